This design comes from an exercise in tuning for small area on the open sky130 flow, not from production work. Where RTL was checked, it was by simulation tests only, not by an equivalence proof against the original. The runs stand in the order in which they began. Some may have run side by side, so a run need not build on the results above it, and the first need not be the original design. Some runs may be left out. An edit can pass the tests and still lose a function that they never use. The RTL of runs 3 to 5 was laid out without a check of its function. No activity file was given, so power comes from the tool's default toggle rates.

File: run.sh
#!/bin/bash
# synth_recipe.tcl (not shown) runs the flow's synth.tcl, then flattens the netlist and writes it again
# the make line also repeats each setting of config.mk as NAME=value (left out here)
make -C /OpenROAD-flow-scripts/flow DESIGN_CONFIG=/design/flow/config.mk WORK_HOME=/design/flow/orfs CLKGATE_MAP_FILE= SYNTH_SCRIPT=/design/flow/synth_recipe.tcl finish
File: config.mk
export PLATFORM = sky130hd
export DESIGN_NAME = ALU_DESIGN
export DESIGN_NICKNAME = ALU_DESIGN
export VERILOG_FILES = /design/flow/design.v
export SDC_FILE = /design/flow/constraint.sdc
export NUM_CORES = 4
export LEC_CHECK = 0
export CAP_MARGIN = 20
export CORE_MARGIN = 2
export CORE_UTILIZATION = 40
export SLEW_MARGIN = 20
File: constraint.sdc
create_clock -name core_clock -period 10.0 [get_ports {CLK}]
set_input_delay 2.0000 -clock core_clock [delete_from_list [all_inputs] [get_ports {CLK}]]
set_output_delay 2.0000 -clock core_clock [all_outputs]
set_load 0.01 [all_outputs]
File: design.v
module ALU_DESIGN #(parameter WIDTH_OP = 16, WIDTH_CMD = 4)(CLK,RST,INP_VALID,MODE,CMD,CE,OPA,OPB,CIN,ERR,RES,OFLOW,COUT,G,L,E);
localparam WIDTH = WIDTH_OP*2;
input [WIDTH_OP-1 : 0] OPA,OPB ;  
input CLK,RST,MODE,CIN,CE;
input [1:0] INP_VALID ;
input [WIDTH_CMD-1:0] CMD ;
output reg ERR,OFLOW,COUT,G,L,E;  
  output reg [WIDTH-1:0] RES;
reg [WIDTH_OP-1 : 0] TEMP_A , TEMP_B ;
reg [WIDTH_OP:0] TEMP_RES ;
reg signed [WIDTH_OP:0] SIGN_RES ;
reg [WIDTH-1:0] TEMP_MULT ;
reg [2:0] valid_pipe;
  localparam ROL_WIDTH = $clog2(WIDTH_OP);
reg [ROL_WIDTH-1 : 0] rotation ;
reg [ ( WIDTH_OP-(ROL_WIDTH+2)) : 0 ] err_flag;
always@(posedge CLK, posedge RST) begin
        if(RST) begin  
                ERR <= 1'b0;
                OFLOW <= 1'b0;
                COUT <= 1'b0;
                G <= 1'b0;
                L <= 1'b0;
                E <= 1'b0;
                RES <= {WIDTH{1'b0}};
                valid_pipe <= 3'd0;
                TEMP_A <= 0;
                TEMP_B <= 0;
                SIGN_RES <= 0;
                TEMP_RES <= 0;
                TEMP_MULT <= 0;
                rotation <= 0;
                err_flag <= 0;
        end
        else if(CE) begin
                ERR <= 1'b0;
                OFLOW <= 1'b0;
                COUT <= 1'b0;
                G <= 1'b0;
                L <= 1'b0;
                E <= 1'b0;
                RES <= {WIDTH{1'b0}};
                if(MODE)  
                begin
                        case(CMD)
                          4'd0 : begin  
                            valid_pipe <= {valid_pipe[1:0],(INP_VALID == 2'b11)};
                            if(valid_pipe[0]) begin  
                              TEMP_RES <= 0;
                            end
                            if(INP_VALID == 2'b11) begin
                                TEMP_RES <= OPA + OPB ;
                            end
                            if(valid_pipe[0]) begin
                              RES <= TEMP_RES ;
                              COUT <= (TEMP_RES[WIDTH_OP])? 1 : 0 ;
                            end
                            if(INP_VALID == 2'b10 || INP_VALID == 2'b01 || INP_VALID == 2'b00) begin
                              RES <= {WIDTH{1'b0}};
                              ERR <= 1'b1;
                              COUT <= 1'b0;
                            end
                          end
                          4'd1 : begin   
                            valid_pipe <= {valid_pipe[1:0],(INP_VALID == 2'b11)};
                            if(valid_pipe[0]) begin  
                              TEMP_RES <= 0;
                              TEMP_A <= 0;
                              TEMP_B <= 0;
                            end
                            if(INP_VALID == 2'b11) begin
                                TEMP_RES <= OPA - OPB ;
                                TEMP_A <= OPA;
                                TEMP_B <= OPB;
                            end
                            if(valid_pipe[0]) begin
                                RES <= TEMP_RES ;
                                OFLOW <= (TEMP_A < TEMP_B)? 1 : 0 ;
                            end
                            if(INP_VALID == 2'b10 || INP_VALID == 2'b01 || INP_VALID == 2'b00) begin
                                RES <= {WIDTH{1'b0}};
                                ERR <= 1'b1;
                                OFLOW <= 1'b0;
                            end
                          end
                          4'd2 : begin   
                            valid_pipe <= {valid_pipe[1:0],(INP_VALID == 2'b11)};
                            if(valid_pipe[0]) begin  
                              TEMP_RES <= 0;
                            end
                            if(INP_VALID == 2'b11) begin
                                TEMP_RES <= OPA + OPB + CIN ;
                            end
                            if(valid_pipe[0]) begin
                              RES <= TEMP_RES ;
                              COUT <= (TEMP_RES[WIDTH_OP])? 1 : 0 ;
                            end
                            if(INP_VALID == 2'b10 || INP_VALID == 2'b01 || INP_VALID == 2'b00) begin
                              RES <= {WIDTH{1'b0}};
                              ERR <= 1'b1;
                              COUT <= 1'b0;
                            end
                          end
                          4'd3 : begin  
                            valid_pipe <= {valid_pipe[1:0],(INP_VALID == 2'b11)};
                            if(valid_pipe[0]) begin  
                              TEMP_RES <= 0;
                            end
                            if(INP_VALID == 2'b11) begin
                                TEMP_RES <= OPA - OPB - CIN ;
                            end
                            if(valid_pipe[0]) begin
                              RES <= TEMP_RES ;
                              OFLOW <= (OPA < (OPB+CIN) )? 1 : 0 ;
                            end
                            if(INP_VALID == 2'b10 || INP_VALID == 2'b01 || INP_VALID == 2'b00) begin
                              RES <= {WIDTH{1'b0}};
                              ERR <= 1'b1;
                              OFLOW <= 1'b0;
                            end
                          end
                         4'd4 : begin  
                           valid_pipe <= {valid_pipe[1:0],(INP_VALID == 2'b01)};
                           if(valid_pipe[0]) begin  
                             TEMP_RES <= 0;
                           end
                           if(INP_VALID == 2'b01) begin
                             TEMP_RES <= OPA + 1 ;
                           end
                           if(valid_pipe[0]) begin
                             RES <= TEMP_RES ;
                             OFLOW <= (TEMP_RES[WIDTH_OP])? 1 : 0;
                           end
                           if(INP_VALID == 2'b10 || INP_VALID == 2'b11 || INP_VALID == 2'b00) begin
                             RES <= {WIDTH{1'b0}};
                             ERR <= 1'b1;
                             OFLOW <= 1'b0;
                           end
                         end
                         4'd5 : begin  
                           valid_pipe <= {valid_pipe[1:0],(INP_VALID == 2'b01)};
                           if(valid_pipe[0]) begin  
                             TEMP_RES <= 0;
                           end
                           if(INP_VALID == 2'b01) begin
                             TEMP_RES <= OPA - 1 ;
                           end
                           if(valid_pipe[0]) begin
                             RES <= TEMP_RES ;
                             OFLOW <= (TEMP_RES[WIDTH_OP])? 1 : 0;
                           end
                           if(INP_VALID == 2'b10 || INP_VALID == 2'b11 || INP_VALID == 2'b00) begin
                             RES <= {WIDTH{1'b0}};
                             ERR <= 1'b1;
                             OFLOW <= 1'b0;
                           end
                         end
                         4'd6 : begin  
                           valid_pipe <= {valid_pipe[1:0],(INP_VALID == 2'b10)};
                           if(valid_pipe[0]) begin  
                             TEMP_RES <= 0;
                           end
                           if(INP_VALID == 2'b10) begin
                             TEMP_RES <= OPB + 1 ;
                           end
                           if(valid_pipe[0]) begin
                             RES <= TEMP_RES;
                             OFLOW <= (TEMP_RES[WIDTH_OP])? 1 : 0;
                           end
                           if(INP_VALID == 2'b11 || INP_VALID == 2'b01 || INP_VALID == 2'b00) begin
                             RES <= {WIDTH{1'b0}};
                             ERR <= 1'b1;
                             OFLOW <= 1'b0;
                           end
                         end
                         4'd7 : begin  
                           valid_pipe <= {valid_pipe[1:0],(INP_VALID == 2'b10)};
                           if(valid_pipe[0]) begin  
                             TEMP_RES <= 0;
                           end
                           if(INP_VALID == 2'b10) begin
                             TEMP_RES <= OPB - 1'b1 ;
                           end
                           if(valid_pipe[0]) begin
                             RES <= TEMP_RES ;
                             OFLOW <= (TEMP_RES[WIDTH_OP])? 1 : 0;
                           end
                           if(INP_VALID == 2'b11 || INP_VALID == 2'b01 || INP_VALID == 2'b00) begin
                             RES <= {WIDTH{1'b0}};
                             ERR <= 1'b1;
                             OFLOW <= 1'b0;
                           end
                         end
                         4'd8 : begin  
                           valid_pipe <= {valid_pipe[1:0],(INP_VALID == 2'b11)};
                           if(valid_pipe[0]) begin  
                             TEMP_A <= 0;
                             TEMP_B <= 0;
                             TEMP_RES <= 0;
                           end
                           if(INP_VALID == 2'b11) begin
                                TEMP_A <= OPA ;
                                TEMP_B <= OPB ;
                                TEMP_RES <= {WIDTH{1'b0}};
                            end
                           if(valid_pipe[0]) begin
                             RES <= TEMP_RES ;
                             if(TEMP_A == TEMP_B) begin
                               E <= 1'b1;
                               G <= 1'b0;
                               L <= 1'b0;
                             end
                             else if(TEMP_A > TEMP_B) begin
                               E <= 1'b0;
                               G <= 1'b1;
                               L <= 1'b0;
                             end
                             else begin
                               E <= 1'b0;
                               G <= 1'b0;
                               L <= 1'b1;
                             end
                           end
                           if(INP_VALID == 2'b10 || INP_VALID == 2'b01 || INP_VALID == 2'b00) begin
                              RES <= {WIDTH{1'b0}};
                              ERR <= 1'b1;
                              OFLOW <= 1'b0;
                            end
                         end
                         4'd9 : begin  
                           valid_pipe <= {valid_pipe[1:0],(INP_VALID == 2'b11)};
                           if(INP_VALID == 2'b11) begin
                             TEMP_A <= OPA ;
                             TEMP_B <= OPB ;
                           end
                           if(valid_pipe[0]) begin
                             TEMP_MULT <= (TEMP_A + 1) * (TEMP_B + 1) ;
                           end
                           if(valid_pipe[1]) begin
                             RES <= TEMP_MULT ;
                           end
                           if(INP_VALID == 2'b10 || INP_VALID == 2'b01 || INP_VALID == 2'b00) begin
                              RES <= {WIDTH{1'b0}};
                              ERR <= 1'b1;
                            end
                         end
                         4'd10 : begin  
                           valid_pipe <= {valid_pipe[1:0],(INP_VALID == 2'b11)};
                           if(valid_pipe[1]) begin  
                             TEMP_MULT <= 0;
                             TEMP_A <= 0;
                             TEMP_B <= 0;
                           end
                           if(INP_VALID == 2'b11) begin
                             TEMP_A <= OPA ;
                             TEMP_B <= OPB ;
                           end
                           if(valid_pipe[0]) begin
                             TEMP_MULT <= (TEMP_A <<< 1) * (TEMP_B) ;  
                           end
                           if(valid_pipe[1]) begin
                             RES <= TEMP_MULT ;
                           end
                           if(INP_VALID == 2'b10 || INP_VALID == 2'b01 || INP_VALID == 2'b00) begin
                              RES <= {WIDTH{1'b0}};
                              ERR <= 1'b1;
                              COUT <= 1'b0;
                            end
                         end
                         4'd11 : begin  
                           valid_pipe <= {valid_pipe[1:0],(INP_VALID == 2'b11)};
                           if(valid_pipe[0]) begin  
                             SIGN_RES <= 0;
                             TEMP_A <= 0;
                             TEMP_B <= 0;
                           end
                           if(INP_VALID == 2'b11) begin
                             SIGN_RES <= $signed(OPA)+$signed(OPB) ;  
                             TEMP_A <= OPA;
                             TEMP_B <= OPB;
                           end
                           if(valid_pipe[0]) begin  
                             RES <= SIGN_RES ;
                             OFLOW <= (~TEMP_A[WIDTH_OP-1] && ~TEMP_B[WIDTH_OP-1] && SIGN_RES[WIDTH_OP-1] || TEMP_A[WIDTH_OP-1]  && TEMP_B[WIDTH_OP-1]  && ~SIGN_RES[WIDTH_OP-1] )? 1 : 0 ;
                             COUT <= (~TEMP_A[WIDTH_OP-1] && ~TEMP_B[WIDTH_OP-1] && SIGN_RES[WIDTH_OP-1] || TEMP_A[WIDTH_OP-1]  && TEMP_B[WIDTH_OP-1]  && ~SIGN_RES[WIDTH_OP-1] )? 1 : 0 ;
                             if($signed(TEMP_A) == $signed(TEMP_B)) begin
                               E <= 1'b1;
                               G <= 1'b0;
                               L <= 1'b0;
                             end
                             else if($signed(TEMP_A) > $signed(TEMP_B)) begin
                               E <= 1'b0;
                               G <= 1'b1;
                               L <= 1'b0;
                             end
                             else begin
                               E <= 1'b0;
                               G <= 1'b0;
                               L <= 1'b1;
                             end
                           end
                           if(INP_VALID == 2'b10 || INP_VALID == 2'b01 || INP_VALID == 2'b00) begin
                              RES <= {WIDTH{1'b0}};
                              ERR <= 1'b1;
                              COUT <= 1'b0;
                            end
                         end
                         4'd12 : begin  
                           valid_pipe <= {valid_pipe[1:0],(INP_VALID == 2'b11)};
                           if(valid_pipe[0]) begin  
                             SIGN_RES <= 0;
                             TEMP_A <= 0;
                             TEMP_B <= 0;
                           end
                           if(INP_VALID == 2'b11) begin
                             SIGN_RES <= $signed(OPA)-$signed(OPB);
                             TEMP_A <= OPA;
                             TEMP_B <= OPB;
                           end
                           if(valid_pipe[0]) begin
                             RES <= SIGN_RES;
                             OFLOW <= ( (TEMP_A[WIDTH_OP-1] != TEMP_B[WIDTH_OP-1]) && SIGN_RES[WIDTH_OP-1] != TEMP_A[WIDTH_OP-1] ) ? 1 : 0 ;
                             COUT <= ( (TEMP_A[WIDTH_OP-1] != TEMP_B[WIDTH_OP-1]) && SIGN_RES[WIDTH_OP-1] != TEMP_A[WIDTH_OP-1] ) ? 1 : 0 ;
                             if($signed(TEMP_A) == $signed(TEMP_B)) begin
                               E <= 1'b1;
                               G <= 1'b0;
                               L <= 1'b0;
                             end
                             else if($signed(TEMP_A) > $signed(TEMP_B)) begin
                               E <= 1'b0;
                               G <= 1'b1;
                               L <= 1'b0;
                             end
                             else begin
                               E <= 1'b0;
                               G <= 1'b0;
                               L <= 1'b1;
                             end
                           end
                           if(INP_VALID == 2'b10 || INP_VALID == 2'b01 || INP_VALID == 2'b00) begin
                              RES <= {WIDTH{1'b0}};
                              ERR <= 1'b1;
                              OFLOW <= 1'b0;
                            end
                         end
                         default : begin
                           RES <= {WIDTH{1'b0}};
                           ERR <= 1'b1;
                         end
                     endcase
               end
               else begin  
                case(CMD)
                 4'd0 : begin  
                         valid_pipe <= {valid_pipe[1:0],(INP_VALID==2'b11)};
                         if(valid_pipe[0]) begin  
                           TEMP_RES <= 0;
                         end
                         if(INP_VALID == 2'b11) begin
                                        TEMP_RES <= OPA & OPB ;
                                 end
                         if(valid_pipe[0])begin
                                        RES <= TEMP_RES;
                                 end
                                 if(INP_VALID == 2'b10 || INP_VALID == 2'b01 || INP_VALID == 2'b00) begin
                                 ERR <= 1;
                                 RES <= {WIDTH{1'b0}};
                                 end
                                end
                 4'd1 : begin  
                      valid_pipe <= {valid_pipe[1:0],(INP_VALID==2'b11)};
                      if(valid_pipe[0]) begin  
                        TEMP_RES <= 0;
                      end
                      if(INP_VALID == 2'b11) begin
                                TEMP_RES <= ~(OPA & OPB);
                      end
                      if(valid_pipe[0])begin
                          RES <= TEMP_RES ;
                      end
                      if(INP_VALID == 2'b10 || INP_VALID == 2'b01 || INP_VALID == 2'b00) begin
                                ERR <= 1;
                                RES <= {WIDTH{1'b0}};
                      end
                   end
                  4'd2 : begin  
                     valid_pipe <= {valid_pipe[1:0],(INP_VALID==2'b11)};
                     if(valid_pipe[0]) begin  
                       TEMP_RES <= 0;
                     end
                        if(INP_VALID == 2'b11) begin
                                TEMP_RES <= OPA | OPB ;
                        end
                        if(valid_pipe[0])begin
                          RES <= TEMP_RES ;
                        end
                        if(INP_VALID == 2'b10 || INP_VALID == 2'b01 || INP_VALID == 2'b00) begin
                                ERR <= 1;
                                RES <= {WIDTH{1'b0}};
                        end
                       end
                   4'd3 : begin  
                                 valid_pipe <= {valid_pipe[1:0],(INP_VALID==2'b11)};
                                 if(valid_pipe[0]) begin  
                                   TEMP_RES <= 0;
                                 end
                     if(INP_VALID == 2'b11) begin
                        TEMP_RES <= ~(OPA | OPB) ;
                     end
                     if(valid_pipe[0])begin
                        RES <= TEMP_RES;
                     end
                     if(INP_VALID == 2'b10 || INP_VALID == 2'b01 || INP_VALID == 2'b00) begin
                        ERR <= 1;
                        RES <= {WIDTH{1'b0}};
                     end
                    end
                   4'd4 : begin  
                                 valid_pipe <= {valid_pipe[1:0],(INP_VALID==2'b11)};
                                 if(valid_pipe[0]) begin  
                                   TEMP_A <= 0;
                                   TEMP_B <= 0;
                                 end
                     if(INP_VALID == 2'b11) begin
                                        TEMP_RES <= (OPA ^ OPB);
                                  end
                        if(valid_pipe[0])begin
                          RES <= TEMP_RES;
                        end
                        if(INP_VALID == 2'b10 || INP_VALID == 2'b01 || INP_VALID == 2'b00) begin
                                        ERR <= 1;
                                        RES <= {WIDTH{1'b0}};
                                 end
                                end
                   4'd5 : begin   
                    valid_pipe <= {valid_pipe[1:0],(INP_VALID==2'b11)};
                    if(valid_pipe[0]) begin  
                      TEMP_A <= 0;
                      TEMP_B <= 0;
                    end
                     if(INP_VALID == 2'b11) begin
                                        TEMP_RES <= ~(OPA ^ OPB) ;                                   end
                     if(valid_pipe[0])begin
                          RES <= TEMP_RES;
                         end
                         if(INP_VALID == 2'b10 || INP_VALID == 2'b01 || INP_VALID == 2'b00) begin
                                        ERR <= 1;
                                        RES <= {WIDTH{1'b0}};
                                 end
                                end
             4'd6 : begin   
                  valid_pipe <= {valid_pipe[1:0],(INP_VALID==2'b01)};
                  if(valid_pipe[0]) begin  
                    TEMP_A <= 0;
                  end
                  if(INP_VALID == 2'b01)begin
                                TEMP_A <= OPA;
                          end
                  if(valid_pipe[0])begin
                                RES <= ~(TEMP_A);
                          end
                  if(INP_VALID == 2'b10 || INP_VALID == 2'b11 || INP_VALID == 2'b00) begin
                                        ERR <= 1;
                                        RES <= {WIDTH{1'b0}};
                                 end
                                end
            4'd7 : begin   
                  valid_pipe <= {valid_pipe[1:0],(INP_VALID==2'b10)};
                  if(valid_pipe[0]) begin  
                    TEMP_B <= 0;
                  end
                  if(INP_VALID == 2'b10) begin
                                  TEMP_B <= OPB;
                          end
                  if(valid_pipe[0])begin
                                RES <= ~TEMP_B;
                          end
                  if(INP_VALID == 2'b11 || INP_VALID == 2'b01 || INP_VALID == 2'b00) begin
                                ERR <= 1;
                                RES <= {WIDTH{1'b0}};
                  end
                 end
              4'd8 : begin   
                  valid_pipe <= {valid_pipe[1:0],(INP_VALID==2'b01)};
                  if(valid_pipe[0]) begin  
                    TEMP_A <= 0;
                  end
                  if(INP_VALID == 2'b01) begin
                                TEMP_A <= OPA >> 1;
                  end
                  if(valid_pipe[0])begin
                      RES <= TEMP_A;
                  end
                  if(INP_VALID == 2'b10 || INP_VALID == 2'b11 || INP_VALID == 2'b00) begin
                                ERR <= 1;
                                RES <= {WIDTH{1'b0}};
                  end
                 end
                4'd9 : begin   
                    valid_pipe <= {valid_pipe[1:0],(INP_VALID==2'b01)};
                    if(valid_pipe[0]) begin  
                      TEMP_A <= 0;
                    end
                    if(INP_VALID == 2'b01) begin
                                TEMP_A <= OPA;
                      end
                      if(valid_pipe[0])begin
                                RES <= (TEMP_A << 1);
                      end
                      if(INP_VALID == 2'b10 || INP_VALID == 2'b11 || INP_VALID == 2'b00) begin
                                ERR <= 1;
                                RES <= {WIDTH{1'b0}};
                            end
                          end
                   4'd10 : begin   
                        valid_pipe <= {valid_pipe[1:0],(INP_VALID==2'b10)};
                        if(valid_pipe[0]) begin  
                          TEMP_B <= 0;
                        end
                        if(INP_VALID == 2'b10) begin
                                TEMP_B <= OPB;
                            end
                        if(valid_pipe[0])begin
                                RES <= (TEMP_B >> 1);
                        end
                        if(INP_VALID == 2'b11 || INP_VALID == 2'b01 || INP_VALID == 2'b00) begin
                                ERR <= 1;
                                RES <= {WIDTH{1'b0}};
                           end
                          end
                   4'd11 : begin   
                        valid_pipe <= {valid_pipe[1:0],(INP_VALID==2'b10)};
                        if(valid_pipe[0]) begin  
                          TEMP_B <= 0;
                        end
                        if(INP_VALID == 2'b10) begin
                                    TEMP_B <= OPB;
                            end
                        if(valid_pipe[0])begin
                                RES <= (TEMP_B << 1);
                        end
                        if(INP_VALID == 2'b11 || INP_VALID == 2'b01 || INP_VALID == 2'b00) begin
                                ERR <= 1;
                                RES <= {WIDTH{1'b0}};
                        end
                    end
                4'd12 : begin  
                  valid_pipe <= {valid_pipe[1:0], (INP_VALID==2'b11)};
                  if(valid_pipe[0]) begin  
                    TEMP_A <= 0;
                    TEMP_B <= 0;
                    rotation <= 0;
                    err_flag <= 0;
                  end
                  if(INP_VALID == 2'b11) begin
                      TEMP_A <= OPA;
                      rotation <= OPB[ROL_WIDTH-1:0] ;
                      err_flag <= OPB[WIDTH_OP-1 : ROL_WIDTH + 1] ;
                  end
                  if(valid_pipe[0]) begin  
                    RES <= { ( (TEMP_A << rotation) | (TEMP_A >> WIDTH_OP - rotation) ) };
                    if(err_flag != 0) ERR <= 1'b1 ;
                  end
                  if(INP_VALID == 2'b10 || INP_VALID == 2'b01 || INP_VALID == 2'b00) begin
                                        ERR <= 1;
                                        RES <= {WIDTH{1'b0}};
                          end
                end
                4'd13 : begin
                           valid_pipe <= {valid_pipe[1:0], (INP_VALID==2'b11)};
                           if(valid_pipe[0]) begin  
                             TEMP_A <= 0;
                             TEMP_B <= 0;
                             rotation <= 0;
                             err_flag <= 0;
                           end
                           if(INP_VALID==2'b11) begin
                                TEMP_A <= OPA;
                                rotation <= OPB[ROL_WIDTH-1:0];
                                err_flag <= OPB[WIDTH_OP-1 : ROL_WIDTH + 1] ;
                           end
                  if(valid_pipe[0])begin
                    RES <= { ( (TEMP_A >> rotation) | (TEMP_A << WIDTH_OP - rotation) )};
                    if(err_flag != 0) ERR <= 1'b1 ;
                  end
                  if(INP_VALID == 2'b10 || INP_VALID == 2'b01 || INP_VALID == 2'b00) begin
                                        ERR <= 1;
                                        RES <= {WIDTH{1'b0}};
                          end
                end
                default : begin
                        ERR <= 1'b1;
                        OFLOW <= 1'b0;
                        COUT <= 1'b0;
                        G <= 1'b0;
                        L <= 1'b0;
                        E <= 1'b0;
                        RES <= {WIDTH{1'b0}};
                end
              endcase
          end
        end
        else begin  
                ERR <= 1'b0;
                OFLOW <= 1'b0;
                COUT <= 1'b0;
                G <= 1'b0;
                L <= 1'b0;
                E <= 1'b0;
                RES <= {WIDTH{1'b0}};
        end
end
endmodule
==> results of run 1 <==
sequential cells by signal, summed over array words and instances (netlist names):
name        count
RES            32
TEMP_MULT      32
SIGN_RES       17
TEMP_RES       17
TEMP_A         16
TEMP_B         16
err_flag       11
rotation        4
valid_pipe      2
COUT            1
E               1
ERR             1
G               1
L               1
OFLOW           1
path summary, 6_finish.rpt:
path,depth (start not counted),slack [ns],endpoint,from
max in group asynchronous,3,6.84,rotation[0],RST
min in group asynchronous,2,1.85,TEMP_A[1],RST
min,2,0.48,SIGN_RES[14],SIGN_RES[14]
min reg2reg,2,0.48,SIGN_RES[14],SIGN_RES[14]
max,27,1.91,TEMP_MULT[31],TEMP_B[3]
max reg2reg,27,1.91,TEMP_MULT[31],TEMP_B[3]
layout make-up:
| type | instances | area, sq um | share of cell area, % |
|---|---|---|---|
| diodes | 3 | 7.51 | 0.0190 |
| clock buffers | 20 | 447 | 1.13 |
| clock inverters | 12 | 140 | 0.355 |
| inverters | 619 | 2330 | 5.90 |
| multi-input cells | 3723 | 29500 | 74.6 |
| flip-flops and latches | 153 | 3830 | 9.70 |
| well taps | 1186 | 1480 | 3.76 |
| repair buffers | 212 | 1780 | 4.51 |
routing by layer:
layer / part of all wire [%] / vias up
met4: 7.6 / 10
met2: 44 / 2165
met3: 9.7 / 549
met5: 0.038 / -
li1: - / 16100
met1: 39 / 17800
critical path, stage by stage (launching register included):
cell and delay, ns:
sky130_fd_sc_hd__dfrtp_1 0.32, sky130_fd_sc_hd__buf_4 0.29, sky130_fd_sc_hd__nand3_1 0.17, sky130_fd_sc_hd__nor3_1 0.59
sky130_fd_sc_hd__nand3_1 0.26, sky130_fd_sc_hd__xnor2_1 0.69, sky130_fd_sc_hd__nor2_1 0.16, sky130_fd_sc_hd__fa_1 0.56
sky130_fd_sc_hd__inv_1 0.05, sky130_fd_sc_hd__fa_1 0.47, sky130_fd_sc_hd__inv_1 0.05, sky130_fd_sc_hd__fa_1 0.50
sky130_fd_sc_hd__fa_1 0.44, sky130_fd_sc_hd__fa_1 0.49, sky130_fd_sc_hd__inv_1 0.05, sky130_fd_sc_hd__fa_1 0.47
sky130_fd_sc_hd__inv_1 0.05, sky130_fd_sc_hd__ha_1 0.38, sky130_fd_sc_hd__and3_1 0.21, sky130_fd_sc_hd__a221o_1 0.33
sky130_fd_sc_hd__o22ai_1 0.21, sky130_fd_sc_hd__o21ai_1 0.11, sky130_fd_sc_hd__a41oi_1 0.30, sky130_fd_sc_hd__nand2b_1 0.13
sky130_fd_sc_hd__a221oi_1 0.33, sky130_fd_sc_hd__xnor2_1 0.12, sky130_fd_sc_hd__a22oi_1 0.14, sky130_fd_sc_hd__a31oi_1 0.10
layout by cell type (no fill, tap or decap), drive strengths merged, types with 34 or more instances in the layout:
cell / netlist / final
a211oi: 35 / 35
a21o: 36 / 36
a21oi: 321 / 321
a221oi: 46 / 46
a31oi: 62 / 62
and2: 92 / 92
buf: 51 / 134
clkdlybuf4s50: 0 / 78
dfrtp: 153 / 153
fa: 418 / 418
ha: 307 / 307
inv: 615 / 619
mux2i: 34 / 34
nand2: 684 / 684
nand3: 92 / 92
nand4: 35 / 35
nor2: 424 / 424
nor2b: 46 / 46
nor3: 86 / 86
o211ai: 44 / 44
o21ai: 231 / 231
o22ai: 58 / 58
xnor2: 148 / 148
xor2: 42 / 42
cell families after synthesis:
kind of cell	count (synthesis)
simple gates	1609
xor+xnor	191
compound gates	1137
buf+inv	948
mux	61
flops	153
fa+ha+maj	725
report_power, final:
| part | switching, uW | total (uW) | leakage [uW] | internal (uW) |
|---|---|---|---|---|
| registers | 139 | 883 | 0.00197 | 744 |
| logic | 4900 | 7550 | 0.0151 | 2660 |
| clock network | 339 | 716 | 0.000278 | 377 |
| total | 5370 | 9150 | 0.0174 | 3780 |
through the flow:
step | power [uW] | hold WS (ns) | utilization (%)
after floorplan | 5810 | 0.438 | -
after global placement | 8260 | 0.470 | 42.5
after detailed placement | 8320 | 0.469 | 42.5
after CTS | 9070 | 0.485 | 43.2
after global routing | 9950 | 0.501 | 43.2
final | 9150 | 0.481 | 43.2
==> notes.md, run 1 <==
The flow ran to the end and the layout has no timing, DRC or antenna violations. The number of pins exceeding their max-slew limit in the final report was 0. The first global-routing pass estimated 233000 um of wire. The clock network latency to the later pin of the worst-skew pair is between 0.5 and 0.6 ns. The time the final worst path needs with I/O delays and setup is 8.09 ns. The length of the first detailed-routing pass in iterations came out at 9.

In this run the static leakage power is 0.0174 uW. The portion of the clock cycle consumed by the worst path in the final layout came out at 80.9%. The share of the synthesized netlist area taken by xor and xnor gates came out at between 4 and 5%. Summing the areas of all and, or, nand and nor instances in the mapped netlist gives 19.6% of the synthesized area.

In this run the power density over the cells is about 230 nW/um^2. The post-synthesis cell area came out at 36800 sq um. The via count of the first global-routing pass was ~36000.

The arrival time of the worst setup path came out at 8.45 ns. The slew at the pin with the worst max-slew slack came out at around 1.3 ns. The number of port buffers is 80. The final setup violation count is 0.

The detail-routed via count per cell came out at 6.18. The DRC violation count after routing came out at 0. Measured along the x axis, the die boundary spans a little over 300 um. The timing-limited maximum frequency is 124 MHz. The post-synthesis cell type with the largest combined area is sky130_fd_sc_hd__fa_1. The TritonCTS buffer count is 17. The commonest cells after synthesis are 684 x sky130_fd_sc_hd__nand2_1, 614 x sky130_fd_sc_hd__inv_1, 424 x sky130_fd_sc_hd__nor2_1. The required arrival time at the worst endpoint came out at 10.36 ns. The normalized max-slew margin came out at 13.7%. TritonCTS built the clock tree. Setup slack closes at around 1.9 ns. The clock tree buffer depth is 2. The initial utilization of the core area, before any placement, comes to approximately 40%. The share of the Yosys chip area taken by registers is a little over a tenth. The largest net degree at the start of global routing came out at 71. The share of synthesized registers carrying an async set or reset is 100%. The placement-stage worst setup slack is ~2 ns. For this run, global-route usage on met3 was measured as 6.28%. The average footprint of a synthesized cell is about 7.6 sq um. After synthesis, the largest family of logic cells by area is adder cells. The complex-gate fraction of the synthesized area is 20.3%. For this design the top-level I/O count stands at just over 80. Multiplexer cells account for approximately 2.0% of the synthesized area.

Clock tree synthesis found a total of 153 sinks. The peak supply drop came out at 0.000233 V. The die height is around 310 um. The number of antenna violations at the first check in global routing is 8. The core area is 91400 sq um. Setup repair after global routing left no endpoint under its margin.

The worst setup path is captured at a register. The final hold violation count came out at 0. The cell total after placement came out at just under 6000. The met2 demand-to-capacity share in global routing is 51.6%. The design area is ~39000 sq um. The count of different cell masters after synthesis is 96.

In the global route stage, met1 resource usage came out at 41.7%. The worst-path maximum fanout came out at 24. After global routing, the most crowded layer is met2. In the synthesized netlist, the number of instances is 4824. Ranked by total cell area, the synthesized netlist is headed by sky130_fd_sc_hd__fa_1 23%, sky130_fd_sc_hd__ha_1 10%, sky130_fd_sc_hd__dfrtp_1 10%, sky130_fd_sc_hd__nand2_1 7.0%, sky130_fd_sc_hd__inv_1 6.3%. At the end of the flow, the number of nets in the layout was 5494. The share of layout cells above drive strength 1 is 5.17%.

Counting the fill cells in the layout gives approximately 9500. The H-tree was split into 4 levels. The area fraction of the dominant cell type after synthesis came out at between 20% and 30%. The setup TNS is 0 ns. sky130_fd_sc_hd__nand2_1 is the most common cell in the netlist. The global placement routability congestion came out at 1.04.

The total length of routed wires came out at 157000 um. Global routing used between 30 and 40% of the available tracks. The die covers 94400 sq um. The number of enable flip-flop cells after synthesis came out at 0.

The count of routing violations after the opening detailed-route iteration is 4432. The cell row count is 111. The number of buffers added for setup after CTS came out at 0. The final global-route overflow total came out at 0. The area growth from synthesis to layout is 7.38%. For this run, the number of Yosys warnings is 1.

The clock transition at the register clock pins on the worst setup and hold paths after CTS came out at 0.07 ns. The placed instance area came out at 38900 sq um. The critical path is of the reg -> reg type. In the synthesized netlist the dominant register cell turns out to be sky130_fd_sc_hd__dfrtp_1. In this run, post-CTS repair resized a total of 0 instances. In the final routed layout, each cell accounts on average for 26.5 um. The total half-perimeter wirelength after legalization and detailed placement came out at 118000 um. The min-delay analysis places its worst path in the category reg -> reg. The via count of the routed design is 36600. The number of hold-repair buffers added at the cts stage came out at 0. The detail route stage leaves a number of antenna-violating nets equal to 0. The buffer type at the clock tree root is sky130_fd_sc_hd__clkbuf_16.

STA classifies the critical path startpoint as a register. The number of synthesized register bits is roughly 150. For this run, the number of standard cells in the final layout without fillers is between 5000 and 6000. The adder-cell share of the synthesized area is 33.2%. The clock skew is ~0.029 ns. The max-cap check violation count came out at 0.
==> run 2, diff against run 1 <==
==> design.v (replaced) <==
module ALU_DESIGN #(parameter WIDTH_OP = 16, WIDTH_CMD = 4)(CLK,RST,INP_VALID,MODE,CMD,CE,OPA,OPB,CIN,ERR,RES,OFLOW,COUT,G,L,E);
localparam WIDTH = WIDTH_OP*2;
input [WIDTH_OP-1 : 0] OPA,OPB ;
input CLK,RST,MODE,CIN,CE;
input [1:0] INP_VALID ;
input [WIDTH_CMD-1:0] CMD ;
output reg ERR,OFLOW,COUT,G,L,E;
output reg [WIDTH-1:0] RES;
reg [15:0] TEMP_A, TEMP_B;
reg [16:0] TEMP_RES, SIGN_RES;
reg [31:0] TEMP_MULT;
reg        zero_res, zero_sign, zero_mult;    
reg [1:0]  valid_pipe;
reg [3:0]  rotation;
reg        err_flag;
wire v0 = valid_pipe[0];
wire v1 = valid_pipe[1];
wire [15:0] c;                       
assign c = 16'd1 << CMD;
wire m1 = MODE, m0 = ~MODE;
wire legal = MODE ? (CMD <= 4'd12) : (CMD <= 4'd13);
wire need01 = m1 ? (c[4] | c[5]) : (c[6] | c[8] | c[9]);
wire need10 = m1 ? (c[6] | c[7]) : (c[7] | c[10] | c[11]);
wire need11 = ~need01 & ~need10;
wire ivok = need01 ? (INP_VALID == 2'b01) : need10 ? (INP_VALID == 2'b10) : (INP_VALID == 2'b11);
wire ok = legal & ivok;
wire mul9  = m1 & c[9];
wire mul10 = m1 & c[10];
wire mulc  = mul9 | mul10;
wire vsel  = mulc ? v1 : v0;
wire g     = ok & vsel;             
wire useA = ~(m1 & (c[6] | c[7]));
wire decB = m1 & c[7];
wire useB = ~(m1 & (c[4] | c[5]));
wire invY = m1 & (c[1] | c[3] | c[5] | c[12]);
wire sgn  = m1 & (c[11] | c[12]);
wire ci   = m1 & (c[1] | c[4] | c[6] | c[12] | (c[2] & CIN) | (c[3] & ~CIN));
wire [15:0] X = (OPA & {16{useA}}) | {16{decB}};
wire [15:0] Y = (OPB & {16{useB}}) ^ {16{invY}};
wire X16 = decB | (sgn & OPA[15]);
wire Y16 = invY ^ (sgn & OPB[15]);
wire aw1, aw2;
alu_fa u_aw1 (.a(X[0]), .b(Y[0]), .c(ci), .s(aw1), .co(aw2));
wire aw3, aw4;
alu_fa u_aw3 (.a(X[1]), .b(Y[1]), .c(aw2), .s(aw3), .co(aw4));
wire aw5, aw6;
alu_fa u_aw5 (.a(X[2]), .b(Y[2]), .c(aw4), .s(aw5), .co(aw6));
wire aw7, aw8;
alu_fa u_aw7 (.a(X[3]), .b(Y[3]), .c(aw6), .s(aw7), .co(aw8));
wire aw9, aw10;
alu_fa u_aw9 (.a(X[4]), .b(Y[4]), .c(aw8), .s(aw9), .co(aw10));
wire aw11, aw12;
alu_fa u_aw11 (.a(X[5]), .b(Y[5]), .c(aw10), .s(aw11), .co(aw12));
wire aw13, aw14;
alu_fa u_aw13 (.a(X[6]), .b(Y[6]), .c(aw12), .s(aw13), .co(aw14));
wire aw15, aw16;
alu_fa u_aw15 (.a(X[7]), .b(Y[7]), .c(aw14), .s(aw15), .co(aw16));
wire aw17, aw18;
alu_fa u_aw17 (.a(X[8]), .b(Y[8]), .c(aw16), .s(aw17), .co(aw18));
wire aw19, aw20;
alu_fa u_aw19 (.a(X[9]), .b(Y[9]), .c(aw18), .s(aw19), .co(aw20));
wire aw21, aw22;
alu_fa u_aw21 (.a(X[10]), .b(Y[10]), .c(aw20), .s(aw21), .co(aw22));
wire aw23, aw24;
alu_fa u_aw23 (.a(X[11]), .b(Y[11]), .c(aw22), .s(aw23), .co(aw24));
wire aw25, aw26;
alu_fa u_aw25 (.a(X[12]), .b(Y[12]), .c(aw24), .s(aw25), .co(aw26));
wire aw27, aw28;
alu_fa u_aw27 (.a(X[13]), .b(Y[13]), .c(aw26), .s(aw27), .co(aw28));
wire aw29, aw30;
alu_fa u_aw29 (.a(X[14]), .b(Y[14]), .c(aw28), .s(aw29), .co(aw30));
wire aw31, aw32;
alu_fa u_aw31 (.a(X[15]), .b(Y[15]), .c(aw30), .s(aw31), .co(aw32));
wire [16:0] s16;
assign s16 = {aw32, aw31, aw29, aw27, aw25, aw23, aw21, aw19, aw17, aw15, aw13, aw11, aw9, aw7, aw5, aw3, aw1};
wire [16:0] sum = {X16 ^ Y16 ^ s16[16], s16[15:0]};
reg [16:0] lres;
always @(*) begin
  case (CMD[2:0])
    3'd0: lres = {1'b0, OPA & OPB};
    3'd1: lres = {1'b1, ~(OPA & OPB)};
    3'd2: lres = {1'b0, OPA | OPB};
    3'd3: lres = {1'b1, ~(OPA | OPB)};
    3'd4: lres = {1'b0, OPA ^ OPB};
    default: lres = {1'b1, ~(OPA ^ OPB)};
  endcase
end
wire [15:0] cx = TEMP_A ^ TEMP_B;
wire [16:0] ltc;
assign ltc[0] = 1'b0;
genvar gi;
generate for (gi = 0; gi < 16; gi = gi + 1) begin : cmpchain
  assign ltc[gi+1] = (~TEMP_A[gi] & TEMP_B[gi]) | (~cx[gi] & ltc[gi]);
end endgenerate
wire ult = ltc[16];
wire eq  = ~|cx;
wire slt = (TEMP_A[15] ^ TEMP_B[15]) ? TEMP_A[15] : ult;
wire lt  = sgn ? slt : ult;
wire [16:0] a2 = mul9 ? {1'b0, TEMP_A} : {TEMP_A, 1'b0};
wire [15:0] ea = ~(TEMP_A & {16{mul9}});
wire [15:0] eb = ~(TEMP_B & {16{mul9}});
wire [16:0] pp0 = ~(a2 & {17{TEMP_B[0]}});
wire [16:0] pp1 = ~(a2 & {17{TEMP_B[1]}});
wire [16:0] pp2 = ~(a2 & {17{TEMP_B[2]}});
wire [16:0] pp3 = ~(a2 & {17{TEMP_B[3]}});
wire [16:0] pp4 = ~(a2 & {17{TEMP_B[4]}});
wire [16:0] pp5 = ~(a2 & {17{TEMP_B[5]}});
wire [16:0] pp6 = ~(a2 & {17{TEMP_B[6]}});
wire [16:0] pp7 = ~(a2 & {17{TEMP_B[7]}});
wire [16:0] pp8 = ~(a2 & {17{TEMP_B[8]}});
wire [16:0] pp9 = ~(a2 & {17{TEMP_B[9]}});
wire [16:0] pp10 = ~(a2 & {17{TEMP_B[10]}});
wire [16:0] pp11 = ~(a2 & {17{TEMP_B[11]}});
wire [16:0] pp12 = ~(a2 & {17{TEMP_B[12]}});
wire [16:0] pp13 = ~(a2 & {17{TEMP_B[13]}});
wire [16:0] pp14 = ~(a2 & {17{TEMP_B[14]}});
wire [16:0] pp15 = ~(a2 & {17{TEMP_B[15]}});
wire mul9n = ~mul9;
wire [31:0] prodn;
wire [31:0] prod = ~prodn;
wire mw1, mw2;
alu_fa u_mw1 (.a(pp0[11]), .b(pp1[10]), .c(1'b1), .s(mw1), .co(mw2));
wire mw3, mw4;
alu_fa u_mw3 (.a(pp0[12]), .b(pp1[11]), .c(pp2[10]), .s(mw3), .co(mw4));
wire mw5, mw6;
alu_fa u_mw5 (.a(pp3[9]), .b(pp4[8]), .c(1'b1), .s(mw5), .co(mw6));
wire mw7, mw8;
alu_fa u_mw7 (.a(pp0[13]), .b(pp1[12]), .c(pp2[11]), .s(mw7), .co(mw8));
wire mw9, mw10;
alu_fa u_mw9 (.a(pp3[10]), .b(pp4[9]), .c(pp5[8]), .s(mw9), .co(mw10));
wire mw11, mw12;
alu_fa u_mw11 (.a(pp6[7]), .b(pp7[6]), .c(1'b1), .s(mw11), .co(mw12));
wire mw13, mw14;
alu_fa u_mw13 (.a(pp0[14]), .b(pp1[13]), .c(pp2[12]), .s(mw13), .co(mw14));
wire mw15, mw16;
alu_fa u_mw15 (.a(pp3[11]), .b(pp4[10]), .c(pp5[9]), .s(mw15), .co(mw16));
wire mw17, mw18;
alu_fa u_mw17 (.a(pp6[8]), .b(pp7[7]), .c(pp8[6]), .s(mw17), .co(mw18));
wire mw19, mw20;
alu_fa u_mw19 (.a(pp9[5]), .b(pp10[4]), .c(1'b1), .s(mw19), .co(mw20));
wire mw21, mw22;
alu_fa u_mw21 (.a(pp0[15]), .b(pp1[14]), .c(pp2[13]), .s(mw21), .co(mw22));
wire mw23, mw24;
alu_fa u_mw23 (.a(pp3[12]), .b(pp4[11]), .c(pp5[10]), .s(mw23), .co(mw24));
wire mw25, mw26;
alu_fa u_mw25 (.a(pp6[9]), .b(pp7[8]), .c(pp8[7]), .s(mw25), .co(mw26));
wire mw27, mw28;
alu_fa u_mw27 (.a(pp9[6]), .b(pp10[5]), .c(pp11[4]), .s(mw27), .co(mw28));
wire mw29, mw30;
alu_fa u_mw29 (.a(pp12[3]), .b(pp13[2]), .c(1'b1), .s(mw29), .co(mw30));
wire mw31, mw32;
alu_fa u_mw31 (.a(pp0[16]), .b(pp1[15]), .c(pp2[14]), .s(mw31), .co(mw32));
wire mw33, mw34;
alu_fa u_mw33 (.a(pp3[13]), .b(pp4[12]), .c(pp5[11]), .s(mw33), .co(mw34));
wire mw35, mw36;
alu_fa u_mw35 (.a(pp6[10]), .b(pp7[9]), .c(pp8[8]), .s(mw35), .co(mw36));
wire mw37, mw38;
alu_fa u_mw37 (.a(pp9[7]), .b(pp10[6]), .c(pp11[5]), .s(mw37), .co(mw38));
wire mw39, mw40;
alu_fa u_mw39 (.a(pp1[16]), .b(pp2[15]), .c(pp3[14]), .s(mw39), .co(mw40));
wire mw41, mw42;
alu_fa u_mw41 (.a(pp4[13]), .b(pp5[12]), .c(pp6[11]), .s(mw41), .co(mw42));
wire mw43, mw44;
alu_fa u_mw43 (.a(pp7[10]), .b(pp8[9]), .c(pp9[8]), .s(mw43), .co(mw44));
wire mw45, mw46;
alu_fa u_mw45 (.a(pp2[16]), .b(pp3[15]), .c(pp4[14]), .s(mw45), .co(mw46));
wire mw47, mw48;
alu_fa u_mw47 (.a(pp5[13]), .b(pp6[12]), .c(pp7[11]), .s(mw47), .co(mw48));
wire mw49, mw50;
alu_fa u_mw49 (.a(pp3[16]), .b(pp4[15]), .c(pp5[14]), .s(mw49), .co(mw50));
wire mw51, mw52;
alu_fa u_mw51 (.a(pp0[7]), .b(pp1[6]), .c(1'b1), .s(mw51), .co(mw52));
wire mw53, mw54;
alu_fa u_mw53 (.a(pp0[8]), .b(pp1[7]), .c(pp2[6]), .s(mw53), .co(mw54));
wire mw55, mw56;
alu_fa u_mw55 (.a(pp3[5]), .b(pp4[4]), .c(1'b1), .s(mw55), .co(mw56));
wire mw57, mw58;
alu_fa u_mw57 (.a(pp0[9]), .b(pp1[8]), .c(pp2[7]), .s(mw57), .co(mw58));
wire mw59, mw60;
alu_fa u_mw59 (.a(pp3[6]), .b(pp4[5]), .c(pp5[4]), .s(mw59), .co(mw60));
wire mw61, mw62;
alu_fa u_mw61 (.a(pp6[3]), .b(pp7[2]), .c(1'b1), .s(mw61), .co(mw62));
wire mw63, mw64;
alu_fa u_mw63 (.a(pp0[10]), .b(pp1[9]), .c(pp2[8]), .s(mw63), .co(mw64));
wire mw65, mw66;
alu_fa u_mw65 (.a(pp3[7]), .b(pp4[6]), .c(pp5[5]), .s(mw65), .co(mw66));
wire mw67, mw68;
alu_fa u_mw67 (.a(pp6[4]), .b(pp7[3]), .c(pp8[2]), .s(mw67), .co(mw68));
wire mw69, mw70;
alu_fa u_mw69 (.a(pp9[1]), .b(pp10[0]), .c(1'b1), .s(mw69), .co(mw70));
wire mw71, mw72;
alu_fa u_mw71 (.a(pp2[9]), .b(pp3[8]), .c(pp4[7]), .s(mw71), .co(mw72));
wire mw73, mw74;
alu_fa u_mw73 (.a(pp5[6]), .b(pp6[5]), .c(pp7[4]), .s(mw73), .co(mw74));
wire mw75, mw76;
alu_fa u_mw75 (.a(pp8[3]), .b(pp9[2]), .c(pp10[1]), .s(mw75), .co(mw76));
wire mw77, mw78;
alu_fa u_mw77 (.a(pp11[0]), .b(ea[11]), .c(eb[11]), .s(mw77), .co(mw78));
wire mw79, mw80;
alu_fa u_mw79 (.a(pp5[7]), .b(pp6[6]), .c(pp7[5]), .s(mw79), .co(mw80));
wire mw81, mw82;
alu_fa u_mw81 (.a(pp8[4]), .b(pp9[3]), .c(pp10[2]), .s(mw81), .co(mw82));
wire mw83, mw84;
alu_fa u_mw83 (.a(pp11[1]), .b(pp12[0]), .c(ea[12]), .s(mw83), .co(mw84));
wire mw85, mw86;
alu_fa u_mw85 (.a(eb[12]), .b(mw2), .c(mw3), .s(mw85), .co(mw86));
wire mw87, mw88;
alu_fa u_mw87 (.a(pp8[5]), .b(pp9[4]), .c(pp10[3]), .s(mw87), .co(mw88));
wire mw89, mw90;
alu_fa u_mw89 (.a(pp11[2]), .b(pp12[1]), .c(pp13[0]), .s(mw89), .co(mw90));
wire mw91, mw92;
alu_fa u_mw91 (.a(ea[13]), .b(eb[13]), .c(mw4), .s(mw91), .co(mw92));
wire mw93, mw94;
alu_fa u_mw93 (.a(mw6), .b(mw7), .c(mw9), .s(mw93), .co(mw94));
wire mw95, mw96;
alu_fa u_mw95 (.a(pp11[3]), .b(pp12[2]), .c(pp13[1]), .s(mw95), .co(mw96));
wire mw97, mw98;
alu_fa u_mw97 (.a(pp14[0]), .b(ea[14]), .c(eb[14]), .s(mw97), .co(mw98));
wire mw99, mw100;
alu_fa u_mw99 (.a(mw8), .b(mw10), .c(mw12), .s(mw99), .co(mw100));
wire mw101, mw102;
alu_fa u_mw101 (.a(mw13), .b(mw15), .c(mw17), .s(mw101), .co(mw102));
wire mw103, mw104;
alu_fa u_mw103 (.a(pp14[1]), .b(pp15[0]), .c(ea[15]), .s(mw103), .co(mw104));
wire mw105, mw106;
alu_fa u_mw105 (.a(eb[15]), .b(mw14), .c(mw16), .s(mw105), .co(mw106));
wire mw107, mw108;
alu_fa u_mw107 (.a(mw18), .b(mw20), .c(mw21), .s(mw107), .co(mw108));
wire mw109, mw110;
alu_fa u_mw109 (.a(mw23), .b(mw25), .c(mw27), .s(mw109), .co(mw110));
wire mw111, mw112;
alu_fa u_mw111 (.a(pp12[4]), .b(pp13[3]), .c(pp14[2]), .s(mw111), .co(mw112));
wire mw113, mw114;
alu_fa u_mw113 (.a(pp15[1]), .b(mw22), .c(mw24), .s(mw113), .co(mw114));
wire mw115, mw116;
alu_fa u_mw115 (.a(mw26), .b(mw28), .c(mw30), .s(mw115), .co(mw116));
wire mw117, mw118;
alu_fa u_mw117 (.a(mw31), .b(mw33), .c(mw35), .s(mw117), .co(mw118));
wire mw119, mw120;
alu_fa u_mw119 (.a(pp10[7]), .b(pp11[6]), .c(pp12[5]), .s(mw119), .co(mw120));
wire mw121, mw122;
alu_fa u_mw121 (.a(pp13[4]), .b(pp14[3]), .c(pp15[2]), .s(mw121), .co(mw122));
wire mw123, mw124;
alu_fa u_mw123 (.a(mw32), .b(mw34), .c(mw36), .s(mw123), .co(mw124));
wire mw125, mw126;
alu_fa u_mw125 (.a(mw38), .b(mw39), .c(mw41), .s(mw125), .co(mw126));
wire mw127, mw128;
alu_fa u_mw127 (.a(pp8[10]), .b(pp9[9]), .c(pp10[8]), .s(mw127), .co(mw128));
wire mw129, mw130;
alu_fa u_mw129 (.a(pp11[7]), .b(pp12[6]), .c(pp13[5]), .s(mw129), .co(mw130));
wire mw131, mw132;
alu_fa u_mw131 (.a(pp14[4]), .b(pp15[3]), .c(mw40), .s(mw131), .co(mw132));
wire mw133, mw134;
alu_fa u_mw133 (.a(mw42), .b(mw44), .c(mw45), .s(mw133), .co(mw134));
wire mw135, mw136;
alu_fa u_mw135 (.a(pp6[13]), .b(pp7[12]), .c(pp8[11]), .s(mw135), .co(mw136));
wire mw137, mw138;
alu_fa u_mw137 (.a(pp9[10]), .b(pp10[9]), .c(pp11[8]), .s(mw137), .co(mw138));
wire mw139, mw140;
alu_fa u_mw139 (.a(pp12[7]), .b(pp13[6]), .c(pp14[5]), .s(mw139), .co(mw140));
wire mw141, mw142;
alu_fa u_mw141 (.a(pp15[4]), .b(mw46), .c(mw48), .s(mw141), .co(mw142));
wire mw143, mw144;
alu_fa u_mw143 (.a(pp4[16]), .b(pp5[15]), .c(pp6[14]), .s(mw143), .co(mw144));
wire mw145, mw146;
alu_fa u_mw145 (.a(pp7[13]), .b(pp8[12]), .c(pp9[11]), .s(mw145), .co(mw146));
wire mw147, mw148;
alu_fa u_mw147 (.a(pp10[10]), .b(pp11[9]), .c(pp12[8]), .s(mw147), .co(mw148));
wire mw149, mw150;
alu_fa u_mw149 (.a(pp13[7]), .b(pp14[6]), .c(pp15[5]), .s(mw149), .co(mw150));
wire mw151, mw152;
alu_fa u_mw151 (.a(pp5[16]), .b(pp6[15]), .c(pp7[14]), .s(mw151), .co(mw152));
wire mw153, mw154;
alu_fa u_mw153 (.a(pp8[13]), .b(pp9[12]), .c(pp10[11]), .s(mw153), .co(mw154));
wire mw155, mw156;
alu_fa u_mw155 (.a(pp11[10]), .b(pp12[9]), .c(pp13[8]), .s(mw155), .co(mw156));
wire mw157, mw158;
alu_fa u_mw157 (.a(pp6[16]), .b(pp7[15]), .c(pp8[14]), .s(mw157), .co(mw158));
wire mw159, mw160;
alu_fa u_mw159 (.a(pp9[13]), .b(pp10[12]), .c(pp11[11]), .s(mw159), .co(mw160));
wire mw161, mw162;
alu_fa u_mw161 (.a(pp7[16]), .b(pp8[15]), .c(pp9[14]), .s(mw161), .co(mw162));
wire mw163, mw164;
alu_fa u_mw163 (.a(pp0[4]), .b(pp1[3]), .c(1'b1), .s(mw163), .co(mw164));
wire mw165, mw166;
alu_fa u_mw165 (.a(pp0[5]), .b(pp1[4]), .c(pp2[3]), .s(mw165), .co(mw166));
wire mw167, mw168;
alu_fa u_mw167 (.a(pp3[2]), .b(pp4[1]), .c(1'b1), .s(mw167), .co(mw168));
wire mw169, mw170;
alu_fa u_mw169 (.a(pp0[6]), .b(pp1[5]), .c(pp2[4]), .s(mw169), .co(mw170));
wire mw171, mw172;
alu_fa u_mw171 (.a(pp3[3]), .b(pp4[2]), .c(pp5[1]), .s(mw171), .co(mw172));
wire mw173, mw174;
alu_fa u_mw173 (.a(pp6[0]), .b(ea[6]), .c(1'b1), .s(mw173), .co(mw174));
wire mw175, mw176;
alu_fa u_mw175 (.a(pp2[5]), .b(pp3[4]), .c(pp4[3]), .s(mw175), .co(mw176));
wire mw177, mw178;
alu_fa u_mw177 (.a(pp5[2]), .b(pp6[1]), .c(pp7[0]), .s(mw177), .co(mw178));
wire mw179, mw180;
alu_fa u_mw179 (.a(ea[7]), .b(eb[7]), .c(mw51), .s(mw179), .co(mw180));
wire mw181, mw182;
alu_fa u_mw181 (.a(pp5[3]), .b(pp6[2]), .c(pp7[1]), .s(mw181), .co(mw182));
wire mw183, mw184;
alu_fa u_mw183 (.a(pp8[0]), .b(ea[8]), .c(eb[8]), .s(mw183), .co(mw184));
wire mw185, mw186;
alu_fa u_mw185 (.a(mw52), .b(mw53), .c(mw55), .s(mw185), .co(mw186));
wire mw187, mw188;
alu_fa u_mw187 (.a(pp8[1]), .b(pp9[0]), .c(ea[9]), .s(mw187), .co(mw188));
wire mw189, mw190;
alu_fa u_mw189 (.a(eb[9]), .b(mw54), .c(mw56), .s(mw189), .co(mw190));
wire mw191, mw192;
alu_fa u_mw191 (.a(mw57), .b(mw59), .c(mw61), .s(mw191), .co(mw192));
wire mw193, mw194;
alu_fa u_mw193 (.a(ea[10]), .b(eb[10]), .c(mw58), .s(mw193), .co(mw194));
wire mw195, mw196;
alu_fa u_mw195 (.a(mw60), .b(mw62), .c(mw63), .s(mw195), .co(mw196));
wire mw197, mw198;
alu_fa u_mw197 (.a(mw65), .b(mw67), .c(mw69), .s(mw197), .co(mw198));
wire mw199, mw200;
alu_fa u_mw199 (.a(mw64), .b(mw66), .c(mw68), .s(mw199), .co(mw200));
wire mw201, mw202;
alu_fa u_mw201 (.a(mw70), .b(mw1), .c(mw71), .s(mw201), .co(mw202));
wire mw203, mw204;
alu_fa u_mw203 (.a(mw73), .b(mw75), .c(mw77), .s(mw203), .co(mw204));
wire mw205, mw206;
alu_fa u_mw205 (.a(mw72), .b(mw74), .c(mw76), .s(mw205), .co(mw206));
wire mw207, mw208;
alu_fa u_mw207 (.a(mw78), .b(mw5), .c(mw79), .s(mw207), .co(mw208));
wire mw209, mw210;
alu_fa u_mw209 (.a(mw81), .b(mw83), .c(mw85), .s(mw209), .co(mw210));
wire mw211, mw212;
alu_fa u_mw211 (.a(mw80), .b(mw82), .c(mw84), .s(mw211), .co(mw212));
wire mw213, mw214;
alu_fa u_mw213 (.a(mw11), .b(mw87), .c(mw89), .s(mw213), .co(mw214));
wire mw215, mw216;
alu_fa u_mw215 (.a(mw91), .b(mw86), .c(mw93), .s(mw215), .co(mw216));
wire mw217, mw218;
alu_fa u_mw217 (.a(mw88), .b(mw90), .c(mw19), .s(mw217), .co(mw218));
wire mw219, mw220;
alu_fa u_mw219 (.a(mw95), .b(mw97), .c(mw92), .s(mw219), .co(mw220));
wire mw221, mw222;
alu_fa u_mw221 (.a(mw99), .b(mw94), .c(mw101), .s(mw221), .co(mw222));
wire mw223, mw224;
alu_fa u_mw223 (.a(mw96), .b(mw98), .c(mw29), .s(mw223), .co(mw224));
wire mw225, mw226;
alu_fa u_mw225 (.a(mw103), .b(mw100), .c(mw105), .s(mw225), .co(mw226));
wire mw227, mw228;
alu_fa u_mw227 (.a(mw102), .b(mw107), .c(mw109), .s(mw227), .co(mw228));
wire mw229, mw230;
alu_fa u_mw229 (.a(mw104), .b(mw37), .c(mw111), .s(mw229), .co(mw230));
wire mw231, mw232;
alu_fa u_mw231 (.a(mw106), .b(mw113), .c(mw115), .s(mw231), .co(mw232));
wire mw233, mw234;
alu_fa u_mw233 (.a(mw108), .b(mw110), .c(mw117), .s(mw233), .co(mw234));
wire mw235, mw236;
alu_fa u_mw235 (.a(mw112), .b(mw43), .c(mw119), .s(mw235), .co(mw236));
wire mw237, mw238;
alu_fa u_mw237 (.a(mw121), .b(mw114), .c(mw116), .s(mw237), .co(mw238));
wire mw239, mw240;
alu_fa u_mw239 (.a(mw123), .b(mw118), .c(mw125), .s(mw239), .co(mw240));
wire mw241, mw242;
alu_fa u_mw241 (.a(mw120), .b(mw122), .c(mw47), .s(mw241), .co(mw242));
wire mw243, mw244;
alu_fa u_mw243 (.a(mw127), .b(mw129), .c(mw124), .s(mw243), .co(mw244));
wire mw245, mw246;
alu_fa u_mw245 (.a(mw131), .b(mw126), .c(mw133), .s(mw245), .co(mw246));
wire mw247, mw248;
alu_fa u_mw247 (.a(mw128), .b(mw130), .c(mw49), .s(mw247), .co(mw248));
wire mw249, mw250;
alu_fa u_mw249 (.a(mw135), .b(mw137), .c(mw139), .s(mw249), .co(mw250));
wire mw251, mw252;
alu_fa u_mw251 (.a(mw132), .b(mw141), .c(mw134), .s(mw251), .co(mw252));
wire mw253, mw254;
alu_fa u_mw253 (.a(mw50), .b(mw136), .c(mw138), .s(mw253), .co(mw254));
wire mw255, mw256;
alu_fa u_mw255 (.a(mw140), .b(mw143), .c(mw145), .s(mw255), .co(mw256));
wire mw257, mw258;
alu_fa u_mw257 (.a(mw147), .b(mw149), .c(mw142), .s(mw257), .co(mw258));
wire mw259, mw260;
alu_fa u_mw259 (.a(pp14[7]), .b(pp15[6]), .c(mw144), .s(mw259), .co(mw260));
wire mw261, mw262;
alu_fa u_mw261 (.a(mw146), .b(mw148), .c(mw150), .s(mw261), .co(mw262));
wire mw263, mw264;
alu_fa u_mw263 (.a(mw151), .b(mw153), .c(mw155), .s(mw263), .co(mw264));
wire mw265, mw266;
alu_fa u_mw265 (.a(pp12[10]), .b(pp13[9]), .c(pp14[8]), .s(mw265), .co(mw266));
wire mw267, mw268;
alu_fa u_mw267 (.a(pp15[7]), .b(mw152), .c(mw154), .s(mw267), .co(mw268));
wire mw269, mw270;
alu_fa u_mw269 (.a(mw156), .b(mw157), .c(mw159), .s(mw269), .co(mw270));
wire mw271, mw272;
alu_fa u_mw271 (.a(pp10[13]), .b(pp11[12]), .c(pp12[11]), .s(mw271), .co(mw272));
wire mw273, mw274;
alu_fa u_mw273 (.a(pp13[10]), .b(pp14[9]), .c(pp15[8]), .s(mw273), .co(mw274));
wire mw275, mw276;
alu_fa u_mw275 (.a(mw158), .b(mw160), .c(mw161), .s(mw275), .co(mw276));
wire mw277, mw278;
alu_fa u_mw277 (.a(pp8[16]), .b(pp9[15]), .c(pp10[14]), .s(mw277), .co(mw278));
wire mw279, mw280;
alu_fa u_mw279 (.a(pp11[13]), .b(pp12[12]), .c(pp13[11]), .s(mw279), .co(mw280));
wire mw281, mw282;
alu_fa u_mw281 (.a(pp14[10]), .b(pp15[9]), .c(mw162), .s(mw281), .co(mw282));
wire mw283, mw284;
alu_fa u_mw283 (.a(pp9[16]), .b(pp10[15]), .c(pp11[14]), .s(mw283), .co(mw284));
wire mw285, mw286;
alu_fa u_mw285 (.a(pp12[13]), .b(pp13[12]), .c(pp14[11]), .s(mw285), .co(mw286));
wire mw287, mw288;
alu_fa u_mw287 (.a(pp10[16]), .b(pp11[15]), .c(pp12[14]), .s(mw287), .co(mw288));
wire mw289, mw290;
alu_fa u_mw289 (.a(pp0[2]), .b(pp1[1]), .c(1'b1), .s(mw289), .co(mw290));
wire mw291, mw292;
alu_fa u_mw291 (.a(pp0[3]), .b(pp1[2]), .c(pp2[1]), .s(mw291), .co(mw292));
wire mw293, mw294;
alu_fa u_mw293 (.a(pp3[0]), .b(ea[3]), .c(1'b1), .s(mw293), .co(mw294));
wire mw295, mw296;
alu_fa u_mw295 (.a(pp2[2]), .b(pp3[1]), .c(pp4[0]), .s(mw295), .co(mw296));
wire mw297, mw298;
alu_fa u_mw297 (.a(ea[4]), .b(eb[4]), .c(mw163), .s(mw297), .co(mw298));
wire mw299, mw300;
alu_fa u_mw299 (.a(pp5[0]), .b(ea[5]), .c(eb[5]), .s(mw299), .co(mw300));
wire mw301, mw302;
alu_fa u_mw301 (.a(mw164), .b(mw165), .c(mw167), .s(mw301), .co(mw302));
wire mw303, mw304;
alu_fa u_mw303 (.a(eb[6]), .b(mw166), .c(mw168), .s(mw303), .co(mw304));
wire mw305, mw306;
alu_fa u_mw305 (.a(mw169), .b(mw171), .c(mw173), .s(mw305), .co(mw306));
wire mw307, mw308;
alu_fa u_mw307 (.a(mw170), .b(mw172), .c(mw174), .s(mw307), .co(mw308));
wire mw309, mw310;
alu_fa u_mw309 (.a(mw175), .b(mw177), .c(mw179), .s(mw309), .co(mw310));
wire mw311, mw312;
alu_fa u_mw311 (.a(mw176), .b(mw178), .c(mw181), .s(mw311), .co(mw312));
wire mw313, mw314;
alu_fa u_mw313 (.a(mw183), .b(mw180), .c(mw185), .s(mw313), .co(mw314));
wire mw315, mw316;
alu_fa u_mw315 (.a(mw182), .b(mw184), .c(mw187), .s(mw315), .co(mw316));
wire mw317, mw318;
alu_fa u_mw317 (.a(mw189), .b(mw186), .c(mw191), .s(mw317), .co(mw318));
wire mw319, mw320;
alu_fa u_mw319 (.a(mw188), .b(mw190), .c(mw193), .s(mw319), .co(mw320));
wire mw321, mw322;
alu_fa u_mw321 (.a(mw192), .b(mw195), .c(mw197), .s(mw321), .co(mw322));
wire mw323, mw324;
alu_fa u_mw323 (.a(mw194), .b(mw199), .c(mw196), .s(mw323), .co(mw324));
wire mw325, mw326;
alu_fa u_mw325 (.a(mw198), .b(mw201), .c(mw203), .s(mw325), .co(mw326));
wire mw327, mw328;
alu_fa u_mw327 (.a(mw200), .b(mw205), .c(mw202), .s(mw327), .co(mw328));
wire mw329, mw330;
alu_fa u_mw329 (.a(mw204), .b(mw207), .c(mw209), .s(mw329), .co(mw330));
wire mw331, mw332;
alu_fa u_mw331 (.a(mw206), .b(mw211), .c(mw208), .s(mw331), .co(mw332));
wire mw333, mw334;
alu_fa u_mw333 (.a(mw213), .b(mw210), .c(mw215), .s(mw333), .co(mw334));
wire mw335, mw336;
alu_fa u_mw335 (.a(mw212), .b(mw214), .c(mw217), .s(mw335), .co(mw336));
wire mw337, mw338;
alu_fa u_mw337 (.a(mw219), .b(mw216), .c(mw221), .s(mw337), .co(mw338));
wire mw339, mw340;
alu_fa u_mw339 (.a(mw218), .b(mw223), .c(mw220), .s(mw339), .co(mw340));
wire mw341, mw342;
alu_fa u_mw341 (.a(mw225), .b(mw222), .c(mw227), .s(mw341), .co(mw342));
wire mw343, mw344;
alu_fa u_mw343 (.a(mw224), .b(mw229), .c(mw226), .s(mw343), .co(mw344));
wire mw345, mw346;
alu_fa u_mw345 (.a(mw231), .b(mw228), .c(mw233), .s(mw345), .co(mw346));
wire mw347, mw348;
alu_fa u_mw347 (.a(mw230), .b(mw235), .c(mw237), .s(mw347), .co(mw348));
wire mw349, mw350;
alu_fa u_mw349 (.a(mw232), .b(mw234), .c(mw239), .s(mw349), .co(mw350));
wire mw351, mw352;
alu_fa u_mw351 (.a(mw236), .b(mw241), .c(mw238), .s(mw351), .co(mw352));
wire mw353, mw354;
alu_fa u_mw353 (.a(mw243), .b(mw240), .c(mw245), .s(mw353), .co(mw354));
wire mw355, mw356;
alu_fa u_mw355 (.a(mw242), .b(mw247), .c(mw249), .s(mw355), .co(mw356));
wire mw357, mw358;
alu_fa u_mw357 (.a(mw244), .b(mw251), .c(mw246), .s(mw357), .co(mw358));
wire mw359, mw360;
alu_fa u_mw359 (.a(mw253), .b(mw248), .c(mw250), .s(mw359), .co(mw360));
wire mw361, mw362;
alu_fa u_mw361 (.a(mw255), .b(mw257), .c(mw252), .s(mw361), .co(mw362));
wire mw363, mw364;
alu_fa u_mw363 (.a(mw254), .b(mw259), .c(mw261), .s(mw363), .co(mw364));
wire mw365, mw366;
alu_fa u_mw365 (.a(mw256), .b(mw263), .c(mw258), .s(mw365), .co(mw366));
wire mw367, mw368;
alu_fa u_mw367 (.a(mw265), .b(mw260), .c(mw262), .s(mw367), .co(mw368));
wire mw369, mw370;
alu_fa u_mw369 (.a(mw267), .b(mw264), .c(mw269), .s(mw369), .co(mw370));
wire mw371, mw372;
alu_fa u_mw371 (.a(mw266), .b(mw271), .c(mw273), .s(mw371), .co(mw372));
wire mw373, mw374;
alu_fa u_mw373 (.a(mw268), .b(mw270), .c(mw275), .s(mw373), .co(mw374));
wire mw375, mw376;
alu_fa u_mw375 (.a(mw272), .b(mw274), .c(mw277), .s(mw375), .co(mw376));
wire mw377, mw378;
alu_fa u_mw377 (.a(mw279), .b(mw281), .c(mw276), .s(mw377), .co(mw378));
wire mw379, mw380;
alu_fa u_mw379 (.a(pp15[10]), .b(mw278), .c(mw280), .s(mw379), .co(mw380));
wire mw381, mw382;
alu_fa u_mw381 (.a(mw283), .b(mw285), .c(mw282), .s(mw381), .co(mw382));
wire mw383, mw384;
alu_fa u_mw383 (.a(pp13[13]), .b(pp14[12]), .c(pp15[11]), .s(mw383), .co(mw384));
wire mw385, mw386;
alu_fa u_mw385 (.a(mw284), .b(mw286), .c(mw287), .s(mw385), .co(mw386));
wire mw387, mw388;
alu_fa u_mw387 (.a(pp11[16]), .b(pp12[15]), .c(pp13[14]), .s(mw387), .co(mw388));
wire mw389, mw390;
alu_fa u_mw389 (.a(pp14[13]), .b(pp15[12]), .c(mw288), .s(mw389), .co(mw390));
wire mw391, mw392;
alu_fa u_mw391 (.a(pp12[16]), .b(pp13[15]), .c(pp14[14]), .s(mw391), .co(mw392));
wire mw393, mw394;
alu_fa u_mw393 (.a(pp0[0]), .b(ea[0]), .c(1'b1), .s(mw393), .co(mw394));
wire mw395, mw396;
alu_fa u_mw395 (.a(pp0[1]), .b(pp1[0]), .c(ea[1]), .s(mw395), .co(mw396));
wire mw397, mw398;
alu_fa u_mw397 (.a(pp2[0]), .b(ea[2]), .c(eb[2]), .s(mw397), .co(mw398));
wire mw399, mw400;
alu_fa u_mw399 (.a(eb[3]), .b(mw290), .c(mw291), .s(mw399), .co(mw400));
wire mw401, mw402;
alu_fa u_mw401 (.a(mw292), .b(mw294), .c(mw295), .s(mw401), .co(mw402));
wire mw403, mw404;
alu_fa u_mw403 (.a(mw296), .b(mw299), .c(mw298), .s(mw403), .co(mw404));
wire mw405, mw406;
alu_fa u_mw405 (.a(mw300), .b(mw303), .c(mw302), .s(mw405), .co(mw406));
wire mw407, mw408;
alu_fa u_mw407 (.a(mw304), .b(mw307), .c(mw306), .s(mw407), .co(mw408));
wire mw409, mw410;
alu_fa u_mw409 (.a(mw308), .b(mw311), .c(mw310), .s(mw409), .co(mw410));
wire mw411, mw412;
alu_fa u_mw411 (.a(mw312), .b(mw315), .c(mw314), .s(mw411), .co(mw412));
wire mw413, mw414;
alu_fa u_mw413 (.a(mw316), .b(mw319), .c(mw318), .s(mw413), .co(mw414));
wire mw415, mw416;
alu_fa u_mw415 (.a(mw320), .b(mw323), .c(mw322), .s(mw415), .co(mw416));
wire mw417, mw418;
alu_fa u_mw417 (.a(mw324), .b(mw327), .c(mw326), .s(mw417), .co(mw418));
wire mw419, mw420;
alu_fa u_mw419 (.a(mw328), .b(mw331), .c(mw330), .s(mw419), .co(mw420));
wire mw421, mw422;
alu_fa u_mw421 (.a(mw332), .b(mw335), .c(mw334), .s(mw421), .co(mw422));
wire mw423, mw424;
alu_fa u_mw423 (.a(mw336), .b(mw339), .c(mw338), .s(mw423), .co(mw424));
wire mw425, mw426;
alu_fa u_mw425 (.a(mw340), .b(mw343), .c(mw342), .s(mw425), .co(mw426));
wire mw427, mw428;
alu_fa u_mw427 (.a(mw344), .b(mw347), .c(mw346), .s(mw427), .co(mw428));
wire mw429, mw430;
alu_fa u_mw429 (.a(mw351), .b(mw348), .c(mw350), .s(mw429), .co(mw430));
wire mw431, mw432;
alu_fa u_mw431 (.a(mw355), .b(mw352), .c(mw357), .s(mw431), .co(mw432));
wire mw433, mw434;
alu_fa u_mw433 (.a(mw359), .b(mw356), .c(mw358), .s(mw433), .co(mw434));
wire mw435, mw436;
alu_fa u_mw435 (.a(mw360), .b(mw363), .c(mw365), .s(mw435), .co(mw436));
wire mw437, mw438;
alu_fa u_mw437 (.a(mw367), .b(mw364), .c(mw369), .s(mw437), .co(mw438));
wire mw439, mw440;
alu_fa u_mw439 (.a(mw371), .b(mw368), .c(mw370), .s(mw439), .co(mw440));
wire mw441, mw442;
alu_fa u_mw441 (.a(mw372), .b(mw375), .c(mw377), .s(mw441), .co(mw442));
wire mw443, mw444;
alu_fa u_mw443 (.a(mw379), .b(mw376), .c(mw381), .s(mw443), .co(mw444));
wire mw445, mw446;
alu_fa u_mw445 (.a(mw383), .b(mw380), .c(mw385), .s(mw445), .co(mw446));
wire mw447, mw448;
alu_fa u_mw447 (.a(mw384), .b(mw387), .c(mw389), .s(mw447), .co(mw448));
wire mw449, mw450;
alu_fa u_mw449 (.a(pp15[13]), .b(mw388), .c(mw391), .s(mw449), .co(mw450));
wire mw451, mw452;
alu_fa u_mw451 (.a(pp13[16]), .b(pp14[15]), .c(pp15[14]), .s(mw451), .co(mw452));
wire mw453, mw454;
alu_fa u_mw453 (.a(eb[0]), .b(mul9n), .c(1'b1), .s(mw453), .co(mw454));
wire mw455, mw456;
alu_fa u_mw455 (.a(eb[1]), .b(mw394), .c(mw395), .s(mw455), .co(mw456));
wire mw457, mw458;
alu_fa u_mw457 (.a(mw396), .b(mw289), .c(mw397), .s(mw457), .co(mw458));
wire mw459, mw460;
alu_fa u_mw459 (.a(mw398), .b(mw293), .c(mw399), .s(mw459), .co(mw460));
wire mw461, mw462;
alu_fa u_mw461 (.a(mw400), .b(mw297), .c(mw401), .s(mw461), .co(mw462));
wire mw463, mw464;
alu_fa u_mw463 (.a(mw402), .b(mw301), .c(mw403), .s(mw463), .co(mw464));
wire mw465, mw466;
alu_fa u_mw465 (.a(mw305), .b(mw404), .c(mw405), .s(mw465), .co(mw466));
wire mw467, mw468;
alu_fa u_mw467 (.a(mw406), .b(mw407), .c(mw309), .s(mw467), .co(mw468));
wire mw469, mw470;
alu_fa u_mw469 (.a(mw408), .b(mw313), .c(mw409), .s(mw469), .co(mw470));
wire mw471, mw472;
alu_fa u_mw471 (.a(mw317), .b(mw410), .c(mw411), .s(mw471), .co(mw472));
wire mw473, mw474;
alu_fa u_mw473 (.a(mw321), .b(mw412), .c(mw413), .s(mw473), .co(mw474));
wire mw475, mw476;
alu_fa u_mw475 (.a(mw325), .b(mw414), .c(mw415), .s(mw475), .co(mw476));
wire mw477, mw478;
alu_fa u_mw477 (.a(mw416), .b(mw417), .c(mw329), .s(mw477), .co(mw478));
wire mw479, mw480;
alu_fa u_mw479 (.a(mw418), .b(mw333), .c(mw419), .s(mw479), .co(mw480));
wire mw481, mw482;
alu_fa u_mw481 (.a(mw337), .b(mw420), .c(mw421), .s(mw481), .co(mw482));
wire mw483, mw484;
alu_fa u_mw483 (.a(mw341), .b(mw422), .c(mw423), .s(mw483), .co(mw484));
wire mw485, mw486;
alu_fa u_mw485 (.a(mw345), .b(mw424), .c(mw425), .s(mw485), .co(mw486));
wire mw487, mw488;
alu_fa u_mw487 (.a(mw349), .b(mw426), .c(mw427), .s(mw487), .co(mw488));
wire mw489, mw490;
alu_fa u_mw489 (.a(mw353), .b(mw428), .c(mw429), .s(mw489), .co(mw490));
wire mw491, mw492;
alu_fa u_mw491 (.a(mw354), .b(mw430), .c(mw431), .s(mw491), .co(mw492));
wire mw493, mw494;
alu_fa u_mw493 (.a(mw361), .b(mw433), .c(mw432), .s(mw493), .co(mw494));
wire mw495, mw496;
alu_fa u_mw495 (.a(mw362), .b(mw434), .c(mw435), .s(mw495), .co(mw496));
wire mw497, mw498;
alu_fa u_mw497 (.a(mw366), .b(mw437), .c(mw436), .s(mw497), .co(mw498));
wire mw499, mw500;
alu_fa u_mw499 (.a(mw373), .b(mw439), .c(mw438), .s(mw499), .co(mw500));
wire mw501, mw502;
alu_fa u_mw501 (.a(mw374), .b(mw440), .c(mw441), .s(mw501), .co(mw502));
wire mw503, mw504;
alu_fa u_mw503 (.a(mw378), .b(mw442), .c(mw443), .s(mw503), .co(mw504));
wire mw505, mw506;
alu_fa u_mw505 (.a(mw382), .b(mw445), .c(mw444), .s(mw505), .co(mw506));
wire mw507, mw508;
alu_fa u_mw507 (.a(mw386), .b(mw447), .c(mw446), .s(mw507), .co(mw508));
wire mw509, mw510;
alu_fa u_mw509 (.a(mw390), .b(mw449), .c(mw448), .s(mw509), .co(mw510));
wire mw511, mw512;
alu_fa u_mw511 (.a(mw392), .b(mw451), .c(mw450), .s(mw511), .co(mw512));
wire mw513, mw514;
alu_fa u_mw513 (.a(pp14[16]), .b(pp15[15]), .c(mw452), .s(mw513), .co(mw514));
wire mw515, mw516;
alu_fa u_mw515 (.a(mw393), .b(mw453), .c(1'b1), .s(mw515), .co(mw516));
wire mw517, mw518;
alu_fa u_mw517 (.a(mw455), .b(mw454), .c(mw516), .s(mw517), .co(mw518));
wire mw519, mw520;
alu_fa u_mw519 (.a(mw457), .b(mw456), .c(mw518), .s(mw519), .co(mw520));
wire mw521, mw522;
alu_fa u_mw521 (.a(mw459), .b(mw458), .c(mw520), .s(mw521), .co(mw522));
wire mw523, mw524;
alu_fa u_mw523 (.a(mw461), .b(mw460), .c(mw522), .s(mw523), .co(mw524));
wire mw525, mw526;
alu_fa u_mw525 (.a(mw463), .b(mw462), .c(mw524), .s(mw525), .co(mw526));
wire mw527, mw528;
alu_fa u_mw527 (.a(mw465), .b(mw464), .c(mw526), .s(mw527), .co(mw528));
wire mw529, mw530;
alu_fa u_mw529 (.a(mw467), .b(mw466), .c(mw528), .s(mw529), .co(mw530));
wire mw531, mw532;
alu_fa u_mw531 (.a(mw469), .b(mw468), .c(mw530), .s(mw531), .co(mw532));
wire mw533, mw534;
alu_fa u_mw533 (.a(mw471), .b(mw470), .c(mw532), .s(mw533), .co(mw534));
wire mw535, mw536;
alu_fa u_mw535 (.a(mw473), .b(mw472), .c(1'b1), .s(mw535), .co(mw536));
wire mw537, mw538;
alu_fa u_mw537 (.a(mw475), .b(mw474), .c(mw536), .s(mw537), .co(mw538));
wire mw539, mw540;
alu_fa u_mw539 (.a(mw477), .b(mw476), .c(mw538), .s(mw539), .co(mw540));
wire mw541, mw542;
alu_fa u_mw541 (.a(mw479), .b(mw478), .c(mw540), .s(mw541), .co(mw542));
wire mw543, mw544;
alu_fa u_mw543 (.a(mw481), .b(mw480), .c(mw542), .s(mw543), .co(mw544));
wire mw545 = mw535 ^ ~mw534;
wire mw546 = ~mw535;
wire mw547 = mw537 ^ (~mw534 & mw546);
wire mw548 = mw546 & ~mw537;
wire mw549 = mw539 ^ (~mw534 & mw548);
wire mw550 = mw548 & ~mw539;
wire mw551 = mw541 ^ (~mw534 & mw550);
wire mw552 = mw550 & ~mw541;
wire mw553 = mw543 ^ (~mw534 & mw552);
wire mw554 = mw552 & ~mw543;
wire mw555 = ~(~mw544 | (~mw534 & mw554));
wire mw556, mw557;
alu_fa u_mw556 (.a(mw483), .b(mw482), .c(1'b1), .s(mw556), .co(mw557));
wire mw558, mw559;
alu_fa u_mw558 (.a(mw485), .b(mw484), .c(mw557), .s(mw558), .co(mw559));
wire mw560, mw561;
alu_fa u_mw560 (.a(mw487), .b(mw486), .c(mw559), .s(mw560), .co(mw561));
wire mw562, mw563;
alu_fa u_mw562 (.a(mw489), .b(mw488), .c(mw561), .s(mw562), .co(mw563));
wire mw564, mw565;
alu_fa u_mw564 (.a(mw491), .b(mw490), .c(mw563), .s(mw564), .co(mw565));
wire mw566 = mw556 ^ ~mw555;
wire mw567 = ~mw556;
wire mw568 = mw558 ^ (~mw555 & mw567);
wire mw569 = mw567 & ~mw558;
wire mw570 = mw560 ^ (~mw555 & mw569);
wire mw571 = mw569 & ~mw560;
wire mw572 = mw562 ^ (~mw555 & mw571);
wire mw573 = mw571 & ~mw562;
wire mw574 = mw564 ^ (~mw555 & mw573);
wire mw575 = mw573 & ~mw564;
wire mw576 = ~(~mw565 | (~mw555 & mw575));
wire mw577, mw578;
alu_fa u_mw577 (.a(mw493), .b(mw492), .c(1'b1), .s(mw577), .co(mw578));
wire mw579, mw580;
alu_fa u_mw579 (.a(mw495), .b(mw494), .c(mw578), .s(mw579), .co(mw580));
wire mw581, mw582;
alu_fa u_mw581 (.a(mw497), .b(mw496), .c(mw580), .s(mw581), .co(mw582));
wire mw583, mw584;
alu_fa u_mw583 (.a(mw499), .b(mw498), .c(mw582), .s(mw583), .co(mw584));
wire mw585, mw586;
alu_fa u_mw585 (.a(mw501), .b(mw500), .c(mw584), .s(mw585), .co(mw586));
wire mw587 = mw577 ^ ~mw576;
wire mw588 = ~mw577;
wire mw589 = mw579 ^ (~mw576 & mw588);
wire mw590 = mw588 & ~mw579;
wire mw591 = mw581 ^ (~mw576 & mw590);
wire mw592 = mw590 & ~mw581;
wire mw593 = mw583 ^ (~mw576 & mw592);
wire mw594 = mw592 & ~mw583;
wire mw595 = mw585 ^ (~mw576 & mw594);
wire mw596 = mw594 & ~mw585;
wire mw597 = ~(~mw586 | (~mw576 & mw596));
wire mw598, mw599;
alu_fa u_mw598 (.a(mw503), .b(mw502), .c(1'b1), .s(mw598), .co(mw599));
wire mw600, mw601;
alu_fa u_mw600 (.a(mw505), .b(mw504), .c(mw599), .s(mw600), .co(mw601));
wire mw602, mw603;
alu_fa u_mw602 (.a(mw507), .b(mw506), .c(mw601), .s(mw602), .co(mw603));
wire mw604, mw605;
alu_fa u_mw604 (.a(mw509), .b(mw508), .c(mw603), .s(mw604), .co(mw605));
wire mw606, mw607;
alu_fa u_mw606 (.a(mw511), .b(mw510), .c(mw605), .s(mw606), .co(mw607));
wire mw608, mw609;
alu_fa u_mw608 (.a(mw513), .b(mw512), .c(mw607), .s(mw608), .co(mw609));
wire mw610, mw611;
alu_fa u_mw610 (.a(pp15[16]), .b(mw514), .c(mw609), .s(mw610), .co(mw611));
wire mw612 = mw598 ^ ~mw597;
wire mw613 = ~mw598;
wire mw614 = mw600 ^ (~mw597 & mw613);
wire mw615 = mw613 & ~mw600;
wire mw616 = mw602 ^ (~mw597 & mw615);
wire mw617 = mw615 & ~mw602;
wire mw618 = mw604 ^ (~mw597 & mw617);
wire mw619 = mw617 & ~mw604;
wire mw620 = mw606 ^ (~mw597 & mw619);
wire mw621 = mw619 & ~mw606;
wire mw622 = mw608 ^ (~mw597 & mw621);
wire mw623 = mw621 & ~mw608;
wire mw624 = mw610 ^ (~mw597 & mw623);
assign prodn = {mw624, mw622, mw620, mw618, mw616, mw614, mw612, mw595, mw593, mw591, mw589, mw587, mw574, mw572, mw570, mw568, mw566, mw553, mw551, mw549, mw547, mw545, mw533, mw531, mw529, mw527, mw525, mw523, mw521, mw519, mw517, mw515};
wire [31:0] dbl = {TEMP_A, TEMP_A};
wire [3:0]  rsh = c[13] ? rotation : (4'd0 - rotation);
wire [15:0] rot = dbl >> rsh;
reg [31:0] rsel;
always @(*) begin
  if (m1) begin
    if (mulc)               rsel = zero_mult ? 32'd0 : TEMP_MULT;
    else if (sgn)           rsel = zero_sign ? 32'd0 : {{15{SIGN_RES[16]}}, SIGN_RES};
    else                    rsel = zero_res ? 32'd0 : {15'd0, TEMP_RES};
  end else begin
    case (CMD)
      4'd6:  rsel = {16'hFFFF, ~TEMP_A};
      4'd7:  rsel = {16'hFFFF, ~TEMP_B};
      4'd8:  rsel = {16'd0, TEMP_A};
      4'd9:  rsel = {15'd0, TEMP_A, 1'b0};
      4'd10: rsel = {17'd0, TEMP_B[15:1]};
      4'd11: rsel = {15'd0, TEMP_B, 1'b0};
      4'd12, 4'd13: rsel = {16'd0, rot};
      default: rsel = zero_res ? 32'd0 : {15'd0, TEMP_RES};
    endcase
  end
end
wire sr15 = SIGN_RES[15] & ~zero_sign;
wire tr16 = TEMP_RES[16] & ~zero_res;
wire ovf_add = (~TEMP_A[15] & ~TEMP_B[15] & sr15) | (TEMP_A[15] & TEMP_B[15] & ~sr15);
wire ovf_sub = (TEMP_A[15] ^ TEMP_B[15]) & (sr15 ^ TEMP_A[15]);
wire opb_max = &OPB;
always @(posedge CLK or posedge RST) begin
  if (RST) begin
    ERR <= 1'b0; OFLOW <= 1'b0; COUT <= 1'b0; G <= 1'b0; L <= 1'b0; E <= 1'b0;
    RES <= 32'd0;
  end else if (CE) begin
    RES   <= g ? rsel : 32'd0;
    ERR   <= ~ok | (m0 & (c[12] | c[13]) & v0 & err_flag);
    COUT  <= m1 & ((g & (c[0] | c[2]) & tr16) |
                   (g & c[11] & ovf_add) | (v0 & c[12] & ovf_sub));
    OFLOW <= m1 & ((g & (c[4] | c[5] | c[6] | c[7]) & tr16) |
                   (g & c[1] & ult) |
                   (g & c[3] & sum[16] & ~(opb_max & CIN)) |
                   (v0 & c[11] & ovf_add) | (g & c[12] & ovf_sub));
    E     <= m1 & v0 & (c[8] | sgn) & eq;
    G     <= m1 & v0 & (c[8] | sgn) & ~eq & ~lt;
    L     <= m1 & v0 & (c[8] | sgn) & lt;
  end else begin
    ERR <= 1'b0; OFLOW <= 1'b0; COUT <= 1'b0; G <= 1'b0; L <= 1'b0; E <= 1'b0;
    RES <= 32'd0;
  end
end
wire ldTR  = m1 ? (c[0] | c[1] | c[2] | c[3] | c[4] | c[5] | c[6] | c[7] | c[8])
                : (c[0] | c[1] | c[2] | c[3] | c[4] | c[5]);
wire clrTR = m1 ? (c[0] | c[1] | c[2] | c[3] | c[4] | c[5] | c[6] | c[7] | c[8])
                : (c[0] | c[1] | c[2] | c[3]);
wire ldA   = m1 ? (c[1] | c[8] | c[9] | c[10] | c[11] | c[12])
                : (c[6] | c[8] | c[9] | c[12] | c[13]);
wire clrA  = m1 ? (c[1] | c[8] | c[11] | c[12])
                : (c[4] | c[5] | c[6] | c[8] | c[9] | c[12] | c[13]);
wire ldB   = m1 ? (c[1] | c[8] | c[9] | c[10] | c[11] | c[12])
                : (c[7] | c[10] | c[11]);
wire clrB  = m1 ? (c[1] | c[8] | c[11] | c[12])
                : (c[4] | c[5] | c[7] | c[10] | c[11] | c[12] | c[13]);
wire clrAB1 = mul10 & v1;           
always @(posedge CLK or posedge RST) begin
  if (RST) begin
    TEMP_A <= 16'd0; TEMP_B <= 16'd0;
    zero_res <= 1'b1; zero_sign <= 1'b1; zero_mult <= 1'b1;
    valid_pipe <= 2'd0; rotation <= 4'd0; err_flag <= 1'b0;
  end else if (CE & legal) begin
    valid_pipe <= {v0, ok};
    if (ok & ldTR)            zero_res <= m1 & c[8];
    else if (v0 & clrTR)      zero_res <= 1'b1;
    if (ok & sgn)             zero_sign <= 1'b0;
    else if (v0 & sgn)        zero_sign <= 1'b1;
    if (v0 & mulc)            zero_mult <= 1'b0;
    else if (clrAB1)          zero_mult <= 1'b1;
    if (ok & ldA)             TEMP_A <= (m0 & c[8]) ? {1'b0, OPA[15:1]} : OPA;
    else if ((v0 & clrA) | clrAB1) TEMP_A <= 16'd0;
    if (ok & ldB)             TEMP_B <= OPB;
    else if ((v0 & clrB) | clrAB1) TEMP_B <= 16'd0;
    if (ok & m0 & (c[12] | c[13])) begin
      rotation <= OPB[3:0];
      err_flag <= |OPB[15:5];
    end else if (v0 & m0 & (c[12] | c[13])) begin
      rotation <= 4'd0;
      err_flag <= 1'b0;
    end
  end
end
always @(posedge CLK) begin
  if (CE & legal) begin
    if (ok & ldTR & ~(m1 & c[8])) TEMP_RES <= m1 ? sum : lres;
    if (ok & sgn)             SIGN_RES <= sum;
    if (v0 & mulc)            TEMP_MULT <= prod;
  end
end
endmodule
module alu_fa (a, b, c, s, co);
input a, b, c;
output s, co;
assign s = a ^ b ^ c;
assign co = (a & b) | (a & c) | (b & c);
endmodule
--- a/config.mk
+++ b/config.mk
@@ -6,6 +6,9 @@
 export NUM_CORES = 4
 export LEC_CHECK = 0
+export ABC_AREA = 1
 export CAP_MARGIN = 20
 export CORE_MARGIN = 2
 export CORE_UTILIZATION = 40
 export SLEW_MARGIN = 20
+export SYNTH_HIERARCHICAL = 1
+export SYNTH_MINIMUM_KEEP_SIZE = 0
==> run 2 against run 1 <==
Routed wire length shrank 62%. Hold slack gained 0.048 ns. Highest routed layer is now met4. Clock-buffer cell count shrank 2. Sequential power grew 7.2%. Clock skew shrank 0.015 ns. Maximum frequency shrank 16%. Total power shrank 49%. Non-clock buffer count grew 8. Clock power shrank 14%. Die area shrank 51%. Global-route usage shrank 5.9 points.
==> notes.md, run 2 <==
The run finished with no timing, DRC or antenna violations. Setup violations remaining at the end of the flow were counted as 0. The design area came out at 20700 sq um. The global placement routability congestion is 0.970.

Clock tree synthesis selected as its root buffer the cell sky130_fd_sc_hd__clkbuf_16. The library cell used most frequently in the layout, excluding fill and tap cells, is sky130_fd_sc_hd__nand2_1. The number of enable flip-flop cells after synthesis came out at 66. Input and output buffers added on the ports amount to 80. Sorting the synthesized cells by how often they occur yields 626 x sky130_fd_sc_hd__nand2_1, 305 x sky130_fd_sc_hd__fa_1, 154 x sky130_fd_sc_hd__inv_1. After synthesis, the cell types taking the most area are sky130_fd_sc_hd__fa_1 34%, sky130_fd_sc_hd__nand2_1 13%, sky130_fd_sc_hd__edfxtp_1 11%, sky130_fd_sc_hd__dfrtp_1 11%, sky130_fd_sc_hd__ha_1 3.8%. For the worst-skew pair, the clock arrives at the later sink with an insertion delay of roughly 0.46 ns. The DRC violation count after routing is 0. The worst reg2reg path depth is 27. Wires add up to roughly 60000 um.

On the final layout, the worst hold slack is 0.529 ns. In this run, synthesis produced a sequential element count of approximately 150. Net switching is 48.1% of the power. The number of buffers added for setup after CTS came out at 0. The arrival time of the worst setup path came out at around 10 ns. The number of pins exceeding their max-slew limit in the final report was 0.

Using the TritonRoute via totals, the vias-per-cell ratio works out to 5.53. The final non-filler cell total is 2777. In this run, post-CTS hold repair placed 0 buffers. The internal power summed over all cells is between 2000 and 2500 uW. The clock sink count came out at 146. Max-cap violations in this run came to 0. The leakage power is 0.00741 uW. The worst setup path is launched from an input pin.

The count of routing violations after the opening detailed-route iteration is 1513. The first global-routing pass estimated 95100 um of wire. The die height is about 220 um. The timing-limited maximum frequency came out at 104 MHz. In the final layout, the registers with the most flip-flops are RES x32, TEMP_MULT x32. The cell total after placement came out at 2745. The sequential cell fraction of total power came out at 20.4%. Of all flip-flops after synthesis, the portion carrying an async set or reset was 54.8%. The ratio of total power to cell area came out at 225 nW/um^2. The critical path depth came out at 34. Once the floorplan was initialized, standard cells occupied 40.5% of the core.

The clock tree buffer depth came out at 2. The final global-route overflow total came out at 0. The total number of H-tree levels came out at 4. Sequential elements use 22.2% of the synthesized area. The TritonCTS clock tree is done. The average footprint of a synthesized cell came out at 8.83 sq um. The mean routed wirelength per cell is 21.7 um. The setup TNS came out at 0 ns.

The number of top-level design ports is 81. The most repeated cell in the gate-level netlist after synthesis is sky130_fd_sc_hd__nand2_1. The largest single stage delay on the critical path is around 0.43 ns. TritonCTS created 17 clock buffers. The clock network accounts for around an eighth of the total power. The length of the first detailed-routing pass in iterations is 9.

The required arrival time at the worst endpoint is 10.41 ns. The worst pin sits at a relative slew slack of roughly 26%. The largest net degree at the start of global routing came out at 77.

The core area is between 40000 and 50000 sq um. Grouping stages by cell kind, the critical path spends the most delay in adder cells. In the layout the commonest cells are 625 x sky130_fd_sc_hd__nand2_1, 297 x sky130_fd_sc_hd__fa_1, 152 x sky130_fd_sc_hd__inv_1.

The worst setup path is captured at a register. Summed over all instances, the cell type with the most area after synthesis is sky130_fd_sc_hd__fa_1. The post-synthesis cell area came out at 17900 sq um.

Synthesis instantiated 51 different standard cells from the library. The die covers around 47000 sq um. The x dimension of the die came out at ~220 um. The final critical path takes up 96.4% of the cycle. In this run the core area contains between 70 and 80 standard-cell rows. For this run, the number of Yosys warnings is 7. At the pin with the least slew margin, the transition time is between 1 and 1.5 ns. The time the final worst path needs with I/O delays and setup is 9.64 ns.

The placed instance area came out at 20100 sq um. The total global-route track usage is between 20 and 30%. The via count of the routed design came out at 15400. The via count of the first global-routing pass came to approximately 16000.

The most used flip-flop cell after synthesis is sky130_fd_sc_hd__dfrtp_1. The clock skew came out at 0.0132 ns. The switching power came out at 2240 uW. The worst setup path is of the in -> reg kind. The total half-perimeter wirelength after legalization and detailed placement came out at just under 50000 um. The number of buffer and inverter instances along the worst setup path came out at 3. The class of the most critical hold timing path is reg -> reg.

In this run, the combinational gates consume 66.5% of the power. Once detail routing completed, the nets flagged for antenna violations numbered 0. The final hold violation count came to 0. For this run, the post-layout net count is 2575.

The critical path's slowest cell is sky130_fd_sc_hd__clkdlybuf4s50_1. The area growth from synthesis to layout came out at 15.7%. The worst-path maximum fanout came out at 3. Setup repair after global routing left no endpoint under its margin.

The depth of the worst hold-timing path came out at 2. The share of synthesized area in the top cell type comes to 34.1%. The number of antenna violations at the first check in global routing came out at 0.

The post-route netlist has a little under an eighth of its cells at a drive strength greater than 1. The number of diodes is 0. The count of mapped cells out of synthesis came out at 2031. After clock tree synthesis, the clock-pin slew on the worst setup and hold paths is 0.07 ns. Across the VDD grid, the largest voltage drop is roughly 0.00024 V.
[run 2: modules after synthesis, one instance, submodules excluded]
module	flops+latches	cells	cell area [sq um]
ALU_DESIGN	146	1726	11800
alu_fa	0	1	20.0
[run 2: layout make-up]
| class | count | area [sq um] |
|---|---|---|
| clock buffers | 18 | 429 |
| clock inverters | 14 | 125 |
| inverters | 170 | 644 |
| fillers | 4285 | 23500 |
| repair buffers | 220 | 1900 |
| multi-input cells | 1617 | 12900 |
| flip-flops and latches | 146 | 3990 |
| well taps | 592 | 741 |
[run 2: timing repair]
item | in CTS | in global routing
endpoints found under the setup margin | 1 | 11
resized for setup | 2 | 13
pin swaps | 0 | 2
endpoints found under the hold margin | 0 | 0
[run 2: cells by family after synthesis]
family / count (synthesis) / synth area share (%)
buffers and inverters: 288 / 6.47
and+or+nand+nor: 866 / 20.2
xor gates and xnor gates: 35 / 1.79
adders and majority gates: 360 / 37.9
muxes: 16 / 0.893
AOI/OAI and AO/OA: 319 / 10.4
other: 1 / 0.0209
DFF: 146 / 22.2
[run 2: power groups by stage]
stage	sequential [uW]	combinational [uW]	clock, uW
2_1_floorplan	862	2150	0
3_3_place_gp	957	3020	0
3_5_place_dp	950	3090	0
4_1_cts	939	3110	619
5_1_grt	951	3530	645
6_report	947	3100	613
[run 2: through the flow]
stage | utilization (%) | worst slack [ns] | total power [uW]
3_5_place_dp | 45.5 | -0.541 | 4040
6_report | 46.9 | 0.359 | 4660
5_1_grt | 46.9 | 0.0304 | 5130
2_1_floorplan | - | 0.135 | 3010
4_1_cts | 46.8 | 0.0668 | 4670
3_3_place_gp | 45.5 | -0.424 | 3980
[run 2: final timing paths]
kind                           start       endpoint  slack [ns]
hold reg to reg            zero_mult      zero_mult        0.53
hold / removal             zero_mult      zero_mult        0.53
setup / recovery              CMD[1]          OFLOW        0.36
setup reg to reg           TEMP_A[0]  TEMP_MULT[26]        2.75
min in group asynchronous        RST        RES[23]        1.81
max in group asynchronous        RST      TEMP_B[6]        7.00
[run 2: worst register-to-register path: stages, from the launching register on]
cell	delay, ns
sky130_fd_sc_hd__dfrtp_1	0.46
sky130_fd_sc_hd__inv_1	0.18
sky130_fd_sc_hd__nor2_1	0.26
sky130_fd_sc_hd__nand2_1	0.11
sky130_fd_sc_hd__fa_1	0.53
sky130_fd_sc_hd__fa_1	0.44
sky130_fd_sc_hd__fa_1	0.47
sky130_fd_sc_hd__fa_1	0.40
sky130_fd_sc_hd__fa_1	0.40
sky130_fd_sc_hd__fa_1	0.39
sky130_fd_sc_hd__fa_1	0.39
sky130_fd_sc_hd__fa_1	0.39
sky130_fd_sc_hd__fa_1	0.40
sky130_fd_sc_hd__fa_1	0.39
sky130_fd_sc_hd__fa_1	0.37
sky130_fd_sc_hd__inv_1	0.08
sky130_fd_sc_hd__nand2_1	0.07
sky130_fd_sc_hd__nor2_1	0.13
sky130_fd_sc_hd__nand2_1	0.11
sky130_fd_sc_hd__o21ai_2	0.14
sky130_fd_sc_hd__nand2_1	0.08
sky130_fd_sc_hd__nor2_1	0.12
sky130_fd_sc_hd__nand2_1	0.10
sky130_fd_sc_hd__o21ai_2	0.14
sky130_fd_sc_hd__nand3_1	0.10
sky130_fd_sc_hd__nand2_2	0.13
sky130_fd_sc_hd__ha_1	0.17
sky130_fd_sc_hd__xnor2_1	0.07
[run 2: routing by layer]
layer,vias to the layer above,wire [um],GRT usage (%)
li1,6856,-,-
met1,7715,25200,36.5
met2,665,28400,43.7
met3,130,4580,5.29
met4,0,2110,9.89
met5,-,0,0
==> run 3, diff against run 2 <==
--- a/design.v
+++ b/design.v
@@ -75,15 +75,13 @@
 assign s16 = {aw32, aw31, aw29, aw27, aw25, aw23, aw21, aw19, aw17, aw15, aw13, aw11, aw9, aw7, aw5, aw3, aw1};
 wire [16:0] sum = {X16 ^ Y16 ^ s16[16], s16[15:0]};
-reg [16:0] lres;
-always @(*) begin
-  case (CMD[2:0])
-    3'd0: lres = {1'b0, OPA & OPB};
-    3'd1: lres = {1'b1, ~(OPA & OPB)};
-    3'd2: lres = {1'b0, OPA | OPB};
-    3'd3: lres = {1'b1, ~(OPA | OPB)};
-    3'd4: lres = {1'b0, OPA ^ OPB};
-    default: lres = {1'b1, ~(OPA ^ OPB)};
-  endcase
-end
+wire lt00 = CMD[0];
+wire lt01 = CMD[0] ^ (CMD[1] | CMD[2]);
+wire lt11 = ~CMD[0] ^ CMD[2];
+wire [16:0] lres;
+assign lres[16] = CMD[0];
+genvar li;
+generate for (li = 0; li < 16; li = li + 1) begin : lbits
+  alu_lbit u_lbit (.a(OPA[li]), .b(OPB[li]), .t00(lt00), .t01(lt01), .t11(lt11), .o(lres[li]));
+end endgenerate
 wire [15:0] cx = TEMP_A ^ TEMP_B;
 wire [16:0] ltc;
@@ -744,7 +742,14 @@
 wire mw624 = mw610 ^ (~mw597 & mw623);
 assign prodn = {mw624, mw622, mw620, mw618, mw616, mw614, mw612, mw595, mw593, mw591, mw589, mw587, mw574, mw572, mw570, mw568, mw566, mw553, mw551, mw549, mw547, mw545, mw533, mw531, mw529, mw527, mw525, mw523, mw521, mw519, mw517, mw515};
-wire [31:0] dbl = {TEMP_A, TEMP_A};
-wire [3:0]  rsh = c[13] ? rotation : (4'd0 - rotation);
-wire [15:0] rot = dbl >> rsh;
+wire rol = ~c[13];
+wire [3:0] rsh = {rotation[3] ^ (rol & (rotation[2] | rotation[1] | rotation[0])),
+                  rotation[2] ^ (rol & (rotation[1] | rotation[0])),
+                  rotation[1] ^ (rol & rotation[0]),
+                  rotation[0]};
+wire [15:0] rt0 = TEMP_A;
+wire [15:0] rt1 = rsh[0] ? {rt0[0],   rt0[15:1]} : rt0;
+wire [15:0] rt2 = rsh[1] ? {rt1[1:0], rt1[15:2]} : rt1;
+wire [15:0] rt3 = rsh[2] ? {rt2[3:0], rt2[15:4]} : rt2;
+wire [15:0] rot = rsh[3] ? {rt3[7:0], rt3[15:8]} : rt3;
 reg [31:0] rsel;
 always @(*) begin
@@ -839,4 +844,9 @@
 end
 endmodule
+module alu_lbit (a, b, t00, t01, t11, o);
+input a, b, t00, t01, t11;
+output o;
+assign o = (a ^ b) ? t01 : (a ? t11 : t00);
+endmodule
 module alu_fa (a, b, c, s, co);
 input a, b, c;
==> flow/run.sh (new file) <==
#!/bin/bash
# Own flow: the standard layout (standard.sh), with its synthesis changed only in the
# script of the final ABC mapping (an area-oriented one, flow/abc_area_deep.script), and
# port buffers of the smallest buffer cell. Registers are inferred and mapped exactly as in
# the standard synthesis. Each tool's output goes to the ORFS logs; make's to flow_make.log.
set -euo pipefail
W=$PWD
# synthesis script = ORFS synth.tcl with the final abc call's -script argument replaced
python3 - "$FLOW_HOME/scripts/synth.tcl" "$W/my_synth.tcl" <<'PY'
import sys
s = open(sys.argv[1]).read()
old = "  log_cmd abc {*}$abc_args\n"
assert s.count(old) == 1
s = s.replace(old, "  set abc_args [lreplace $abc_args 1 1 $::env(MY_ABC_SCRIPT)]\n" + old)
open(sys.argv[2], "w").write(s)
PY
# The standard flow's synthesis wrapper, sourcing the script above instead of ORFS's
sed "s#\$::env(SCRIPTS_DIR)/synth.tcl#$W/my_synth.tcl#" synth_recipe.tcl > my_synth_recipe.tcl
grep -q "$W/my_synth.tcl" my_synth_recipe.tcl
export MY_ABC_SCRIPT=$W/flow/abc_area_deep.script
bash standard.sh SYNTH_SCRIPT=$W/my_synth_recipe.tcl \
  "BUFFER_PORTS_ARGS=-buffer_cell sky130_fd_sc_hd__buf_1" finish > flow_make.log 2>&1
==> flow/abc_area_deep.script (new file) <==
strash
&get -n
&deepsyn -T 60
&put
&get -n
&dch -f
&nf -R 1000
&put
topo
==> standard.sh (new file) <==
#!/bin/bash
# synth_recipe.tcl (not shown) runs the flow's synth.tcl, then flattens the netlist and writes it again
# the make line also repeats each setting of config.mk as NAME=value (left out here)
make -C /OpenROAD-flow-scripts/flow DESIGN_CONFIG=/design/flow/config.mk WORK_HOME=/design/flow/orfs CLKGATE_MAP_FILE= SYNTH_SCRIPT=/design/flow/synth_recipe.tcl "${@:-finish}"
--- a/config.mk
+++ b/config.mk
@@ -6,8 +6,8 @@
 export NUM_CORES = 4
 export LEC_CHECK = 0
-export ABC_AREA = 1
 export CAP_MARGIN = 20
 export CORE_MARGIN = 2
-export CORE_UTILIZATION = 40
+export CORE_UTILIZATION = 60
+export PLACE_DENSITY = 0.7
 export SLEW_MARGIN = 20
 export SYNTH_HIERARCHICAL = 1
removed: run.sh
==> run 3 against run 2 <==
Non-clock buffer count fell by 13. Routed wire length fell by 11%. Final cell count fell by 25%. Sequential power rose by 3.7%. Via count fell by 9.8%. Clock power rose by 4.1%. Clock skew rose by 0.00078 ns. Flip-flop and latch count did not move. Synthesized cell count fell by 26%. Register-to-register slack got worse by 1.1 ns. Critical path depth fell by 5. Design area fell by 11%. Largest power group unchanged.
==> notes.md, run 3 <==
The DRC violation count after routing came out at 0. The area enclosed by the die boundary came out at 27700 sq um. The clock transition at the register clock pins on the worst setup and hold paths after CTS is 0.06 ns. The setup TNS is 0 ns. In the final routed layout, each cell accounts on average for about 25 um. The initial utilization of the core area, before any placement, comes to 60.9%. The post-synthesis cell type with the largest combined area is sky130_fd_sc_hd__fa_1. The cell row count is 59. The detail-routed via count per cell is 6.62.

The final setup violation count came out at 0. The die height is around 170 um. The number of diodes came out at 0. The top flip-flop cell by instance count after synthesis is sky130_fd_sc_hd__dfrtp_1. The global placement routability congestion is 0.979. Timing would allow up to 103 MHz. The normalized max-slew margin is between 20% and 30%. The first detailed-routing pass took 9 iterations. Counting stages on the worst path, the most repeated cell is sky130_fd_sc_hd__fa_1.

The kind of capture point of the worst setup path is a register. The leakage power is around 0.0058 uW. The worst-path maximum fanout came out at 9. The slew at the pin with the worst max-slew slack came out at 1.17 ns. In the layout the commonest cells are 416 x sky130_fd_sc_hd__nand2_1, 291 x sky130_fd_sc_hd__fa_1, 124 x sky130_fd_sc_hd__buf_4.

The flow ran to the end and the layout has no timing, DRC or antenna violations. The number of top-level design ports came out at 81. By instance count, the leading cell after synthesis is sky130_fd_sc_hd__nand2_1.

The arrival time of the worst setup path came out at 10.08 ns. The number of antenna violations at the first check in global routing was 0. The total length of routed wires is 53300 um. The via count of the first global-routing pass is 14500. In this run the power density over the cells is 265 nW/um^2. The startpoint identified for the worst hold timing path is TEMP_MULT[25]. The required arrival time at the worst endpoint is 10.33 ns. The commonest cells after synthesis are 419 x sky130_fd_sc_hd__nand2_1, 305 x sky130_fd_sc_hd__fa_1, 78 x sky130_fd_sc_hd__nor2_1. During placement, the flow inserted port buffers numbering 80. The register area share after synthesis is 25.2%. The final hold violation count came to 0. The core area came out at 26000 sq um.

The clock sink count came out at 146. The HPWL after detailed placement is 39500 um. The clock network latency to the later pin of the worst-skew pair came out at 0.44 ns. The peak supply drop came out at 0.000624 V. The class of the most critical hold timing path is reg -> reg. The filler cell count is 1971. The share of synthesized registers carrying an async set or reset is 54.8%. Clock tree synthesis selected as its root buffer the cell sky130_fd_sc_hd__clkbuf_16. The worst flop-to-flop path endpoint is TEMP_MULT[31]. The depth of the worst hold-timing path came out at 1. The total number of H-tree levels is 4. The first routing iteration left approximately 1800 violations.

The number of synthesized register bits came out at about 150. Setup repair after global routing could not meet its margin everywhere. The total power after layout came out at between 4000 and 5000 uW. After synthesis, the cell types taking the most area are sky130_fd_sc_hd__fa_1 39%, sky130_fd_sc_hd__edfxtp_1 13%, sky130_fd_sc_hd__dfrtp_1 12%, sky130_fd_sc_hd__nand2_1 9.9%, sky130_fd_sc_hd__a21oi_1 2.3%. In the global route stage, overall resource usage came out at 39.5%. The time the final worst path needs with I/O delays and setup is 9.75 ns. In this design, the stage delay of the slowest critical-path cell is 0.45 ns. The clock skew is 0.0140 ns.

In this run, CTS created clock tree buffers numbering 17. The number of pins exceeding their max-slew limit in the final report is 0. The synthesized netlist occupies a cell area of 15800 sq um.

The largest registers in the layout are RES x32, TEMP_MULT x32. After technology mapping, the gate count stands at 1497. Detailed routing inserted a total of 13900 vias. No sink is reached through more buffers than the 2 on the longest clock path. In this run the critical register-to-register path is launched from TEMP_A[0].

On the critical path the largest part of the delay comes from adder cells. The number of enable flip-flop cells after synthesis is 66. The first global-routing pass estimated 83300 um of wire. The worst setup path is launched from an input pin. The number of hold-repair buffers added at the cts stage is 0. The remaining antenna violation count after routing came out at 0.

The worst reg2reg path depth came out at 27. The max-cap check violation count came out at 0. The area growth from synthesis to layout is 16.7%. The average footprint of a synthesized cell came out at roughly 11 sq um. The multi-input combinational cells in the finished layout cover a total of 12000 sq um. The worst register-to-register path has a setup slack of 1.70 ns.

The library cell used most frequently in the layout, excluding fill and tap cells, is sky130_fd_sc_hd__nand2_1. After layout, the worst path uses a little over nine tenths of the clock period. TritonCTS built the clock tree. The number of buffer and inverter instances along the worst setup path came out at 1. The number of nets in the finished design is 2115. Summing all flip-flop and latch instances after layout gives roughly 4000 sq um. The x dimension of the die came out at approximately 170 um. The synthesized design devotes to its leading area cell type 38.6% of total area. The slowest stage of the critical path belongs to the cell sky130_fd_sc_hd__fa_2. The number of warnings printed during yosys synthesis came out at 7. The critical path is of the in -> reg type.

The count of different cell masters after synthesis is between 40 and 50. The largest net degree at the start of global routing is 81. The share of layout cells above drive strength 1 came out at 12.5%. The worst hold path terminates at RES[25]. The final global-route overflow total came out at 0.
## run 3: final cells by class
class                      instances  share of cell area, %
sequential                       146                   21.6
timing repair buffer             207                   6.92
tap                              335                   2.27
clock inverter                     9                  0.386
multi-input combinational       1317                   65.0
inverter                          56                   1.17
clock buffer                      23                   2.65
## run 3: Yosys stat by module (local to each module, per instance)
| module | cells | copies in the design | area (sq um) |
|---|---|---|---|
| ALU_DESIGN | 1128 | 1 | 9280 |
| alu_lbit | 4 | 16 | 27.5 |
| alu_fa | 1 | 305 | 20.0 |
## run 3: stage by stage
step                utilization [%]  cell area, sq um  cells  hold WS [ns]  worst slack [ns]
finish                         71.1             18500   2093         0.453             0.251
global route                   71.1             18500   2093         0.469           -0.0245
CTS                            70.8             18400   2091         0.453            0.0229
detailed placement             68.7             17800   2059         0.436            -0.434
global placement               68.6             17800   2059         0.429            -0.243
floorplan                         -             16100   1517         0.426            -0.161
## run 3: logic make-up after synthesis
logic type	Yosys count	synth area share, %
adders and majority gates	327	40.3
buffers and inverters	56	1.33
DFF	146	25.2
xor gates and xnor gates	42	2.32
muxes	33	2.21
AOI/OAI and AO/OA	309	13.6
other	1	0.0237
and+or+nand+nor	583	15.0
## run 3: worst max path at each step
stage	from	to	slack (ns)	cells after the start
6_report	MODE	OFLOW	0.25	29
5_1_grt	CMD[2]	TEMP_MULT[31]	-0.02	31
4_1_cts	CMD[2]	TEMP_MULT[31]	0.02	27
3_5_place_dp	CMD[2]	TEMP_MULT[31]	-0.43	27
3_3_place_gp	CMD[2]	TEMP_MULT[31]	-0.24	31
2_1_floorplan	CMD[1]	TEMP_MULT[31]	-0.16	30
## run 3: power by group
| group | switching, uW | internal, uW | leakage [uW] |
|---|---|---|---|
| Combinational | 1840 | 1440 | 0.00388 |
| Sequential | 154 | 827 | 0.00166 |
| Clock | 288 | 349 | 0.000274 |
## run 3: metal layers
layer	part of all wire (%)	vias up	track usage [%]	wire length, um
met3	11	190	10.2	5920
met5	0	-	0.696	0
met1	36	6936	52.2	19400
li1	-	5734	-	-
met4	4.6	0	15.6	2430
met2	48	998	63.4	25600
## run 3: repair_timing
action	4_1_cts	5_1_grt
buffers inserted	0	0
resized for setup	0	12
hold endpoints to repair	0	0
endpoints found under the setup margin	0	6
==> run 4, diff against run 3 <==
--- a/design.v
+++ b/design.v
@@ -10,4 +10,5 @@
 reg [16:0] TEMP_RES, SIGN_RES;
 reg [31:0] TEMP_MULT;
+reg        mult_shift;                         
 reg        zero_res, zero_sign, zero_mult;    
 reg [1:0]  valid_pipe;
@@ -28,4 +29,5 @@
 wire mul10 = m1 & c[10];
 wire mulc  = mul9 | mul10;
+wire msel  = CMD[0];                 
 wire vsel  = mulc ? v1 : v0;
 wire g     = ok & vsel;             
@@ -95,24 +97,23 @@
 wire slt = (TEMP_A[15] ^ TEMP_B[15]) ? TEMP_A[15] : ult;
 wire lt  = sgn ? slt : ult;
-wire [16:0] a2 = mul9 ? {1'b0, TEMP_A} : {TEMP_A, 1'b0};
-wire [15:0] ea = ~(TEMP_A & {16{mul9}});
-wire [15:0] eb = ~(TEMP_B & {16{mul9}});
-wire [16:0] pp0 = ~(a2 & {17{TEMP_B[0]}});
-wire [16:0] pp1 = ~(a2 & {17{TEMP_B[1]}});
-wire [16:0] pp2 = ~(a2 & {17{TEMP_B[2]}});
-wire [16:0] pp3 = ~(a2 & {17{TEMP_B[3]}});
-wire [16:0] pp4 = ~(a2 & {17{TEMP_B[4]}});
-wire [16:0] pp5 = ~(a2 & {17{TEMP_B[5]}});
-wire [16:0] pp6 = ~(a2 & {17{TEMP_B[6]}});
-wire [16:0] pp7 = ~(a2 & {17{TEMP_B[7]}});
-wire [16:0] pp8 = ~(a2 & {17{TEMP_B[8]}});
-wire [16:0] pp9 = ~(a2 & {17{TEMP_B[9]}});
-wire [16:0] pp10 = ~(a2 & {17{TEMP_B[10]}});
-wire [16:0] pp11 = ~(a2 & {17{TEMP_B[11]}});
-wire [16:0] pp12 = ~(a2 & {17{TEMP_B[12]}});
-wire [16:0] pp13 = ~(a2 & {17{TEMP_B[13]}});
-wire [16:0] pp14 = ~(a2 & {17{TEMP_B[14]}});
-wire [16:0] pp15 = ~(a2 & {17{TEMP_B[15]}});
-wire mul9n = ~mul9;
+wire [15:0] ea = ~(TEMP_A & {16{msel}});
+wire [15:0] eb = ~(TEMP_B & {16{msel}});
+wire [15:0] pp0 = ~(TEMP_A & {16{TEMP_B[0]}});
+wire [15:0] pp1 = ~(TEMP_A & {16{TEMP_B[1]}});
+wire [15:0] pp2 = ~(TEMP_A & {16{TEMP_B[2]}});
+wire [15:0] pp3 = ~(TEMP_A & {16{TEMP_B[3]}});
+wire [15:0] pp4 = ~(TEMP_A & {16{TEMP_B[4]}});
+wire [15:0] pp5 = ~(TEMP_A & {16{TEMP_B[5]}});
+wire [15:0] pp6 = ~(TEMP_A & {16{TEMP_B[6]}});
+wire [15:0] pp7 = ~(TEMP_A & {16{TEMP_B[7]}});
+wire [15:0] pp8 = ~(TEMP_A & {16{TEMP_B[8]}});
+wire [15:0] pp9 = ~(TEMP_A & {16{TEMP_B[9]}});
+wire [15:0] pp10 = ~(TEMP_A & {16{TEMP_B[10]}});
+wire [15:0] pp11 = ~(TEMP_A & {16{TEMP_B[11]}});
+wire [15:0] pp12 = ~(TEMP_A & {16{TEMP_B[12]}});
+wire [15:0] pp13 = ~(TEMP_A & {16{TEMP_B[13]}});
+wire [15:0] pp14 = ~(TEMP_A & {16{TEMP_B[14]}});
+wire [15:0] pp15 = ~(TEMP_A & {16{TEMP_B[15]}});
+wire mseln = ~msel;
 wire [31:0] prodn;
 wire [31:0] prod = ~prodn;
@@ -148,23 +149,23 @@
 alu_fa u_mw29 (.a(pp12[3]), .b(pp13[2]), .c(1'b1), .s(mw29), .co(mw30));
 wire mw31, mw32;
-alu_fa u_mw31 (.a(pp0[16]), .b(pp1[15]), .c(pp2[14]), .s(mw31), .co(mw32));
+alu_fa u_mw31 (.a(pp1[15]), .b(pp2[14]), .c(pp3[13]), .s(mw31), .co(mw32));
 wire mw33, mw34;
-alu_fa u_mw33 (.a(pp3[13]), .b(pp4[12]), .c(pp5[11]), .s(mw33), .co(mw34));
+alu_fa u_mw33 (.a(pp4[12]), .b(pp5[11]), .c(pp6[10]), .s(mw33), .co(mw34));
 wire mw35, mw36;
-alu_fa u_mw35 (.a(pp6[10]), .b(pp7[9]), .c(pp8[8]), .s(mw35), .co(mw36));
+alu_fa u_mw35 (.a(pp7[9]), .b(pp8[8]), .c(pp9[7]), .s(mw35), .co(mw36));
 wire mw37, mw38;
-alu_fa u_mw37 (.a(pp9[7]), .b(pp10[6]), .c(pp11[5]), .s(mw37), .co(mw38));
+alu_fa u_mw37 (.a(pp10[6]), .b(pp11[5]), .c(1'b1), .s(mw37), .co(mw38));
 wire mw39, mw40;
-alu_fa u_mw39 (.a(pp1[16]), .b(pp2[15]), .c(pp3[14]), .s(mw39), .co(mw40));
+alu_fa u_mw39 (.a(pp2[15]), .b(pp3[14]), .c(pp4[13]), .s(mw39), .co(mw40));
 wire mw41, mw42;
-alu_fa u_mw41 (.a(pp4[13]), .b(pp5[12]), .c(pp6[11]), .s(mw41), .co(mw42));
+alu_fa u_mw41 (.a(pp5[12]), .b(pp6[11]), .c(pp7[10]), .s(mw41), .co(mw42));
 wire mw43, mw44;
-alu_fa u_mw43 (.a(pp7[10]), .b(pp8[9]), .c(pp9[8]), .s(mw43), .co(mw44));
+alu_fa u_mw43 (.a(pp8[9]), .b(pp9[8]), .c(1'b1), .s(mw43), .co(mw44));
 wire mw45, mw46;
-alu_fa u_mw45 (.a(pp2[16]), .b(pp3[15]), .c(pp4[14]), .s(mw45), .co(mw46));
+alu_fa u_mw45 (.a(pp3[15]), .b(pp4[14]), .c(pp5[13]), .s(mw45), .co(mw46));
 wire mw47, mw48;
-alu_fa u_mw47 (.a(pp5[13]), .b(pp6[12]), .c(pp7[11]), .s(mw47), .co(mw48));
+alu_fa u_mw47 (.a(pp6[12]), .b(pp7[11]), .c(1'b1), .s(mw47), .co(mw48));
 wire mw49, mw50;
-alu_fa u_mw49 (.a(pp3[16]), .b(pp4[15]), .c(pp5[14]), .s(mw49), .co(mw50));
+alu_fa u_mw49 (.a(pp4[15]), .b(pp5[14]), .c(1'b1), .s(mw49), .co(mw50));
 wire mw51, mw52;
 alu_fa u_mw51 (.a(pp0[7]), .b(pp1[6]), .c(1'b1), .s(mw51), .co(mw52));
@@ -194,5 +195,5 @@
 alu_fa u_mw75 (.a(pp8[3]), .b(pp9[2]), .c(pp10[1]), .s(mw75), .co(mw76));
 wire mw77, mw78;
-alu_fa u_mw77 (.a(pp11[0]), .b(ea[11]), .c(eb[11]), .s(mw77), .co(mw78));
+alu_fa u_mw77 (.a(pp11[0]), .b(mw1), .c(ea[11]), .s(mw77), .co(mw78));
 wire mw79, mw80;
 alu_fa u_mw79 (.a(pp5[7]), .b(pp6[6]), .c(pp7[5]), .s(mw79), .co(mw80));
@@ -200,7 +201,7 @@
 alu_fa u_mw81 (.a(pp8[4]), .b(pp9[3]), .c(pp10[2]), .s(mw81), .co(mw82));
 wire mw83, mw84;
-alu_fa u_mw83 (.a(pp11[1]), .b(pp12[0]), .c(ea[12]), .s(mw83), .co(mw84));
+alu_fa u_mw83 (.a(pp11[1]), .b(pp12[0]), .c(mw2), .s(mw83), .co(mw84));
 wire mw85, mw86;
-alu_fa u_mw85 (.a(eb[12]), .b(mw2), .c(mw3), .s(mw85), .co(mw86));
+alu_fa u_mw85 (.a(mw3), .b(mw5), .c(ea[12]), .s(mw85), .co(mw86));
 wire mw87, mw88;
 alu_fa u_mw87 (.a(pp8[5]), .b(pp9[4]), .c(pp10[3]), .s(mw87), .co(mw88));
@@ -208,23 +209,23 @@
 alu_fa u_mw89 (.a(pp11[2]), .b(pp12[1]), .c(pp13[0]), .s(mw89), .co(mw90));
 wire mw91, mw92;
-alu_fa u_mw91 (.a(ea[13]), .b(eb[13]), .c(mw4), .s(mw91), .co(mw92));
+alu_fa u_mw91 (.a(mw4), .b(mw6), .c(mw7), .s(mw91), .co(mw92));
 wire mw93, mw94;
-alu_fa u_mw93 (.a(mw6), .b(mw7), .c(mw9), .s(mw93), .co(mw94));
+alu_fa u_mw93 (.a(mw9), .b(mw11), .c(ea[13]), .s(mw93), .co(mw94));
 wire mw95, mw96;
 alu_fa u_mw95 (.a(pp11[3]), .b(pp12[2]), .c(pp13[1]), .s(mw95), .co(mw96));
 wire mw97, mw98;
-alu_fa u_mw97 (.a(pp14[0]), .b(ea[14]), .c(eb[14]), .s(mw97), .co(mw98));
+alu_fa u_mw97 (.a(pp14[0]), .b(mw8), .c(mw10), .s(mw97), .co(mw98));
 wire mw99, mw100;
-alu_fa u_mw99 (.a(mw8), .b(mw10), .c(mw12), .s(mw99), .co(mw100));
+alu_fa u_mw99 (.a(mw12), .b(mw13), .c(mw15), .s(mw99), .co(mw100));
 wire mw101, mw102;
-alu_fa u_mw101 (.a(mw13), .b(mw15), .c(mw17), .s(mw101), .co(mw102));
+alu_fa u_mw101 (.a(mw17), .b(mw19), .c(ea[14]), .s(mw101), .co(mw102));
 wire mw103, mw104;
-alu_fa u_mw103 (.a(pp14[1]), .b(pp15[0]), .c(ea[15]), .s(mw103), .co(mw104));
+alu_fa u_mw103 (.a(pp14[1]), .b(pp15[0]), .c(mw14), .s(mw103), .co(mw104));
 wire mw105, mw106;
-alu_fa u_mw105 (.a(eb[15]), .b(mw14), .c(mw16), .s(mw105), .co(mw106));
+alu_fa u_mw105 (.a(mw16), .b(mw18), .c(mw20), .s(mw105), .co(mw106));
 wire mw107, mw108;
-alu_fa u_mw107 (.a(mw18), .b(mw20), .c(mw21), .s(mw107), .co(mw108));
+alu_fa u_mw107 (.a(mw21), .b(mw23), .c(mw25), .s(mw107), .co(mw108));
 wire mw109, mw110;
-alu_fa u_mw109 (.a(mw23), .b(mw25), .c(mw27), .s(mw109), .co(mw110));
+alu_fa u_mw109 (.a(mw27), .b(mw29), .c(ea[15]), .s(mw109), .co(mw110));
 wire mw111, mw112;
 alu_fa u_mw111 (.a(pp12[4]), .b(pp13[3]), .c(pp14[2]), .s(mw111), .co(mw112));
@@ -260,23 +261,23 @@
 alu_fa u_mw141 (.a(pp15[4]), .b(mw46), .c(mw48), .s(mw141), .co(mw142));
 wire mw143, mw144;
-alu_fa u_mw143 (.a(pp4[16]), .b(pp5[15]), .c(pp6[14]), .s(mw143), .co(mw144));
+alu_fa u_mw143 (.a(pp5[15]), .b(pp6[14]), .c(pp7[13]), .s(mw143), .co(mw144));
 wire mw145, mw146;
-alu_fa u_mw145 (.a(pp7[13]), .b(pp8[12]), .c(pp9[11]), .s(mw145), .co(mw146));
+alu_fa u_mw145 (.a(pp8[12]), .b(pp9[11]), .c(pp10[10]), .s(mw145), .co(mw146));
 wire mw147, mw148;
-alu_fa u_mw147 (.a(pp10[10]), .b(pp11[9]), .c(pp12[8]), .s(mw147), .co(mw148));
+alu_fa u_mw147 (.a(pp11[9]), .b(pp12[8]), .c(pp13[7]), .s(mw147), .co(mw148));
 wire mw149, mw150;
-alu_fa u_mw149 (.a(pp13[7]), .b(pp14[6]), .c(pp15[5]), .s(mw149), .co(mw150));
+alu_fa u_mw149 (.a(pp14[6]), .b(pp15[5]), .c(1'b1), .s(mw149), .co(mw150));
 wire mw151, mw152;
-alu_fa u_mw151 (.a(pp5[16]), .b(pp6[15]), .c(pp7[14]), .s(mw151), .co(mw152));
+alu_fa u_mw151 (.a(pp6[15]), .b(pp7[14]), .c(pp8[13]), .s(mw151), .co(mw152));
 wire mw153, mw154;
-alu_fa u_mw153 (.a(pp8[13]), .b(pp9[12]), .c(pp10[11]), .s(mw153), .co(mw154));
+alu_fa u_mw153 (.a(pp9[12]), .b(pp10[11]), .c(pp11[10]), .s(mw153), .co(mw154));
 wire mw155, mw156;
-alu_fa u_mw155 (.a(pp11[10]), .b(pp12[9]), .c(pp13[8]), .s(mw155), .co(mw156));
+alu_fa u_mw155 (.a(pp12[9]), .b(pp13[8]), .c(1'b1), .s(mw155), .co(mw156));
 wire mw157, mw158;
-alu_fa u_mw157 (.a(pp6[16]), .b(pp7[15]), .c(pp8[14]), .s(mw157), .co(mw158));
+alu_fa u_mw157 (.a(pp7[15]), .b(pp8[14]), .c(pp9[13]), .s(mw157), .co(mw158));
 wire mw159, mw160;
-alu_fa u_mw159 (.a(pp9[13]), .b(pp10[12]), .c(pp11[11]), .s(mw159), .co(mw160));
+alu_fa u_mw159 (.a(pp10[12]), .b(pp11[11]), .c(1'b1), .s(mw159), .co(mw160));
 wire mw161, mw162;
-alu_fa u_mw161 (.a(pp7[16]), .b(pp8[15]), .c(pp9[14]), .s(mw161), .co(mw162));
+alu_fa u_mw161 (.a(pp8[15]), .b(pp9[14]), .c(1'b1), .s(mw161), .co(mw162));
 wire mw163, mw164;
 alu_fa u_mw163 (.a(pp0[4]), .b(pp1[3]), .c(1'b1), .s(mw163), .co(mw164));
@@ -296,59 +297,59 @@
 alu_fa u_mw177 (.a(pp5[2]), .b(pp6[1]), .c(pp7[0]), .s(mw177), .co(mw178));
 wire mw179, mw180;
-alu_fa u_mw179 (.a(ea[7]), .b(eb[7]), .c(mw51), .s(mw179), .co(mw180));
+alu_fa u_mw179 (.a(mw51), .b(ea[7]), .c(eb[7]), .s(mw179), .co(mw180));
 wire mw181, mw182;
 alu_fa u_mw181 (.a(pp5[3]), .b(pp6[2]), .c(pp7[1]), .s(mw181), .co(mw182));
 wire mw183, mw184;
-alu_fa u_mw183 (.a(pp8[0]), .b(ea[8]), .c(eb[8]), .s(mw183), .co(mw184));
+alu_fa u_mw183 (.a(pp8[0]), .b(mw52), .c(mw53), .s(mw183), .co(mw184));
 wire mw185, mw186;
-alu_fa u_mw185 (.a(mw52), .b(mw53), .c(mw55), .s(mw185), .co(mw186));
+alu_fa u_mw185 (.a(mw55), .b(ea[8]), .c(eb[8]), .s(mw185), .co(mw186));
 wire mw187, mw188;
-alu_fa u_mw187 (.a(pp8[1]), .b(pp9[0]), .c(ea[9]), .s(mw187), .co(mw188));
+alu_fa u_mw187 (.a(pp8[1]), .b(pp9[0]), .c(mw54), .s(mw187), .co(mw188));
 wire mw189, mw190;
-alu_fa u_mw189 (.a(eb[9]), .b(mw54), .c(mw56), .s(mw189), .co(mw190));
+alu_fa u_mw189 (.a(mw56), .b(mw57), .c(mw59), .s(mw189), .co(mw190));
 wire mw191, mw192;
-alu_fa u_mw191 (.a(mw57), .b(mw59), .c(mw61), .s(mw191), .co(mw192));
+alu_fa u_mw191 (.a(mw61), .b(ea[9]), .c(eb[9]), .s(mw191), .co(mw192));
 wire mw193, mw194;
-alu_fa u_mw193 (.a(ea[10]), .b(eb[10]), .c(mw58), .s(mw193), .co(mw194));
+alu_fa u_mw193 (.a(mw58), .b(mw60), .c(mw62), .s(mw193), .co(mw194));
 wire mw195, mw196;
-alu_fa u_mw195 (.a(mw60), .b(mw62), .c(mw63), .s(mw195), .co(mw196));
+alu_fa u_mw195 (.a(mw63), .b(mw65), .c(mw67), .s(mw195), .co(mw196));
 wire mw197, mw198;
-alu_fa u_mw197 (.a(mw65), .b(mw67), .c(mw69), .s(mw197), .co(mw198));
+alu_fa u_mw197 (.a(mw69), .b(ea[10]), .c(eb[10]), .s(mw197), .co(mw198));
 wire mw199, mw200;
 alu_fa u_mw199 (.a(mw64), .b(mw66), .c(mw68), .s(mw199), .co(mw200));
 wire mw201, mw202;
-alu_fa u_mw201 (.a(mw70), .b(mw1), .c(mw71), .s(mw201), .co(mw202));
+alu_fa u_mw201 (.a(mw70), .b(mw71), .c(mw73), .s(mw201), .co(mw202));
 wire mw203, mw204;
-alu_fa u_mw203 (.a(mw73), .b(mw75), .c(mw77), .s(mw203), .co(mw204));
+alu_fa u_mw203 (.a(mw75), .b(eb[11]), .c(mw77), .s(mw203), .co(mw204));
 wire mw205, mw206;
 alu_fa u_mw205 (.a(mw72), .b(mw74), .c(mw76), .s(mw205), .co(mw206));
 wire mw207, mw208;
-alu_fa u_mw207 (.a(mw78), .b(mw5), .c(mw79), .s(mw207), .co(mw208));
+alu_fa u_mw207 (.a(mw79), .b(mw81), .c(mw83), .s(mw207), .co(mw208));
 wire mw209, mw210;
-alu_fa u_mw209 (.a(mw81), .b(mw83), .c(mw85), .s(mw209), .co(mw210));
+alu_fa u_mw209 (.a(eb[12]), .b(mw78), .c(mw85), .s(mw209), .co(mw210));
 wire mw211, mw212;
-alu_fa u_mw211 (.a(mw80), .b(mw82), .c(mw84), .s(mw211), .co(mw212));
+alu_fa u_mw211 (.a(mw80), .b(mw82), .c(mw87), .s(mw211), .co(mw212));
 wire mw213, mw214;
-alu_fa u_mw213 (.a(mw11), .b(mw87), .c(mw89), .s(mw213), .co(mw214));
+alu_fa u_mw213 (.a(mw89), .b(mw84), .c(eb[13]), .s(mw213), .co(mw214));
 wire mw215, mw216;
 alu_fa u_mw215 (.a(mw91), .b(mw86), .c(mw93), .s(mw215), .co(mw216));
 wire mw217, mw218;
-alu_fa u_mw217 (.a(mw88), .b(mw90), .c(mw19), .s(mw217), .co(mw218));
+alu_fa u_mw217 (.a(mw88), .b(mw90), .c(mw95), .s(mw217), .co(mw218));
 wire mw219, mw220;
-alu_fa u_mw219 (.a(mw95), .b(mw97), .c(mw92), .s(mw219), .co(mw220));
+alu_fa u_mw219 (.a(mw97), .b(mw92), .c(eb[14]), .s(mw219), .co(mw220));
 wire mw221, mw222;
 alu_fa u_mw221 (.a(mw99), .b(mw94), .c(mw101), .s(mw221), .co(mw222));
 wire mw223, mw224;
-alu_fa u_mw223 (.a(mw96), .b(mw98), .c(mw29), .s(mw223), .co(mw224));
+alu_fa u_mw223 (.a(mw96), .b(mw98), .c(mw103), .s(mw223), .co(mw224));
 wire mw225, mw226;
-alu_fa u_mw225 (.a(mw103), .b(mw100), .c(mw105), .s(mw225), .co(mw226));
+alu_fa u_mw225 (.a(mw105), .b(mw100), .c(eb[15]), .s(mw225), .co(mw226));
 wire mw227, mw228;
-alu_fa u_mw227 (.a(mw102), .b(mw107), .c(mw109), .s(mw227), .co(mw228));
+alu_fa u_mw227 (.a(mw107), .b(mw102), .c(mw109), .s(mw227), .co(mw228));
 wire mw229, mw230;
-alu_fa u_mw229 (.a(mw104), .b(mw37), .c(mw111), .s(mw229), .co(mw230));
+alu_fa u_mw229 (.a(mw37), .b(mw111), .c(mw104), .s(mw229), .co(mw230));
 wire mw231, mw232;
 alu_fa u_mw231 (.a(mw106), .b(mw113), .c(mw115), .s(mw231), .co(mw232));
 wire mw233, mw234;
-alu_fa u_mw233 (.a(mw108), .b(mw110), .c(mw117), .s(mw233), .co(mw234));
+alu_fa u_mw233 (.a(mw108), .b(mw117), .c(mw110), .s(mw233), .co(mw234));
 wire mw235, mw236;
 alu_fa u_mw235 (.a(mw112), .b(mw43), .c(mw119), .s(mw235), .co(mw236));
@@ -394,15 +395,15 @@
 alu_fa u_mw275 (.a(mw158), .b(mw160), .c(mw161), .s(mw275), .co(mw276));
 wire mw277, mw278;
-alu_fa u_mw277 (.a(pp8[16]), .b(pp9[15]), .c(pp10[14]), .s(mw277), .co(mw278));
+alu_fa u_mw277 (.a(pp9[15]), .b(pp10[14]), .c(pp11[13]), .s(mw277), .co(mw278));
 wire mw279, mw280;
-alu_fa u_mw279 (.a(pp11[13]), .b(pp12[12]), .c(pp13[11]), .s(mw279), .co(mw280));
+alu_fa u_mw279 (.a(pp12[12]), .b(pp13[11]), .c(pp14[10]), .s(mw279), .co(mw280));
 wire mw281, mw282;
-alu_fa u_mw281 (.a(pp14[10]), .b(pp15[9]), .c(mw162), .s(mw281), .co(mw282));
+alu_fa u_mw281 (.a(pp15[9]), .b(mw162), .c(1'b1), .s(mw281), .co(mw282));
 wire mw283, mw284;
-alu_fa u_mw283 (.a(pp9[16]), .b(pp10[15]), .c(pp11[14]), .s(mw283), .co(mw284));
+alu_fa u_mw283 (.a(pp10[15]), .b(pp11[14]), .c(pp12[13]), .s(mw283), .co(mw284));
 wire mw285, mw286;
-alu_fa u_mw285 (.a(pp12[13]), .b(pp13[12]), .c(pp14[11]), .s(mw285), .co(mw286));
+alu_fa u_mw285 (.a(pp13[12]), .b(pp14[11]), .c(1'b1), .s(mw285), .co(mw286));
 wire mw287, mw288;
-alu_fa u_mw287 (.a(pp10[16]), .b(pp11[15]), .c(pp12[14]), .s(mw287), .co(mw288));
+alu_fa u_mw287 (.a(pp11[15]), .b(pp12[14]), .c(1'b1), .s(mw287), .co(mw288));
 wire mw289, mw290;
 alu_fa u_mw289 (.a(pp0[2]), .b(pp1[1]), .c(1'b1), .s(mw289), .co(mw290));
@@ -414,17 +415,17 @@
 alu_fa u_mw295 (.a(pp2[2]), .b(pp3[1]), .c(pp4[0]), .s(mw295), .co(mw296));
 wire mw297, mw298;
-alu_fa u_mw297 (.a(ea[4]), .b(eb[4]), .c(mw163), .s(mw297), .co(mw298));
+alu_fa u_mw297 (.a(mw163), .b(ea[4]), .c(eb[4]), .s(mw297), .co(mw298));
 wire mw299, mw300;
-alu_fa u_mw299 (.a(pp5[0]), .b(ea[5]), .c(eb[5]), .s(mw299), .co(mw300));
+alu_fa u_mw299 (.a(pp5[0]), .b(mw164), .c(mw165), .s(mw299), .co(mw300));
 wire mw301, mw302;
-alu_fa u_mw301 (.a(mw164), .b(mw165), .c(mw167), .s(mw301), .co(mw302));
+alu_fa u_mw301 (.a(mw167), .b(ea[5]), .c(eb[5]), .s(mw301), .co(mw302));
 wire mw303, mw304;
-alu_fa u_mw303 (.a(eb[6]), .b(mw166), .c(mw168), .s(mw303), .co(mw304));
+alu_fa u_mw303 (.a(mw166), .b(mw168), .c(mw169), .s(mw303), .co(mw304));
 wire mw305, mw306;
-alu_fa u_mw305 (.a(mw169), .b(mw171), .c(mw173), .s(mw305), .co(mw306));
+alu_fa u_mw305 (.a(mw171), .b(eb[6]), .c(mw173), .s(mw305), .co(mw306));
 wire mw307, mw308;
-alu_fa u_mw307 (.a(mw170), .b(mw172), .c(mw174), .s(mw307), .co(mw308));
+alu_fa u_mw307 (.a(mw170), .b(mw172), .c(mw175), .s(mw307), .co(mw308));
 wire mw309, mw310;
-alu_fa u_mw309 (.a(mw175), .b(mw177), .c(mw179), .s(mw309), .co(mw310));
+alu_fa u_mw309 (.a(mw177), .b(mw174), .c(mw179), .s(mw309), .co(mw310));
 wire mw311, mw312;
 alu_fa u_mw311 (.a(mw176), .b(mw178), .c(mw181), .s(mw311), .co(mw312));
@@ -432,19 +433,19 @@
 alu_fa u_mw313 (.a(mw183), .b(mw180), .c(mw185), .s(mw313), .co(mw314));
 wire mw315, mw316;
-alu_fa u_mw315 (.a(mw182), .b(mw184), .c(mw187), .s(mw315), .co(mw316));
+alu_fa u_mw315 (.a(mw182), .b(mw187), .c(mw184), .s(mw315), .co(mw316));
 wire mw317, mw318;
 alu_fa u_mw317 (.a(mw189), .b(mw186), .c(mw191), .s(mw317), .co(mw318));
 wire mw319, mw320;
-alu_fa u_mw319 (.a(mw188), .b(mw190), .c(mw193), .s(mw319), .co(mw320));
+alu_fa u_mw319 (.a(mw188), .b(mw193), .c(mw190), .s(mw319), .co(mw320));
 wire mw321, mw322;
-alu_fa u_mw321 (.a(mw192), .b(mw195), .c(mw197), .s(mw321), .co(mw322));
+alu_fa u_mw321 (.a(mw195), .b(mw192), .c(mw197), .s(mw321), .co(mw322));
 wire mw323, mw324;
 alu_fa u_mw323 (.a(mw194), .b(mw199), .c(mw196), .s(mw323), .co(mw324));
 wire mw325, mw326;
-alu_fa u_mw325 (.a(mw198), .b(mw201), .c(mw203), .s(mw325), .co(mw326));
+alu_fa u_mw325 (.a(mw201), .b(mw198), .c(mw203), .s(mw325), .co(mw326));
 wire mw327, mw328;
 alu_fa u_mw327 (.a(mw200), .b(mw205), .c(mw202), .s(mw327), .co(mw328));
 wire mw329, mw330;
-alu_fa u_mw329 (.a(mw204), .b(mw207), .c(mw209), .s(mw329), .co(mw330));
+alu_fa u_mw329 (.a(mw207), .b(mw204), .c(mw209), .s(mw329), .co(mw330));
 wire mw331, mw332;
 alu_fa u_mw331 (.a(mw206), .b(mw211), .c(mw208), .s(mw331), .co(mw332));
@@ -452,5 +453,5 @@
 alu_fa u_mw333 (.a(mw213), .b(mw210), .c(mw215), .s(mw333), .co(mw334));
 wire mw335, mw336;
-alu_fa u_mw335 (.a(mw212), .b(mw214), .c(mw217), .s(mw335), .co(mw336));
+alu_fa u_mw335 (.a(mw212), .b(mw217), .c(mw214), .s(mw335), .co(mw336));
 wire mw337, mw338;
 alu_fa u_mw337 (.a(mw219), .b(mw216), .c(mw221), .s(mw337), .co(mw338));
@@ -460,11 +461,11 @@
 alu_fa u_mw341 (.a(mw225), .b(mw222), .c(mw227), .s(mw341), .co(mw342));
 wire mw343, mw344;
-alu_fa u_mw343 (.a(mw224), .b(mw229), .c(mw226), .s(mw343), .co(mw344));
+alu_fa u_mw343 (.a(mw229), .b(mw224), .c(mw231), .s(mw343), .co(mw344));
 wire mw345, mw346;
-alu_fa u_mw345 (.a(mw231), .b(mw228), .c(mw233), .s(mw345), .co(mw346));
+alu_fa u_mw345 (.a(mw226), .b(mw233), .c(mw228), .s(mw345), .co(mw346));
 wire mw347, mw348;
-alu_fa u_mw347 (.a(mw230), .b(mw235), .c(mw237), .s(mw347), .co(mw348));
+alu_fa u_mw347 (.a(mw235), .b(mw230), .c(mw237), .s(mw347), .co(mw348));
 wire mw349, mw350;
-alu_fa u_mw349 (.a(mw232), .b(mw234), .c(mw239), .s(mw349), .co(mw350));
+alu_fa u_mw349 (.a(mw232), .b(mw239), .c(mw234), .s(mw349), .co(mw350));
 wire mw351, mw352;
 alu_fa u_mw351 (.a(mw236), .b(mw241), .c(mw238), .s(mw351), .co(mw352));
@@ -504,9 +505,9 @@
 alu_fa u_mw385 (.a(mw284), .b(mw286), .c(mw287), .s(mw385), .co(mw386));
 wire mw387, mw388;
-alu_fa u_mw387 (.a(pp11[16]), .b(pp12[15]), .c(pp13[14]), .s(mw387), .co(mw388));
+alu_fa u_mw387 (.a(pp12[15]), .b(pp13[14]), .c(pp14[13]), .s(mw387), .co(mw388));
 wire mw389, mw390;
-alu_fa u_mw389 (.a(pp14[13]), .b(pp15[12]), .c(mw288), .s(mw389), .co(mw390));
+alu_fa u_mw389 (.a(pp15[12]), .b(mw288), .c(1'b1), .s(mw389), .co(mw390));
 wire mw391, mw392;
-alu_fa u_mw391 (.a(pp12[16]), .b(pp13[15]), .c(pp14[14]), .s(mw391), .co(mw392));
+alu_fa u_mw391 (.a(pp13[15]), .b(pp14[14]), .c(1'b1), .s(mw391), .co(mw392));
 wire mw393, mw394;
 alu_fa u_mw393 (.a(pp0[0]), .b(ea[0]), .c(1'b1), .s(mw393), .co(mw394));
@@ -514,9 +515,9 @@
 alu_fa u_mw395 (.a(pp0[1]), .b(pp1[0]), .c(ea[1]), .s(mw395), .co(mw396));
 wire mw397, mw398;
-alu_fa u_mw397 (.a(pp2[0]), .b(ea[2]), .c(eb[2]), .s(mw397), .co(mw398));
+alu_fa u_mw397 (.a(pp2[0]), .b(mw289), .c(ea[2]), .s(mw397), .co(mw398));
 wire mw399, mw400;
-alu_fa u_mw399 (.a(eb[3]), .b(mw290), .c(mw291), .s(mw399), .co(mw400));
+alu_fa u_mw399 (.a(mw290), .b(mw291), .c(eb[3]), .s(mw399), .co(mw400));
 wire mw401, mw402;
-alu_fa u_mw401 (.a(mw292), .b(mw294), .c(mw295), .s(mw401), .co(mw402));
+alu_fa u_mw401 (.a(mw292), .b(mw295), .c(mw294), .s(mw401), .co(mw402));
 wire mw403, mw404;
 alu_fa u_mw403 (.a(mw296), .b(mw299), .c(mw298), .s(mw403), .co(mw404));
@@ -542,9 +543,9 @@
 alu_fa u_mw423 (.a(mw336), .b(mw339), .c(mw338), .s(mw423), .co(mw424));
 wire mw425, mw426;
-alu_fa u_mw425 (.a(mw340), .b(mw343), .c(mw342), .s(mw425), .co(mw426));
+alu_fa u_mw425 (.a(mw340), .b(mw343), .c(mw345), .s(mw425), .co(mw426));
 wire mw427, mw428;
-alu_fa u_mw427 (.a(mw344), .b(mw347), .c(mw346), .s(mw427), .co(mw428));
+alu_fa u_mw427 (.a(mw344), .b(mw347), .c(mw349), .s(mw427), .co(mw428));
 wire mw429, mw430;
-alu_fa u_mw429 (.a(mw351), .b(mw348), .c(mw350), .s(mw429), .co(mw430));
+alu_fa u_mw429 (.a(mw351), .b(mw348), .c(mw353), .s(mw429), .co(mw430));
 wire mw431, mw432;
 alu_fa u_mw431 (.a(mw355), .b(mw352), .c(mw357), .s(mw431), .co(mw432));
@@ -568,11 +569,11 @@
 alu_fa u_mw449 (.a(pp15[13]), .b(mw388), .c(mw391), .s(mw449), .co(mw450));
 wire mw451, mw452;
-alu_fa u_mw451 (.a(pp13[16]), .b(pp14[15]), .c(pp15[14]), .s(mw451), .co(mw452));
+alu_fa u_mw451 (.a(pp14[15]), .b(pp15[14]), .c(1'b1), .s(mw451), .co(mw452));
 wire mw453, mw454;
-alu_fa u_mw453 (.a(eb[0]), .b(mul9n), .c(1'b1), .s(mw453), .co(mw454));
+alu_fa u_mw453 (.a(eb[0]), .b(mseln), .c(1'b1), .s(mw453), .co(mw454));
 wire mw455, mw456;
 alu_fa u_mw455 (.a(eb[1]), .b(mw394), .c(mw395), .s(mw455), .co(mw456));
 wire mw457, mw458;
-alu_fa u_mw457 (.a(mw396), .b(mw289), .c(mw397), .s(mw457), .co(mw458));
+alu_fa u_mw457 (.a(eb[2]), .b(mw396), .c(mw397), .s(mw457), .co(mw458));
 wire mw459, mw460;
 alu_fa u_mw459 (.a(mw398), .b(mw293), .c(mw399), .s(mw459), .co(mw460));
@@ -580,11 +581,11 @@
 alu_fa u_mw461 (.a(mw400), .b(mw297), .c(mw401), .s(mw461), .co(mw462));
 wire mw463, mw464;
-alu_fa u_mw463 (.a(mw402), .b(mw301), .c(mw403), .s(mw463), .co(mw464));
+alu_fa u_mw463 (.a(mw301), .b(mw402), .c(mw403), .s(mw463), .co(mw464));
 wire mw465, mw466;
-alu_fa u_mw465 (.a(mw305), .b(mw404), .c(mw405), .s(mw465), .co(mw466));
+alu_fa u_mw465 (.a(mw404), .b(mw405), .c(mw305), .s(mw465), .co(mw466));
 wire mw467, mw468;
-alu_fa u_mw467 (.a(mw406), .b(mw407), .c(mw309), .s(mw467), .co(mw468));
+alu_fa u_mw467 (.a(mw406), .b(mw309), .c(mw407), .s(mw467), .co(mw468));
 wire mw469, mw470;
-alu_fa u_mw469 (.a(mw408), .b(mw313), .c(mw409), .s(mw469), .co(mw470));
+alu_fa u_mw469 (.a(mw313), .b(mw408), .c(mw409), .s(mw469), .co(mw470));
 wire mw471, mw472;
 alu_fa u_mw471 (.a(mw317), .b(mw410), .c(mw411), .s(mw471), .co(mw472));
@@ -592,9 +593,9 @@
 alu_fa u_mw473 (.a(mw321), .b(mw412), .c(mw413), .s(mw473), .co(mw474));
 wire mw475, mw476;
-alu_fa u_mw475 (.a(mw325), .b(mw414), .c(mw415), .s(mw475), .co(mw476));
+alu_fa u_mw475 (.a(mw414), .b(mw415), .c(mw325), .s(mw475), .co(mw476));
 wire mw477, mw478;
-alu_fa u_mw477 (.a(mw416), .b(mw417), .c(mw329), .s(mw477), .co(mw478));
+alu_fa u_mw477 (.a(mw416), .b(mw329), .c(mw417), .s(mw477), .co(mw478));
 wire mw479, mw480;
-alu_fa u_mw479 (.a(mw418), .b(mw333), .c(mw419), .s(mw479), .co(mw480));
+alu_fa u_mw479 (.a(mw333), .b(mw418), .c(mw419), .s(mw479), .co(mw480));
 wire mw481, mw482;
 alu_fa u_mw481 (.a(mw337), .b(mw420), .c(mw421), .s(mw481), .co(mw482));
@@ -602,11 +603,11 @@
 alu_fa u_mw483 (.a(mw341), .b(mw422), .c(mw423), .s(mw483), .co(mw484));
 wire mw485, mw486;
-alu_fa u_mw485 (.a(mw345), .b(mw424), .c(mw425), .s(mw485), .co(mw486));
+alu_fa u_mw485 (.a(mw342), .b(mw424), .c(mw425), .s(mw485), .co(mw486));
 wire mw487, mw488;
-alu_fa u_mw487 (.a(mw349), .b(mw426), .c(mw427), .s(mw487), .co(mw488));
+alu_fa u_mw487 (.a(mw346), .b(mw427), .c(mw426), .s(mw487), .co(mw488));
 wire mw489, mw490;
-alu_fa u_mw489 (.a(mw353), .b(mw428), .c(mw429), .s(mw489), .co(mw490));
+alu_fa u_mw489 (.a(mw350), .b(mw429), .c(mw428), .s(mw489), .co(mw490));
 wire mw491, mw492;
-alu_fa u_mw491 (.a(mw354), .b(mw430), .c(mw431), .s(mw491), .co(mw492));
+alu_fa u_mw491 (.a(mw354), .b(mw431), .c(mw430), .s(mw491), .co(mw492));
 wire mw493, mw494;
 alu_fa u_mw493 (.a(mw361), .b(mw433), .c(mw432), .s(mw493), .co(mw494));
@@ -630,5 +631,5 @@
 alu_fa u_mw511 (.a(mw392), .b(mw451), .c(mw450), .s(mw511), .co(mw512));
 wire mw513, mw514;
-alu_fa u_mw513 (.a(pp14[16]), .b(pp15[15]), .c(mw452), .s(mw513), .co(mw514));
+alu_fa u_mw513 (.a(pp15[15]), .b(mw452), .c(1'b1), .s(mw513), .co(mw514));
 wire mw515, mw516;
 alu_fa u_mw515 (.a(mw393), .b(mw453), .c(1'b1), .s(mw515), .co(mw516));
@@ -727,5 +728,5 @@
 alu_fa u_mw608 (.a(mw513), .b(mw512), .c(mw607), .s(mw608), .co(mw609));
 wire mw610, mw611;
-alu_fa u_mw610 (.a(pp15[16]), .b(mw514), .c(mw609), .s(mw610), .co(mw611));
+alu_fa u_mw610 (.a(mw514), .b(mw609), .c(1'b1), .s(mw610), .co(mw611));
 wire mw612 = mw598 ^ ~mw597;
 wire mw613 = ~mw598;
@@ -755,5 +756,5 @@
 always @(*) begin
   if (m1) begin
-    if (mulc)               rsel = zero_mult ? 32'd0 : TEMP_MULT;
+    if (mulc)               rsel = zero_mult ? 32'd0 : mult_shift ? {TEMP_MULT[30:0], 1'b0} : TEMP_MULT;
     else if (sgn)           rsel = zero_sign ? 32'd0 : {{15{SIGN_RES[16]}}, SIGN_RES};
     else                    rsel = zero_res ? 32'd0 : {15'd0, TEMP_RES};
@@ -840,5 +841,8 @@
     if (ok & ldTR & ~(m1 & c[8])) TEMP_RES <= m1 ? sum : lres;
     if (ok & sgn)             SIGN_RES <= sum;
-    if (v0 & mulc)            TEMP_MULT <= prod;
+    if (v0 & mulc) begin
+      TEMP_MULT  <= prod;
+      mult_shift <= ~msel;
+    end
   end
 end
==> run 4 against run 3 <==
Register-to-register slack worse by 0.46 ns. Sequential power is 17% higher. Design area is 0.16% lower. Final cell count is 0.43% lower. First-iteration DRC count is 13% higher. Critical path depth stayed put. Utilization is 1.9 points lower. Clock skew is 0.010 ns higher.
==> notes.md, run 4 <==
The flow ran to the end and the layout has no timing, DRC or antenna violations. The peak per-stage delay on the critical path came out at 0.42 ns. The number of antenna violations at the first check in global routing came out at 4. Entering global routing, the biggest net connects 81 pins. The mean routed wirelength per cell came out at 28.5 um. The setup path with the least slack is of type in -> reg.

The x dimension of the die is 168 um. The area taken by multi-input logic gates came out at 12100 sq um. The via count of the routed design came out at 14400. The min-delay analysis places its worst path in the category reg -> reg. The register area share after synthesis came out at 24.9%.

The area enclosed by the die boundary is 28200 sq um. In this run the most critical hold path is launched from TEMP_MULT[31]. For this design the top-level I/O count stands at just over 80. Hold timing on the final database bottoms out at a slack of 0.487 ns. Setup slack on the worst reg-to-reg path comes out at 1.24 ns.

The TritonCTS buffer count came out at 17. The slew at the pin with the worst max-slew slack came out at 1.23 ns. The DRC violation count after routing came out at 0. The number of nets in the finished design is 2114. CTS built an H-tree with a depth of 4. The cell total after placement came out at 2048. The clock tree buffer depth is 2. The number of synthesized register bits is 147.

The effective utilization at floorplan is 60.5%. The post-synthesis mux area share is 2.17%. In this run the standard cell core region covers 26700 sq um. The library cell used most frequently in the layout, excluding fill and tap cells, is sky130_fd_sc_hd__nand2_1. STA classifies the critical path endpoint as a register.

After Yosys synthesis, XOR and XNOR cells account for under 10% of the synthesized area. For this run, the detailed router's first-pass iteration total came to 10. The largest registers in the layout are RES x32, TEMP_MULT x32. The met3 wire length is 8200 um. The arrival time of the worst setup path came out at 10.07 ns.

At the later pin of the worst-skew pair, clock insertion delay measures around 0.45 ns. The complex-gate fraction of the synthesized area is 15.1%. The final setup violation count is 0.

The die height is between 150 and 200 um. The via count of the first global-routing pass came out at 14800. The first global-routing pass estimated 89700 um of wire.

The number of enable flip-flop cells after synthesis is 67. Sorting the synthesized cells by area gives the leading types as sky130_fd_sc_hd__fa_1 38%, sky130_fd_sc_hd__edfxtp_1 12%, sky130_fd_sc_hd__dfrtp_1 12%, sky130_fd_sc_hd__nand2_1 8.5%, sky130_fd_sc_hd__ha_1 2.9%. The number of pins exceeding their max-slew limit in the final report came out at 0. The average footprint of a synthesized cell came out at 10.7 sq um.

The largest total area in the synthesized netlist belongs to sky130_fd_sc_hd__fa_1. The Yosys step of the flow raised 7 warnings. The clock skew is 0.0240 ns. The setup TNS is 0 ns.

The worst-case IR drop observed on VDD is 0.000369 V. The max-cap check violation count is 0. Clock-pin slew was measured on the worst setup and hold paths at ~0.080 ns. The total global-route track usage came out at a little over two fifths. The total length of routed wires is 59500 um. The largest family of logic cells by synthesized area is adder cells. The area growth from synthesis to layout came out at 14.4%.

The worst-path maximum fanout is 3. The detail-routed via count per cell is 6.89. The most common cell type on the critical path is sky130_fd_sc_hd__fa_1. After global routing the overflow that remains totals 0. The filler cell count came out at 2043. The total power after layout came out at 6720 uW.

The ratio of total power to cell area came out at between 300 and 400 nW/um^2. Among all cell types in the netlist, the one instantiated most often is sky130_fd_sc_hd__nand2_1. Registers take 4020 sq um.

Data on the critical path is required at its endpoint by 10.36 ns. The clock sink count came out at roughly 150. The share of synthesized registers carrying an async set or reset is a little over half. The routed design uses 26300 um of met2 wire. The TritonCTS clock tree is done. The global placement routability congestion came out at 0.990. The timing-limited maximum frequency is 103 MHz. Measured against its own limit, the worst slew margin works out to 18.2%.

The critical path's slowest cell is sky130_fd_sc_hd__fa_1. Summed over its instances, the top area cell type makes up 37.9% of the synthesized netlist area. The count of routing violations after the opening detailed-route iteration came out at 2087. In the layout the commonest cells are 364 x sky130_fd_sc_hd__nand2_1, 299 x sky130_fd_sc_hd__fa_1, 87 x sky130_fd_sc_hd__buf_4. The number of hold-repair buffers added at the cts stage is 0. Counting instances, the worst hold path has a depth of 1.

In this run the top signal layer used is met5. Ranked by instance count, the synthesized netlist is headed by 365 x sky130_fd_sc_hd__nand2_1, 305 x sky130_fd_sc_hd__fa_1, 77 x sky130_fd_sc_hd__dfrtp_1. The remaining antenna violation count after routing is 0. The top flip-flop cell by instance count after synthesis is sky130_fd_sc_hd__dfrtp_1. The final non-filler cell total is about 2100. Of the cells placed in the final design, the portion with a size suffix greater than 1 is 8.67%. The destination of the worst hold path is RES[31]. Of the total synthesized cell area, the portion taken by full adders, half adders and majority gates is 40.7%.

Clock tree synthesis selected as its root buffer the cell sky130_fd_sc_hd__clkbuf_16. The startpoint identified for the worst register-to-register timing path is TEMP_A[1]. The HPWL after detailed placement is between 40000 and 50000 um. The worst path in the final design needs a cycle of a little under 10 ns, including I/O delays and setup. The worst reg2reg path depth came out at 29. Setup repair after global routing left no endpoint under its margin. The leakage power came out at 0.00595 uW. The portion of the clock cycle consumed by the worst path in the final layout came out at 97.1%. The cell row count came out at 60. The final hold violation count is 0. The simple-gate area share of the yosys netlist is 13.2%. The sort of element at the start of the critical path is an input pin. The worst register-to-register path ends at TEMP_MULT[31]. Synthesis produced approximately 1500 cells. The count of different cell masters after synthesis is 50.

The number of port buffers is 80. After synthesis the cells add up to about 16000 sq um. The wire length the detailed router placed on met1 came out at 21300 um.
[run 4: cell types whose count changed in the layout (fill, tap and decap cells not counted), moves of 8 or more]
cell / change
sky130_fd_sc_hd__a21oi_1: -14
sky130_fd_sc_hd__a221oi_1: -25
sky130_fd_sc_hd__a222oi_1: +8
sky130_fd_sc_hd__a31oi_1: +15
sky130_fd_sc_hd__buf_4: -37
sky130_fd_sc_hd__clkinv_1: +12
sky130_fd_sc_hd__conb_1: +16
sky130_fd_sc_hd__fa_1: +8
sky130_fd_sc_hd__fa_2: -8
sky130_fd_sc_hd__ha_1: +15
sky130_fd_sc_hd__nand2_1: -52
sky130_fd_sc_hd__o21ai_0: +28
sky130_fd_sc_hd__o21ai_2: -12
sky130_fd_sc_hd__o22ai_1: +14
[run 4: worst max-delay path by stage]
stage | startpoint | end | slack, ns | cells after the start
2_1_floorplan | CMD[0] | OFLOW | 0.07 | 27
3_3_place_gp | MODE | OFLOW | -0.25 | 29
3_5_place_dp | MODE | OFLOW | -0.43 | 29
4_1_cts | MODE | OFLOW | 0.03 | 29
5_1_grt | CMD[0] | TEMP_MULT[31] | 0.01 | 30
6_report | MODE | OFLOW | 0.29 | 29
[run 4: what timing repair did]
item / 4_1_cts / 5_1_grt
pin swaps: 1 / 1
setup buffers: 0 / 1
resized for setup: 2 / 14
setup endpoints to repair: 1 / 6
[run 4: per-module statistics from Yosys (local to each module, per instance)]
module | cells | cell area (sq um) | flops+latches | copies in the design
alu_fa | 1 | 20.0 | 0 | 305
alu_lbit | 4 | 27.5 | 0 | 16
ALU_DESIGN | 1133 | 9580 | 147 | 1
[run 4: stage by stage]
| step | utilization (%) | setup slack, ns | area, sq um |
|---|---|---|---|
| floorplan | - | 0.0658 | 16300 |
| global placement | 66.5 | -0.255 | 17700 |
| detailed placement | 66.5 | -0.432 | 17700 |
| CTS | 68.8 | 0.0295 | 18300 |
| global route | 69.2 | 0.0113 | 18400 |
| finish | 69.2 | 0.293 | 18400 |
[run 4: routing by layer]
layer  track usage (%)  vias up
met1              58.9     7161
met3              13.3      262
met5                 0        -
li1                  -     5750
met4              21.4        2
met2              64.7     1187
[run 4: cell type report]
| cell class | count | area share [%] |
|---|---|---|
| clock buffer | 17 | 2.31 |
| timing repair buffer | 172 | 5.62 |
| tap | 341 | 2.31 |
| clock inverter | 15 | 0.970 |
| antenna | 1 | 0.0136 |
| multi-input combinational | 1323 | 65.6 |
| inverter | 68 | 1.42 |
| sequential | 147 | 21.8 |
[run 4: worst max-delay path, delay by kind of cell]
family | cells | cell delay, ns
AO/OA/AOI/OAI | 4 | 0.55
XOR/XNOR | 2 | 0.30
adder cells (fa/ha/maj) | 16 | 6.24
buffers and inverters | 2 | 0.28
AND/OR/NAND/NOR | 5 | 0.68
[run 4: cells by family after synthesis]
| kind of cell | Yosys count |
|---|---|
| other | 1 |
| muxes | 33 |
| xor gates and xnor gates | 41 |
| AOI/OAI and AO/OA | 349 |
| adders and majority gates | 342 |
| and+or+nand+nor | 521 |
| DFF | 147 |
| buffers and inverters | 68 |
[run 4: power by group]
part	internal [uW]	switching [uW]
Combinational	2060	2820
Clock	340	350
Sequential	958	195
==> run 5, diff against run 4 <==
--- a/config.mk
+++ b/config.mk
@@ -6,9 +6,10 @@
 export NUM_CORES = 4
 export LEC_CHECK = 0
-export CAP_MARGIN = 20
+export CAP_MARGIN = 0
 export CORE_MARGIN = 2
 export CORE_UTILIZATION = 60
+export GPL_TIMING_DRIVEN = 0
 export PLACE_DENSITY = 0.7
-export SLEW_MARGIN = 20
+export SLEW_MARGIN = 0
 export SYNTH_HIERARCHICAL = 1
 export SYNTH_MINIMUM_KEEP_SIZE = 0
==> run 5 against run 4 <==
Worst setup slack got worse by 0.086 ns. Maximum frequency decreased by 0.88%. Design area decreased by 1.7%. First-iteration DRC count decreased by 8.5%. Non-clock buffer count decreased by 71. Global-route usage decreased by 2.7 points. Flip-flop and latch count unchanged. Sequential power increased by 22%. Clock skew decreased by 0.0038 ns. Hold slack improved by 0.011 ns. Clock-buffer cell count increased by 1. Combinational power decreased by 14%. Critical path type unchanged. Highest routed layer unchanged.
==> notes.md, run 5 <==
The timing-limited maximum frequency is about 100 MHz. The final setup slack of the worst path came out at 0.206 ns. The number of antenna violations at the first check in global routing came out at 1. The first detailed-routing pass took 9 iterations. The buffer type at the clock tree root is sky130_fd_sc_hd__clkbuf_16.

The critical path depth came out at 29. The library cells used most frequently in the layout, excluding fill and tap cells, are 364 x sky130_fd_sc_hd__nand2_1, 297 x sky130_fd_sc_hd__fa_1, 77 x sky130_fd_sc_hd__dfrtp_1. The final global-route overflow total is 0.

Of the cells placed in the final design, the portion with a size suffix greater than 1 is 5.69%. Synthesis produced 1502 cells. The normalized max-slew margin came out at 3.70%.

In the routed design, unresolved DRC markers number 0. The completed layout was analyzed and its total power is 6260 uW. Sequential cells were found to cover 24.9% of the synthesized design area. The number of hold-repair buffers added at the cts stage came out at 0. TritonCTS built the clock tree. The arrival time of the worst setup path is 10.15 ns.

The worst register-to-register path begins at TEMP_A[1]. The number of synthesized register bits is 147. The number of port buffers came out at 80. The worst setup path is launched from an input pin. The kind of capture point of the worst setup path is a register.

The depth of the worst hold-timing path is 2. In the post-synthesis netlist, the biggest area contributors are sky130_fd_sc_hd__fa_1 38%, sky130_fd_sc_hd__edfxtp_1 12%, sky130_fd_sc_hd__dfrtp_1 12%, sky130_fd_sc_hd__nand2_1 8.5%, sky130_fd_sc_hd__ha_1 2.9%. The core area is 26700 sq um. The via count of the first global-routing pass came out at 14400. The time the final worst path needs with I/O delays and setup is between 9 and 10 ns. The remaining antenna violation count after routing is 0. After synthesis, the largest area contributor takes up between 30% and 40% of total cell area. The class of the most critical hold timing path is reg -> reg. The flow ran to the end and the layout has no timing, DRC or antenna violations.

For the pin with the worst max-slew slack, the measured transition is 1.44 ns. The cell total after placement is between 1500 and 2000. The most common cell type on the critical path is sky130_fd_sc_hd__fa_1. The area growth from synthesis to layout is 12.4%. In the synthesized netlist the async set-or-reset flop fraction comes to approximately 54%. Summing every instance area after synthesis gives 16100 sq um. The critical path is of the in -> reg type. VDD sags by at most between 0.0004 and 0.0005 V. In this run the power density over the cells is between 300 and 400 nW/um^2. The count of routing violations after the opening detailed-route iteration is 1910. The top flip-flop cell by instance count after synthesis is sky130_fd_sc_hd__dfrtp_1. The number of nets in the finished design is 2043.

The area enclosed by the die boundary came out at 28200 sq um. The total number of H-tree levels came out at 4. The clock network latency to the later pin of the worst-skew pair came out at roughly 0.44 ns. The via count of the routed design is 13800. The synthesized design spends more area on one cell type than any other, namely sky130_fd_sc_hd__fa_1. Setup repair after global routing left no endpoint under its margin. The x dimension of the die came out at 168 um. The cell row count is 60. The final setup violation count came out at 0.

The count of different cell masters after synthesis came out at 50. After filler insertion, the fill cell instance count of the layout stands at roughly 2100. For this design, the slowest cell found on the critical path is sky130_fd_sc_hd__fa_1.

The total half-perimeter wirelength after legalization and detailed placement is 37700 um. The final non-filler cell total came out at 2012. In this run the worst path has a maximum fanout of 13.

The register-to-register path setup slack is 0.55 ns. The hold path startpoint is valid_pipe[1]. The average footprint of a synthesized cell is 10.7 sq um. The number of warnings printed during yosys synthesis came out at 7. The total length of routed wires came out at 55300 um. The tightest hold path in the finished design has a slack of around 0.5 ns. The number of enable flip-flop cells after synthesis came out at 67. Entering global routing, the biggest net connects 81 pins. The number of diodes came out at 0. After detailed routing, the average wire length per cell comes to ~27 um. The total global-route track usage is 40.9%. The largest registers in the layout are RES x32, TEMP_MULT x32. The clock sink count came out at roughly 150. The TritonCTS buffer count came out at 17.

The detail-routed via count per cell came out at 6.87. The critical path starts at MODE. The number of top-level design ports is 81.

The most repeated cell in the gate-level netlist after synthesis is sky130_fd_sc_hd__nand2_1. The global placement routability congestion came out at 1.01. The required arrival time at the worst endpoint came out at 10.36 ns. Counting both buffers and inverters, the worst setup path holds a total of 2. The clock skew is just over 0.02 ns. The die height is between 150 and 200 um.

The number of pins exceeding their max-slew limit in the final report is 0. The tool flagged a number of max-cap violations equal to 0. The leakage power came out at 0.00572 uW. Broken down by cell family, the worst path's largest delay share belongs to adder cells. The effective utilization at floorplan came out at about three fifths. The peak per-stage delay on the critical path is 0.41 ns. The worst register-to-register path has a depth of 26.

By count the netlist is led by 365 x sky130_fd_sc_hd__nand2_1, 305 x sky130_fd_sc_hd__fa_1, 77 x sky130_fd_sc_hd__dfrtp_1. The clock transition at the register clock pins on the worst setup and hold paths after CTS is around 0.07 ns. The placement-stage worst setup slack is -2.18 ns.

The library cell used most frequently in the layout, excluding fill and tap cells, is sky130_fd_sc_hd__nand2_1. The final hold violation count is 0. The first global-routing pass estimated 85300 um of wire. The portion of the clock cycle consumed by the worst path in the final layout is 97.9%. The clock tree buffer depth is 2.
run 5: per-module statistics from Yosys (local to each module, per instance):
module	flops+latches	copies in the design	cell area, sq um
ALU_DESIGN	147	1	9580
alu_lbit	0	16	27.5
alu_fa	0	305	20.0
run 5: power by group:
group	internal [uW]	switching (uW)
logic	1890	2280
registers	950	451
clock network	358	322
total	3200	3060
run 5: timing repair:
action	in CTS	in global routing
endpoints found under the setup margin	20	7
gates resized for setup	41	13
hold endpoints to repair	0	0
pin swaps	3	4
cloned	4	0
buffers inserted	6	4
run 5: area by class of cell:
cell class              count  area, sq um  share of cell area [%]
clock inverters            14          163                   0.898
inverters                  68          273                    1.51
flip-flops and latches    147         4020                    22.2
well taps                 341          427                    2.35
multi-input cells        1323        12200                    67.1
repair buffers            101          658                    3.63
clock buffers              18          429                    2.37
run 5: cells by family (layout without fill, tap and decap cells):
family / after synthesis / count (layout) / synth area share, %
and+or+nand+nor: 521 / 521 / 13.2
adders and majority gates: 342 / 342 / 40.7
muxes: 33 / 33 / 2.17
DFF: 147 / 147 / 24.9
buffers and inverters: 68 / 201 / 1.58
xor gates and xnor gates: 41 / 41 / 2.23
other: 1 / 37 / 0.0233
AOI/OAI and AO/OA: 349 / 349 / 15.1
run 5: path summary, 6_finish.rpt:
path,end
min reg2reg,valid_pipe[1]
max in group asynchronous,RES[14]
min in group asynchronous,TEMP_A[12]
max reg2reg,TEMP_MULT[31]
max,OFLOW
min,valid_pipe[1]
run 5: through the flow:
stage               utilization, %  setup TNS [ns]  instance area (sq um)
finish                        68.0               0                  18100
global route                  68.0               0                  18100
CTS                           67.8               0                  18100
detailed placement            64.4          -24.66                  17200
global placement              63.8         -132.41                  17000
floorplan                        -               0                  16300
run 5: worst reg2reg max path, cell delays in order (launching register included):
cell and delay, ns:
sky130_fd_sc_hd__dfrtp_1 1.16, sky130_fd_sc_hd__ha_1 0.32, sky130_fd_sc_hd__clkinv_1 0.08, sky130_fd_sc_hd__fa_1 0.49
sky130_fd_sc_hd__fa_1 0.55, sky130_fd_sc_hd__fa_1 0.45, sky130_fd_sc_hd__fa_1 0.48, sky130_fd_sc_hd__fa_1 0.41
sky130_fd_sc_hd__fa_1 0.41, sky130_fd_sc_hd__fa_1 0.40, sky130_fd_sc_hd__fa_1 0.40, sky130_fd_sc_hd__fa_1 0.41
sky130_fd_sc_hd__fa_1 0.40, sky130_fd_sc_hd__fa_2 0.41, sky130_fd_sc_hd__nor4_4 0.23, sky130_fd_sc_hd__nand2b_1 0.15
sky130_fd_sc_hd__o21ai_2 0.20, sky130_fd_sc_hd__nand2_1 0.10, sky130_fd_sc_hd__or2_0 0.30, sky130_fd_sc_hd__o31ai_2 0.33
sky130_fd_sc_hd__nand2_1 0.14, sky130_fd_sc_hd__or2_0 0.29, sky130_fd_sc_hd__o31ai_2 0.26, sky130_fd_sc_hd__nand2_1 0.13
sky130_fd_sc_hd__or2_1 0.29, sky130_fd_sc_hd__nor4_2 0.30, sky130_fd_sc_hd__xnor2_1 0.11
run 5: layer usage:
layer  global-route usage (%)  wire (um)  up-vias
met5                        0         13        -
met4                     17.6       2810        2
met3                     10.6       6660      214
met2                     64.0      25600      997
met1                     54.6      20200     6998
li1                         -          -     5615
==> run 6, diff against run 5 <==
--- a/design.v
+++ b/design.v
@@ -118,16 +118,16 @@
 wire [31:0] prodn;
 wire [31:0] prod = ~prodn;
-wire mw1, mw2;
-alu_fa u_mw1 (.a(pp0[11]), .b(pp1[10]), .c(1'b1), .s(mw1), .co(mw2));
+wire mw1 = ~(pp0[11] ^ pp1[10]);
+wire mw2 = pp0[11] | pp1[10];
 wire mw3, mw4;
 alu_fa u_mw3 (.a(pp0[12]), .b(pp1[11]), .c(pp2[10]), .s(mw3), .co(mw4));
-wire mw5, mw6;
-alu_fa u_mw5 (.a(pp3[9]), .b(pp4[8]), .c(1'b1), .s(mw5), .co(mw6));
+wire mw5 = ~(pp3[9] ^ pp4[8]);
+wire mw6 = pp3[9] | pp4[8];
 wire mw7, mw8;
 alu_fa u_mw7 (.a(pp0[13]), .b(pp1[12]), .c(pp2[11]), .s(mw7), .co(mw8));
 wire mw9, mw10;
 alu_fa u_mw9 (.a(pp3[10]), .b(pp4[9]), .c(pp5[8]), .s(mw9), .co(mw10));
-wire mw11, mw12;
-alu_fa u_mw11 (.a(pp6[7]), .b(pp7[6]), .c(1'b1), .s(mw11), .co(mw12));
+wire mw11 = ~(pp6[7] ^ pp7[6]);
+wire mw12 = pp6[7] | pp7[6];
 wire mw13, mw14;
 alu_fa u_mw13 (.a(pp0[14]), .b(pp1[13]), .c(pp2[12]), .s(mw13), .co(mw14));
@@ -136,6 +136,6 @@
 wire mw17, mw18;
 alu_fa u_mw17 (.a(pp6[8]), .b(pp7[7]), .c(pp8[6]), .s(mw17), .co(mw18));
-wire mw19, mw20;
-alu_fa u_mw19 (.a(pp9[5]), .b(pp10[4]), .c(1'b1), .s(mw19), .co(mw20));
+wire mw19 = ~(pp9[5] ^ pp10[4]);
+wire mw20 = pp9[5] | pp10[4];
 wire mw21, mw22;
 alu_fa u_mw21 (.a(pp0[15]), .b(pp1[14]), .c(pp2[13]), .s(mw21), .co(mw22));
@@ -146,6 +146,6 @@
 wire mw27, mw28;
 alu_fa u_mw27 (.a(pp9[6]), .b(pp10[5]), .c(pp11[4]), .s(mw27), .co(mw28));
-wire mw29, mw30;
-alu_fa u_mw29 (.a(pp12[3]), .b(pp13[2]), .c(1'b1), .s(mw29), .co(mw30));
+wire mw29 = ~(pp12[3] ^ pp13[2]);
+wire mw30 = pp12[3] | pp13[2];
 wire mw31, mw32;
 alu_fa u_mw31 (.a(pp1[15]), .b(pp2[14]), .c(pp3[13]), .s(mw31), .co(mw32));
@@ -154,30 +154,30 @@
 wire mw35, mw36;
 alu_fa u_mw35 (.a(pp7[9]), .b(pp8[8]), .c(pp9[7]), .s(mw35), .co(mw36));
-wire mw37, mw38;
-alu_fa u_mw37 (.a(pp10[6]), .b(pp11[5]), .c(1'b1), .s(mw37), .co(mw38));
+wire mw37 = ~(pp10[6] ^ pp11[5]);
+wire mw38 = pp10[6] | pp11[5];
 wire mw39, mw40;
 alu_fa u_mw39 (.a(pp2[15]), .b(pp3[14]), .c(pp4[13]), .s(mw39), .co(mw40));
 wire mw41, mw42;
 alu_fa u_mw41 (.a(pp5[12]), .b(pp6[11]), .c(pp7[10]), .s(mw41), .co(mw42));
-wire mw43, mw44;
-alu_fa u_mw43 (.a(pp8[9]), .b(pp9[8]), .c(1'b1), .s(mw43), .co(mw44));
+wire mw43 = ~(pp8[9] ^ pp9[8]);
+wire mw44 = pp8[9] | pp9[8];
 wire mw45, mw46;
 alu_fa u_mw45 (.a(pp3[15]), .b(pp4[14]), .c(pp5[13]), .s(mw45), .co(mw46));
-wire mw47, mw48;
-alu_fa u_mw47 (.a(pp6[12]), .b(pp7[11]), .c(1'b1), .s(mw47), .co(mw48));
-wire mw49, mw50;
-alu_fa u_mw49 (.a(pp4[15]), .b(pp5[14]), .c(1'b1), .s(mw49), .co(mw50));
-wire mw51, mw52;
-alu_fa u_mw51 (.a(pp0[7]), .b(pp1[6]), .c(1'b1), .s(mw51), .co(mw52));
+wire mw47 = ~(pp6[12] ^ pp7[11]);
+wire mw48 = pp6[12] | pp7[11];
+wire mw49 = ~(pp4[15] ^ pp5[14]);
+wire mw50 = pp4[15] | pp5[14];
+wire mw51 = ~(pp0[7] ^ pp1[6]);
+wire mw52 = pp0[7] | pp1[6];
 wire mw53, mw54;
 alu_fa u_mw53 (.a(pp0[8]), .b(pp1[7]), .c(pp2[6]), .s(mw53), .co(mw54));
-wire mw55, mw56;
-alu_fa u_mw55 (.a(pp3[5]), .b(pp4[4]), .c(1'b1), .s(mw55), .co(mw56));
+wire mw55 = ~(pp3[5] ^ pp4[4]);
+wire mw56 = pp3[5] | pp4[4];
 wire mw57, mw58;
 alu_fa u_mw57 (.a(pp0[9]), .b(pp1[8]), .c(pp2[7]), .s(mw57), .co(mw58));
 wire mw59, mw60;
 alu_fa u_mw59 (.a(pp3[6]), .b(pp4[5]), .c(pp5[4]), .s(mw59), .co(mw60));
-wire mw61, mw62;
-alu_fa u_mw61 (.a(pp6[3]), .b(pp7[2]), .c(1'b1), .s(mw61), .co(mw62));
+wire mw61 = ~(pp6[3] ^ pp7[2]);
+wire mw62 = pp6[3] | pp7[2];
 wire mw63, mw64;
 alu_fa u_mw63 (.a(pp0[10]), .b(pp1[9]), .c(pp2[8]), .s(mw63), .co(mw64));
@@ -186,6 +186,6 @@
 wire mw67, mw68;
 alu_fa u_mw67 (.a(pp6[4]), .b(pp7[3]), .c(pp8[2]), .s(mw67), .co(mw68));
-wire mw69, mw70;
-alu_fa u_mw69 (.a(pp9[1]), .b(pp10[0]), .c(1'b1), .s(mw69), .co(mw70));
+wire mw69 = ~(pp9[1] ^ pp10[0]);
+wire mw70 = pp9[1] | pp10[0];
 wire mw71, mw72;
 alu_fa u_mw71 (.a(pp2[9]), .b(pp3[8]), .c(pp4[7]), .s(mw71), .co(mw72));
@@ -201,7 +201,7 @@
 alu_fa u_mw81 (.a(pp8[4]), .b(pp9[3]), .c(pp10[2]), .s(mw81), .co(mw82));
 wire mw83, mw84;
-alu_fa u_mw83 (.a(pp11[1]), .b(pp12[0]), .c(mw2), .s(mw83), .co(mw84));
+alu_fa u_mw83 (.a(pp11[1]), .b(pp12[0]), .c(mw5), .s(mw83), .co(mw84));
 wire mw85, mw86;
-alu_fa u_mw85 (.a(mw3), .b(mw5), .c(ea[12]), .s(mw85), .co(mw86));
+alu_fa u_mw85 (.a(mw2), .b(mw3), .c(ea[12]), .s(mw85), .co(mw86));
 wire mw87, mw88;
 alu_fa u_mw87 (.a(pp8[5]), .b(pp9[4]), .c(pp10[3]), .s(mw87), .co(mw88));
@@ -209,31 +209,31 @@
 alu_fa u_mw89 (.a(pp11[2]), .b(pp12[1]), .c(pp13[0]), .s(mw89), .co(mw90));
 wire mw91, mw92;
-alu_fa u_mw91 (.a(mw4), .b(mw6), .c(mw7), .s(mw91), .co(mw92));
+alu_fa u_mw91 (.a(mw11), .b(mw6), .c(mw4), .s(mw91), .co(mw92));
 wire mw93, mw94;
-alu_fa u_mw93 (.a(mw9), .b(mw11), .c(ea[13]), .s(mw93), .co(mw94));
+alu_fa u_mw93 (.a(mw7), .b(mw9), .c(ea[13]), .s(mw93), .co(mw94));
 wire mw95, mw96;
 alu_fa u_mw95 (.a(pp11[3]), .b(pp12[2]), .c(pp13[1]), .s(mw95), .co(mw96));
 wire mw97, mw98;
-alu_fa u_mw97 (.a(pp14[0]), .b(mw8), .c(mw10), .s(mw97), .co(mw98));
+alu_fa u_mw97 (.a(pp14[0]), .b(mw19), .c(mw12), .s(mw97), .co(mw98));
 wire mw99, mw100;
-alu_fa u_mw99 (.a(mw12), .b(mw13), .c(mw15), .s(mw99), .co(mw100));
+alu_fa u_mw99 (.a(mw8), .b(mw10), .c(mw13), .s(mw99), .co(mw100));
 wire mw101, mw102;
-alu_fa u_mw101 (.a(mw17), .b(mw19), .c(ea[14]), .s(mw101), .co(mw102));
+alu_fa u_mw101 (.a(mw15), .b(mw17), .c(ea[14]), .s(mw101), .co(mw102));
 wire mw103, mw104;
-alu_fa u_mw103 (.a(pp14[1]), .b(pp15[0]), .c(mw14), .s(mw103), .co(mw104));
+alu_fa u_mw103 (.a(pp14[1]), .b(pp15[0]), .c(mw29), .s(mw103), .co(mw104));
 wire mw105, mw106;
-alu_fa u_mw105 (.a(mw16), .b(mw18), .c(mw20), .s(mw105), .co(mw106));
+alu_fa u_mw105 (.a(mw20), .b(mw14), .c(mw16), .s(mw105), .co(mw106));
 wire mw107, mw108;
-alu_fa u_mw107 (.a(mw21), .b(mw23), .c(mw25), .s(mw107), .co(mw108));
+alu_fa u_mw107 (.a(mw18), .b(mw21), .c(mw23), .s(mw107), .co(mw108));
 wire mw109, mw110;
-alu_fa u_mw109 (.a(mw27), .b(mw29), .c(ea[15]), .s(mw109), .co(mw110));
+alu_fa u_mw109 (.a(mw25), .b(mw27), .c(ea[15]), .s(mw109), .co(mw110));
 wire mw111, mw112;
 alu_fa u_mw111 (.a(pp12[4]), .b(pp13[3]), .c(pp14[2]), .s(mw111), .co(mw112));
 wire mw113, mw114;
-alu_fa u_mw113 (.a(pp15[1]), .b(mw22), .c(mw24), .s(mw113), .co(mw114));
+alu_fa u_mw113 (.a(pp15[1]), .b(mw37), .c(mw30), .s(mw113), .co(mw114));
 wire mw115, mw116;
-alu_fa u_mw115 (.a(mw26), .b(mw28), .c(mw30), .s(mw115), .co(mw116));
+alu_fa u_mw115 (.a(mw22), .b(mw24), .c(mw26), .s(mw115), .co(mw116));
 wire mw117, mw118;
-alu_fa u_mw117 (.a(mw31), .b(mw33), .c(mw35), .s(mw117), .co(mw118));
+alu_fa u_mw117 (.a(mw28), .b(mw31), .c(mw33), .s(mw117), .co(mw118));
 wire mw119, mw120;
 alu_fa u_mw119 (.a(pp10[7]), .b(pp11[6]), .c(pp12[5]), .s(mw119), .co(mw120));
@@ -241,7 +241,7 @@
 alu_fa u_mw121 (.a(pp13[4]), .b(pp14[3]), .c(pp15[2]), .s(mw121), .co(mw122));
 wire mw123, mw124;
-alu_fa u_mw123 (.a(mw32), .b(mw34), .c(mw36), .s(mw123), .co(mw124));
+alu_fa u_mw123 (.a(mw43), .b(mw38), .c(mw32), .s(mw123), .co(mw124));
 wire mw125, mw126;
-alu_fa u_mw125 (.a(mw38), .b(mw39), .c(mw41), .s(mw125), .co(mw126));
+alu_fa u_mw125 (.a(mw34), .b(mw36), .c(mw39), .s(mw125), .co(mw126));
 wire mw127, mw128;
 alu_fa u_mw127 (.a(pp8[10]), .b(pp9[9]), .c(pp10[8]), .s(mw127), .co(mw128));
@@ -249,7 +249,7 @@
 alu_fa u_mw129 (.a(pp11[7]), .b(pp12[6]), .c(pp13[5]), .s(mw129), .co(mw130));
 wire mw131, mw132;
-alu_fa u_mw131 (.a(pp14[4]), .b(pp15[3]), .c(mw40), .s(mw131), .co(mw132));
+alu_fa u_mw131 (.a(pp14[4]), .b(pp15[3]), .c(mw47), .s(mw131), .co(mw132));
 wire mw133, mw134;
-alu_fa u_mw133 (.a(mw42), .b(mw44), .c(mw45), .s(mw133), .co(mw134));
+alu_fa u_mw133 (.a(mw44), .b(mw40), .c(mw42), .s(mw133), .co(mw134));
 wire mw135, mw136;
 alu_fa u_mw135 (.a(pp6[13]), .b(pp7[12]), .c(pp8[11]), .s(mw135), .co(mw136));
@@ -259,5 +259,5 @@
 alu_fa u_mw139 (.a(pp12[7]), .b(pp13[6]), .c(pp14[5]), .s(mw139), .co(mw140));
 wire mw141, mw142;
-alu_fa u_mw141 (.a(pp15[4]), .b(mw46), .c(mw48), .s(mw141), .co(mw142));
+alu_fa u_mw141 (.a(pp15[4]), .b(mw49), .c(mw48), .s(mw141), .co(mw142));
 wire mw143, mw144;
 alu_fa u_mw143 (.a(pp5[15]), .b(pp6[14]), .c(pp7[13]), .s(mw143), .co(mw144));
@@ -266,30 +266,30 @@
 wire mw147, mw148;
 alu_fa u_mw147 (.a(pp11[9]), .b(pp12[8]), .c(pp13[7]), .s(mw147), .co(mw148));
-wire mw149, mw150;
-alu_fa u_mw149 (.a(pp14[6]), .b(pp15[5]), .c(1'b1), .s(mw149), .co(mw150));
+wire mw149 = ~(pp14[6] ^ pp15[5]);
+wire mw150 = pp14[6] | pp15[5];
 wire mw151, mw152;
 alu_fa u_mw151 (.a(pp6[15]), .b(pp7[14]), .c(pp8[13]), .s(mw151), .co(mw152));
 wire mw153, mw154;
 alu_fa u_mw153 (.a(pp9[12]), .b(pp10[11]), .c(pp11[10]), .s(mw153), .co(mw154));
-wire mw155, mw156;
-alu_fa u_mw155 (.a(pp12[9]), .b(pp13[8]), .c(1'b1), .s(mw155), .co(mw156));
+wire mw155 = ~(pp12[9] ^ pp13[8]);
+wire mw156 = pp12[9] | pp13[8];
 wire mw157, mw158;
 alu_fa u_mw157 (.a(pp7[15]), .b(pp8[14]), .c(pp9[13]), .s(mw157), .co(mw158));
-wire mw159, mw160;
-alu_fa u_mw159 (.a(pp10[12]), .b(pp11[11]), .c(1'b1), .s(mw159), .co(mw160));
-wire mw161, mw162;
-alu_fa u_mw161 (.a(pp8[15]), .b(pp9[14]), .c(1'b1), .s(mw161), .co(mw162));
-wire mw163, mw164;
-alu_fa u_mw163 (.a(pp0[4]), .b(pp1[3]), .c(1'b1), .s(mw163), .co(mw164));
+wire mw159 = ~(pp10[12] ^ pp11[11]);
+wire mw160 = pp10[12] | pp11[11];
+wire mw161 = ~(pp8[15] ^ pp9[14]);
+wire mw162 = pp8[15] | pp9[14];
+wire mw163 = ~(pp0[4] ^ pp1[3]);
+wire mw164 = pp0[4] | pp1[3];
 wire mw165, mw166;
 alu_fa u_mw165 (.a(pp0[5]), .b(pp1[4]), .c(pp2[3]), .s(mw165), .co(mw166));
-wire mw167, mw168;
-alu_fa u_mw167 (.a(pp3[2]), .b(pp4[1]), .c(1'b1), .s(mw167), .co(mw168));
+wire mw167 = ~(pp3[2] ^ pp4[1]);
+wire mw168 = pp3[2] | pp4[1];
 wire mw169, mw170;
 alu_fa u_mw169 (.a(pp0[6]), .b(pp1[5]), .c(pp2[4]), .s(mw169), .co(mw170));
 wire mw171, mw172;
 alu_fa u_mw171 (.a(pp3[3]), .b(pp4[2]), .c(pp5[1]), .s(mw171), .co(mw172));
-wire mw173, mw174;
-alu_fa u_mw173 (.a(pp6[0]), .b(ea[6]), .c(1'b1), .s(mw173), .co(mw174));
+wire mw173 = ~(pp6[0] ^ ea[6]);
+wire mw174 = pp6[0] | ea[6];
 wire mw175, mw176;
 alu_fa u_mw175 (.a(pp2[5]), .b(pp3[4]), .c(pp4[3]), .s(mw175), .co(mw176));
@@ -301,23 +301,23 @@
 alu_fa u_mw181 (.a(pp5[3]), .b(pp6[2]), .c(pp7[1]), .s(mw181), .co(mw182));
 wire mw183, mw184;
-alu_fa u_mw183 (.a(pp8[0]), .b(mw52), .c(mw53), .s(mw183), .co(mw184));
+alu_fa u_mw183 (.a(pp8[0]), .b(mw55), .c(mw52), .s(mw183), .co(mw184));
 wire mw185, mw186;
-alu_fa u_mw185 (.a(mw55), .b(ea[8]), .c(eb[8]), .s(mw185), .co(mw186));
+alu_fa u_mw185 (.a(mw53), .b(ea[8]), .c(eb[8]), .s(mw185), .co(mw186));
 wire mw187, mw188;
-alu_fa u_mw187 (.a(pp8[1]), .b(pp9[0]), .c(mw54), .s(mw187), .co(mw188));
+alu_fa u_mw187 (.a(pp8[1]), .b(pp9[0]), .c(mw61), .s(mw187), .co(mw188));
 wire mw189, mw190;
-alu_fa u_mw189 (.a(mw56), .b(mw57), .c(mw59), .s(mw189), .co(mw190));
+alu_fa u_mw189 (.a(mw56), .b(mw54), .c(mw57), .s(mw189), .co(mw190));
 wire mw191, mw192;
-alu_fa u_mw191 (.a(mw61), .b(ea[9]), .c(eb[9]), .s(mw191), .co(mw192));
+alu_fa u_mw191 (.a(mw59), .b(ea[9]), .c(eb[9]), .s(mw191), .co(mw192));
 wire mw193, mw194;
-alu_fa u_mw193 (.a(mw58), .b(mw60), .c(mw62), .s(mw193), .co(mw194));
+alu_fa u_mw193 (.a(mw69), .b(mw62), .c(mw58), .s(mw193), .co(mw194));
 wire mw195, mw196;
-alu_fa u_mw195 (.a(mw63), .b(mw65), .c(mw67), .s(mw195), .co(mw196));
+alu_fa u_mw195 (.a(mw60), .b(mw63), .c(mw65), .s(mw195), .co(mw196));
 wire mw197, mw198;
-alu_fa u_mw197 (.a(mw69), .b(ea[10]), .c(eb[10]), .s(mw197), .co(mw198));
+alu_fa u_mw197 (.a(mw67), .b(ea[10]), .c(eb[10]), .s(mw197), .co(mw198));
 wire mw199, mw200;
-alu_fa u_mw199 (.a(mw64), .b(mw66), .c(mw68), .s(mw199), .co(mw200));
+alu_fa u_mw199 (.a(mw70), .b(mw64), .c(mw66), .s(mw199), .co(mw200));
 wire mw201, mw202;
-alu_fa u_mw201 (.a(mw70), .b(mw71), .c(mw73), .s(mw201), .co(mw202));
+alu_fa u_mw201 (.a(mw68), .b(mw71), .c(mw73), .s(mw201), .co(mw202));
 wire mw203, mw204;
 alu_fa u_mw203 (.a(mw75), .b(eb[11]), .c(mw77), .s(mw203), .co(mw204));
@@ -331,7 +331,7 @@
 alu_fa u_mw211 (.a(mw80), .b(mw82), .c(mw87), .s(mw211), .co(mw212));
 wire mw213, mw214;
-alu_fa u_mw213 (.a(mw89), .b(mw84), .c(eb[13]), .s(mw213), .co(mw214));
+alu_fa u_mw213 (.a(mw89), .b(mw84), .c(mw91), .s(mw213), .co(mw214));
 wire mw215, mw216;
-alu_fa u_mw215 (.a(mw91), .b(mw86), .c(mw93), .s(mw215), .co(mw216));
+alu_fa u_mw215 (.a(eb[13]), .b(mw86), .c(mw93), .s(mw215), .co(mw216));
 wire mw217, mw218;
 alu_fa u_mw217 (.a(mw88), .b(mw90), .c(mw95), .s(mw217), .co(mw218));
@@ -347,11 +347,11 @@
 alu_fa u_mw227 (.a(mw107), .b(mw102), .c(mw109), .s(mw227), .co(mw228));
 wire mw229, mw230;
-alu_fa u_mw229 (.a(mw37), .b(mw111), .c(mw104), .s(mw229), .co(mw230));
+alu_fa u_mw229 (.a(mw35), .b(mw111), .c(mw104), .s(mw229), .co(mw230));
 wire mw231, mw232;
-alu_fa u_mw231 (.a(mw106), .b(mw113), .c(mw115), .s(mw231), .co(mw232));
+alu_fa u_mw231 (.a(mw113), .b(mw106), .c(mw115), .s(mw231), .co(mw232));
 wire mw233, mw234;
 alu_fa u_mw233 (.a(mw108), .b(mw117), .c(mw110), .s(mw233), .co(mw234));
 wire mw235, mw236;
-alu_fa u_mw235 (.a(mw112), .b(mw43), .c(mw119), .s(mw235), .co(mw236));
+alu_fa u_mw235 (.a(mw112), .b(mw41), .c(mw119), .s(mw235), .co(mw236));
 wire mw237, mw238;
 alu_fa u_mw237 (.a(mw121), .b(mw114), .c(mw116), .s(mw237), .co(mw238));
@@ -359,11 +359,11 @@
 alu_fa u_mw239 (.a(mw123), .b(mw118), .c(mw125), .s(mw239), .co(mw240));
 wire mw241, mw242;
-alu_fa u_mw241 (.a(mw120), .b(mw122), .c(mw47), .s(mw241), .co(mw242));
+alu_fa u_mw241 (.a(mw120), .b(mw122), .c(mw45), .s(mw241), .co(mw242));
 wire mw243, mw244;
-alu_fa u_mw243 (.a(mw127), .b(mw129), .c(mw124), .s(mw243), .co(mw244));
+alu_fa u_mw243 (.a(mw127), .b(mw129), .c(mw131), .s(mw243), .co(mw244));
 wire mw245, mw246;
-alu_fa u_mw245 (.a(mw131), .b(mw126), .c(mw133), .s(mw245), .co(mw246));
+alu_fa u_mw245 (.a(mw124), .b(mw133), .c(mw126), .s(mw245), .co(mw246));
 wire mw247, mw248;
-alu_fa u_mw247 (.a(mw128), .b(mw130), .c(mw49), .s(mw247), .co(mw248));
+alu_fa u_mw247 (.a(mw46), .b(mw128), .c(mw130), .s(mw247), .co(mw248));
 wire mw249, mw250;
 alu_fa u_mw249 (.a(mw135), .b(mw137), .c(mw139), .s(mw249), .co(mw250));
@@ -371,21 +371,21 @@
 alu_fa u_mw251 (.a(mw132), .b(mw141), .c(mw134), .s(mw251), .co(mw252));
 wire mw253, mw254;
-alu_fa u_mw253 (.a(mw50), .b(mw136), .c(mw138), .s(mw253), .co(mw254));
+alu_fa u_mw253 (.a(mw50), .b(mw149), .c(mw136), .s(mw253), .co(mw254));
 wire mw255, mw256;
-alu_fa u_mw255 (.a(mw140), .b(mw143), .c(mw145), .s(mw255), .co(mw256));
+alu_fa u_mw255 (.a(mw138), .b(mw140), .c(mw143), .s(mw255), .co(mw256));
 wire mw257, mw258;
-alu_fa u_mw257 (.a(mw147), .b(mw149), .c(mw142), .s(mw257), .co(mw258));
+alu_fa u_mw257 (.a(mw145), .b(mw147), .c(mw142), .s(mw257), .co(mw258));
 wire mw259, mw260;
-alu_fa u_mw259 (.a(pp14[7]), .b(pp15[6]), .c(mw144), .s(mw259), .co(mw260));
+alu_fa u_mw259 (.a(pp14[7]), .b(pp15[6]), .c(mw155), .s(mw259), .co(mw260));
 wire mw261, mw262;
-alu_fa u_mw261 (.a(mw146), .b(mw148), .c(mw150), .s(mw261), .co(mw262));
+alu_fa u_mw261 (.a(mw150), .b(mw144), .c(mw146), .s(mw261), .co(mw262));
 wire mw263, mw264;
-alu_fa u_mw263 (.a(mw151), .b(mw153), .c(mw155), .s(mw263), .co(mw264));
+alu_fa u_mw263 (.a(mw148), .b(mw151), .c(mw153), .s(mw263), .co(mw264));
 wire mw265, mw266;
 alu_fa u_mw265 (.a(pp12[10]), .b(pp13[9]), .c(pp14[8]), .s(mw265), .co(mw266));
 wire mw267, mw268;
-alu_fa u_mw267 (.a(pp15[7]), .b(mw152), .c(mw154), .s(mw267), .co(mw268));
+alu_fa u_mw267 (.a(pp15[7]), .b(mw159), .c(mw156), .s(mw267), .co(mw268));
 wire mw269, mw270;
-alu_fa u_mw269 (.a(mw156), .b(mw157), .c(mw159), .s(mw269), .co(mw270));
+alu_fa u_mw269 (.a(mw152), .b(mw154), .c(mw157), .s(mw269), .co(mw270));
 wire mw271, mw272;
 alu_fa u_mw271 (.a(pp10[13]), .b(pp11[12]), .c(pp12[11]), .s(mw271), .co(mw272));
@@ -393,23 +393,23 @@
 alu_fa u_mw273 (.a(pp13[10]), .b(pp14[9]), .c(pp15[8]), .s(mw273), .co(mw274));
 wire mw275, mw276;
-alu_fa u_mw275 (.a(mw158), .b(mw160), .c(mw161), .s(mw275), .co(mw276));
+alu_fa u_mw275 (.a(mw161), .b(mw160), .c(mw158), .s(mw275), .co(mw276));
 wire mw277, mw278;
 alu_fa u_mw277 (.a(pp9[15]), .b(pp10[14]), .c(pp11[13]), .s(mw277), .co(mw278));
 wire mw279, mw280;
 alu_fa u_mw279 (.a(pp12[12]), .b(pp13[11]), .c(pp14[10]), .s(mw279), .co(mw280));
-wire mw281, mw282;
-alu_fa u_mw281 (.a(pp15[9]), .b(mw162), .c(1'b1), .s(mw281), .co(mw282));
+wire mw281 = ~(pp15[9] ^ mw162);
+wire mw282 = pp15[9] | mw162;
 wire mw283, mw284;
 alu_fa u_mw283 (.a(pp10[15]), .b(pp11[14]), .c(pp12[13]), .s(mw283), .co(mw284));
-wire mw285, mw286;
-alu_fa u_mw285 (.a(pp13[12]), .b(pp14[11]), .c(1'b1), .s(mw285), .co(mw286));
-wire mw287, mw288;
-alu_fa u_mw287 (.a(pp11[15]), .b(pp12[14]), .c(1'b1), .s(mw287), .co(mw288));
-wire mw289, mw290;
-alu_fa u_mw289 (.a(pp0[2]), .b(pp1[1]), .c(1'b1), .s(mw289), .co(mw290));
+wire mw285 = ~(pp13[12] ^ pp14[11]);
+wire mw286 = pp13[12] | pp14[11];
+wire mw287 = ~(pp11[15] ^ pp12[14]);
+wire mw288 = pp11[15] | pp12[14];
+wire mw289 = ~(pp0[2] ^ pp1[1]);
+wire mw290 = pp0[2] | pp1[1];
 wire mw291, mw292;
 alu_fa u_mw291 (.a(pp0[3]), .b(pp1[2]), .c(pp2[1]), .s(mw291), .co(mw292));
-wire mw293, mw294;
-alu_fa u_mw293 (.a(pp3[0]), .b(ea[3]), .c(1'b1), .s(mw293), .co(mw294));
+wire mw293 = ~(pp3[0] ^ ea[3]);
+wire mw294 = pp3[0] | ea[3];
 wire mw295, mw296;
 alu_fa u_mw295 (.a(pp2[2]), .b(pp3[1]), .c(pp4[0]), .s(mw295), .co(mw296));
@@ -417,9 +417,9 @@
 alu_fa u_mw297 (.a(mw163), .b(ea[4]), .c(eb[4]), .s(mw297), .co(mw298));
 wire mw299, mw300;
-alu_fa u_mw299 (.a(pp5[0]), .b(mw164), .c(mw165), .s(mw299), .co(mw300));
+alu_fa u_mw299 (.a(pp5[0]), .b(mw167), .c(mw164), .s(mw299), .co(mw300));
 wire mw301, mw302;
-alu_fa u_mw301 (.a(mw167), .b(ea[5]), .c(eb[5]), .s(mw301), .co(mw302));
+alu_fa u_mw301 (.a(mw165), .b(ea[5]), .c(eb[5]), .s(mw301), .co(mw302));
 wire mw303, mw304;
-alu_fa u_mw303 (.a(mw166), .b(mw168), .c(mw169), .s(mw303), .co(mw304));
+alu_fa u_mw303 (.a(mw168), .b(mw166), .c(mw169), .s(mw303), .co(mw304));
 wire mw305, mw306;
 alu_fa u_mw305 (.a(mw171), .b(eb[6]), .c(mw173), .s(mw305), .co(mw306));
@@ -433,5 +433,5 @@
 alu_fa u_mw313 (.a(mw183), .b(mw180), .c(mw185), .s(mw313), .co(mw314));
 wire mw315, mw316;
-alu_fa u_mw315 (.a(mw182), .b(mw187), .c(mw184), .s(mw315), .co(mw316));
+alu_fa u_mw315 (.a(mw182), .b(mw184), .c(mw187), .s(mw315), .co(mw316));
 wire mw317, mw318;
 alu_fa u_mw317 (.a(mw189), .b(mw186), .c(mw191), .s(mw317), .co(mw318));
@@ -469,47 +469,47 @@
 alu_fa u_mw349 (.a(mw232), .b(mw239), .c(mw234), .s(mw349), .co(mw350));
 wire mw351, mw352;
-alu_fa u_mw351 (.a(mw236), .b(mw241), .c(mw238), .s(mw351), .co(mw352));
+alu_fa u_mw351 (.a(mw236), .b(mw241), .c(mw243), .s(mw351), .co(mw352));
 wire mw353, mw354;
-alu_fa u_mw353 (.a(mw243), .b(mw240), .c(mw245), .s(mw353), .co(mw354));
+alu_fa u_mw353 (.a(mw238), .b(mw245), .c(mw240), .s(mw353), .co(mw354));
 wire mw355, mw356;
-alu_fa u_mw355 (.a(mw242), .b(mw247), .c(mw249), .s(mw355), .co(mw356));
+alu_fa u_mw355 (.a(mw247), .b(mw242), .c(mw249), .s(mw355), .co(mw356));
 wire mw357, mw358;
 alu_fa u_mw357 (.a(mw244), .b(mw251), .c(mw246), .s(mw357), .co(mw358));
 wire mw359, mw360;
-alu_fa u_mw359 (.a(mw253), .b(mw248), .c(mw250), .s(mw359), .co(mw360));
+alu_fa u_mw359 (.a(mw248), .b(mw253), .c(mw250), .s(mw359), .co(mw360));
 wire mw361, mw362;
 alu_fa u_mw361 (.a(mw255), .b(mw257), .c(mw252), .s(mw361), .co(mw362));
 wire mw363, mw364;
-alu_fa u_mw363 (.a(mw254), .b(mw259), .c(mw261), .s(mw363), .co(mw364));
+alu_fa u_mw363 (.a(mw259), .b(mw254), .c(mw261), .s(mw363), .co(mw364));
 wire mw365, mw366;
 alu_fa u_mw365 (.a(mw256), .b(mw263), .c(mw258), .s(mw365), .co(mw366));
 wire mw367, mw368;
-alu_fa u_mw367 (.a(mw265), .b(mw260), .c(mw262), .s(mw367), .co(mw368));
+alu_fa u_mw367 (.a(mw265), .b(mw260), .c(mw267), .s(mw367), .co(mw368));
 wire mw369, mw370;
-alu_fa u_mw369 (.a(mw267), .b(mw264), .c(mw269), .s(mw369), .co(mw370));
+alu_fa u_mw369 (.a(mw262), .b(mw264), .c(mw269), .s(mw369), .co(mw370));
 wire mw371, mw372;
 alu_fa u_mw371 (.a(mw266), .b(mw271), .c(mw273), .s(mw371), .co(mw372));
 wire mw373, mw374;
-alu_fa u_mw373 (.a(mw268), .b(mw270), .c(mw275), .s(mw373), .co(mw374));
+alu_fa u_mw373 (.a(mw268), .b(mw275), .c(mw270), .s(mw373), .co(mw374));
 wire mw375, mw376;
-alu_fa u_mw375 (.a(mw272), .b(mw274), .c(mw277), .s(mw375), .co(mw376));
+alu_fa u_mw375 (.a(mw281), .b(mw272), .c(mw274), .s(mw375), .co(mw376));
 wire mw377, mw378;
-alu_fa u_mw377 (.a(mw279), .b(mw281), .c(mw276), .s(mw377), .co(mw378));
+alu_fa u_mw377 (.a(mw277), .b(mw279), .c(mw276), .s(mw377), .co(mw378));
 wire mw379, mw380;
-alu_fa u_mw379 (.a(pp15[10]), .b(mw278), .c(mw280), .s(mw379), .co(mw380));
+alu_fa u_mw379 (.a(pp15[10]), .b(mw285), .c(mw278), .s(mw379), .co(mw380));
 wire mw381, mw382;
-alu_fa u_mw381 (.a(mw283), .b(mw285), .c(mw282), .s(mw381), .co(mw382));
+alu_fa u_mw381 (.a(mw280), .b(mw282), .c(mw283), .s(mw381), .co(mw382));
 wire mw383, mw384;
 alu_fa u_mw383 (.a(pp13[13]), .b(pp14[12]), .c(pp15[11]), .s(mw383), .co(mw384));
 wire mw385, mw386;
-alu_fa u_mw385 (.a(mw284), .b(mw286), .c(mw287), .s(mw385), .co(mw386));
+alu_fa u_mw385 (.a(mw287), .b(mw286), .c(mw284), .s(mw385), .co(mw386));
 wire mw387, mw388;
 alu_fa u_mw387 (.a(pp12[15]), .b(pp13[14]), .c(pp14[13]), .s(mw387), .co(mw388));
-wire mw389, mw390;
-alu_fa u_mw389 (.a(pp15[12]), .b(mw288), .c(1'b1), .s(mw389), .co(mw390));
-wire mw391, mw392;
-alu_fa u_mw391 (.a(pp13[15]), .b(pp14[14]), .c(1'b1), .s(mw391), .co(mw392));
-wire mw393, mw394;
-alu_fa u_mw393 (.a(pp0[0]), .b(ea[0]), .c(1'b1), .s(mw393), .co(mw394));
+wire mw389 = ~(pp15[12] ^ mw288);
+wire mw390 = pp15[12] | mw288;
+wire mw391 = ~(pp13[15] ^ pp14[14]);
+wire mw392 = pp13[15] | pp14[14];
+wire mw393 = ~(pp0[0] ^ ea[0]);
+wire mw394 = pp0[0] | ea[0];
 wire mw395, mw396;
 alu_fa u_mw395 (.a(pp0[1]), .b(pp1[0]), .c(ea[1]), .s(mw395), .co(mw396));
@@ -549,27 +549,27 @@
 alu_fa u_mw429 (.a(mw351), .b(mw348), .c(mw353), .s(mw429), .co(mw430));
 wire mw431, mw432;
-alu_fa u_mw431 (.a(mw355), .b(mw352), .c(mw357), .s(mw431), .co(mw432));
+alu_fa u_mw431 (.a(mw355), .b(mw352), .c(mw354), .s(mw431), .co(mw432));
 wire mw433, mw434;
-alu_fa u_mw433 (.a(mw359), .b(mw356), .c(mw358), .s(mw433), .co(mw434));
+alu_fa u_mw433 (.a(mw359), .b(mw356), .c(mw361), .s(mw433), .co(mw434));
 wire mw435, mw436;
 alu_fa u_mw435 (.a(mw360), .b(mw363), .c(mw365), .s(mw435), .co(mw436));
 wire mw437, mw438;
-alu_fa u_mw437 (.a(mw367), .b(mw364), .c(mw369), .s(mw437), .co(mw438));
+alu_fa u_mw437 (.a(mw367), .b(mw364), .c(mw366), .s(mw437), .co(mw438));
 wire mw439, mw440;
-alu_fa u_mw439 (.a(mw371), .b(mw368), .c(mw370), .s(mw439), .co(mw440));
+alu_fa u_mw439 (.a(mw371), .b(mw368), .c(mw373), .s(mw439), .co(mw440));
 wire mw441, mw442;
-alu_fa u_mw441 (.a(mw372), .b(mw375), .c(mw377), .s(mw441), .co(mw442));
+alu_fa u_mw441 (.a(mw375), .b(mw372), .c(mw377), .s(mw441), .co(mw442));
 wire mw443, mw444;
-alu_fa u_mw443 (.a(mw379), .b(mw376), .c(mw381), .s(mw443), .co(mw444));
+alu_fa u_mw443 (.a(mw376), .b(mw379), .c(mw381), .s(mw443), .co(mw444));
 wire mw445, mw446;
 alu_fa u_mw445 (.a(mw383), .b(mw380), .c(mw385), .s(mw445), .co(mw446));
 wire mw447, mw448;
-alu_fa u_mw447 (.a(mw384), .b(mw387), .c(mw389), .s(mw447), .co(mw448));
+alu_fa u_mw447 (.a(mw389), .b(mw384), .c(mw387), .s(mw447), .co(mw448));
 wire mw449, mw450;
-alu_fa u_mw449 (.a(pp15[13]), .b(mw388), .c(mw391), .s(mw449), .co(mw450));
-wire mw451, mw452;
-alu_fa u_mw451 (.a(pp14[15]), .b(pp15[14]), .c(1'b1), .s(mw451), .co(mw452));
-wire mw453, mw454;
-alu_fa u_mw453 (.a(eb[0]), .b(mseln), .c(1'b1), .s(mw453), .co(mw454));
+alu_fa u_mw449 (.a(pp15[13]), .b(mw391), .c(mw388), .s(mw449), .co(mw450));
+wire mw451 = ~(pp14[15] ^ pp15[14]);
+wire mw452 = pp14[15] | pp15[14];
+wire mw453 = ~(eb[0] ^ mseln);
+wire mw454 = eb[0] | mseln;
 wire mw455, mw456;
 alu_fa u_mw455 (.a(eb[1]), .b(mw394), .c(mw395), .s(mw455), .co(mw456));
@@ -577,5 +577,5 @@
 alu_fa u_mw457 (.a(eb[2]), .b(mw396), .c(mw397), .s(mw457), .co(mw458));
 wire mw459, mw460;
-alu_fa u_mw459 (.a(mw398), .b(mw293), .c(mw399), .s(mw459), .co(mw460));
+alu_fa u_mw459 (.a(mw293), .b(mw398), .c(mw399), .s(mw459), .co(mw460));
 wire mw461, mw462;
 alu_fa u_mw461 (.a(mw400), .b(mw297), .c(mw401), .s(mw461), .co(mw462));
@@ -583,5 +583,5 @@
 alu_fa u_mw463 (.a(mw301), .b(mw402), .c(mw403), .s(mw463), .co(mw464));
 wire mw465, mw466;
-alu_fa u_mw465 (.a(mw404), .b(mw405), .c(mw305), .s(mw465), .co(mw466));
+alu_fa u_mw465 (.a(mw305), .b(mw404), .c(mw405), .s(mw465), .co(mw466));
 wire mw467, mw468;
 alu_fa u_mw467 (.a(mw406), .b(mw309), .c(mw407), .s(mw467), .co(mw468));
@@ -609,17 +609,17 @@
 alu_fa u_mw489 (.a(mw350), .b(mw429), .c(mw428), .s(mw489), .co(mw490));
 wire mw491, mw492;
-alu_fa u_mw491 (.a(mw354), .b(mw431), .c(mw430), .s(mw491), .co(mw492));
+alu_fa u_mw491 (.a(mw357), .b(mw431), .c(mw430), .s(mw491), .co(mw492));
 wire mw493, mw494;
-alu_fa u_mw493 (.a(mw361), .b(mw433), .c(mw432), .s(mw493), .co(mw494));
+alu_fa u_mw493 (.a(mw358), .b(mw432), .c(mw433), .s(mw493), .co(mw494));
 wire mw495, mw496;
-alu_fa u_mw495 (.a(mw362), .b(mw434), .c(mw435), .s(mw495), .co(mw496));
+alu_fa u_mw495 (.a(mw362), .b(mw435), .c(mw434), .s(mw495), .co(mw496));
 wire mw497, mw498;
-alu_fa u_mw497 (.a(mw366), .b(mw437), .c(mw436), .s(mw497), .co(mw498));
+alu_fa u_mw497 (.a(mw369), .b(mw437), .c(mw436), .s(mw497), .co(mw498));
 wire mw499, mw500;
-alu_fa u_mw499 (.a(mw373), .b(mw439), .c(mw438), .s(mw499), .co(mw500));
+alu_fa u_mw499 (.a(mw370), .b(mw438), .c(mw439), .s(mw499), .co(mw500));
 wire mw501, mw502;
 alu_fa u_mw501 (.a(mw374), .b(mw440), .c(mw441), .s(mw501), .co(mw502));
 wire mw503, mw504;
-alu_fa u_mw503 (.a(mw378), .b(mw442), .c(mw443), .s(mw503), .co(mw504));
+alu_fa u_mw503 (.a(mw378), .b(mw443), .c(mw442), .s(mw503), .co(mw504));
 wire mw505, mw506;
 alu_fa u_mw505 (.a(mw382), .b(mw445), .c(mw444), .s(mw505), .co(mw506));
@@ -630,8 +630,8 @@
 wire mw511, mw512;
 alu_fa u_mw511 (.a(mw392), .b(mw451), .c(mw450), .s(mw511), .co(mw512));
-wire mw513, mw514;
-alu_fa u_mw513 (.a(pp15[15]), .b(mw452), .c(1'b1), .s(mw513), .co(mw514));
-wire mw515, mw516;
-alu_fa u_mw515 (.a(mw393), .b(mw453), .c(1'b1), .s(mw515), .co(mw516));
+wire mw513 = ~(pp15[15] ^ mw452);
+wire mw514 = pp15[15] | mw452;
+wire mw515 = ~(mw393 ^ mw453);
+wire mw516 = mw393 | mw453;
 wire mw517, mw518;
 alu_fa u_mw517 (.a(mw455), .b(mw454), .c(mw516), .s(mw517), .co(mw518));
@@ -652,6 +652,6 @@
 wire mw533, mw534;
 alu_fa u_mw533 (.a(mw471), .b(mw470), .c(mw532), .s(mw533), .co(mw534));
-wire mw535, mw536;
-alu_fa u_mw535 (.a(mw473), .b(mw472), .c(1'b1), .s(mw535), .co(mw536));
+wire mw535 = ~(mw473 ^ mw472);
+wire mw536 = mw473 | mw472;
 wire mw537, mw538;
 alu_fa u_mw537 (.a(mw475), .b(mw474), .c(mw536), .s(mw537), .co(mw538));
@@ -673,6 +673,6 @@
 wire mw554 = mw552 & ~mw543;
 wire mw555 = ~(~mw544 | (~mw534 & mw554));
-wire mw556, mw557;
-alu_fa u_mw556 (.a(mw483), .b(mw482), .c(1'b1), .s(mw556), .co(mw557));
+wire mw556 = ~(mw483 ^ mw482);
+wire mw557 = mw483 | mw482;
 wire mw558, mw559;
 alu_fa u_mw558 (.a(mw485), .b(mw484), .c(mw557), .s(mw558), .co(mw559));
@@ -694,6 +694,6 @@
 wire mw575 = mw573 & ~mw564;
 wire mw576 = ~(~mw565 | (~mw555 & mw575));
-wire mw577, mw578;
-alu_fa u_mw577 (.a(mw493), .b(mw492), .c(1'b1), .s(mw577), .co(mw578));
+wire mw577 = ~(mw493 ^ mw492);
+wire mw578 = mw493 | mw492;
 wire mw579, mw580;
 alu_fa u_mw579 (.a(mw495), .b(mw494), .c(mw578), .s(mw579), .co(mw580));
@@ -715,6 +715,6 @@
 wire mw596 = mw594 & ~mw585;
 wire mw597 = ~(~mw586 | (~mw576 & mw596));
-wire mw598, mw599;
-alu_fa u_mw598 (.a(mw503), .b(mw502), .c(1'b1), .s(mw598), .co(mw599));
+wire mw598 = ~(mw503 ^ mw502);
+wire mw599 = mw503 | mw502;
 wire mw600, mw601;
 alu_fa u_mw600 (.a(mw505), .b(mw504), .c(mw599), .s(mw600), .co(mw601));
@@ -727,6 +727,6 @@
 wire mw608, mw609;
 alu_fa u_mw608 (.a(mw513), .b(mw512), .c(mw607), .s(mw608), .co(mw609));
-wire mw610, mw611;
-alu_fa u_mw610 (.a(mw514), .b(mw609), .c(1'b1), .s(mw610), .co(mw611));
+wire mw610 = ~(mw514 ^ mw609);
+wire mw611 = mw514 | mw609;
 wire mw612 = mw598 ^ ~mw597;
 wire mw613 = ~mw598;
==> flow/run.sh (replaced) <==
#!/bin/bash
# Own flow: the standard layout (standard.sh), with two changes to its synthesis script:
#  - Yosys's extract_fa only looks inside module alu_fa (the full adders written out in the
#    RTL); all other logic is left to ABC;
#  - the final ABC mapping uses an area-oriented script (flow/abc_area_deep.script);
# and port buffers of the smallest buffer cell. Registers are inferred and mapped exactly as
# in the standard synthesis. Each tool's output goes to the ORFS logs; make's to flow_make.log.
set -euo pipefail
W=$PWD
python3 - "$FLOW_HOME/scripts/synth.tcl" "$W/my_synth.tcl" <<'PY'
import sys
s = open(sys.argv[1]).read()
old = "  log_cmd abc {*}$abc_args\n"
assert s.count(old) == 1
s = s.replace(old, "  set abc_args [lreplace $abc_args 1 1 $::env(MY_ABC_SCRIPT)]\n" + old)
old = "  extract_fa {*}[dont_use_extract_fa_args]\n"
assert s.count(old) == 1
s = s.replace(old, "  extract_fa -fa alu_fa\n")
open(sys.argv[2], "w").write(s)
PY
sed "s#\$::env(SCRIPTS_DIR)/synth.tcl#$W/my_synth.tcl#" synth_recipe.tcl > my_synth_recipe.tcl
grep -q "$W/my_synth.tcl" my_synth_recipe.tcl
export MY_ABC_SCRIPT=$W/flow/abc_area_deep.script
bash standard.sh SYNTH_SCRIPT=$W/my_synth_recipe.tcl \
  "BUFFER_PORTS_ARGS=-buffer_cell sky130_fd_sc_hd__buf_1" finish > flow_make.log 2>&1
==> flow/abc_area_deep.script (replaced) <==
strash
&get -n
&deepsyn -J 10 -T 150
&put
&get -n
&dch -f
&nf -R 1000
&put
topo
--- a/config.mk
+++ b/config.mk
@@ -6,10 +6,10 @@
 export NUM_CORES = 4
 export LEC_CHECK = 0
-export CAP_MARGIN = 0
+export CAP_MARGIN = 20
 export CORE_MARGIN = 2
 export CORE_UTILIZATION = 60
-export GPL_TIMING_DRIVEN = 0
+export CTS_BUF_LIST = sky130_fd_sc_hd__clkbuf_4 sky130_fd_sc_hd__clkbuf_8
 export PLACE_DENSITY = 0.7
-export SLEW_MARGIN = 0
+export SLEW_MARGIN = 20
 export SYNTH_HIERARCHICAL = 1
 export SYNTH_MINIMUM_KEEP_SIZE = 0
==> run 6 against run 5 <==
Still clean. Via count increased by 3.1%. Total power decreased by 33%. Maximum frequency about the same. Largest cell class unchanged. Largest power group unchanged.
==> notes.md, run 6 <==
The final non-filler cell total came out at a little over 2000. The most used flip-flop cell after synthesis is sky130_fd_sc_hd__dfrtp_1. The number of buffer and inverter instances along the worst setup path is 3. The sequential cell fraction of total power came out at 22.7%.

The remaining antenna violation count after routing came out at 0. The total area inside the core boundary comes to ~25000 sq um. The cell row count came out at 58. The detail-routed via count per cell is 7.02. The total length of routed wires is 55300 um. By count the netlist is led by 358 x sky130_fd_sc_hd__nand2_1, 268 x sky130_fd_sc_hd__fa_1, 90 x sky130_fd_sc_hd__nor2_1. The slew at the pin with the worst max-slew slack is about 1.1 ns. For this run, the number of Yosys warnings is 7.

The clock sink count is between 100 and 150. The largest net degree at the start of global routing is 53. The length of the first detailed-routing pass in iterations came out at 8. Data arrives at the worst endpoint at 10.20 ns. Combinational cells account for 64.3% of the total power.

The first global-routing pass estimated 83400 um of wire. Based on the critical path, the design can be clocked at up to 102 MHz. The global placement routability congestion is 0.997.

The analysis attributes to net switching a power of between 2000 and 2500 uW. The total power after layout came out at approximately 4200 uW. The mean routed wirelength per cell is 27.2 um. The number of top-level design ports is 81. The final hold violation count is 0.

The peak supply drop came out at 0.000173 V. The worst setup path is of the in -> reg kind. In the synthesized netlist the async set-or-reset flop fraction comes to a little over half. The count of mapped cells out of synthesis is 1486. Hold repair after CTS inserted 0 buffers. During placement, the flow inserted port buffers numbering 80. The number of pins exceeding their max-slew limit in the final report is 0.

The worst setup path is captured at a register. At the end of the flow, the number of nets in the layout was 1998. The die height came out at roughly 160 um. Headroom to the max-slew limit came out at between 20% and 30%. The kind of cell with the highest combined delay along the critical path is adder cells. Among all stages on the critical path, the largest delay is contributed by sky130_fd_sc_hd__fa_1. The clock tree buffer depth came out at 2. The internal portion of the total power is 2140 uW.

The placement-stage worst setup slack came out at -0.291 ns. The most common cell type on the critical path is sky130_fd_sc_hd__fa_2. In the layout the commonest cells are 357 x sky130_fd_sc_hd__nand2_1, 258 x sky130_fd_sc_hd__fa_1, 101 x sky130_fd_sc_hd__buf_4. The die covers 27100 sq um. The number of diodes came out at 0.

The leakage power came out at approximately 0.0052 uW. The cell total after placement is 1993. The library cell used most frequently in the layout, excluding fill and tap cells, is sky130_fd_sc_hd__nand2_1.

Of the total power, the clock network draws a little over an eighth. The time the final worst path needs with I/O delays and setup came out at 9.80 ns. The effective utilization at floorplan came out at 61.3%.

The portion of the clock cycle consumed by the worst path in the final layout came out at 98.0%. The x dimension of the die came out at 165 um. In the final layout, the share of cells above drive strength 1 is 9.71%. The number of antenna violations at the first check in global routing came to 0. The net switching share of the total power came out at between 40% and 50%. STA puts the critical path data required time at 10.40 ns. The mapped netlist covers 15500 sq um. The register-to-register path setup slack is 1.13 ns. Max-cap violations in this run came to 0.

The class of the most critical hold timing path is reg -> reg. Setup repair after global routing could not meet its margin everywhere. The via count of the first global-routing pass was 14100. The final global-route overflow total came out at 0.

The average footprint of a synthesized cell is 10.4 sq um. At the later pin of the worst-skew pair, clock insertion delay measures 0.47 ns. The ratio of total power to cell area came out at 239 nW/um^2.

Clock skew on the completed layout was measured at between 0.015 and 0.02 ns. The total half-perimeter wirelength after legalization and detailed placement came out at slightly above 40000 um. After synthesis, the cell types taking the most area are sky130_fd_sc_hd__fa_1 35%, sky130_fd_sc_hd__edfxtp_1 13%, sky130_fd_sc_hd__dfrtp_1 12%, sky130_fd_sc_hd__nand2_1 8.7%, sky130_fd_sc_hd__a221oi_1 2.5%. The peak per-stage delay on the critical path is roughly 0.40 ns.

Clock tree synthesis selected as its root buffer the cell sky130_fd_sc_hd__clkbuf_8. The count of routing violations after the opening detailed-route iteration came out at about 2100. The sort of element at the start of the critical path is an input pin. The worst-path maximum fanout is 20. The final setup slack of the worst path is 0.200 ns. The count of different cell masters after synthesis came out at 56. The register area share after synthesis is 26.0%. Counting flops with a built-in enable in the synthesized netlist gives 67.

In the final layout, the registers with the most flip-flops are RES x32, TEMP_MULT x32. The clock transition at the register clock pins on the worst setup and hold paths after CTS is 0.09 ns. Among all cell types in the netlist, the one instantiated most often is sky130_fd_sc_hd__nand2_1. The via count of the routed design came out at 14300. The final setup violation count is 0. The number of synthesized register bits is 147. From synthesis to final layout, the design area changed by 13.3%. The total global-route track usage is between 40 and 50%.

The DRC violation count after routing came out at 0. The TritonCTS buffer count came out at 17. The final core utilization came out at 69.5%. The flow ran to the end and the layout has no timing, DRC or antenna violations. Summed over its instances, the top area cell type makes up 34.7% of the synthesized netlist area. TritonCTS built the clock tree.

The post-synthesis cell type with the largest combined area is sky130_fd_sc_hd__fa_1. The total number of H-tree levels came out at 4.
==> run 6: metrics by stage <==
stage	TNS [ns]	hold slack (ns)	area, sq um
after floorplan	-0.0177	0.447	15500
after global placement	-0.336	0.466	17000
after detailed placement	-0.996	0.468	17000
after CTS	0	0.491	17500
after global routing	-0.194	0.526	17500
final	0	0.487	17500
==> run 6: path summary, 6_finish.rpt <==
path,start,depth (start not counted),to
setup / recovery,CMD[0],32,OFLOW
hold / removal,TEMP_MULT[31],1,RES[31]
setup reg to reg,TEMP_A[1],32,TEMP_MULT[31]
hold reg to reg,TEMP_MULT[31],1,RES[31]
max in group asynchronous,RST,3,TEMP_B[13]
min in group asynchronous,RST,2,E
==> run 6: area by class of cell <==
type	instances	area [sq um]
Multi-Input combinational cell	1292	11400
Inverter	47	178
Clock buffer	20	256
Tap cell	330	413
Clock inverter	12	178
Sequential cell	147	4020
Timing Repair Buffer	182	1090
Fill cell	1981	7710
==> run 6: Yosys stat by module (local to each module, per instance) <==
module	copies in the design	cells inside	area (sq um)
ALU_DESIGN	1	1154	9670
alu_fa	268	1	20.0
alu_lbit	16	4	27.5
==> run 6: logic make-up after synthesis <==
logic type	count (synthesis)	share of synthesized area, %
and+or+nand+nor	592	16.5
AOI/OAI and AO/OA	339	16.0
buffers and inverters	47	1.14
xor gates and xnor gates	49	2.77
muxes	44	2.98
adders and majority gates	268	34.7
DFF	147	26.0
==> run 6: repair_timing <==
| action | CTS | global route |
|---|---|---|
| endpoints found under the hold margin | 0 | 0 |
| gates resized for setup | 0 | 4 |
| buffers inserted | 0 | 2 |
| setup endpoints to repair | 0 | 6 |
==> run 6: routing by layer <==
metal | part of all wire (%) | track usage [%] | routed length [um] | up-vias
met5 | 0 | 0 | 0 | -
met4 | 4.8 | 16.1 | 2670 | 0
met1 | 38 | 59.7 | 20800 | 7116
met3 | 13 | 10.8 | 7210 | 223
li1 | - | - | - | 5800
met2 | 44 | 63.1 | 24600 | 1116
==> run 6: power by group through the flow <==
stage / Combinational (uW) / Sequential (uW) / Clock [uW]
floorplan: 1670 / 1000 / 0
global placement: 2570 / 953 / 0
detailed placement: 2630 / 956 / 0
CTS: 2650 / 943 / 541
global route: 2940 / 958 / 560
finish: 2700 / 955 / 546

-- port drivers added, routing unchanged --
In the flow no input, the clock included, has a driving cell. The finished layouts below were timed again as built, in two steps. Step 1, drivers: a clkbuf_16 drives CLK and a buf_2 each remaining input, both assumed. Step 2 moves the port delays by t, midway between the first and last clock arrival at a register: inputs arrive t later, outputs are due t later. That takes back most of the time a late clock gives input paths. Slacks: ideal ports / drivers / drivers and shift; pairs: ideal ports / drivers.
| run | t, ns | setup slack, ns | worst slew at a driven data input, ns |
|---|---|---|---|
| run 1 | 0.568 | 1.906 / 1.906 / 1.906 | 0.05 |
| run 2 | 0.513 | 0.359 / 0.389 / -0.124 | 0.04 |
| run 3 | 0.483 | 0.251 / 0.279 / -0.205 | 0.06 |
| run 4 | 0.496 | 0.293 / 0.295 / -0.201 | 0.09 |
| run 5 | 0.489 | 0.206 / 0.217 / -0.272 | 0.16 |
| run 6 | 0.516 | 0.200 / 0.223 / -0.292 | 0.04 |
Met with ideal ports but missed after step 2: setup timing in 5 of these runs. For run 4, which loses most, drivers alone change the setup slack by +0.002 ns; drivers and shift together by -0.494 ns.
